Background: an optimization exercise with open tools, aiming at small area. Do not read the settings as production practice. RTL that was checked went through simulation tests only; none was proved equivalent to the original. Runs are listed by start time; runs that overlapped did not see each other's results, and the first one shown may already differ from the original design. Some runs may be left out. An edit can pass the tests and still lose a function that they never use. Only the layout flow was run in runs 2 to 4; the RTL was not checked for function there. Power and IR drop assume default switching activity.

==> design.v <==
`timescale 1ns / 1ps
module uart_fifo #(
	parameter DATA_WIDTH = 8,
	parameter DATA_DEPTH = 8
)
(
	input wire aclk,
	input wire aresetn,
	input wire [DATA_WIDTH-1:0]s_axis_tdata,
	input wire s_axis_tvalid,
	output wire s_axis_tready,
	output wire [DATA_WIDTH-1:0]m_axis_tdata,
	output wire m_axis_tvalid,
	input wire m_axis_tready,
	output wire almost_empty,
	output wire almost_full
);
function integer clogb2;
    input [31:0]value;
    begin
        value = value - 1;
        for (clogb2 = 0; value > 0; clogb2 = clogb2 + 1) begin
            value = value >> 1;
        end
    end
endfunction
localparam RWIDTH = clogb2(DATA_DEPTH);
localparam CWIDTH = RWIDTH+1;
reg [DATA_WIDTH-1:0]data[DATA_DEPTH-1:0];
reg [RWIDTH-1:0]head;
reg [RWIDTH-1:0]tail;
reg [CWIDTH-1:0]count;
reg tready;
reg [DATA_WIDTH-1:0]tdata;
reg tvalid;
reg aempty;
reg afull;
wire wr_valid;
wire rd_valid;
integer i;
assign s_axis_tready = tready;
assign m_axis_tdata = tdata;
assign m_axis_tvalid = tvalid;
assign wr_valid = s_axis_tvalid & s_axis_tready;
assign rd_valid = m_axis_tvalid & m_axis_tready;
assign almost_empty = aempty;
assign almost_full = afull; 
always @(posedge aclk) begin
	if (aresetn == 1'b0) begin
		for (i = 0; i < DATA_DEPTH-1; i = i + 1) begin
			data[i] <= 0;
		end
		head <= 0;
		tail <= 0;
		count <= 0;
	end else begin
		case ({wr_valid,rd_valid})
		2'b00: begin
			head <= head;
			tail <= tail;
			count <= count;
		end
		2'b01: begin
			head <= head;
			tail <= tail + 1;
			count <= count - 1;
		end
		2'b10: begin
			data[head] <= s_axis_tdata;
			head <= head + 1;
			tail <= tail;
			count <= count + 1;
		end
		2'b11: begin
			data[head] <= s_axis_tdata;
			head <= head + 1;
			tail <= tail + 1;
			count <= count;
		end
		endcase
	end
end
always @(*) begin
	if (aresetn == 1'b0) begin
		tready <= 1'b0;
		tdata <= 0;
		tvalid <= 1'b0;
	end else begin
		tready <= (count < DATA_DEPTH) ? 1'b1 : 1'b0;
		tdata <= data[tail];
		tvalid <= (count > 0) ? 1'b1 : 1'b0;
	end
end
always @(*) begin
	if (aresetn == 1'b0) begin
		aempty <= 1'b0;
		afull <= 1'b0;
	end else begin
		aempty <= (count <= 1) ? 1'b1 : 1'b0;
		afull <= (count >= (DATA_DEPTH - 1)) ? 1'b1 : 1'b0;
	end
end
endmodule
`timescale 1ns / 1ps
module uart_prescaler
(
	input wire clk,
	input wire rst,
	input wire en,
	input wire [15:0]div,
	output wire stb,
	output wire half
);
reg [15:0]cnt;
reg stb_out;
reg half_out;
assign stb = stb_out;
assign half = half_out;
always @(posedge clk) begin
	if (rst == 1'b1) begin
		cnt <= 0;
	end else begin
		if (en == 1'b1) begin
			if (cnt == (div - 1)) begin
				cnt <= 0;
			end else begin
				cnt <= cnt + 1;
			end 
		end else begin
			cnt <= 0;
		end
	end
end
always @(*) begin
	if (rst == 1'b1) begin
		stb_out <= 1'b0;
	end else begin
		stb_out <= (cnt == (div - 1)) ? 1'b1 : 1'b0;
	end
end
always @(*) begin
	if (rst == 1'b1) begin
		half_out <= 1'b0;
	end else begin
		half_out <= (cnt == ({1'b0,div[15:1]} - 1)) ? 1'b1 : 1'b0;
	end
end
endmodule
`timescale 1ns / 1ps
module uart_rx #(
	parameter BAUD_PRESCALER = 12,	
	parameter PARITY = 0,
	parameter BYTE_SIZE = 8,
	parameter STOP_BITS = 0,
	parameter FIFO_DEPTH = 16
)
(
	input wire aclk,
	input wire aresetn,
	input wire [23:0]s_axis_config_tdata,
	input wire s_axis_config_tvalid,
	output wire s_axis_config_tready,
	output wire [15:0]m_axis_tdata,
	output wire [0:0]m_axis_tuser,
	output wire m_axis_tvalid,
	input wire m_axis_tready,
	input wire rxd,
	output wire rtsn
);
localparam STATE_IDLE = 0;
localparam STATE_START = 1;
localparam STATE_BYTE = 2;
localparam STATE_PAR = 3;
localparam STATE_STOP = 4;
localparam STATE_END = 5;
localparam PARITY_NONE = 3'd0;
localparam PARITY_EVEN = 3'd1;
localparam PARITY_ODD = 3'd2;
localparam PARITY_MARK = 3'd3;
localparam PARITY_SPACE = 3'd4;
localparam STOP_BITS_ONE = 1'd0;
localparam STOP_BITS_TWO = 1'd1;
reg [3:0]state;
reg [15:0]prescaler;
reg [2:0]parity;
reg [3:0]byte_size;
reg [0:0]stop_bits;
reg pre_en;
wire pre_stb;
wire pre_half;
reg [15:0]s_data;
reg s_valid;
wire s_ready;
reg [15:0]rx_data;
reg rx_par;
reg rx_par_rcv;
reg [7:0]byte_cnt;
reg [15:0]bit_cnt;
reg bit_rec;
reg parity_error;
wire afull;
(* IOB = "TRUE" *) reg rxd_in;
(* IOB = "TRUE" *) reg rtsn_out;
wire rx_fall;
wire rx_rise;
assign s_axis_config_tready = (state == STATE_IDLE) ? 1'b1 : 1'b0;
assign rtsn = rtsn_out;
always @(posedge aclk) begin
	if (aresetn == 1'b0) begin
		prescaler <= BAUD_PRESCALER;
		parity <= PARITY;
		byte_size <= BYTE_SIZE;
		stop_bits <= STOP_BITS;
	end else begin
		if ((s_axis_config_tvalid == 1'b1) && (s_axis_config_tready == 1'b1)) begin
			prescaler <= s_axis_config_tdata[15:0];
			parity <= s_axis_config_tdata[18:16];
			byte_size <= s_axis_config_tdata[22:19];
			stop_bits <= s_axis_config_tdata[23];
		end
	end
end
always @(posedge aclk) begin
	if (aresetn == 1'b0) begin
		rxd_in <= 1'b0;
		rtsn_out <= 1'b1;
	end else begin
		rxd_in <= rxd;
		rtsn_out <= (afull) ? 1'b1 : 1'b0;
	end
end
always @(posedge aclk) begin
	if (aresetn == 1'b0) begin
		bit_cnt <= 0;
	end else begin
		if (state != STATE_IDLE) begin
			if (pre_stb == 1'b1) begin
				bit_cnt <= 0;
			end else begin
				bit_cnt <= bit_cnt + rxd_in;
			end
		end else begin
			bit_cnt <= 0;
		end
	end
end
always @(*) begin
	if (aresetn == 1'b0) begin
		bit_rec <= 1'b0;
	end else begin
		bit_rec <= (bit_cnt >= {1'b0,prescaler[15:1]}) ? 1'b1 : 1'b0;
	end
end
always @(posedge aclk) begin
	if (aresetn == 1'b0) begin
		pre_en <= 1'b0;
		s_data <= 0;
		s_valid <= 1'b0;
		rx_data <= 0;
		byte_cnt <= 0;
		rx_par_rcv <= 1'b0;
		state <= STATE_IDLE;
	end else begin
		case (state)
		STATE_IDLE: begin
			if (rx_fall == 1'b1) begin
				pre_en <= 1'b1;
				state <= STATE_START;
			end else begin
				pre_en <= 1'b0;
			end
		end
		STATE_START: begin
			if (pre_stb == 1'b1) begin
				if (bit_rec == 1'b0) begin
					byte_cnt <= 0;
					rx_data <= 0;
					state <= STATE_BYTE;
				end else begin
					state <= STATE_IDLE;
				end
			end
		end
		STATE_BYTE: begin
			if (pre_stb == 1'b1) begin
				rx_data[byte_cnt] <= bit_rec;
				if (byte_cnt == (byte_size - 1)) begin
					if (parity == PARITY_NONE) begin
						state <= STATE_STOP;
					end else begin
						state <= STATE_PAR;
					end
				end else begin
					byte_cnt <= byte_cnt + 1;
				end
			end
		end
		STATE_PAR: begin
			if (pre_stb == 1'b1) begin
				rx_par_rcv <= bit_rec;
				state <= STATE_STOP;
			end
		end
		STATE_STOP: begin
			if (pre_half == 1'b1) begin
				state <= STATE_END;
			end
		end
		STATE_END: begin
			if (s_valid == 1'b0) begin
				s_valid <= 1'b1;
				s_data <= rx_data;
				if (rx_par != rx_par_rcv) begin
					parity_error <= 1'b1;
				end else begin
					parity_error <= 1'b0;
				end
			end else begin
				s_valid <= 1'b0;
				if (s_ready == 1'b1) begin
				end else begin
				end
				state <= STATE_IDLE;
			end
			pre_en <= 1'b0;
		end
		endcase
	end
end
always @(posedge aclk) begin
	if (aresetn == 1'b0) begin
		rx_par <= 1'b0;
	end else begin
		case (state)
		STATE_BYTE: begin
			if (pre_stb == 1'b1) begin
				case (parity)
				PARITY_EVEN: rx_par <= rx_par + bit_rec;
				PARITY_ODD: rx_par <= rx_par + bit_rec;
				default: rx_par <= rx_par;
				endcase
			end
		end
		STATE_PAR: begin
			rx_par <= rx_par;
		end
		STATE_STOP: begin
			rx_par <= rx_par;
		end
		default: begin
			case (parity)
			PARITY_EVEN: rx_par <= 1'b0;
			PARITY_ODD: rx_par <= 1'b1;
			PARITY_MARK: rx_par <= 1'b1;
			PARITY_SPACE: rx_par <= 1'b0;
			endcase
		end
		endcase
	end
end
uart_fifo #(
	.DATA_WIDTH(16+1),
	.DATA_DEPTH(FIFO_DEPTH)
) fifo_sync_inst (
	.aclk(aclk),
	.aresetn(aresetn),
	.s_axis_tdata({parity_error,s_data}),
	.s_axis_tvalid(s_valid),
	.s_axis_tready(s_ready),
	.m_axis_tdata({m_axis_tuser,m_axis_tdata}),
	.m_axis_tvalid(m_axis_tvalid),
	.m_axis_tready(m_axis_tready),
	.almost_full(afull)
);
uart_prescaler prescaler_inst (
	.clk(aclk),
	.rst(~aresetn),
	.en(pre_en),
	.div(prescaler),	
	.stb(pre_stb),
	.half(pre_half)
);
edge_detect #(
	.ZERO_DELAY("TRUE")
) edge_detect_inst (
	.clk(aclk),
	.sig(rxd_in),
	.fall(rx_fall),
	.rise(rx_rise)
);
endmodule
module edge_detect #(
	parameter ZERO_DELAY = "FALSE"
)
(
	input wire clk,
	input wire sig,
	output wire fall,
	output wire rise
);
reg [1:0]sig_ff;
reg fall_out;
reg rise_out;
assign fall = fall_out;
assign rise = rise_out;
always @(posedge clk) begin
	sig_ff[0] <= sig;
	sig_ff[1] <= sig_ff[0];
end
generate if (ZERO_DELAY == "FALSE") begin
	always @(posedge clk) begin
		if (sig_ff[0] & ~sig_ff[1]) begin
			rise_out <= 1'b1;
		end else begin
			rise_out <= 1'b0;
		end
		if (~sig_ff[0] & sig_ff[1]) begin
			fall_out <= 1'b1;
		end else begin
			fall_out <= 1'b0;
		end
	end
end else begin
	always @(sig, sig_ff[0]) begin
		rise_out <= sig & ~sig_ff[0];
		fall_out <= ~sig & sig_ff[0];
	end
end endgenerate
endmodule
`timescale 1ns / 1ps
module uart_tx #(
	parameter BAUD_PRESCALER = 12,
	parameter PARITY = 0,
	parameter BYTE_SIZE = 8,
	parameter STOP_BITS = 0,
	parameter FIFO_DEPTH = 16
)
(
	input wire aclk,
	input wire aresetn,
	input wire [23:0]s_axis_config_tdata,
	input wire s_axis_config_tvalid,
	output wire s_axis_config_tready,
	input wire [15:0]s_axis_tdata,
	input wire s_axis_tvalid,
	output wire s_axis_tready,
	output wire txd,
	input wire ctsn 
);
localparam PARITY_NONE = 3'd0;
localparam PARITY_EVEN = 3'd1;
localparam PARITY_ODD = 3'd2;
localparam PARITY_MARK = 3'd3;
localparam PARITY_SPACE = 3'd4;
localparam STOP_BITS_ONE = 1'd0;
localparam STOP_BITS_TWO = 1'd1;
localparam STATE_IDLE = 0;
localparam STATE_START = 1;
localparam STATE_BYTE = 2;
localparam STATE_PAR = 3;
localparam STATE_STOP = 4;
localparam STATE_END = 5;
reg [3:0]state;
reg [15:0]prescaler;
reg [2:0]parity;
reg [3:0]byte_size;
reg [0:0]stop_bits;
wire [15:0]m_data;
wire m_valid;
reg m_ready;
reg [15:0]counter;
reg pre_en;
wire pre_stb;
reg [15:0]tx_data;
reg tx_par;
(* IOB = "TRUE" *) reg txd_out;
assign txd = txd_out;
assign s_axis_config_tready = (state == STATE_IDLE) ? 1'b1 : 1'b0;
always @(posedge aclk) begin
	if (aresetn == 1'b0) begin
		prescaler <= BAUD_PRESCALER;
		parity <= PARITY;
		byte_size <= BYTE_SIZE;
		stop_bits <= STOP_BITS;
	end else begin
		if ((s_axis_config_tvalid == 1'b1) && (s_axis_config_tready == 1'b1)) begin
			prescaler <= s_axis_config_tdata[15:0];
			parity <= s_axis_config_tdata[18:16];
			byte_size <= s_axis_config_tdata[22:19];
			stop_bits <= s_axis_config_tdata[23];
		end
	end
end
always @(posedge aclk) begin
	if (aresetn <= 1'b0) begin
		txd_out <= 1'b0;
	end else begin
		case (state)
		STATE_IDLE: begin
			txd_out <= 1'b1;
		end
		STATE_START: begin
			txd_out <= 1'b0;
		end
		STATE_BYTE: begin
			txd_out <= tx_data[0];
		end
		STATE_PAR: begin
			txd_out <= tx_par;
		end
		STATE_STOP: begin
			txd_out <= 1'b1;
		end
		STATE_END: begin
			txd_out <= 1'b1;
		end
		default: begin
			txd_out <= 1'b1;
		end
		endcase
	end
end
always @(posedge aclk) begin
	if (aresetn == 1'b0) begin
		pre_en <= 1'b0;
		m_ready <= 1'b0;
		tx_data <= 0;
		counter <= 0;
		state <= STATE_IDLE;
	end else begin
		case (state)
		STATE_IDLE: begin
			if (m_ready == 1'b0) begin
				if (ctsn == 1'b0) begin
					m_ready <= 1'b1;
				end
			end else begin
				if (m_valid == 1'b1) begin
					m_ready <= 1'b0;
					tx_data <= m_data;
					counter <= 0;
					pre_en <= 1'b1;
					state <= STATE_START;
				end
			end
		end
		STATE_START: begin
			if (pre_stb == 1'b1) begin
				state <= STATE_BYTE;
			end
		end
		STATE_BYTE: begin
			if (pre_stb == 1'b1) begin
				tx_data[14:0] <= tx_data[15:1];
				if (counter == (byte_size - 1)) begin
					counter <= 0;
					if (parity == PARITY_NONE) begin
						state <= STATE_STOP;
					end else begin
						state <= STATE_PAR;
					end
				end else begin
					counter <= counter + 1;
				end
			end
		end
		STATE_PAR: begin
			if (pre_stb == 1'b1) begin
				state <= STATE_STOP;
			end
		end
		STATE_STOP: begin
			if (pre_stb == 1'b1) begin
				case (stop_bits)
				STOP_BITS_ONE: begin
					state <= STATE_END;
				end
				STOP_BITS_TWO: begin
					if (counter == 1) begin
						counter <= 0;
						state <= STATE_END;
					end else begin
						counter <= counter + 1;
					end
				end
				endcase
			end
		end
		STATE_END: begin
			if (m_ready == 1'b0) begin
				pre_en <= 1'b0;
				m_ready <= 1'b1;
			end else begin
				m_ready <= 1'b0;
				if (m_valid == 1'b1) begin
					tx_data <= m_data;
					pre_en <= 1'b1;
					state <= STATE_START;
				end else begin
					state <= STATE_IDLE;
				end
			end
		end
		default: begin
			state <= STATE_IDLE;
		end		
		endcase
	end
end
always @(posedge aclk) begin
	if (aresetn == 1'b0) begin
		tx_par <= 1'b0;
	end else begin
		case (state)
		STATE_BYTE: begin
			if (pre_stb == 1'b1) begin
				case (parity)
				PARITY_EVEN: tx_par <= tx_par + tx_data[0];
				PARITY_ODD: tx_par <= tx_par + tx_data[0];
				default: tx_par <= tx_par;
				endcase
			end
		end
		STATE_PAR: begin
			tx_par <= tx_par;
		end
		default: begin
			case (parity)
			PARITY_EVEN: tx_par <= 1'b0;
			PARITY_ODD: tx_par <= 1'b1;
			PARITY_MARK: tx_par <= 1'b1;
			PARITY_SPACE: tx_par <= 1'b0;
			endcase
		end
		endcase
	end
end
uart_fifo #(
	.DATA_WIDTH(16),
	.DATA_DEPTH(FIFO_DEPTH)
) fifo_sync_inst (
	.aclk(aclk),
	.aresetn(aresetn),
	.s_axis_tdata(s_axis_tdata),
	.s_axis_tvalid(s_axis_tvalid),
	.s_axis_tready(s_axis_tready),
	.m_axis_tdata(m_data),
	.m_axis_tvalid(m_valid),
	.m_axis_tready(m_ready)
);
uart_prescaler prescaler_inst (
	.clk(aclk),
	.rst(~aresetn),
	.en(pre_en),
	.div(prescaler),	
	.stb(pre_stb)
);
endmodule
`timescale 1ns / 1ps
module axis_uart_v1_0 #(
	parameter integer BAUD_PRESCALER = 10,	 
	parameter integer PARITY = 0, 			 
	parameter integer BYTE_SIZE = 8, 		 
	parameter integer STOP_BITS = 0, 		 
	parameter integer FIFO_DEPTH = 16,		 
	parameter integer FLOW_CONTROL = 1,		 
	parameter integer DYNAMIC_CONFIG = 1	 
)
(
	input wire aclk,
	input wire aresetn,
	input wire [23:0]s_axis_config_tdata,	 
	input wire s_axis_config_tvalid,
	output wire s_axis_config_tready,
	input wire [15:0]s_axis_tdata,
	input wire s_axis_tvalid,
	output wire s_axis_tready,
	output wire [15:0]m_axis_tdata,
	output wire m_axis_tuser,				 
	output wire m_axis_tvalid,
	input wire m_axis_tready,
	output wire tx,
	input wire rx,
	output wire rts,						 
	input wire cts							 
);
wire s_axis_config_tx_tready;
wire s_axis_config_rx_tready;
assign s_axis_config_tready = (DYNAMIC_CONFIG) ? s_axis_config_tx_tready & s_axis_config_rx_tready : 1'b0;
uart_tx #(
	.BAUD_PRESCALER(BAUD_PRESCALER),
	.PARITY(PARITY),
	.BYTE_SIZE(BYTE_SIZE),
	.STOP_BITS(STOP_BITS),
	.FIFO_DEPTH(FIFO_DEPTH)
) uart_tx_inst (
	.aclk(aclk),
	.aresetn(aresetn),
	.s_axis_config_tdata(s_axis_config_tdata),
	.s_axis_config_tvalid((DYNAMIC_CONFIG) ? (s_axis_config_tvalid & s_axis_config_rx_tready) : 1'b0),
	.s_axis_config_tready(s_axis_config_tx_tready),
	.s_axis_tdata(s_axis_tdata),
	.s_axis_tvalid(s_axis_tvalid),
	.s_axis_tready(s_axis_tready),
	.txd(tx),
	.ctsn(FLOW_CONTROL ? cts : 1'b0)
);
uart_rx #(
	.BAUD_PRESCALER(BAUD_PRESCALER),
	.PARITY(PARITY),
	.BYTE_SIZE(BYTE_SIZE),
	.STOP_BITS(STOP_BITS),
	.FIFO_DEPTH(FIFO_DEPTH)
) uart_rx_inst (
	.aclk(aclk),
	.aresetn(aresetn),
	.s_axis_config_tdata(s_axis_config_tdata),
	.s_axis_config_tvalid((DYNAMIC_CONFIG) ? (s_axis_config_tvalid & s_axis_config_tx_tready) : 1'b0),
	.s_axis_config_tready(s_axis_config_rx_tready),
	.m_axis_tdata(m_axis_tdata),
	.m_axis_tuser(m_axis_tuser),
	.m_axis_tvalid(m_axis_tvalid),
	.m_axis_tready(m_axis_tready),
	.rxd(rx),
	.rtsn(rts)
);
endmodule
==> run.sh <==
#!/bin/bash
# synth_recipe.tcl (not shown) runs the flow's synth.tcl, then flattens the netlist and writes it again
# the make line also repeats each setting of config.mk as NAME=value (left out here)
make -C /OpenROAD-flow-scripts/flow DESIGN_CONFIG=/design/flow/config.mk WORK_HOME=/design/flow/orfs CLKGATE_MAP_FILE= SYNTH_SCRIPT=/design/flow/synth_recipe.tcl finish
==> config.mk <==
export PLATFORM = sky130hd
export DESIGN_NAME = axis_uart_v1_0
export DESIGN_NICKNAME = axis_uart_v1_0
export VERILOG_FILES = /design/flow/design.v
export SDC_FILE = /design/flow/constraint.sdc
export NUM_CORES = 4
export LEC_CHECK = 0
export CAP_MARGIN = 20
export CORE_MARGIN = 2
export CORE_UTILIZATION = 40
export SLEW_MARGIN = 20
==> constraint.sdc <==
create_clock -name core_clock -period 8.0 [get_ports {aclk}]
set_input_delay 1.6000 -clock core_clock [delete_from_list [all_inputs] [get_ports {aclk}]]
set_output_delay 1.6000 -clock core_clock [all_outputs]
set_load 0.01 [all_outputs]
==> results by group, run 1 <==
Synth
  – Synth Warn #: 16
  – Syn avg cell area: 12.26 um^2
  – Most numerous cell in the Yosys netlist: edfxtp_1
  – Seq cells post-synth: 747
  – Syn_nets: 3023
  – Commonest cells post-synth: 529 x edfxtp_1, 527 x and2_1, 218 x dfxtp_1, 205 x nand2_1, 205 x nor2_1
  – Number of distinct library cells after synthesis: 76
  – Synth Cell Area: 0.03579 mm^2
  – Area leader, netlist: edfxtp_1
  – Top-area cell type share of the netlist area: 0.4439
  – Post-synth EDFFs: 529
  – Syn Inst Count: 2920
  – Sequential fraction of the synthesis area: 0.5659
  – Synth area leaders: edfxtp_1 44%, dfxtp_1 12%, mux4_2 10%
  – Most used DFF post-synth: edfxtp_1
  – Async set or reset register ratio after synthesis: 0

Clocking
  – CTS tree: built
  – CTS Buf Count: 83
  – Clock transition at path regs: 0.06 ns
  – CTS resizes: 0
  – H-tree depth: 3
  – # Post-CTS Setup Buffers: 0
  – Root Driver: clkbuf_16
  – Hold buffer count at cts: 0
  – Clock sink count: 747
  – Clock Latency Late Sink: 0.66 ns
  – Clock Path Buffers: 3

STA
  – Setup TNS: 0 ns
  – Hold Vio Cnt, Final: 0
  – F_max: 178.1 MHz
  – # setup viols final: 0
  – Slew Limit Fails: 0
  – Unrepaired setup endpoints after global routing: no
  – Worst Skew: 0.03465 ns
  – Setup ws final: 2.384 ns
  – Final Critical Period: 5.616 ns
  – Slew HR: 0.2863
  – Worst Tran Pin Value: 1.071 ns
  – Final worst path period share: 0.7020
  – Fin Hold WS: 0.4431 ns

Placement
  – Hpwl dp: 58010 um
  – Routability congestion estimate: 0.8554
  – IO Port Bufs: 68
  – Setup slack at placement: 2.279 ns
  – Post-DP Area: 0.03763 mm^2

Floorplanning
  – Die height: 303.1 um
  – Core region area: 0.08851 mm^2
  – Initial Utilization: 0.4043
  – Die Wd: 303.1 um
  – I/O pins: 69
  – # rows: 109
  – Die Area: 0.09187 mm^2

Power
  – Share of total power in the clock network: 0.389
  – Switching part of the total: 0.2635
  – Pleak: 14.21 nW
  – Cell Pwr Density: 246.8 mW/mm^2
  – Internal: 7.357 mW
  – Flop pwr share: 0.456
  – Worst vdd ir: 0.1879 mV
  – Switch Pwr: 2.632 mW
  – Combinational share of power: 0.155

Layout
  – Final Util: 0.4573
  – Largest Register: uart_rx_inst.fifo_sync_inst.data
  – Largest registers: uart_rx_inst.fifo_sync_inst.data x272, uart_tx_inst.fifo_sync_inst.data x256
  – Layout cell share with drive strength beyond 1: 0.1347
  – Synthesis-to-layout area growth: 13.12%
  – Final-stage net count: 3039
  – Max FFs per register: 272
  – Fill cell count: 7825
  – Final Instance Area: 0.04048 mm^2

Setup path
  – Worst Setup Path Type: flop to output port
  – CP Data Required Time: 6.40 ns
  – FF-to-FF path depth: 11
  – CP Max Fanout: 43
  – Crit path DAT: 4.02 ns
  – R2R Path Start: uart_rx_inst.prescaler[0]
  – Critical path startpoint category: flop
  – CP endpoint kind: output port

Global routing
  – First-pass GRT wire length: 135100 um
  – Pin count of the biggest net entering global routing: 70
  – Grt ovf: 0
  – All-Layer GR Usage: 0.1917
  – Vias in the first global route: 22800
  – Initial antenna violation count: 7

Route
  – Vias: 22620
  – Final WL: 87710 um
  – DRT iter0 DRCs: 1826
  – Drt drc: 0
  – Antenna Violating Nets Remaining: 0
  – DR pass1 iterations: 5
  – Avg Vias per Cell: 5.420
  – Mean routed wirelength per cell: 21.02 um

Min path
  – Hold path depth: 0
  – Min-Delay Path Class: flop to flop
  – Min-Delay Startpoint: uart_rx_inst.rxd_in

Run
  – Number of max-cap violations: 0

Status
  – Status: timing/DRC/antenna clean
## worst max-delay path: stages, from the launching register on
cell and delay (ns):
dfxtp_4 1.00, buf_4 0.60, mux4_2 0.63, mux4_2 0.47, and2_1 0.17, clkdlybuf4s50_1 0.50
## final timing paths
| check | to | slack [ns] |
|---|---|---|
| hold / removal | uart_rx_inst.edge_detect_inst.sig_ff[0] | 0.44 |
| hold reg to reg | uart_rx_inst.edge_detect_inst.sig_ff[0] | 0.44 |
| setup reg to reg | uart_rx_inst.prescaler_inst.cnt[0] | 3.73 |
| setup / recovery | m_axis_tdata[13] | 2.38 |
## cells in the final DEF, fill, tap and decap left out, types with 13 or more instances in the layout
cell type / n
nor4_1: 23
nand2b_1: 28
o32ai_1: 13
mux4_2: 165
nor2_1: 200
dfxtp_1: 213
and3_1: 19
o21ai_0: 48
mux2i_1: 23
nand2_1: 205
and2_1: 527
o31ai_1: 13
clkbuf_1: 21
a211oi_1: 25
buf_4: 64
ha_1: 54
nor3_1: 35
o21ai_1: 23
xor2_1: 63
xnor2_1: 69
a21oi_1: 117
nand4_1: 16
clkdlybuf4s50_1: 67
edfxtp_1: 529
nand3_1: 52
inv_1: 60
clkbuf_16: 84
## logic make-up after synthesis
family,count (synthesis),synth area share
AO/OA/AOI/OAI,348,0.06377
XOR/XNOR,132,0.03231
adder cells (fa/ha/maj),56,0.02000
buffers and inverters,261,0.02829
flip-flops,747,0.5659
multiplexers,189,0.1106
AND/OR/NAND/NOR,1187,0.1792
## metal layers
metal / global-route usage / vias up / wire (um)
met1: 0.2558 / 11300 / 38060
met5: 0 / - / 27
met2: 0.3241 / 577 / 43080
li1: - / 10600 / -
met3: 0.03127 / 142 / 4334
met4: 0.05278 / 4 / 2206
## area by class of cell
class | count | area (um^2) | area share
clock buffer | 117 | 2346 | 0.05795
sequential | 747 | 20260 | 0.5005
tap | 1165 | 1458 | 0.03601
multi-input combinational | 1912 | 14550 | 0.3595
inverter | 61 | 231.5 | 0.005718
clock inverter | 39 | 476.7 | 0.01178
antenna | 1 | 2.502 | 0.00006182
timing repair buffer | 131 | 1151 | 0.02844
## metrics by stage
step,std cells,total power [mW]
2_1_floorplan,2920,5.689
3_5_place_dp,4015,6.193
5_1_grt,4173,10.39
3_3_place_gp,4015,6.138
4_1_cts,4171,10.09
6_report,4173,9.989
## power groups by stage
stage	sequential [mW]	clock [mW]	combinational (mW)
2_1_floorplan	4.49	0	1.20
3_3_place_gp	4.63	0	1.51
3_5_place_dp	4.64	0	1.55
4_1_cts	4.56	3.97	1.56
5_1_grt	4.59	4.12	1.68
6_report	4.55	3.89	1.55
==> run 2: changes to the inputs <==
==> design.v (replaced) <==
`timescale 1ns / 1ps
module axis_uart_v1_0 #(
	parameter integer BAUD_PRESCALER = 10,
	parameter integer PARITY = 0,
	parameter integer BYTE_SIZE = 8,
	parameter integer STOP_BITS = 0,
	parameter integer FIFO_DEPTH = 16,
	parameter integer FLOW_CONTROL = 1,
	parameter integer DYNAMIC_CONFIG = 1
)
(
	input wire aclk,
	input wire aresetn,
	input wire [23:0]s_axis_config_tdata,
	input wire s_axis_config_tvalid,
	output wire s_axis_config_tready,
	input wire [15:0]s_axis_tdata,
	input wire s_axis_tvalid,
	output wire s_axis_tready,
	output wire [15:0]m_axis_tdata,
	output wire m_axis_tuser,
	output wire m_axis_tvalid,
	input wire m_axis_tready,
	output wire tx,
	input wire rx,
	output wire rts,
	input wire cts
);
localparam S_IDLE  = 3'd0;
localparam S_START = 3'd1;
localparam S_BYTE  = 3'd2;
localparam S_PAR   = 3'd3;
localparam S_STOP  = 3'd4;
localparam S_END   = 3'd5;
localparam S_END2  = 3'd6;	 
reg [15:0]prescaler;
reg [2:0]parity;
reg [3:0]byte_size;
reg stop_bits;
reg [2:0]tx_state;
reg [2:0]rx_state;
wire tx_idle = (tx_state == S_IDLE);
wire rx_idle = (rx_state == S_IDLE);
assign s_axis_config_tready = tx_idle & rx_idle;
always @(posedge aclk) begin
	if (!aresetn) begin
		prescaler <= BAUD_PRESCALER;
		parity <= PARITY;
		byte_size <= BYTE_SIZE;
		stop_bits <= STOP_BITS;
	end else if (s_axis_config_tvalid & tx_idle & rx_idle) begin
		prescaler <= s_axis_config_tdata[15:0];
		parity <= s_axis_config_tdata[18:16];
		byte_size <= s_axis_config_tdata[22:19];
		stop_bits <= s_axis_config_tdata[23];
	end
end
wire par_none = (parity == 3'd0);
wire par_calc = (parity == 3'd1) | (parity == 3'd2);	 
wire par_init1 = (parity == 3'd2) | (parity == 3'd3);	 
wire par_init0 = (parity == 3'd1) | (parity == 3'd4);	 
reg [16*15-1:0]tf_mem;
reg [4:0]tf_cnt;
reg tx_m_ready;
wire tf_valid = |tf_cnt;
wire tf_wr = s_axis_tvalid & ~tf_cnt[4];
wire tf_rd = tf_valid & tx_m_ready;
reg [14:0]tf_dout;
integer k;
always @(*) begin
	tf_dout = 15'd0;
	for (k = 0; k < 16; k = k + 1)
		tf_dout = tf_dout | (tf_mem[k*15 +: 15] & {15{tf_cnt == k + 1}});
end
assign s_axis_tready = ~tf_cnt[4];
always @(posedge aclk) begin
	tf_mem <= (tf_mem & {240{~tf_wr}}) | ({tf_mem[15*15-1:0], s_axis_tdata[14:0]} & {240{tf_wr}});
end
always @(posedge aclk) begin
	if (!aresetn)
		tf_cnt <= 5'd0;
	else
		tf_cnt <= tf_cnt + {4'd0, tf_wr} - {4'd0, tf_rd};
end
reg [15:0]tx_pcnt;
wire [15:0]tx_pcnt_inc = tx_pcnt + 16'd1;
wire tx_stb = (tx_pcnt_inc == prescaler);
wire tx_pre_en = ~tx_idle & ~((tx_state == S_END) & tx_m_ready);
always @(posedge aclk) begin
	if (!aresetn | ~tx_pre_en | tx_stb)
		tx_pcnt <= 16'd0;
	else
		tx_pcnt <= tx_pcnt_inc;
end
reg [14:0]tx_data;
reg [3:0]tx_cnt;
reg tx_par;
reg txd_out;
wire [3:0]tx_cnt_inc = tx_cnt + 4'd1;
wire tx_bit = tx_data[tx_cnt];
assign tx = txd_out;
always @(posedge aclk) begin
	if (!aresetn) begin
		tx_m_ready <= 1'b0;
		tx_cnt <= 4'd0;
		tx_state <= S_IDLE;
	end else begin
		case (tx_state)
		S_IDLE: begin
			if (!tx_m_ready) begin
				if (!cts)
					tx_m_ready <= 1'b1;
			end else if (tf_valid) begin
				tx_m_ready <= 1'b0;
				tx_state <= S_START;
			end
		end
		S_START: begin
			if (tx_stb)
				tx_state <= S_BYTE;
		end
		S_BYTE: begin
			if (tx_stb) begin
				if (tx_cnt_inc == byte_size) begin
					tx_cnt <= 4'd0;
					tx_state <= par_none ? S_STOP : S_PAR;
				end else begin
					tx_cnt <= tx_cnt_inc;
				end
			end
		end
		S_PAR: begin
			if (tx_stb)
				tx_state <= S_STOP;
		end
		S_STOP: begin
			if (tx_stb) begin
				if (!stop_bits) begin
					tx_state <= S_END;
				end else if (tx_cnt[0]) begin
					tx_cnt <= 4'd0;
					tx_state <= S_END;
				end else begin
					tx_cnt <= 4'd1;
				end
			end
		end
		default: begin	 
			if (!tx_m_ready) begin
				tx_m_ready <= 1'b1;
			end else begin
				tx_m_ready <= 1'b0;
				tx_state <= tf_valid ? S_START : S_IDLE;
			end
		end
		endcase
	end
end
always @(posedge aclk) begin
	if (tf_rd)
		tx_data <= tf_dout;
end
always @(posedge aclk) begin
	if (!aresetn) begin
		txd_out <= 1'b0;
	end else begin
		case (tx_state)
		S_START: txd_out <= 1'b0;
		S_BYTE:  txd_out <= tx_bit;
		S_PAR:   txd_out <= tx_par;
		default: txd_out <= 1'b1;
		endcase
	end
end
always @(posedge aclk) begin
	if (tx_state == S_BYTE) begin
		if (tx_stb & par_calc)
			tx_par <= tx_par ^ tx_bit;
	end else if (tx_state != S_PAR) begin
		if (par_init1)
			tx_par <= 1'b1;
		else if (par_init0)
			tx_par <= 1'b0;
	end
end
reg rxd_in;
reg rxd_d;
reg rtsn_out;
wire rx_fall = ~rxd_in & rxd_d;
reg [16*16-1:0]rf_mem;
reg [4:0]rf_cnt;
wire rf_valid = |rf_cnt;
wire rf_wr = (rx_state == S_END2) & ~rf_cnt[4];
wire rf_rd = rf_valid & m_axis_tready;
reg [15:0]rf_dout;
always @(*) begin
	rf_dout = 16'd0;
	for (k = 0; k < 16; k = k + 1)
		rf_dout = rf_dout | (rf_mem[k*16 +: 16] & {16{rf_cnt == k + 1}});
end
assign m_axis_tvalid = rf_valid;
assign m_axis_tdata = {1'b0, rf_dout[14:0]};
assign m_axis_tuser = rf_dout[15];
assign rts = rtsn_out;
reg [14:0]rx_data;
reg rx_par;
reg rx_par_rcv;
always @(posedge aclk) begin
	rf_mem <= (rf_mem & {256{~rf_wr}}) | ({rf_mem[15*16-1:0], rx_par ^ rx_par_rcv, rx_data} & {256{rf_wr}});
end
always @(posedge aclk) begin
	if (!aresetn)
		rf_cnt <= 5'd0;
	else
		rf_cnt <= rf_cnt + {4'd0, rf_wr} - {4'd0, rf_rd};
end
always @(posedge aclk) begin
	if (!aresetn) begin
		rxd_in <= 1'b0;
		rtsn_out <= 1'b1;
	end else begin
		rxd_in <= rx;
		rtsn_out <= (rf_cnt >= 5'd15);
	end
	rxd_d <= rxd_in;
end
reg rx_pre_en;
reg [15:0]rx_pcnt;
wire [15:0]rx_pcnt_inc = rx_pcnt + 16'd1;
wire rx_stb = (rx_pcnt_inc == prescaler);
wire rx_half = (rx_pcnt_inc == {1'b0, prescaler[15:1]});
always @(posedge aclk) begin
	if (!aresetn | ~rx_pre_en | rx_stb)
		rx_pcnt <= 16'd0;
	else
		rx_pcnt <= rx_pcnt_inc;
end
reg [15:0]bit_cnt;
wire bit_rec = (bit_cnt >= {1'b0, prescaler[15:1]});
always @(posedge aclk) begin
	if (!aresetn | rx_idle | rx_stb)
		bit_cnt <= 16'd0;
	else
		bit_cnt <= bit_cnt + {15'd0, rxd_in};
end
reg [3:0]rx_cnt;
wire [3:0]rx_cnt_inc = rx_cnt + 4'd1;
always @(posedge aclk) begin
	if (!aresetn) begin
		rx_pre_en <= 1'b0;
		rx_par_rcv <= 1'b0;
		rx_state <= S_IDLE;
	end else begin
		case (rx_state)
		S_IDLE: begin
			rx_pre_en <= rx_fall;
			if (rx_fall)
				rx_state <= S_START;
		end
		S_START: begin
			if (rx_stb)
				rx_state <= bit_rec ? S_IDLE : S_BYTE;
		end
		S_BYTE: begin
			if (rx_stb & (rx_cnt_inc == byte_size))
				rx_state <= par_none ? S_STOP : S_PAR;
		end
		S_PAR: begin
			if (rx_stb) begin
				rx_par_rcv <= bit_rec;
				rx_state <= S_STOP;
			end
		end
		S_STOP: begin
			if (rx_half)
				rx_state <= S_END;
		end
		S_END: begin
			rx_pre_en <= 1'b0;
			rx_state <= S_END2;
		end
		default: begin	 
			rx_pre_en <= 1'b0;
			rx_state <= S_IDLE;
		end
		endcase
	end
end
always @(posedge aclk) begin
	if (rx_state == S_START) begin
		rx_cnt <= 4'd0;
	end else if ((rx_state == S_BYTE) & rx_stb) begin
		rx_cnt <= rx_cnt_inc;
	end
end
integer i;
always @(posedge aclk) begin
	if ((rx_state == S_START) & rx_stb) begin
		rx_data <= 15'd0;
	end else if ((rx_state == S_BYTE) & rx_stb) begin
		for (i = 0; i < 15; i = i + 1)
			if (rx_cnt == i)
				rx_data[i] <= bit_rec;
	end
end
always @(posedge aclk) begin
	if (!aresetn) begin
		rx_par <= 1'b0;
	end else begin
		case (rx_state)
		S_BYTE: begin
			if (rx_stb & par_calc)
				rx_par <= rx_par ^ bit_rec;
		end
		S_PAR, S_STOP, S_END, S_END2: ;
		default: begin
			if (par_init1)
				rx_par <= 1'b1;
			else if (par_init0)
				rx_par <= 1'b0;
		end
		endcase
	end
end
endmodule
==> results by group, run 2 <==
Status
  – Status: timing/DRC/antenna clean

Synth
  – Post-synth EDFFs: 512 (-3.2%)
  – Most numerous cell in the Yosys netlist: edfxtp_1
  – Sequential fraction of the synthesis area: 0.6978 (+0.1320)
  – Syn_nets: 1872 (-38%)
  – Top-area cell type share of the netlist area: 0.6042 (+0.1603)
  – Number of distinct library cells after synthesis: 72 (-5.3%)
  – Synth Warn #: 1 (-15)
  – Async set or reset register ratio after synthesis: 0 (unchanged)
  – Syn Inst Count: 1781 (-39%)
  – Synth Cell Area: 0.02545 mm^2 (-29%)
  – Syn avg cell area: 14.29 um^2 (+17%)
  – Commonest cells post-synth: 512 x edfxtp_1, 119 x dfxtp_1, 116 x nand2_1, 106 x nor2_1, 78 x clkbuf_1
  – Most used DFF post-synth: edfxtp_1
  – Area leader, netlist: edfxtp_1
  – Synth area leaders: edfxtp_1 60%, dfxtp_1 9.4%, a221oi_1 2.3%
  – Seq cells post-synth: 631 (-16%)

Global routing
  – Vias in the first global route: 15530 (-32%)
  – All-Layer GR Usage: 0.1807 (-0.01098)
  – Grt ovf: 0 (unchanged)
  – First-pass GRT wire length: 92660 um (-31%)
  – Initial antenna violation count: 1 (-6)
  – Pin count of the biggest net entering global routing: 161 (+130%)

Setup path
  – Critical path's slowest cell: nor2_1
  – CP Max Fanout: 9 (-79%)
  – Critical path startpoint category: flop
  – CP Data Required Time: 6.40 ns (about the same)
  – R2R Path Start: rx_pcnt[0]
  – CP endpoint kind: output port
  – Worst Setup Path Type: flop to output port
  – WP buf/inv: 2 (unchanged)
  – Crit path largest cell delay: 0.85 ns (-0.15 ns)
  – Top delay family on crit path: simple AND/OR/NAND/NOR gates
  – Crit path DAT: 3.56 ns (-0.46 ns)
  – CP cell instances: nand2_1, nor2_1, buf_4, a22o_1, a221oi_1, nand4_1, clkdlybuf4s50_1
  – Critical Path Start: rf_cnt[0]

STA
  – F_max: 193.8 MHz (+8.8%)
  – Fin Hold WS: 0.4293 ns (-0.01379 ns)
  – # setup viols final: 0 (unchanged)
  – Slew HR: 0.2413 (-0.04503)
  – Final worst path period share: 0.6450 (-0.05698)
  – Final Critical Period: 5.160 ns (-0.4559 ns)
  – Worst Tran Pin Value: 1.137 ns (+0.06633 ns)
  – Worst Skew: 0.02445 ns (-0.01020 ns)
  – Hold Vio Cnt, Final: 0 (unchanged)
  – Slew Limit Fails: 0 (unchanged)
  – Unrepaired setup endpoints after global routing: no
  – Setup TNS: 0 ns (unchanged)

Floorplanning
  – # rows: 92 (-16%)
  – Die height: 256.2 um (-15%)
  – Die Area: 0.06565 mm^2 (-29%)
  – Core region area: 0.06297 mm^2 (-29%)
  – I/O pins: 69 (unchanged)
  – Die Wd: 256.2 um (-15%)
  – Initial Utilization: 0.4041 (about the same)

Placement
  – IO Port Bufs: 66 (-2.9%)
  – Hpwl dp: 35530 um (-39%)
  – Routability congestion estimate: 0.8758 (+2.4%)
  – Cells after DPL: 2619 (-35%)

Layout
  – Most frequent cells in the layout: 512 x edfxtp_1, 119 x dfxtp_1, 116 x nand2_1
  – Synthesis-to-layout area growth: 14.99%
  – Most common cell after layout, fill and taps aside: edfxtp_1
  – Non-filler instance count after layout: 2744 (-34%)
  – ANT cells: 0 (-1)
  – Reg area: 0.01776 mm^2 (-12%)
  – Fill cell count: 5527 (-29%)
  – Area of the multi-input gates: 0.007142 mm^2 (-51%)
  – Final-stage net count: 1936 (-36%)
  – Layout cell share with drive strength beyond 1: 0.08114 (-0.05355)

Route
  – Drt drc: 0 (unchanged)
  – Mean routed wirelength per cell: 21.88 um (+4.1%)
  – Final WL: 60040 um (-32%)
  – Vias: 15770 (-30%)
  – DR pass1 iterations: 8 (+3)
  – Antenna Violating Nets Remaining: 0 (unchanged)
  – Avg Vias per Cell: 5.745 (+6.0%)
  – DRT iter0 DRCs: 1751 (-4.1%)

Clocking
  – Clock transition at path regs: 0.06 ns (about the same)
  – Clock sink count: 631 (-16%)
  – CTS Buf Count: 68 (-18%)
  – Root Driver: clkbuf_16
  – H-tree depth: 3 (unchanged)
  – CTS tree: built
  – CTS resizes: 0 (unchanged)
  – Hold buffer count at cts: 0 (unchanged)
  – Clock Latency Late Sink: 0.61 ns (-0.05 ns)
  – # Post-CTS Setup Buffers: 0 (unchanged)
  – Clock Path Buffers: 3 (unchanged)

Min path
  – Min-Delay Startpoint: rx_data[13]
  – Min-Delay Path Class: flop to flop

Run
  – Number of max-cap violations: 0 (unchanged)

Power
  – Worst vdd ir: 0.1735 mV (-7.7%)
  – Pleak: 9.516 nW (-33%)
  – Cell Pwr Density: 310.0 mW/mm^2 (+26%)
-- run 2: metal layers --
layer / share of wire / track usage
met1: 0.44 / 0.2551
met4: 0.022 / 0.06043
met3: 0.077 / 0.03677
met5: 0 / 0
met2: 0.46 / 0.2794
-- run 2: cells by family after synthesis --
family          Yosys count  synth area share
mux                       9          0.005556
fa+ha+maj                44           0.02222
flops                   631            0.6978
other cells               1         0.0001474
compound gates          392            0.1182
simple gates            443           0.08934
xor+xnor                105           0.04209
buf+inv                 156           0.02463
-- run 2: final cells by class --
cell class	count	share of cell area
Timing Repair Buffer	91	0.03019
Tap cell	846	0.03618
Sequential cell	631	0.6069
Multi-Input combinational cell	994	0.2441
Clock buffer	85	0.06286
Inverter	59	0.008082
Clock inverter	38	0.01176
-- run 2: path summary, 6_finish.rpt --
check	to	slack, ns	cells past startpoint
max	m_axis_tdata[2]	2.84	7
min	flop	0.43	0
max reg2reg	rx_data[7]	3.89	9
min reg2reg	flop	0.43	0
-- run 2: power by group --
group	internal, mW	switching (mW)	leakage, nW
combinational	0.721	0.988	2.79
clock	1.80	1.29	1.06
sequential	3.99	0.276	5.66
-- run 2: metrics by stage --
| step | util | setup slack (ns) | area (um^2) | power [mW] |
|---|---|---|---|---|
| detailed placement | 0.4292 | 3.464 | 27030 | 6.025 |
| global placement | 0.4292 | 3.433 | 27030 | 5.987 |
| finish | 0.4647 | 2.840 | 29260 | 9.071 |
| global route | 0.4647 | 2.675 | 29260 | 9.493 |
| CTS | 0.4639 | 2.806 | 29210 | 9.157 |
| floorplan | - | 1.096 | 25450 | 5.326 |
==> run 3: changes to the inputs <==
==> flow/run.sh (new file) <==
#!/bin/bash
# Standard ORFS layout with two changes: port buffers use the smallest buffer,
# and clock tree synthesis uses no dummy loads and smaller clusters.
set -euo pipefail
export BUFFER_PORTS_ARGS="-buffer_cell sky130_fd_sc_hd__buf_1"
export CTS_ARGS="-sink_clustering_enable -repair_clock_nets -dont_use_dummy_load -buf_list sky130_fd_sc_hd__clkbuf_16 -sink_clustering_size 30 -sink_clustering_max_diameter 60"
bash standard.sh > standard_flow.log 2>&1
==> standard.sh (new file) <==
#!/bin/bash
# synth_recipe.tcl (not shown) runs the flow's synth.tcl, then flattens the netlist and writes it again
# the make line also repeats each setting of config.mk as NAME=value (left out here)
make -C /OpenROAD-flow-scripts/flow DESIGN_CONFIG=/design/flow/config.mk WORK_HOME=/design/flow/orfs CLKGATE_MAP_FILE= SYNTH_SCRIPT=/design/flow/synth_recipe.tcl "${@:-finish}"
--- a/config.mk
+++ b/config.mk
@@ -7,5 +7,5 @@
 export LEC_CHECK = 0
 export CAP_MARGIN = 20
 export CORE_MARGIN = 2
-export CORE_UTILIZATION = 40
+export CORE_UTILIZATION = 60
 export SLEW_MARGIN = 20
removed: run.sh
==> results by group, run 3 <==
Status
  – Status: timing/DRC/antenna clean

Route
  – Drt drc: 0 (unchanged)
  – Avg Vias per Cell: 6.606 (+15%)
  – Vias: 15580 (-1.2%)
  – DR pass1 iterations: 5 (-3)
  – Mean routed wirelength per cell: 24.23 um (+11%)
  – Final WL: 57140 um (-4.8%)
  – DRT iter0 DRCs: 1678 (-4.2%)
  – Antenna Violating Nets Remaining: 0 (unchanged)

Synth
  – Syn Inst Count: 1781 (unchanged)
  – Synth area leaders: edfxtp_1 60%, dfxtp_1 9.4%, a221oi_1 2.3%
  – Top-area cell type share of the netlist area: 0.6042 (unchanged)
  – Syn_nets: 1872 (unchanged)
  – Area leader, netlist: edfxtp_1
  – Synth Cell Area: 0.02545 mm^2 (unchanged)
  – Most numerous cell in the Yosys netlist: edfxtp_1
  – Syn avg cell area: 14.29 um^2 (unchanged)
  – Number of distinct library cells after synthesis: 72 (unchanged)
  – Most used DFF post-synth: edfxtp_1
  – Commonest cells post-synth: 512 x edfxtp_1, 119 x dfxtp_1, 116 x nand2_1, 106 x nor2_1, 78 x clkbuf_1
  – Synth Warn #: 1 (unchanged)
  – Sequential fraction of the synthesis area: 0.6978 (unchanged)
  – Seq cells post-synth: 631 (unchanged)
  – Async set or reset register ratio after synthesis: 0 (unchanged)
  – Post-synth EDFFs: 512 (unchanged)

STA
  – F_max: 215.9 MHz (+11%)
  – Slew Limit Fails: 0 (unchanged)
  – Worst Tran Pin Value: 1.149 ns (+0.01228 ns)
  – Slew HR: 0.2331 (-0.008195)
  – Setup TNS: 0 ns (unchanged)
  – Final worst path period share: 0.5789 (-0.06609)
  – Final Critical Period: 4.631 ns (-0.5287 ns)
  – Worst Skew: 0.05383 ns (+0.02938 ns)
  – # setup viols final: 0 (unchanged)
  – Hold Vio Cnt, Final: 0 (unchanged)
  – Unrepaired setup endpoints after global routing: no

Floorplanning
  – I/O pins: 69 (unchanged)
  – Die Wd: 209.9 um (-18%)
  – Die Area: 0.04407 mm^2 (-33%)
  – Initial Utilization: 0.6067 (+0.2025)
  – Die height: 209.9 um (-18%)
  – Core region area: 0.04195 mm^2 (-33%)
  – # rows: 75 (-18%)

Placement
  – Hpwl dp: 35460 um (-0.19%)
  – Routability congestion estimate: 0.8789 (+0.35%)
  – Post-DP Area: 0.02626 mm^2 (-2.8%)
  – IO Port Bufs: 66 (unchanged)

Power
  – Switch Pwr: 2.234 mW (-13%)
  – Pleak: 8.790 nW (-7.6%)
  – Switching part of the total: 0.2898 (+0.007935)
  – Flop pwr share: 0.552 (+0.082)
  – Combinational share of power: 0.200 (+0.012)
  – Share of total power in the clock network: 0.248 (-0.093)
  – Worst vdd ir: 0.2572 mV (+48%)
  – Total power: 7.710 mW (-15%)
  – Cell Pwr Density: 282.5 mW/mm^2 (-8.9%)
  – Internal: 5.476 mW (-16%)

Setup path
  – Critical path startpoint category: flop
  – CP cell instances: inv_1, ha_1, nand2_1, nor2_1, buf_4, a22o_1, a221oi_1, nand4_1, buf_1
  – WP buf/inv: 3 (+1)
  – Top delay family on crit path: simple AND/OR/NAND/NOR gates
  – Crit path DAT: 3.03 ns (-0.53 ns)
  – Worst Setup Path Type: flop to output port
  – CP Data Required Time: 6.40 ns (about the same)
  – CP endpoint kind: output port
  – CP Max Fanout: 9 (unchanged)
  – Crit path largest cell delay: 0.74 ns (-0.11 ns)
  – Critical path's slowest cell: nor2_1

Clocking
  – Root Driver: clkbuf_16
  – Clock Path Buffers: 3 (unchanged)
  – Clock sink count: 631 (unchanged)
  – Clock Latency Late Sink: 0.59 ns (-0.02 ns)
  – CTS tree: built
  – Clock transition at path regs: 0.09 ns (+0.03 ns)
  – # Post-CTS Setup Buffers: 0 (unchanged)
  – Hold buffer count at cts: 0 (unchanged)
  – H-tree depth: 2 (-1)
  – CTS resizes: 0 (unchanged)
  – CTS Buf Count: 41 (-40%)

Layout
  – Layout cell share with drive strength beyond 1: 0.05717 (-0.02396)
  – ANT cells: 0 (unchanged)
  – Most frequent cells in the layout: 512 x edfxtp_1, 119 x dfxtp_1, 116 x nand2_1
  – Most common cell after layout, fill and taps aside: edfxtp_1
  – Synthesis-to-layout area growth: 7.257%
  – Final Instance Area: 0.02729 mm^2 (-6.7%)
  – Final-stage net count: 1912 (-1.2%)

Global routing
  – Pin count of the biggest net entering global routing: 162 (+0.62%)
  – All-Layer GR Usage: 0.2585 (+0.07782)
  – Vias in the first global route: 14920 (-3.9%)
  – Grt ovf: 0 (unchanged)
  – First-pass GRT wire length: 87010 um (-6.1%)
  – Initial antenna violation count: 0 (-1)

Min path
  – Min-Delay Path Class: flop to flop

Run
  – Number of max-cap violations: 0 (unchanged)
==> run 3: cells by family after synthesis <==
group | share of synthesized area
mux | 0.005556
compound gates | 0.1182
buf+inv | 0.02463
xor+xnor | 0.04209
simple gates | 0.08934
fa+ha+maj | 0.02222
other cells | 0.0001474
flops | 0.6978
==> run 3: worst reg2reg max path, stage by stage (launching register included) <==
cell and delay, ns:
dfxtp_1 0.49, ha_1 0.32, nand4_1 0.26, or4_1 0.60
xnor2_1 0.18, o22ai_1 0.12, a211o_1 0.38, or2_1 0.51
nor3b_2 0.89, nor3_1 0.13
==> run 3: cell type report <==
cell class | count | area (um^2)
sequential | 631 | 17760
fill | 3025 | 14650
multi-input combinational | 994 | 7138
clock buffer | 41 | 1026
tap | 539 | 674.4
timing repair buffer | 94 | 461.7
inverter | 59 | 236.5
==> run 3: worst paths after layout <==
| check | from | depth (start not counted) | end | slack, ns |
|---|---|---|---|---|
| hold / removal | rx_data[4] | 0 | flop | 0.41 |
| setup reg to reg | rx_pcnt[0] | 9 | rx_data[4] | 3.99 |
| setup / recovery | rf_cnt[2] | 9 | m_axis_tdata[12] | 3.37 |
| hold reg to reg | rx_data[4] | 0 | flop | 0.41 |
==> run 3: power groups by stage <==
stage	Clock (mW)	Combinational (mW)	Sequential, mW
floorplan	0	1.10	4.22
global placement	0	1.52	4.31
detailed placement	0	1.54	4.32
CTS	1.95	1.55	4.25
global route	2.05	1.70	4.30
finish	1.91	1.54	4.26
==> run 3: per-layer routing <==
metal / share of wire / vias up / track usage
li1: - / 7030 / -
met1: 0.44 / 7825 / 0.3786
met2: 0.47 / 636 / 0.4109
met3: 0.071 / 86 / 0.03159
met4: 0.023 / 0 / 0.08144
met5: 0 / - / 0
==> run 3: per-stage QoR <==
step,std cells,setup slack (ns),util,hold slack [ns]
after global routing,2358,3.190,0.6507,0.4248
final,2358,3.369,0.6507,0.4133
after global placement,2317,3.991,0.6261,0.4167
after CTS,2358,3.316,0.6506,0.4213
after detailed placement,2317,3.949,0.6261,0.4133
after floorplan,1781,1.096,-,0.3650
==> run 4: changes to the inputs <==
==> flow/run.sh (replaced) <==
#!/bin/bash
# Standard ORFS layout with two changes: port buffers use the smallest buffer,
# and clock tree synthesis uses no dummy loads and smaller clusters.
set -euo pipefail
export BUFFER_PORTS_ARGS="-buffer_cell sky130_fd_sc_hd__buf_1"
export CTS_ARGS="-sink_clustering_enable -repair_clock_nets -dont_use_dummy_load -buf_list sky130_fd_sc_hd__clkbuf_8 -sink_clustering_size 16 -sink_clustering_max_diameter 50"
bash standard.sh > standard_flow.log 2>&1
==> results by group, run 4 <==
Layout
  – Reg area: 0.01776 mm^2 (unchanged)
  – Non-filler instance count after layout: 2369 (+0.47%)
  – Layout cell share with drive strength beyond 1: 0.06284 (+0.005667)
  – Most common cell after layout, fill and taps aside: edfxtp_1
  – Most frequent cells in the layout: 512 x edfxtp_1, 119 x dfxtp_1, 116 x nand2_1
  – Final Instance Area: 0.02698 mm^2 (-1.1%)
  – ANT cells: 0 (unchanged)
  – Fill cell count: 3068 (+1.4%)
  – Area of the multi-input gates: 0.007138 mm^2 (unchanged)
  – Synthesis-to-layout area growth: 6.038%
  – Final-stage net count: 1923 (+0.58%)

Power
  – Total power: 7.351 mW (-4.7%)
  – Pleak: 8.659 nW (-1.5%)
  – Cell Pwr Density: 272.4 mW/mm^2 (-3.6%)
  – Worst vdd ir: 0.2588 mV (+0.62%)

Floorplanning
  – Die Area: 0.04407 mm^2 (unchanged)
  – Die Wd: 209.9 um (unchanged)
  – Die height: 209.9 um (unchanged)
  – # rows: 75 (unchanged)
  – I/O pins: 69 (unchanged)
  – Initial Utilization: 0.6067 (unchanged)
  – Core region area: 0.04195 mm^2 (unchanged)

Synth
  – Number of distinct library cells after synthesis: 72 (unchanged)
  – Area leader, netlist: edfxtp_1
  – Most used DFF post-synth: edfxtp_1
  – Post-synth EDFFs: 512 (unchanged)
  – Synth Warn #: 1 (unchanged)
  – Syn_nets: 1872 (unchanged)
  – Seq cells post-synth: 631 (unchanged)
  – Syn Inst Count: 1781 (unchanged)
  – Sequential fraction of the synthesis area: 0.6978 (unchanged)
  – Async set or reset register ratio after synthesis: 0 (unchanged)
  – Synth area leaders: edfxtp_1 60%, dfxtp_1 9.4%, a221oi_1 2.3%
  – Synth Cell Area: 0.02545 mm^2 (unchanged)
  – Top-area cell type share of the netlist area: 0.6042 (unchanged)
  – Syn avg cell area: 14.29 um^2 (unchanged)
  – Most numerous cell in the Yosys netlist: edfxtp_1
  – Commonest cells post-synth: 512 x edfxtp_1, 119 x dfxtp_1, 116 x nand2_1, 106 x nor2_1, 78 x clkbuf_1

Clocking
  – CTS Buf Count: 52 (+27%)
  – Clock Path Buffers: 3 (unchanged)
  – CTS tree: built
  – CTS resizes: 0 (unchanged)
  – Hold buffer count at cts: 0 (unchanged)
  – H-tree depth: 2 (unchanged)
  – Root Driver: clkbuf_8
  – Clock transition at path regs: 0.10 ns (about the same)
  – Clock sink count: 631 (unchanged)
  – # Post-CTS Setup Buffers: 0 (unchanged)
  – Clock Latency Late Sink: 0.66 ns (+0.07 ns)

Route
  – Final WL: 57300 um (+0.27%)
  – Drt drc: 0 (unchanged)
  – Vias: 15550 (-0.21%)
  – DRT iter0 DRCs: 1741 (+3.8%)
  – Antenna Violating Nets Remaining: 0 (unchanged)
  – Mean routed wirelength per cell: 24.19 um (-0.19%)
  – DR pass1 iterations: 6 (+1)
  – Avg Vias per Cell: 6.562 (-0.67%)

STA
  – Final worst path period share: 0.5960 (+0.01708)
  – Setup ws final: 3.232 ns (-0.1367 ns)
  – # setup viols final: 0 (unchanged)
  – F_max: 209.7 MHz (-2.9%)
  – Setup TNS: 0 ns (unchanged)
  – Worst Tran Pin Value: 1.147 ns (-0.001914 ns)
  – Unrepaired setup endpoints after global routing: no
  – Slew Limit Fails: 0 (unchanged)
  – Worst Skew: 0.07389 ns (+0.02007 ns)
  – Hold Vio Cnt, Final: 0 (unchanged)
  – Final Critical Period: 4.768 ns (+0.1367 ns)
  – Slew HR: 0.2327 (-0.0003840)

Placement
  – IO Port Bufs: 66 (unchanged)
  – Cells after DPL: 2317 (unchanged)
  – Routability congestion estimate: 0.8789 (unchanged)
  – Setup slack at placement: 3.949 ns (unchanged)
  – Hpwl dp: 35460 um (unchanged)
  – Post-DP Area: 0.02626 mm^2 (unchanged)

Run
  – Number of max-cap violations: 0 (unchanged)

Global routing
  – Vias in the first global route: 15030 (+0.69%)
  – GR Layer Usage met1: 0.3789 (about the same)
  – GR peak layer: met2
  – All-Layer GR Usage: 0.2598 (+0.001224)
  – Grt ovf: 0 (unchanged)
  – Met3 global-route usage: 0.03486 (+0.003278)
  – Initial antenna violation count: 0 (unchanged)
  – First-pass GRT wire length: 87420 um (+0.47%)
  – Pin count of the biggest net entering global routing: 162 (unchanged)
  – GR Util met2: 0.4124 (+0.001489)

Setup path
  – Crit path DAT: 3.17 ns (+0.14 ns)
  – R2R Path Start: rx_pcnt[0]
  – Critical Path Start: rf_cnt[1]
  – CP endpoint kind: output port
  – Worst Setup Path Type: flop to output port
  – CP Data Required Time: 6.40 ns (about the same)
  – CP Max Fanout: 10 (+1)
  – Critical path startpoint category: flop

Status
  – Status: timing/DRC/antenna clean

Min path
  – Min-Delay Path Class: flop to flop
[run 4: cell counts after synthesis]
No cell type changed its count.
[run 4: kinds of logic after synthesis]
kind of cell | share of synthesized area
DFF | 0.6978
and+or+nand+nor | 0.08934
AOI/OAI and AO/OA | 0.1182
buffers and inverters | 0.02463
xor gates and xnor gates | 0.04209
adders and majority gates | 0.02222
muxes | 0.005556
other | 0.0001474
[run 4: layout make-up]
type	count	share of cell area
tap	539	0.02499
clock buffer	52	0.02652
multi-input combinational	994	0.2645
inverter	59	0.008764
timing repair buffer	94	0.01711
sequential	631	0.6581
[run 4: report_power, final]
part | switching, mW | total (mW) | internal (mW)
logic | 0.962 | 1.54 | 0.580
registers | 0.271 | 4.26 | 3.98
clock network | 0.973 | 1.55 | 0.580
[run 4: path summary, 6_finish.rpt]
kind,endpoint,slack (ns),depth (start not counted)
max,m_axis_tdata[12],3.23,7
max reg2reg,rx_data[4],4.01,9
min reg2reg,flop,0.41,0
min,flop,0.41,0
[run 4: metal layers]
metal / vias to the layer above / part of all wire
met5: - / 0
met4: 0 / 0.024
met3: 102 / 0.071
met2: 631 / 0.46
met1: 7767 / 0.44
li1: 7045 / -
[run 4: metrics by stage]
stage	hold WS, ns	util
finish	0.4058	0.6433
global route	0.4079	0.6433
CTS	0.4017	0.6432
detailed placement	0.4133	0.6261
global placement	0.4167	0.6261
floorplan	0.3650	-
[run 4: critical path, stage by stage (launching register included)]
cell	delay, ns
dfxtp_1	0.61
nand2b_1	0.18
nor2_1	0.76
buf_4	0.35
a22o_1	0.19
a221oi_1	0.06
nand4_1	0.17
buf_1	0.17
==> run 5: changes to the inputs <==
--- a/design.v
+++ b/design.v
@@ -1,4 +1,17 @@
 `timescale 1ns / 1ps
+module uart_hold_mux #(
+	parameter W = 1
+)
+(
+	input wire [W-1:0]q,
+	input wire [W-1:0]d,
+	input wire s,
+	input wire sn,
+	output wire [W-1:0]y
+);
+assign y = (q & {W{sn}}) | (d & {W{s}});
+endmodule
+`timescale 1ns / 1ps
 module axis_uart_v1_0 #(
 	parameter integer BAUD_PRESCALER = 10,
 	parameter integer PARITY = 0,
@@ -26,6 +39,7 @@
 	output wire rts,
 	input wire cts
 );
+genvar gi;
 localparam S_IDLE  = 3'd0;
 localparam S_START = 3'd1;
 localparam S_BYTE  = 3'd2;
@@ -73,17 +87,36 @@
 		tf_dout = tf_dout | (tf_mem[k*15 +: 15] & {15{tf_cnt == k + 1}});
 end
 assign s_axis_tready = ~tf_cnt[4];
+wire [16*15-1:0]tf_mem_nx;
+uart_hold_mux #(.W(16*15)) tf_hold (
+	.q(tf_mem), .d({tf_mem[15*15-1:0], s_axis_tdata[14:0]}),
+	.s(tf_wr), .sn(~tf_wr), .y(tf_mem_nx)
+);
 always @(posedge aclk) begin
-	tf_mem <= (tf_mem & {240{~tf_wr}}) | ({tf_mem[15*15-1:0], s_axis_tdata[14:0]} & {240{tf_wr}});
+	tf_mem <= tf_mem_nx;
 end
+wire [5:0]tf_up, tf_dn;
+wire [4:0]tf_t;
+assign tf_up[0] = tf_wr & ~tf_rd;
+assign tf_dn[0] = tf_rd & ~tf_wr;
+generate for (gi = 0; gi < 5; gi = gi + 1) begin : g_tfcnt
+	assign tf_up[gi+1] = tf_up[gi] & tf_cnt[gi];
+	assign tf_dn[gi+1] = tf_dn[gi] & ~tf_cnt[gi];
+	assign tf_t[gi] = tf_up[gi] | tf_dn[gi];
+end endgenerate
 always @(posedge aclk) begin
 	if (!aresetn)
 		tf_cnt <= 5'd0;
 	else
-		tf_cnt <= tf_cnt + {4'd0, tf_wr} - {4'd0, tf_rd};
+		tf_cnt <= tf_cnt ^ tf_t;
 end
 reg [15:0]tx_pcnt;
-wire [15:0]tx_pcnt_inc = tx_pcnt + 16'd1;
+wire [16:0]tx_c;
+assign tx_c[0] = 1'b1;
+generate for (gi = 0; gi < 16; gi = gi + 1) begin : g_txinc
+	assign tx_c[gi+1] = tx_c[gi] & tx_pcnt[gi];
+end endgenerate
+wire [15:0]tx_pcnt_inc = tx_pcnt ^ tx_c[15:0];
 wire tx_stb = (tx_pcnt_inc == prescaler);
 wire tx_pre_en = ~tx_idle & ~((tx_state == S_END) & tx_m_ready);
 always @(posedge aclk) begin
@@ -205,14 +238,28 @@
 reg [14:0]rx_data;
 reg rx_par;
 reg rx_par_rcv;
+wire [16*16-1:0]rf_mem_nx;
+uart_hold_mux #(.W(16*16)) rf_hold (
+	.q(rf_mem), .d({rf_mem[15*16-1:0], rx_par ^ rx_par_rcv, rx_data}),
+	.s(rf_wr), .sn(~rf_wr), .y(rf_mem_nx)
+);
 always @(posedge aclk) begin
-	rf_mem <= (rf_mem & {256{~rf_wr}}) | ({rf_mem[15*16-1:0], rx_par ^ rx_par_rcv, rx_data} & {256{rf_wr}});
+	rf_mem <= rf_mem_nx;
 end
+wire [5:0]rf_up, rf_dn;
+wire [4:0]rf_t;
+assign rf_up[0] = rf_wr & ~rf_rd;
+assign rf_dn[0] = rf_rd & ~rf_wr;
+generate for (gi = 0; gi < 5; gi = gi + 1) begin : g_rfcnt
+	assign rf_up[gi+1] = rf_up[gi] & rf_cnt[gi];
+	assign rf_dn[gi+1] = rf_dn[gi] & ~rf_cnt[gi];
+	assign rf_t[gi] = rf_up[gi] | rf_dn[gi];
+end endgenerate
 always @(posedge aclk) begin
 	if (!aresetn)
 		rf_cnt <= 5'd0;
 	else
-		rf_cnt <= rf_cnt + {4'd0, rf_wr} - {4'd0, rf_rd};
+		rf_cnt <= rf_cnt ^ rf_t;
 end
 always @(posedge aclk) begin
 	if (!aresetn) begin
@@ -226,9 +273,16 @@
 end
 reg rx_pre_en;
 reg [15:0]rx_pcnt;
-wire [15:0]rx_pcnt_inc = rx_pcnt + 16'd1;
-wire rx_stb = (rx_pcnt_inc == prescaler);
-wire rx_half = (rx_pcnt_inc == {1'b0, prescaler[15:1]});
+wire rx_step2 = (rx_state == S_STOP);
+wire [16:0]rx_c;
+assign rx_c[0] = 1'b1;
+assign rx_c[1] = rx_step2 | rx_pcnt[0];
+generate for (gi = 1; gi < 16; gi = gi + 1) begin : g_rxinc
+	assign rx_c[gi+1] = rx_c[gi] & rx_pcnt[gi];
+end endgenerate
+wire [15:0]rx_pcnt_inc = {rx_pcnt[15:1] ^ rx_c[15:1], rx_pcnt[0] ^ ~rx_step2};
+wire rx_half = (rx_pcnt_inc[15:1] == prescaler[15:1]);
+wire rx_stb = rx_half & (rx_pcnt_inc[0] == prescaler[0]);
 always @(posedge aclk) begin
 	if (!aresetn | ~rx_pre_en | rx_stb)
 		rx_pcnt <= 16'd0;
@@ -236,12 +290,23 @@
 		rx_pcnt <= rx_pcnt_inc;
 end
 reg [15:0]bit_cnt;
-wire bit_rec = (bit_cnt >= {1'b0, prescaler[15:1]});
+wire [16:0]bc_c;
+assign bc_c[0] = rxd_in;
+generate for (gi = 0; gi < 16; gi = gi + 1) begin : g_bcinc
+	assign bc_c[gi+1] = bc_c[gi] & bit_cnt[gi];
+end endgenerate
+wire [16:0]bc_g;
+wire [15:0]bc_thr = {1'b0, prescaler[15:1]};
+assign bc_g[0] = 1'b1;
+generate for (gi = 0; gi < 16; gi = gi + 1) begin : g_bcge
+	assign bc_g[gi+1] = (bit_cnt[gi] & ~bc_thr[gi]) | (bit_cnt[gi] & bc_g[gi]) | (~bc_thr[gi] & bc_g[gi]);
+end endgenerate
+wire bit_rec = bc_g[16];
 always @(posedge aclk) begin
 	if (!aresetn | rx_idle | rx_stb)
 		bit_cnt <= 16'd0;
 	else
-		bit_cnt <= bit_cnt + {15'd0, rxd_in};
+		bit_cnt <= bit_cnt ^ bc_c[15:0];
 end
 reg [3:0]rx_cnt;
 wire [3:0]rx_cnt_inc = rx_cnt + 4'd1;
--- a/config.mk
+++ b/config.mk
@@ -9,3 +9,4 @@
 export CORE_MARGIN = 2
 export CORE_UTILIZATION = 60
 export SLEW_MARGIN = 20
+export SYNTH_HIERARCHICAL = 1
==> results by group, run 5 <==
Status
  – Status: timing/DRC/antenna clean

Setup path
  – Worst Setup Path Type: flop to flop
  – Top delay family on crit path: adder cells
  – CP Data Required Time: 8.50 ns (+2.10 ns)
  – End of the worst register-to-register path: rx_data[3]
  – Crit path largest cell delay: 0.67 ns (-0.09 ns)
  – CP endpoint kind: flop
  – FF-to-FF path depth: 25 (+16)
  – Stages on worst setup path: 25 (+18)
  – Crit path DAT: 6.18 ns (+3.01 ns)
  – Worst R2R Setup Slack: 2.32 ns (-1.69 ns)
  – Critical path's slowest cell: and4_1
  – CP Max Fanout: 18 (+8)
  – R2R Path Start: rx_state[0]
  – Cell repeated most along the worst path: ha_1
  – WP buf/inv: 1 (-1)
  – Critical path startpoint category: flop

Clocking
  – Hold buffer count at cts: 0 (unchanged)
  – Clock transition at path regs: 0.08 ns (-0.02 ns)
  – Root Driver: clkbuf_8
  – H-tree depth: 2 (unchanged)
  – Clock sink count: 631 (unchanged)
  – Clock Latency Late Sink: 0.68 ns (+0.02 ns)
  – CTS Buf Count: 53 (+1.9%)
  – CTS resizes: 0 (unchanged)
  – Clock Path Buffers: 3 (unchanged)
  – CTS tree: built
  – # Post-CTS Setup Buffers: 0 (unchanged)

Min path
  – Hold Path Sink: rxd_d
  – Min-Delay Path Class: flop to flop
  – Min-Delay Startpoint: rxd_in
  – Hold path depth: 0 (unchanged)

Layout
  – Final-stage net count: 2260 (+18%)
  – Non-filler instance count after layout: 2690 (+14%)
  – Largest registers: rf_mem x256, tf_mem x240
  – Most common cell after layout, fill and taps aside: dfxtp_1
  – Max FFs per register: 256
  – Synthesis-to-layout area growth: 2.738%
  – Final Instance Area: 0.02540 mm^2 (-5.9%)
  – Layout cell share with drive strength beyond 1: 0.05422 (-0.008625)
  – Largest Register: rf_mem
  – ANT cells: 0 (unchanged)
  – Most frequent cells in the layout: 615 x dfxtp_1, 610 x a22o_1, 112 x a221oi_1

STA
  – Slew HR: 0.1566 (-0.07611)
  – F_max: 176.0 MHz (-16%)
  – Setup TNS: 0 ns (unchanged)
  – Worst Tran Pin Value: 1.264 ns (+0.1165 ns)
  – Hold Vio Cnt, Final: 0 (unchanged)
  – Unrepaired setup endpoints after global routing: no
  – Fin Hold WS: 0.4141 ns (+0.008309 ns)
  – Worst Skew: 0.04770 ns (-0.02619 ns)
  – # setup viols final: 0 (unchanged)
  – Slew Limit Fails: 0 (unchanged)
  – Final worst path period share: 0.7101 (+0.1141)
  – Final Critical Period: 5.681 ns (+0.9128 ns)

Synth
  – Commonest cells post-synth: 615 x dfxtp_1, 610 x a22o_1, 112 x a221oi_1, 86 x nand2_1, 62 x buf_6
  – Number of distinct library cells after synthesis: 68 (-5.6%)
  – Seq cells post-synth: 631 (unchanged)
  – Synth Warn #: 7 (+6)
  – Syn Inst Count: 2191 (+23%)
  – Most used DFF post-synth: dfxtp_1
  – Async set or reset register ratio after synthesis: 0 (unchanged)
  – Top-area cell type share of the netlist area: 0.4980 (-0.1062)
  – Synth area leaders: dfxtp_1 50%, a22o_1 22%, a221oi_1 4.0%
  – Synth Cell Area: 0.02472 mm^2 (-2.9%)
  – Sequential fraction of the synthesis area: 0.5175 (-0.1803)
  – Post-synth EDFFs: 16 (-97%)
  – Syn_nets: 2291 (+22%)
  – Syn avg cell area: 11.28 um^2 (-21%)
  – Area leader, netlist: dfxtp_1
  – Most numerous cell in the Yosys netlist: dfxtp_1

Power
  – Internal: 5.098 mW (-0.90%)
  – Share of total power in the clock network: 0.208 (-0.003)
  – Worst vdd ir: 0.2254 mV (-13%)
  – Combinational share of power: 0.210 (about the same)
  – Cell Pwr Density: 297.4 mW/mm^2 (+9.2%)
  – Pleak: 9.858 nW (+14%)
  – Flop pwr share: 0.582 (+0.003)
  – Switch Pwr: 2.455 mW (+11%)
  – Switching part of the total: 0.3250 (+0.02485)

Global routing
  – Grt ovf: 0 (unchanged)
  – First-pass GRT wire length: 94360 um (+7.9%)
  – All-Layer GR Usage: 0.2783 (+0.01857)
  – Pin count of the biggest net entering global routing: 154 (-4.9%)
  – Initial antenna violation count: 0 (unchanged)
  – Vias in the first global route: 16710 (+11%)

Placement
  – Post-DP Area: 0.02466 mm^2 (-6.1%)
  – Hpwl dp: 36220 um (+2.2%)
  – Cells after DPL: 2637 (+14%)
  – IO Port Bufs: 66 (unchanged)
  – Routability congestion estimate: 0.8525 (-3.0%)

Route
  – Final WL: 60750 um (+6.0%)
  – Met3 routed WL: 3348 um (-17%)
  – Met2 WL: 28730 um (+8.0%)
  – DRT iter0 DRCs: 1853 (+6.4%)
  – Antenna Violating Nets Remaining: 0 (unchanged)
  – Vias: 17960 (+16%)
  – Wl on met1: 26830 um (+6.1%)
  – Drt drc: 0 (unchanged)
  – Avg Vias per Cell: 6.676 (+1.7%)
  – DR pass1 iterations: 5 (-1)
  – Mean routed wirelength per cell: 22.58 um (-6.6%)
  – Max layer used: met4

Run
  – Number of max-cap violations: 0 (unchanged)

Floorplanning
  – Die Wd: 207.0 um (-1.4%)
  – Die Area: 0.04284 mm^2 (-2.8%)
  – I/O pins: 69 (unchanged)
  – Initial Utilization: 0.6068 (about the same)
  – Core region area: 0.04074 mm^2 (-2.9%)
  – # rows: 74 (-1.3%)
  – Die height: 207.0 um (-1.4%)
run 5: cell types whose count changed after synthesis, moves of 30 or more:
cell | before | now
a22oi_1 | 73 | 14
a221oi_1 | 67 | 112
inv_1 | 58 | 21
nand2_1 | 116 | 86
dfxtp_1 | 119 | 615
nor2_1 | 106 | 56
buf_6 | 1 | 62
edfxtp_1 | 512 | 16
a22o_1 | 65 | 610
and2_1 | 9 | 50
run 5: power by group through the flow:
stage	Sequential, mW	Combinational, mW	Clock (mW)
2_1_floorplan	4.21	1.33	0
3_3_place_gp	4.43	1.54	0
3_5_place_dp	4.44	1.58	0
4_1_cts	4.38	1.58	1.61
5_1_grt	4.47	1.73	1.72
6_report	4.39	1.59	1.57
run 5: cells by family (layout without fill, tap and decap cells):
| kind of cell | count (synthesis) | after routing | share of synthesized area |
|---|---|---|---|
| compound gates | 866 | 866 | 0.2918 |
| xor+xnor | 64 | 64 | 0.02267 |
| fa+ha+maj | 54 | 54 | 0.02728 |
| buf+inv | 202 | 169 | 0.05598 |
| flops | 631 | 631 | 0.5175 |
| mux | 12 | 12 | 0.006884 |
| other cells | 1 | 1 | 0.0001517 |
| simple gates | 361 | 361 | 0.07774 |
run 5: layer usage:
metal | vias to the layer above | GRT usage
li1 | 8440 | -
met1 | 8860 | 0.3711
met2 | 527 | 0.4592
met3 | 132 | 0.04239
met4 | 0 | 0.1008
met5 | - | 0
run 5: area by class of cell:
| cell class | instances | area, um^2 |
|---|---|---|
| repair buffers | 93 | 450.4 |
| clock buffers | 53 | 729.5 |
| multi-input cells | 1358 | 10660 |
| inverters | 23 | 96.34 |
| well taps | 532 | 665.6 |
| fillers | 3484 | 15340 |
| flip-flops and latches | 631 | 12790 |
run 5: worst max path at each step:
stage / from / endpoint / slack [ns]
finish: rx_state[0] / rx_data[3] / 2.32
global route: rx_state[0] / rx_data[3] / 1.93
CTS: rx_state[0] / rx_data[3] / 2.38
detailed placement: rx_state[0] / rx_data[3] / 2.42
global placement: rx_state[0] / rx_data[3] / 2.51
floorplan: rx_state[2] / rx_data[3] / 3.26
run 5: through the flow:
step                setup WS [ns]    util  total power, mW
floorplan                   3.257       -            5.545
global placement            2.508  0.6054            5.968
detailed placement          2.415  0.6054            6.019
CTS                         2.379  0.6233            7.570
global route                1.930  0.6234            7.928
finish                      2.319  0.6234            7.553
==> run 6: changes to the inputs <==
--- a/design.v
+++ b/design.v
@@ -1,17 +1,4 @@
 `timescale 1ns / 1ps
-module uart_hold_mux #(
-	parameter W = 1
-)
-(
-	input wire [W-1:0]q,
-	input wire [W-1:0]d,
-	input wire s,
-	input wire sn,
-	output wire [W-1:0]y
-);
-assign y = (q & {W{sn}}) | (d & {W{s}});
-endmodule
-`timescale 1ns / 1ps
 module axis_uart_v1_0 #(
 	parameter integer BAUD_PRESCALER = 10,
 	parameter integer PARITY = 0,
@@ -87,13 +74,8 @@
 		tf_dout = tf_dout | (tf_mem[k*15 +: 15] & {15{tf_cnt == k + 1}});
 end
 assign s_axis_tready = ~tf_cnt[4];
-wire [16*15-1:0]tf_mem_nx;
-uart_hold_mux #(.W(16*15)) tf_hold (
-	.q(tf_mem), .d({tf_mem[15*15-1:0], s_axis_tdata[14:0]}),
-	.s(tf_wr), .sn(~tf_wr), .y(tf_mem_nx)
-);
 always @(posedge aclk) begin
-	tf_mem <= tf_mem_nx;
+	tf_mem <= (tf_mem & {240{~tf_wr}}) | ({tf_mem[15*15-1:0], s_axis_tdata[14:0]} & {240{tf_wr}});
 end
 wire [5:0]tf_up, tf_dn;
 wire [4:0]tf_t;
@@ -238,13 +220,8 @@
 reg [14:0]rx_data;
 reg rx_par;
 reg rx_par_rcv;
-wire [16*16-1:0]rf_mem_nx;
-uart_hold_mux #(.W(16*16)) rf_hold (
-	.q(rf_mem), .d({rf_mem[15*16-1:0], rx_par ^ rx_par_rcv, rx_data}),
-	.s(rf_wr), .sn(~rf_wr), .y(rf_mem_nx)
-);
 always @(posedge aclk) begin
-	rf_mem <= rf_mem_nx;
+	rf_mem <= (rf_mem & {256{~rf_wr}}) | ({rf_mem[15*16-1:0], rx_par ^ rx_par_rcv, rx_data} & {256{rf_wr}});
 end
 wire [5:0]rf_up, rf_dn;
 wire [4:0]rf_t;
--- a/config.mk
+++ b/config.mk
@@ -9,4 +9,3 @@
 export CORE_MARGIN = 2
 export CORE_UTILIZATION = 60
 export SLEW_MARGIN = 20
-export SYNTH_HIERARCHICAL = 1
==> results by group, run 6 <==
Power
  – Switch Pwr: 2.107 mW (-14%)
  – Worst vdd ir: 0.1808 mV (-20%)
  – Pleak: 8.703 nW (-12%)
  – Combinational share of power: 0.200 (-0.010)
  – Internal: 5.002 mW (-1.9%)
  – Share of total power in the clock network: 0.217 (+0.009)
  – Flop pwr share: 0.583 (about the same)
  – Switching part of the total: 0.2964 (-0.02865)
  – Cell Pwr Density: 272.2 mW/mm^2 (-8.5%)

Route
  – Mean routed wirelength per cell: 24.08 um (+6.6%)
  – DRT iter0 DRCs: 1350 (-27%)
  – Drt drc: 0 (unchanged)
  – Final WL: 53060 um (-13%)
  – DR pass1 iterations: 5 (unchanged)
  – Antenna Violating Nets Remaining: 0 (unchanged)
  – Vias: 14400 (-20%)
  – Avg Vias per Cell: 6.536 (-2.1%)

Synth
  – Synth Warn #: 1 (-6)
  – Synth Cell Area: 0.02443 mm^2 (-1.2%)
  – Most used DFF post-synth: edfxtp_1
  – Number of distinct library cells after synthesis: 61 (-10%)
  – Seq cells post-synth: 631 (unchanged)
  – Area leader, netlist: edfxtp_1
  – Async set or reset register ratio after synthesis: 0 (unchanged)
  – Post-synth EDFFs: 512 (+496)
  – Most numerous cell in the Yosys netlist: edfxtp_1
  – Syn avg cell area: 15.22 um^2 (+35%)
  – Commonest cells post-synth: 512 x edfxtp_1, 126 x a221oi_1, 124 x a22o_1, 119 x dfxtp_1, 92 x nand2_1
  – Synth area leaders: edfxtp_1 63%, dfxtp_1 9.8%, a221oi_1 4.5%
  – Syn_nets: 1705 (-26%)
  – Top-area cell type share of the netlist area: 0.6293 (+0.1313)
  – Syn Inst Count: 1605 (-27%)
  – Sequential fraction of the synthesis area: 0.7268 (+0.2094)

Floorplanning
  – # rows: 73 (-1.4%)
  – Core region area: 0.04001 mm^2 (-1.8%)
  – Die height: 205.8 um (-0.58%)
  – Initial Utilization: 0.6107 (+0.003865)
  – Die Area: 0.04235 mm^2 (-1.2%)
  – Die Wd: 205.8 um (-0.58%)
  – I/O pins: 69 (unchanged)

Clocking
  – Hold buffer count at cts: 0 (unchanged)
  – Clock Path Buffers: 3 (unchanged)
  – H-tree depth: 2 (unchanged)
  – Clock sink count: 631 (unchanged)
  – CTS resizes: 0 (unchanged)
  – CTS Buf Count: 52 (-1.9%)
  – Clock Latency Late Sink: 0.66 ns (-0.02 ns)
  – Clock transition at path regs: 0.09 ns (about the same)
  – Root Driver: clkbuf_8
  – CTS tree: built
  – # Post-CTS Setup Buffers: 0 (unchanged)

Layout
  – Reg area: 0.01776 mm^2 (+39%)
  – Synthesis-to-layout area growth: 6.888%
  – Final-stage net count: 1780 (-21%)
  – Area of the multi-input gates: 0.006425 mm^2 (-40%)
  – Most frequent cells in the layout: 512 x edfxtp_1, 126 x a221oi_1, 124 x a22o_1
  – ANT cells: 0 (unchanged)
  – Layout cell share with drive strength beyond 1: 0.07151 (+0.01730)
  – Final Util: 0.6527 (+0.02931)
  – Non-filler instance count after layout: 2203 (-18%)
  – Most common cell after layout, fill and taps aside: edfxtp_1
  – Fill cell count: 2917 (-16%)

Setup path
  – FF-to-FF path depth: 24 (-4.0%)
  – Critical path startpoint category: flop
  – CP endpoint kind: flop
  – Crit path DAT: 6.27 ns (+0.09 ns)
  – CP Max Fanout: 18 (unchanged)
  – CP Data Required Time: 8.53 ns (+0.03 ns)
  – Worst Setup Path Type: flop to flop

Min path
  – Min-Delay Path Class: flop to flop
  – Hold path depth: 0 (unchanged)

Global routing
  – Pin count of the biggest net entering global routing: 109 (-29%)
  – All-Layer GR Usage: 0.2540 (-0.02430)
  – Vias in the first global route: 13910 (-17%)
  – Initial antenna violation count: 1 (+1)
  – First-pass GRT wire length: 81260 um (-14%)
  – Grt ovf: 0 (unchanged)

STA
  – Worst Tran Pin Value: 1.159 ns (-0.1051 ns)
  – Worst Skew: 0.04491 ns (-0.002792 ns)
  – Slew HR: 0.2267 (+0.07012)
  – Unrepaired setup endpoints after global routing: no
  – Slew Limit Fails: 0 (unchanged)
  – # setup viols final: 0 (unchanged)
  – Setup TNS: 0 ns (unchanged)
  – Final worst path period share: 0.7173 (+0.007254)
  – Setup ws final: 2.261 ns (-0.05803 ns)
  – Final Critical Period: 5.739 ns (+0.05803 ns)
  – Hold Vio Cnt, Final: 0 (unchanged)
  – F_max: 174.3 MHz (-1.0%)

Placement
  – Setup slack at placement: 2.299 ns (-0.1165 ns)
  – Cells after DPL: 2151 (-18%)
  – IO Port Bufs: 66 (unchanged)
  – Routability congestion estimate: 0.8286 (-2.8%)
  – Hpwl dp: 33000 um (-8.9%)

Run
  – Number of max-cap violations: 0 (unchanged)

Status
  – Status: timing/DRC/antenna clean
==> run 6: cell types whose count changed in the layout (fill, tap and decap cells not counted), moves of 13 or more <==
cell	previous run	this run
edfxtp_1	16	512
a2111oi_0	1	16
a22o_1	610	124
and3_1	19	5
dfxtp_1	615	119
a22oi_1	14	1
nor3_1	8	27
o21ai_0	36	23
a221oi_1	112	126
a21oi_1	57	37
==> run 6: cell type report <==
cell class | count | share of cell area
inverter | 25 | 0.004168
multi-input combinational | 877 | 0.2460
clock buffer | 52 | 0.02741
tap | 525 | 0.02515
sequential | 631 | 0.6800
timing repair buffer | 93 | 0.01725
==> run 6: path summary, 6_finish.rpt <==
path | start | to | slack [ns]
setup reg to reg | rx_state[0] | rx_data[7] | 2.26
setup / recovery | rx_state[0] | rx_data[7] | 2.26
hold / removal | flop | flop | 0.44
hold reg to reg | flop | flop | 0.44
==> run 6: kinds of logic after synthesis <==
kind of cell	Yosys count	synth area share
XOR/XNOR	63	0.02258
multiplexers	10	0.006146
buffers and inverters	97	0.01572
AND/OR/NAND/NOR	378	0.07989
AO/OA/AOI/OAI	372	0.1215
flip-flops	631	0.7268
other	1	0.0001535
adder cells (fa/ha/maj)	53	0.02714
==> run 6: stage by stage <==
step / power (mW) / cell area (um^2) / hold WS, ns
2_1_floorplan: 5.106 / 24430 / 0.3679
3_3_place_gp: 5.603 / 25390 / 0.4219
3_5_place_dp: 5.633 / 25390 / 0.4179
4_1_cts: 7.158 / 26100 / 0.4262
5_1_grt: 7.446 / 26110 / 0.4256
6_report: 7.109 / 26110 / 0.4350
==> run 6: power groups by stage <==
| stage | registers (mW) | logic, mW | clock network (mW) |
|---|---|---|---|
| detailed placement | 4.22 | 1.42 | 0 |
| CTS | 4.15 | 1.42 | 1.59 |
| global placement | 4.21 | 1.40 | 0 |
| floorplan | 4.11 | 0.999 | 0 |
| finish | 4.15 | 1.42 | 1.54 |
| global route | 4.19 | 1.56 | 1.70 |
==> run 6: metal layers <==
layer | vias to the layer above | wire, um | GRT usage
met2 | 594 | 25050 | 0.4055
met3 | 90 | 3809 | 0.04308
met1 | 7220 | 22940 | 0.3650
met4 | 0 | 1262 | 0.06964
met5 | - | 0 | 0
li1 | 6494 | - | -
==> run 6: critical path: stages (launching register included) <==
cell	delay [ns]
dfxtp_1	0.55
nor2_1	0.18
nand2_1	0.14
ha_1	0.16
inv_1	0.04
ha_1	0.17
ha_1	0.18
ha_1	0.19
ha_1	0.19
ha_1	0.19
ha_1	0.18
ha_1	0.18
ha_1	0.18
ha_1	0.18
ha_1	0.18
ha_1	0.18
ha_1	0.18
ha_1	0.18
ha_1	0.29
xnor2_1	0.15
nand2_1	0.08
or3_4	0.41
or4_4	0.65
a2111oi_0	0.50
nor3_1	0.08
==> run 7: changes to the inputs <==
--- a/design.v
+++ b/design.v
@@ -1,4 +1,17 @@
 `timescale 1ns / 1ps
+module uart_hold_mux #(
+	parameter W = 1
+)
+(
+	input wire [W-1:0]q,
+	input wire [W-1:0]d,
+	input wire s,
+	input wire sn,
+	output wire [W-1:0]y
+);
+assign y = (q & {W{sn}}) | (d & {W{s}});
+endmodule
+`timescale 1ns / 1ps
 module axis_uart_v1_0 #(
 	parameter integer BAUD_PRESCALER = 10,
 	parameter integer PARITY = 0,
@@ -74,8 +87,13 @@
 		tf_dout = tf_dout | (tf_mem[k*15 +: 15] & {15{tf_cnt == k + 1}});
 end
 assign s_axis_tready = ~tf_cnt[4];
+wire [16*15-1:0]tf_mem_nx;
+uart_hold_mux #(.W(16*15)) tf_hold (
+	.q(tf_mem), .d({tf_mem[15*15-1:0], s_axis_tdata[14:0]}),
+	.s(tf_wr), .sn(~tf_wr), .y(tf_mem_nx)
+);
 always @(posedge aclk) begin
-	tf_mem <= (tf_mem & {240{~tf_wr}}) | ({tf_mem[15*15-1:0], s_axis_tdata[14:0]} & {240{tf_wr}});
+	tf_mem <= tf_mem_nx;
 end
 wire [5:0]tf_up, tf_dn;
 wire [4:0]tf_t;
@@ -220,8 +238,13 @@
 reg [14:0]rx_data;
 reg rx_par;
 reg rx_par_rcv;
+wire [16*16-1:0]rf_mem_nx;
+uart_hold_mux #(.W(16*16)) rf_hold (
+	.q(rf_mem), .d({rf_mem[15*16-1:0], rx_par ^ rx_par_rcv, rx_data}),
+	.s(rf_wr), .sn(~rf_wr), .y(rf_mem_nx)
+);
 always @(posedge aclk) begin
-	rf_mem <= (rf_mem & {256{~rf_wr}}) | ({rf_mem[15*16-1:0], rx_par ^ rx_par_rcv, rx_data} & {256{rf_wr}});
+	rf_mem <= rf_mem_nx;
 end
 wire [5:0]rf_up, rf_dn;
 wire [4:0]rf_t;
==> flow/run.sh (replaced) <==
#!/bin/bash
# Standard ORFS layout (standard.sh) with two changes: port buffers use
# the smallest buffer, and clock tree synthesis uses no dummy loads and small
# clusters of small clock buffers.
set -euo pipefail
export BUFFER_PORTS_ARGS="-buffer_cell sky130_fd_sc_hd__buf_1"
export CTS_ARGS="-sink_clustering_enable -repair_clock_nets -dont_use_dummy_load -buf_list sky130_fd_sc_hd__clkbuf_4 -sink_clustering_size 11 -sink_clustering_max_diameter 45"
bash standard.sh > standard_flow.log 2>&1
--- a/config.mk
+++ b/config.mk
@@ -7,5 +7,7 @@
 export LEC_CHECK = 0
 export CAP_MARGIN = 20
 export CORE_MARGIN = 2
-export CORE_UTILIZATION = 60
+export CORE_UTILIZATION = 70
+export PLACE_DENSITY = 0.75
 export SLEW_MARGIN = 20
+export SYNTH_HIERARCHICAL = 1
==> results by group, run 7 <==
Setup path
  – End of the worst register-to-register path: rx_data[3]
  – Worst Setup Path Type: flop to flop
  – CP Data Required Time: 8.69 ns (+0.16 ns)
  – Worst R2R Setup Slack: 2.25 ns (about the same)
  – CP Max Fanout: 18 (unchanged)
  – FF-to-FF path depth: 25 (+4.2%)
  – Crit path DAT: 6.44 ns (+0.17 ns)
  – CP endpoint kind: flop
  – Critical path startpoint category: flop
  – R2R Path Start: rx_state[0]

Synth
  – Async set or reset register ratio after synthesis: 0 (unchanged)
  – Sequential fraction of the synthesis area: 0.5175 (-0.2094)
  – Commonest cells post-synth: 615 x dfxtp_1, 610 x a22o_1, 112 x a221oi_1, 86 x nand2_1, 62 x buf_6
  – Post-synth EDFFs: 16 (-97%)
  – Syn avg cell area: 11.28 um^2 (-26%)
  – Seq cells post-synth: 631 (unchanged)
  – Syn_nets: 2291 (+34%)
  – Area leader, netlist: dfxtp_1
  – Synth Cell Area: 0.02472 mm^2 (+1.2%)
  – Syn Inst Count: 2191 (+37%)
  – Synth area leaders: dfxtp_1 50%, a22o_1 22%, a221oi_1 4.0%
  – Number of distinct library cells after synthesis: 68 (+11%)
  – Synth Warn #: 7 (+6)
  – Most numerous cell in the Yosys netlist: dfxtp_1
  – Top-area cell type share of the netlist area: 0.4980 (-0.1313)
  – Most used DFF post-synth: dfxtp_1

Clocking
  – CTS resizes: 0 (unchanged)
  – Hold buffer count at cts: 0 (unchanged)
  – # Post-CTS Setup Buffers: 0 (unchanged)
  – Clock sink count: 631 (unchanged)
  – CTS Buf Count: 68 (+31%)
  – CTS tree: built
  – H-tree depth: 3 (+1)
  – Clock Path Buffers: 3 (unchanged)
  – Clock transition at path regs: 0.12 ns (+0.03 ns)
  – Root Driver: clkbuf_4
  – Clock Latency Late Sink: 0.79 ns (+0.13 ns)

Layout
  – Final Util: 0.7249 (+0.07217)
  – Largest registers: rf_mem x256, tf_mem x240
  – Most common cell after layout, fill and taps aside: dfxtp_1
  – Most frequent cells in the layout: 615 x dfxtp_1, 610 x a22o_1, 112 x a221oi_1
  – Layout cell share with drive strength beyond 1: 0.06215 (-0.009359)
  – Largest Register: rf_mem
  – Max FFs per register: 256
  – Final-stage net count: 2274 (+28%)
  – Synthesis-to-layout area growth: 1.544%

Floorplanning
  – Die height: 191.9 um (-6.7%)
  – Die Area: 0.03684 mm^2 (-13%)
  – I/O pins: 69 (unchanged)
  – # rows: 68 (-6.8%)
  – Die Wd: 191.9 um (-6.7%)
  – Initial Utilization: 0.7139 (+0.1032)
  – Core region area: 0.03463 mm^2 (-13%)

Status
  – Status: timing/DRC/antenna clean

Placement
  – IO Port Bufs: 66 (unchanged)
  – Setup slack at placement: 2.374 ns (+0.07554 ns)
  – Hpwl dp: 35620 um (+7.9%)
  – Routability congestion estimate: 0.8593 (+3.7%)

Min path
  – Min-Delay Path Class: flop to flop
  – Hold path depth: 0 (unchanged)
  – Hold Path Sink: rxd_d
  – Min-Delay Startpoint: rxd_in

STA
  – Setup ws final: 2.253 ns (-0.007960 ns)
  – Slew Limit Fails: 0 (unchanged)
  – # setup viols final: 0 (unchanged)
  – Final worst path period share: 0.7183 (+0.0009950)
  – Slew HR: 0.1380 (-0.08872)
  – Unrepaired setup endpoints after global routing: no
  – Final Critical Period: 5.747 ns (+0.007960 ns)
  – Hold Vio Cnt, Final: 0 (unchanged)
  – Setup TNS: 0 ns (unchanged)
  – Worst Skew: 0.04928 ns (+0.004370 ns)
  – F_max: 174.0 MHz (-0.14%)
  – Worst Tran Pin Value: 1.289 ns (+0.1301 ns)

Route
  – Avg Vias per Cell: 6.939 (+6.2%)
  – Mean routed wirelength per cell: 22.54 um (-6.4%)
  – Antenna Violating Nets Remaining: 0 (unchanged)
  – Drt drc: 0 (unchanged)
  – Final WL: 59230 um (+12%)
  – DRT iter0 DRCs: 1723 (+28%)
  – Vias: 18240 (+27%)
  – DR pass1 iterations: 5 (unchanged)

Run
  – Number of max-cap violations: 0 (unchanged)

Global routing
  – Grt ovf: 0 (unchanged)
  – Initial antenna violation count: 2 (+1)
  – Pin count of the biggest net entering global routing: 147 (+35%)
  – Vias in the first global route: 17160 (+23%)
  – First-pass GRT wire length: 93440 um (+15%)
  – All-Layer GR Usage: 0.3198 (+0.06575)

Power
  – Worst vdd ir: 0.2272 mV (+26%)
  – Cell Pwr Density: 292.9 mW/mm^2 (+7.6%)
  – Total power: 7.352 mW (+3.4%)
  – Pleak: 9.778 nW (+12%)
## run 7: changes by cell type after synthesis, sizes merged, moves of 20 or more
cell    previous run  this run
nor3              36        16
a22o             124       610
edfxtp           512        16
a21oi             37        57
buf                7       123
dfxtp            119       615
## run 7: worst max-delay path, cell delays in order, from the launching register on
cell and delay (ns):
dfxtp_1 0.55, nor2_1 0.18, nand2_1 0.14, ha_1 0.16, inv_1 0.04, ha_1 0.17
ha_1 0.19, ha_1 0.19, ha_1 0.18, ha_1 0.18, ha_1 0.18, ha_1 0.19
ha_1 0.18, ha_1 0.18, ha_1 0.18, ha_1 0.18, ha_1 0.19, ha_1 0.19
ha_1 0.30, xnor2_1 0.20, nand4_1 0.18, nor4_4 0.31, and4_1 0.64, nand2_2 0.16
nand4b_1 0.23, a21oi_1 0.19
## run 7: metal layers
layer	part of all wire	vias to the layer above	GRT usage
met2	0.46	702	0.5074
li1	-	8474	-
met4	0.035	2	0.1231
met3	0.073	161	0.06158
met1	0.43	8897	0.4335
met5	0.00022	-	0
## run 7: cell type report
type	count	area [um^2]
well taps	455	569.3
fillers	2520	9525
inverters	23	96.34
clock buffers	68	510.5
diodes	1	2.502
multi-input cells	1358	10680
repair buffers	92	450.4
flip-flops and latches	631	12790
## run 7: logic make-up (layout without fill, tap and decap cells)
family	Yosys count	after routing	synth area share
multiplexers	12	12	0.006884
adder cells (fa/ha/maj)	54	54	0.02728
XOR/XNOR	64	64	0.02267
flip-flops	631	631	0.5175
other	1	2	0.0001517
AND/OR/NAND/NOR	361	361	0.07774
AO/OA/AOI/OAI	866	866	0.2918
buffers and inverters	202	183	0.05598
## run 7: stage by stage
step	instances	hold WS, ns	cell area, um^2
6_report	2628	0.4187	25100
2_1_floorplan	2191	0.3630	24720
5_1_grt	2628	0.4200	25100
3_5_place_dp	2558	0.3894	24570
4_1_cts	2626	0.4126	25090
3_3_place_gp	2558	0.3967	24570
## run 7: worst max path at each step
stage	start	end	slack, ns	cells past startpoint
after detailed placement	rx_state[0]	rx_data[3]	2.37	25
after floorplan	rx_state[2]	rx_data[3]	3.26	27
after global routing	rx_state[0]	rx_data[3]	1.83	25
final	rx_state[0]	rx_data[3]	2.25	25
after global placement	rx_state[0]	rx_data[3]	2.56	25
after CTS	rx_state[0]	rx_data[3]	2.33	25
## run 7: power by group
group / leakage (nW) / switching, mW / internal (mW) / total (mW)
Sequential: 5.16 / 0.606 / 3.79 / 4.40
Combinational: 4.30 / 0.889 / 0.712 / 1.60
Clock: 0.313 / 0.955 / 0.394 / 1.35
Total: 9.78 / 2.45 / 4.90 / 7.35
==> run 8: changes to the inputs <==
--- a/design.v
+++ b/design.v
@@ -11,6 +11,35 @@
 );
 assign y = (q & {W{sn}}) | (d & {W{s}});
 endmodule
+module uart_aoi222
+(
+	input wire a1, a2, b1, b2, c1, c2,
+	output wire y
+);
+assign y = ~((a1 & a2) | (b1 & b2) | (c1 & c2));
+endmodule
+module uart_rd_mux #(
+	parameter W = 1
+)
+(
+	input wire [16*W-1:0]mem,
+	input wire [15:0]sel,
+	output wire [W-1:0]y
+);
+genvar b, g;
+generate for (b = 0; b < W; b = b + 1) begin : g_bit
+	wire [4:0]o;
+	for (g = 0; g < 5; g = g + 1) begin : g_grp
+		uart_aoi222 u_aoi (
+			.a1(mem[(3*g)*W + b]), .a2(sel[3*g]),
+			.b1(mem[(3*g+1)*W + b]), .b2(sel[3*g+1]),
+			.c1(mem[(3*g+2)*W + b]), .c2(sel[3*g+2]),
+			.y(o[g])
+		);
+	end
+	assign y[b] = ~(&o & ~(mem[15*W + b] & sel[15]));
+end endgenerate
+endmodule
 `timescale 1ns / 1ps
 module axis_uart_v1_0 #(
 	parameter integer BAUD_PRESCALER = 10,
@@ -79,13 +108,12 @@
 wire tf_valid = |tf_cnt;
 wire tf_wr = s_axis_tvalid & ~tf_cnt[4];
 wire tf_rd = tf_valid & tx_m_ready;
-reg [14:0]tf_dout;
-integer k;
-always @(*) begin
-	tf_dout = 15'd0;
-	for (k = 0; k < 16; k = k + 1)
-		tf_dout = tf_dout | (tf_mem[k*15 +: 15] & {15{tf_cnt == k + 1}});
-end
+wire [15:0]tf_sel;
+wire [14:0]tf_dout;
+generate for (gi = 0; gi < 16; gi = gi + 1) begin : g_tfsel
+	assign tf_sel[gi] = (tf_cnt == gi + 1);
+end endgenerate
+uart_rd_mux #(.W(15)) tf_rdmux (.mem(tf_mem), .sel(tf_sel), .y(tf_dout));
 assign s_axis_tready = ~tf_cnt[4];
 wire [16*15-1:0]tf_mem_nx;
 uart_hold_mux #(.W(16*15)) tf_hold (
@@ -225,12 +253,12 @@
 wire rf_valid = |rf_cnt;
 wire rf_wr = (rx_state == S_END2) & ~rf_cnt[4];
 wire rf_rd = rf_valid & m_axis_tready;
-reg [15:0]rf_dout;
-always @(*) begin
-	rf_dout = 16'd0;
-	for (k = 0; k < 16; k = k + 1)
-		rf_dout = rf_dout | (rf_mem[k*16 +: 16] & {16{rf_cnt == k + 1}});
-end
+wire [15:0]rf_sel;
+wire [15:0]rf_dout;
+generate for (gi = 0; gi < 16; gi = gi + 1) begin : g_rfsel
+	assign rf_sel[gi] = (rf_cnt == gi + 1);
+end endgenerate
+uart_rd_mux #(.W(16)) rf_rdmux (.mem(rf_mem), .sel(rf_sel), .y(rf_dout));
 assign m_axis_tvalid = rf_valid;
 assign m_axis_tdata = {1'b0, rf_dout[14:0]};
 assign m_axis_tuser = rf_dout[15];
==> flow/run.sh (replaced) <==
#!/bin/bash
# Standard ORFS layout (standard.sh) with two changes: port buffers use
# the smallest buffer, and clock tree synthesis uses no dummy loads and small
# clusters of small clock buffers.
set -euo pipefail
export BUFFER_PORTS_ARGS="-buffer_cell sky130_fd_sc_hd__buf_1"
export CTS_ARGS="-sink_clustering_enable -repair_clock_nets -dont_use_dummy_load -buf_list sky130_fd_sc_hd__clkbuf_4 -sink_clustering_size 9 -sink_clustering_max_diameter 40"
bash standard.sh > standard_flow.log 2>&1
==> results by group, run 8 <==
Clocking
  – CTS resizes: 0 (unchanged)
  – Clock Path Buffers: 3 (unchanged)
  – Root Driver: clkbuf_4
  – Hold buffer count at cts: 0 (unchanged)
  – Clock transition at path regs: 0.11 ns (about the same)
  – Clock sink count: 631 (unchanged)
  – CTS tree: built
  – Clock Latency Late Sink: 0.78 ns (about the same)
  – CTS Buf Count: 83 (+22%)
  – # Post-CTS Setup Buffers: 0 (unchanged)
  – H-tree depth: 3 (unchanged)

Floorplanning
  – Die Wd: 190.5 um (-0.75%)
  – Initial Utilization: 0.7082 (-0.005692)
  – Die Area: 0.03628 mm^2 (-1.5%)
  – I/O pins: 69 (unchanged)
  – Die height: 190.5 um (-0.75%)
  – Core region area: 0.03437 mm^2 (-0.74%)
  – # rows: 68 (unchanged)

Synth
  – Syn avg cell area: 11.59 um^2 (+2.7%)
  – Syn_nets: 2201 (-3.9%)
  – Simple-gate share of the synthesized area: 0.09139 (+0.01365)
  – Seq cells post-synth: 631 (unchanged)
  – Top-area cell type share of the netlist area: 0.5058 (+0.007730)
  – Sequential fraction of the synthesis area: 0.5255 (+0.008032)
  – Synth area leaders: dfxtp_1 51%, a22o_1 18%, a222oi_1 6.4%
  – Syn Inst Count: 2101 (-4.1%)
  – Most used DFF post-synth: dfxtp_1
  – Largest family of logic cells by synthesized area: compound AO/OA/AOI/OAI gates
  – Area leader, netlist: dfxtp_1
  – Synth Area in Adders: 0.02724 (-0.00003914)
  – Synth Warn #: 7 (unchanged)
  – Compound-gate portion of the synthesized area: 0.2662 (-0.02564)
  – Synth Cell Area: 0.02434 mm^2 (-1.5%)
  – Number of distinct library cells after synthesis: 68 (unchanged)
  – Commonest cells post-synth: 615 x dfxtp_1, 496 x a22o_1, 155 x a222oi_1, 107 x nand2_1, 66 x buf_6
  – Async set or reset register ratio after synthesis: 0 (unchanged)
  – Post-synthesis mux area share: 0.01357 (+0.006686)
  – Post-synth EDFFs: 16 (unchanged)
  – Most numerous cell in the Yosys netlist: dfxtp_1
  – Synth Area in XOR/XNOR: 0.02231 (-0.0003676)

Route
  – Final WL: 56470 um (-4.7%)
  – Vias: 17750 (-2.6%)
  – Mean routed wirelength per cell: 21.87 um (-3.0%)
  – Drt drc: 0 (unchanged)
  – DRT iter0 DRCs: 2033 (+18%)
  – Antenna Violating Nets Remaining: 0 (unchanged)
  – DR pass1 iterations: 10 (+5)
  – Avg Vias per Cell: 6.876 (-0.91%)

Min path
  – Min-Delay Path Class: flop to flop
  – Hold path depth: 0 (unchanged)
  – Min-Delay Startpoint: rxd_in

Layout
  – Largest registers: rf_mem x256, tf_mem x240
  – Most common cell after layout, fill and taps aside: dfxtp_1
  – Fill cell count: 2582 (+2.5%)
  – Area of the multi-input gates: 0.01037 mm^2 (-2.9%)
  – Max FFs per register: 256 (unchanged)
  – Synthesis-to-layout area growth: 2.334%
  – Largest Register: rf_mem
  – Final-stage net count: 2228 (-2.0%)
  – Layout cell share with drive strength beyond 1: 0.07667 (+0.01452)
  – Reg area: 0.01279 mm^2 (unchanged)
  – Most frequent cells in the layout: 615 x dfxtp_1, 496 x a22o_1, 155 x a222oi_1
  – Non-filler instance count after layout: 2582 (-1.8%)

Placement
  – IO Port Bufs: 66 (unchanged)
  – Routability congestion estimate: 0.8141 (-5.3%)
  – Hpwl dp: 33480 um (-6.0%)
  – Cells after DPL: 2496 (-2.4%)

Global routing
  – Grt ovf: 0 (unchanged)
  – Pin count of the biggest net entering global routing: 112 (-24%)
  – Vias in the first global route: 16630 (-3.1%)
  – First-pass GRT wire length: 88690 um (-5.1%)
  – All-Layer GR Usage: 0.3066 (-0.01320)
  – Initial antenna violation count: 2 (unchanged)

Power
  – Internal: 4.872 mW (-0.60%)
  – Switching part of the total: 0.3068 (-0.02652)
  – Share of total power in the clock network: 0.206 (+0.022)
  – Cell Pwr Density: 282.1 mW/mm^2 (-3.7%)
  – Pleak: 9.736 nW (-0.42%)
  – Combinational share of power: 0.183 (-0.035)
  – Worst vdd ir: 0.2497 mV (+9.9%)
  – Switch Pwr: 2.156 mW (-12%)
  – Flop pwr share: 0.612 (+0.013)

Setup path
  – CP Data Required Time: 8.64 ns (-0.05 ns)
  – FF-to-FF path depth: 25 (unchanged)
  – Critical Path Start: rx_state[1]
  – CP endpoint kind: flop
  – Worst R2R Setup Slack: 2.25 ns (about the same)
  – Critical path startpoint category: flop
  – CP Max Fanout: 18 (unchanged)
  – Worst Setup Path Type: flop to flop
  – Crit path DAT: 6.40 ns (-0.04 ns)
  – R2R Path Start: rx_state[1]

Status
  – Status: timing/DRC/antenna clean

STA
  – Unrepaired setup endpoints after global routing: no
  – # setup viols final: 0 (unchanged)
  – Setup TNS: 0 ns (unchanged)
  – Slew HR: 0.2042 (+0.06615)
  – Worst Skew: 0.07339 ns (+0.02411 ns)
  – Final worst path period share: 0.7193 (+0.0009787)
  – Worst Tran Pin Value: 1.190 ns (-0.09890 ns)
  – Slew Limit Fails: 0 (unchanged)
  – Final Critical Period: 5.754 ns (+0.007830 ns)
  – Hold Vio Cnt, Final: 0 (unchanged)
  – F_max: 173.8 MHz (-0.14%)

Run
  – Number of max-cap violations: 0 (unchanged)
[run 8: cell types whose count changed after synthesis, sizes merged, moves of 18 or more]
cell    previous run  this run
a21boi             0        22
a21oi             57        13
a221oi           112         2
a222oi             3       155
a22o             610       496
and3              19        37
clkbuf            56        25
nand2             87       112
o21ai             38        19
[run 8: cells by family after synthesis]
family | after synthesis
other | 1
multiplexers | 28
adder cells (fa/ha/maj) | 53
AND/OR/NAND/NOR | 418
flip-flops | 631
XOR/XNOR | 62
AO/OA/AOI/OAI | 735
buffers and inverters | 173
[run 8: routing by layer]
metal	GRT usage	up-vias	part of all wire
li1	-	8319	-
met1	0.4101	8743	0.43
met2	0.4934	576	0.47
met3	0.05521	116	0.066
met4	0.1240	0	0.036
met5	0	-	0
[run 8: worst paths after layout]
check / to
worst max register to register: rx_data[7]
worst min register to register: rxd_d
worst min-delay path: rxd_d
worst max-delay path: rx_data[7]
[run 8: layout make-up]
type                            instances  area share
Antenna cell                            1   0.0001005
Clock buffer                           83     0.02501
Inverter                               24    0.004018
Multi-Input combinational cell       1297      0.4164
Sequential cell                       631      0.5135
Tap cell                              455     0.02285
Timing Repair Buffer                   91     0.01813
[run 8: per-module statistics from Yosys, one instance, submodules excluded, a selection]
| module | flip-flops and latches | cells | times used | area [um^2] |
|---|---|---|---|---|
| axis_uart_v1_0 | 631 | 1244 | 1 | 16880 |
| uart_aoi222 | 0 | 1 | 155 | 10.01 |
[run 8: stage by stage]
step	hold slack [ns]	power, mW	utilization	setup WS (ns)	cell area (um^2)
finish	0.3849	7.028	0.7247	2.246	24910
detailed placement	0.3831	5.610	0.7056	2.352	24250
global route	0.4208	7.383	0.7247	1.782	24910
global placement	0.3777	5.537	0.7050	2.468	24230
CTS	0.3916	7.036	0.7237	2.288	24880
floorplan	0.3488	5.231	-	3.224	24340
[run 8: critical path, stage by stage, from the launching register on]
cell and delay (ns):
dfxtp_1 0.53, nor2_1 0.21, nand2_1 0.12, ha_1 0.14, inv_1 0.04, ha_1 0.17, ha_1 0.18, ha_1 0.18
ha_1 0.18, ha_1 0.18, ha_1 0.18, ha_1 0.18, ha_1 0.18, ha_1 0.19, ha_1 0.18, ha_1 0.19
ha_1 0.20, ha_1 0.18, ha_1 0.29, xor2_1 0.15, nor4_1 0.18, nand3_1 0.24, nor4_4 0.87, nand3_1 0.20
mux2i_1 0.22, nor2_1 0.07
[run 8: power groups by stage]
stage	clock network, mW	logic [mW]	registers (mW)
6_report	1.45	1.28	4.30
4_1_cts	1.49	1.27	4.28
2_1_floorplan	0	1.07	4.16
3_3_place_gp	0	1.22	4.32
5_1_grt	1.62	1.39	4.37
3_5_place_dp	0	1.26	4.35
==> run 9: changes to the inputs <==
==> flow/run.sh (replaced) <==
#!/bin/bash
# Standard ORFS layout (standard.sh) with two changes: port buffers use
# the smallest buffer, and clock tree synthesis uses no dummy loads and small
# clusters of small clock buffers.
set -euo pipefail
export BUFFER_PORTS_ARGS="-buffer_cell sky130_fd_sc_hd__buf_1"
export CTS_ARGS="-sink_clustering_enable -repair_clock_nets -dont_use_dummy_load -buf_list sky130_fd_sc_hd__clkbuf_4 -sink_clustering_size 10 -sink_clustering_max_diameter 45"
bash standard.sh > standard_flow.log 2>&1
==> results by group, run 9 <==
Status
  – Status: timing/DRC/antenna clean

Global routing
  – Pin count of the biggest net entering global routing: 112 (unchanged)
  – All-Layer GR Usage: 0.3060 (-0.0005871)
  – Grt ovf: 0 (unchanged)
  – First-pass GRT wire length: 88460 um (-0.25%)
  – Initial antenna violation count: 3 (+1)
  – Vias in the first global route: 16510 (-0.72%)

Setup path
  – CP Data Required Time: 8.66 ns (+0.02 ns)
  – FF-to-FF path depth: 25 (unchanged)
  – R2R Path Start: rx_state[1]
  – Crit path largest cell delay: 0.84 ns (-0.03 ns)
  – CP endpoint kind: flop
  – Cell repeated most along the worst path: ha_1
  – Critical path's slowest cell: nor4_4
  – Critical path startpoint category: flop
  – End of the worst register-to-register path: rx_data[7]
  – Worst R2R Setup Slack: 2.31 ns (+0.07 ns)
  – Worst Setup Path Type: flop to flop
  – CP Max Fanout: 18 (unchanged)
  – Crit path DAT: 6.35 ns (-0.05 ns)

Min path
  – Min-Delay Startpoint: rxd_in
  – Hold Path Sink: rxd_d
  – Min-Delay Path Class: flop to flop
  – Hold path depth: 0 (unchanged)

STA
  – Slew Limit Fails: 0 (unchanged)
  – Hold Vio Cnt, Final: 0 (unchanged)
  – Final worst path period share: 0.7109 (-0.008387)
  – Worst Tran Pin Value: 1.144 ns (-0.04619 ns)
  – Fin Hold WS: 0.3693 ns (-0.01563 ns)
  – # setup viols final: 0 (unchanged)
  – Setup TNS: 0 ns (unchanged)
  – Slew HR: 0.2351 (+0.03090)
  – Unrepaired setup endpoints after global routing: no
  – Worst Skew: 0.05569 ns (-0.01770 ns)
  – Final Critical Period: 5.687 ns (-0.06710 ns)
  – F_max: 175.8 MHz (+1.2%)

Synth
  – Synth Cell Area: 0.02434 mm^2 (unchanged)
  – Post-synth EDFFs: 16 (unchanged)
  – Commonest cells post-synth: 615 x dfxtp_1, 496 x a22o_1, 155 x a222oi_1, 107 x nand2_1, 66 x buf_6
  – Simple-gate share of the synthesized area: 0.09139 (unchanged)
  – Synth Area in Adders: 0.02724 (unchanged)
  – Syn Inst Count: 2101 (unchanged)
  – Synth area leaders: dfxtp_1 51%, a22o_1 18%, a222oi_1 6.4%
  – Top-area cell type share of the netlist area: 0.5058 (unchanged)
  – Most used DFF post-synth: dfxtp_1
  – Syn_nets: 2201 (unchanged)
  – Synth Area in XOR/XNOR: 0.02231 (unchanged)
  – Async set or reset register ratio after synthesis: 0 (unchanged)
  – Syn avg cell area: 11.59 um^2 (unchanged)
  – Post-synthesis mux area share: 0.01357 (unchanged)
  – Synth Warn #: 7 (unchanged)
  – Compound-gate portion of the synthesized area: 0.2662 (unchanged)
  – Number of distinct library cells after synthesis: 68 (unchanged)
  – Sequential fraction of the synthesis area: 0.5255 (unchanged)
  – Largest family of logic cells by synthesized area: compound AO/OA/AOI/OAI gates
  – Most numerous cell in the Yosys netlist: dfxtp_1
  – Seq cells post-synth: 631 (unchanged)
  – Area leader, netlist: dfxtp_1

Clocking
  – Hold buffer count at cts: 0 (unchanged)
  – H-tree depth: 3 (unchanged)
  – Clock Path Buffers: 3 (unchanged)
  – Clock transition at path regs: 0.11 ns (about the same)
  – # Post-CTS Setup Buffers: 0 (unchanged)
  – CTS resizes: 0 (unchanged)
  – CTS tree: built
  – Clock Latency Late Sink: 0.78 ns (about the same)
  – Root Driver: clkbuf_4
  – Clock sink count: 631 (unchanged)
  – CTS Buf Count: 73 (-12%)

Floorplanning
  – Initial Utilization: 0.7082 (unchanged)
  – Die height: 190.5 um (unchanged)
  – Core region area: 0.03437 mm^2 (unchanged)
  – Die Wd: 190.5 um (unchanged)
  – I/O pins: 69 (unchanged)
  – Die Area: 0.03628 mm^2 (unchanged)
  – # rows: 68 (unchanged)

Placement
  – IO Port Bufs: 66 (unchanged)
  – Post-DP Area: 0.02425 mm^2 (unchanged)
  – Hpwl dp: 33480 um (unchanged)
  – Routability congestion estimate: 0.8141 (unchanged)
  – Cells after DPL: 2496 (unchanged)

Layout
  – Synthesis-to-layout area growth: 2.046%
  – Largest registers: rf_mem x256, tf_mem x240
  – Most frequent cells in the layout: 615 x dfxtp_1, 496 x a22o_1, 155 x a222oi_1
  – Non-filler instance count after layout: 2574 (-0.31%)
  – Final Instance Area: 0.02484 mm^2 (-0.28%)
  – Max FFs per register: 256 (unchanged)
  – Most common cell after layout, fill and taps aside: dfxtp_1
  – Layout cell share with drive strength beyond 1: 0.07231 (-0.004364)
  – Final-stage net count: 2218 (-0.45%)
  – Largest Register: rf_mem

Route
  – Final WL: 56420 um (about the same)
  – Avg Vias per Cell: 6.890 (+0.21%)
  – Vias: 17740 (-0.10%)
  – Drt drc: 0 (unchanged)
  – DRT iter0 DRCs: 2052 (+0.93%)
  – Antenna Violating Nets Remaining: 0 (unchanged)
  – Mean routed wirelength per cell: 21.92 um (+0.22%)
  – DR pass1 iterations: 10 (unchanged)

Run
  – Number of max-cap violations: 0 (unchanged)

Power
  – Worst vdd ir: 0.2601 mV (+4.2%)
  – Pleak: 9.690 nW (-0.47%)
  – Cell Pwr Density: 280.1 mW/mm^2 (-0.71%)
run 9: cell counts after synthesis:
Identical to the previous run, type by type.
run 9: kinds of logic (layout without fill, tap and decap cells):
logic type / after synthesis / after routing
DFF: 631 / 631
adders and majority gates: 53 / 53
other: 1 / 4
muxes: 28 / 28
xor gates and xnor gates: 62 / 62
AOI/OAI and AO/OA: 735 / 735
and+or+nand+nor: 418 / 418
buffers and inverters: 173 / 188
run 9: final cells by class:
class / instances / area [um^2]
Sequential cell: 631 / 12790
Multi-Input combinational cell: 1297 / 10370
Fill cell: 2608 / 9532
Tap cell: 455 / 569.3
Clock buffer: 73 / 548.0
Timing Repair Buffer: 91 / 451.7
Inverter: 24 / 100.1
Antenna cell: 3 / 7.507
run 9: how the worst max path moves through the flow:
stage,startpoint,end,slack [ns],cells after the start
floorplan,rx_state[0],rx_pcnt[10],3.22,26
global placement,rx_state[1],rx_data[3],2.47,25
detailed placement,rx_state[1],rx_data[7],2.35,25
CTS,rx_state[1],rx_data[7],2.32,25
global route,rx_state[1],rx_data[4],1.81,25
finish,rx_state[1],rx_data[7],2.31,25
run 9: where the power goes:
| group | switching, mW | internal, mW | total [mW] | leakage [nW] |
|---|---|---|---|---|
| Sequential | 0.529 | 3.77 | 4.30 | 5.16 |
| Combinational | 0.656 | 0.627 | 1.28 | 4.19 |
| Clock | 0.957 | 0.422 | 1.38 | 0.336 |
run 9: critical path, delay by kind of cell, from the launching register on:
| family | cells | cell delay, ns |
|---|---|---|
| fa+ha+maj | 15 | 2.80 |
| flops | 1 | 0.53 |
| mux | 1 | 0.21 |
| xor+xnor | 1 | 0.15 |
| buf+inv | 1 | 0.04 |
| simple gates | 7 | 1.86 |
run 9: per-stage QoR:
stage / power (mW) / setup WS (ns) / utilization
detailed placement: 5.610 / 2.352 / 0.7056
global route: 7.306 / 1.813 / 0.7227
CTS: 6.961 / 2.316 / 0.7215
floorplan: 5.231 / 3.224 / -
finish: 6.958 / 2.313 / 0.7227
global placement: 5.537 / 2.468 / 0.7050
run 9: per-module statistics from Yosys, one instance, submodules excluded, a selection:
module / copies in the design / flip-flops and latches / cells / cell area [um^2]
uart_aoi222: 155 / 0 / 1 / 10.01
axis_uart_v1_0: 1 / 631 / 1244 / 16880
run 9: layer usage:
| metal | vias up | part of all wire | global-route usage |
|---|---|---|---|
| li1 | 8286 | - | - |
| met2 | 582 | 0.47 | 0.4972 |
| met4 | 0 | 0.032 | 0.1184 |
| met3 | 97 | 0.067 | 0.04748 |
| met5 | - | 0 | 0 |
| met1 | 8771 | 0.43 | 0.4124 |
==> run 10: changes to the inputs <==
==> config.mk (replaced) <==
export PLATFORM = sky130hd
export DESIGN_NAME = axis_uart_v1_0
export DESIGN_NICKNAME = axis_uart_v1_0
export VERILOG_FILES = /design/flow/design.v
export SDC_FILE = /design/flow/constraint.sdc
export NUM_CORES = 4
export LEC_CHECK = 0
export CAP_MARGIN = 10
export CORE_MARGIN = 2
export CORE_UTILIZATION = 80
export PLACE_DENSITY = 0.85
export SLEW_MARGIN = 10
export SYNTH_HIERARCHICAL = 1
==> results by group, run 10 <==
Layout
  – Largest Register: rf_mem
  – Most common cell after layout, fill and taps aside: dfxtp_1
  – Largest registers: rf_mem x256, tf_mem x240
  – Synthesis-to-layout area growth: 1.434%
  – Final Util: 0.8287 (+0.1060)
  – Final-stage net count: 2214 (-0.18%)
  – Most frequent cells in the layout: 615 x dfxtp_1, 496 x a22o_1, 155 x a222oi_1
  – Max FFs per register: 256 (unchanged)
  – Layout cell share with drive strength beyond 1: 0.07102 (-0.001284)

Setup path
  – Worst R2R Setup Slack: 2.10 ns (-0.21 ns)
  – CP Data Required Time: 8.61 ns (-0.05 ns)
  – Crit path DAT: 6.51 ns (+0.16 ns)
  – Worst Setup Path Type: flop to flop
  – CP endpoint kind: flop
  – CP Max Fanout: 18 (unchanged)
  – Critical path startpoint category: flop

STA
  – Worst Skew: 0.07370 ns (+0.01800 ns)
  – Final worst path period share: 0.7375 (+0.02662)
  – Unrepaired setup endpoints after global routing: no
  – Setup TNS: 0 ns (unchanged)
  – # setup viols final: 0 (unchanged)
  – Hold Vio Cnt, Final: 0 (unchanged)
  – Worst Tran Pin Value: 1.305 ns (+0.1614 ns)
  – F_max: 169.5 MHz (-3.6%)
  – Slew Limit Fails: 0 (unchanged)
  – Final Critical Period: 5.900 ns (+0.2130 ns)
  – Slew HR: 0.1290 (-0.1061)

Clocking
  – CTS Buf Count: 73 (unchanged)
  – Clock Path Buffers: 3 (unchanged)
  – Root Driver: clkbuf_4
  – CTS tree: built
  – # Post-CTS Setup Buffers: 0 (unchanged)
  – Clock transition at path regs: 0.11 ns (about the same)
  – Clock sink count: 631 (unchanged)
  – Clock Latency Late Sink: 0.78 ns (about the same)
  – H-tree depth: 3 (unchanged)
  – CTS resizes: 0 (unchanged)
  – Hold buffer count at cts: 0 (unchanged)

Synth
  – Syn_nets: 2201 (unchanged)
  – Syn Inst Count: 2101 (unchanged)
  – Compound-gate portion of the synthesized area: 0.2662 (unchanged)
  – Synth Cell Area: 0.02434 mm^2 (unchanged)
  – Most used DFF post-synth: dfxtp_1
  – Async set or reset register ratio after synthesis: 0 (unchanged)
  – Synth Warn #: 7 (unchanged)
  – Syn avg cell area: 11.59 um^2 (unchanged)
  – Post-synth EDFFs: 16 (unchanged)
  – Synth Area in Adders: 0.02724 (unchanged)
  – Synth Area in XOR/XNOR: 0.02231 (unchanged)
  – Top-area cell type share of the netlist area: 0.5058 (unchanged)
  – Number of distinct library cells after synthesis: 68 (unchanged)
  – Sequential fraction of the synthesis area: 0.5255 (unchanged)
  – Simple-gate share of the synthesized area: 0.09139 (unchanged)
  – Most numerous cell in the Yosys netlist: dfxtp_1
  – Seq cells post-synth: 631 (unchanged)
  – Synth area leaders: dfxtp_1 51%, a22o_1 18%, a222oi_1 6.4%
  – Post-synthesis mux area share: 0.01357 (unchanged)
  – Largest family of logic cells by synthesized area: compound AO/OA/AOI/OAI gates
  – Area leader, netlist: dfxtp_1
  – Commonest cells post-synth: 615 x dfxtp_1, 496 x a22o_1, 155 x a222oi_1, 107 x nand2_1, 66 x buf_6

Route
  – Mean routed wirelength per cell: 22.29 um (+1.7%)
  – DRT iter0 DRCs: 2555 (+25%)
  – Vias: 18040 (+1.7%)
  – Antenna Violating Nets Remaining: 0 (unchanged)
  – Final WL: 55800 um (-1.1%)
  – DR pass1 iterations: 13 (+3)
  – Avg Vias per Cell: 7.205 (+4.6%)
  – Drt drc: 0 (unchanged)

Global routing
  – Initial antenna violation count: 1 (-2)
  – First-pass GRT wire length: 87230 um (-1.4%)
  – GR Util met2: 0.5576 (+0.06039)
  – Met3 global-route usage: 0.05009 (+0.002606)
  – Pin count of the biggest net entering global routing: 140 (+25%)
  – GR peak layer: met2
  – Grt ovf: 0 (unchanged)
  – GR Layer Usage met1: 0.4550 (+0.04254)
  – Vias in the first global route: 16680 (+1.0%)
  – All-Layer GR Usage: 0.3425 (+0.03653)

Floorplanning
  – I/O pins: 69 (unchanged)
  – # rows: 63 (-7.4%)
  – Core region area: 0.02980 mm^2 (-13%)
  – Initial Utilization: 0.8170 (+0.1088)
  – Die Area: 0.03184 mm^2 (-12%)
  – Die Wd: 178.4 um (-6.3%)
  – Die height: 178.4 um (-6.3%)

Status
  – Status: timing/DRC/antenna clean

Power
  – Cell Pwr Density: 282.1 mW/mm^2 (+0.74%)
  – Pleak: 9.675 nW (-0.16%)
  – Worst vdd ir: 0.2812 mV (+8.1%)

Placement
  – Routability congestion estimate: 0.8396 (+3.1%)
  – IO Port Bufs: 66 (unchanged)
  – Hpwl dp: 33680 um (+0.59%)

Min path
  – Min-Delay Path Class: flop to flop

Run
  – Number of max-cap violations: 0 (unchanged)
run 10: path summary, 6_finish.rpt:
path / to / start / depth (start not counted)
worst max-delay path: rx_data[11] / rx_state[1] / 25
worst min-delay path: rxd_d / rxd_in / 0
worst max register to register: rx_data[11] / rx_state[1] / 25
worst min register to register: rxd_d / rxd_in / 0
run 10: final cells by class:
| type | instances | area [um^2] |
|---|---|---|
| well taps | 390 | 488.0 |
| fillers | 1818 | 5104 |
| inverters | 24 | 100.1 |
| multi-input cells | 1297 | 10350 |
| flip-flops and latches | 631 | 12790 |
| repair buffers | 87 | 406.6 |
| clock buffers | 73 | 548.0 |
| diodes | 1 | 2.502 |
run 10: worst max-delay path, cell delays in order, from the launching register on:
cell     delay [ns]
dfxtp_1        0.53
nor2_1         0.21
nand2_1        0.12
ha_1           0.14
inv_1          0.04
ha_1           0.17
ha_1           0.19
ha_1           0.18
ha_1           0.18
ha_1           0.18
ha_1           0.17
ha_1           0.18
ha_1           0.19
ha_1           0.18
ha_1           0.18
ha_1           0.19
ha_1           0.21
ha_1           0.19
ha_1           0.31
xor2_1         0.16
nor4_1         0.23
nand3_1        0.24
nor4_4         0.87
nand3_1        0.24
mux2i_1        0.26
nor2_1         0.07
run 10: cells by family after synthesis:
| group | Yosys count |
|---|---|
| multiplexers | 28 |
| AO/OA/AOI/OAI | 735 |
| XOR/XNOR | 62 |
| other | 1 |
| adder cells (fa/ha/maj) | 53 |
| AND/OR/NAND/NOR | 418 |
| flip-flops | 631 |
| buffers and inverters | 173 |
run 10: power by group:
part / switching [mW] / leakage (nW) / internal [mW] / total (mW)
Clock: 0.943 / 0.336 / 0.422 / 1.37
Combinational: 0.662 / 4.18 / 0.629 / 1.29
Sequential: 0.544 / 5.16 / 3.77 / 4.31
Total: 2.15 / 9.68 / 4.82 / 6.97
run 10: stage by stage:
stage | setup WS, ns | power, mW | cell area [um^2] | hold WS, ns | instances
after floorplan | 3.224 | 5.231 | 24340 | 0.3488 | 2101
after global placement | 2.489 | 5.532 | 24140 | 0.4171 | 2429
after detailed placement | 2.231 | 5.628 | 24140 | 0.4227 | 2429
after CTS | 2.218 | 6.949 | 24690 | 0.4278 | 2502
after global routing | 1.816 | 7.264 | 24690 | 0.4377 | 2503
final | 2.100 | 6.967 | 24690 | 0.4321 | 2503
run 10: layer usage:
metal / vias to the layer above / share of wire
li1: 8297 / -
met1: 8771 / 0.41
met2: 824 / 0.47
met3: 143 / 0.078
met4: 0 / 0.037
met5: - / 0
run 10: per-module statistics from Yosys (local to each module, per instance), a selection:
| module | flip-flops and latches | area [um^2] | times used |
|---|---|---|---|
| axis_uart_v1_0 | 631 | 16880 | 1 |
| uart_aoi222 | 0 | 10.01 | 155 |
==> run 11: changes to the inputs <==
--- a/design.v
+++ b/design.v
@@ -80,23 +80,24 @@
 reg [2:0]parity;
 reg [3:0]byte_size;
 reg stop_bits;
+localparam [23:0] CFG_INV = (STOP_BITS << 23) | (BYTE_SIZE << 19) | (PARITY << 16) | BAUD_PRESCALER;
+reg [23:0]cfg_q;
+wire [23:0]cfg_nx;
 reg [2:0]tx_state;
 reg [2:0]rx_state;
 wire tx_idle = (tx_state == S_IDLE);
 wire rx_idle = (rx_state == S_IDLE);
 assign s_axis_config_tready = tx_idle & rx_idle;
+wire cfg_load = s_axis_config_tvalid & tx_idle & rx_idle;
+uart_hold_mux #(.W(24)) cfg_hold (
+	.q(cfg_q), .d(s_axis_config_tdata ^ CFG_INV),
+	.s(cfg_load & aresetn), .sn(~cfg_load & aresetn), .y(cfg_nx)
+);
 always @(posedge aclk) begin
-	if (!aresetn) begin
-		prescaler <= BAUD_PRESCALER;
-		parity <= PARITY;
-		byte_size <= BYTE_SIZE;
-		stop_bits <= STOP_BITS;
-	end else if (s_axis_config_tvalid & tx_idle & rx_idle) begin
-		prescaler <= s_axis_config_tdata[15:0];
-		parity <= s_axis_config_tdata[18:16];
-		byte_size <= s_axis_config_tdata[22:19];
-		stop_bits <= s_axis_config_tdata[23];
-	end
+	cfg_q <= cfg_nx;
+end
+always @(*) begin
+	{stop_bits, byte_size, parity, prescaler} = cfg_q ^ CFG_INV;
 end
 wire par_none = (parity == 3'd0);
 wire par_calc = (parity == 3'd1) | (parity == 3'd2);	 
@@ -217,9 +218,12 @@
 		endcase
 	end
 end
+wire [14:0]tx_data_nx;
+uart_hold_mux #(.W(15)) tx_data_hold (
+	.q(tx_data), .d(tf_dout), .s(tf_rd), .sn(~tf_rd), .y(tx_data_nx)
+);
 always @(posedge aclk) begin
-	if (tf_rd)
-		tx_data <= tf_dout;
+	tx_data <= tx_data_nx;
 end
 always @(posedge aclk) begin
 	if (!aresetn) begin
==> config.mk (replaced) <==
export PLATFORM = sky130hd
export DESIGN_NAME = axis_uart_v1_0
export DESIGN_NICKNAME = axis_uart_v1_0
export VERILOG_FILES = /design/flow/design.v
export SDC_FILE = /design/flow/constraint.sdc
export NUM_CORES = 4
export LEC_CHECK = 0
export CAP_MARGIN = 20
export CORE_MARGIN = 2
export CORE_UTILIZATION = 70
export PLACE_DENSITY = 0.75
export SLEW_MARGIN = 20
export SYNTH_HIERARCHICAL = 1
==> results by group, run 11 <==
Status
  – Status: timing/DRC/antenna clean

Setup path
  – CP Data Required Time: 8.62 ns (about the same)
  – Critical path startpoint category: flop
  – Crit path DAT: 6.55 ns (+0.04 ns)
  – Critical path's slowest cell: nor2b_1
  – Cell repeated most along the worst path: ha_1
  – WP buf/inv: 1 (unchanged)
  – Worst Setup Path Type: flop to flop
  – Top delay family on crit path: adder cells
  – Crit path largest cell delay: 0.83 ns (-0.04 ns)
  – CP endpoint kind: flop
  – CP Max Fanout: 15 (-3)
  – CP cell instances: nor2_1, nand2_1, ha_1, inv_1, ha_1, ha_1, ha_1, ha_1, ha_1, ha_1, ha_1, ha_1, ha_1, ha_1, ha_1, ha_1, ha_1, ha_1, xor2_1, nor4_1, nand3b_1, or3_1, nor2b_1, nor2_1

Floorplanning
  – I/O pins: 69 (unchanged)
  – Die Wd: 190.4 um (+6.7%)
  – Die height: 190.4 um (+6.7%)
  – Die Area: 0.03624 mm^2 (+14%)
  – Core region area: 0.03437 mm^2 (+15%)
  – # rows: 68 (+7.9%)
  – Initial Utilization: 0.7074 (-0.1096)

Synth
  – Async set or reset register ratio after synthesis: 0 (unchanged)
  – Most used DFF post-synth: dfxtp_1
  – Syn avg cell area: 11.72 um^2 (+1.1%)
  – Synth area leaders: dfxtp_1 52%, a22o_1 19%, a222oi_1 6.4%
  – Number of distinct library cells after synthesis: 66 (-2.9%)
  – Top-area cell type share of the netlist area: 0.5187 (+0.01295)
  – Seq cells post-synth: 631 (unchanged)
  – Commonest cells post-synth: 630 x dfxtp_1, 526 x a22o_1, 156 x a222oi_1, 70 x buf_6, 63 x nor2_1
  – Syn Inst Count: 2075 (-1.2%)
  – Syn_nets: 2175 (-1.2%)
  – Synth Cell Area: 0.02431 mm^2 (-0.12%)
  – Post-synth EDFFs: 1 (-15)
  – Synth Warn #: 7 (unchanged)
  – Area leader, netlist: dfxtp_1
  – Most numerous cell in the Yosys netlist: dfxtp_1
  – Sequential fraction of the synthesis area: 0.5199 (-0.005553)

STA
  – Final Critical Period: 5.928 ns (+0.02781 ns)
  – Fin Hold WS: 0.4469 ns (+0.01483 ns)
  – Hold Vio Cnt, Final: 0 (unchanged)
  – Slew Limit Fails: 0 (unchanged)
  – Worst Tran Pin Value: 1.208 ns (-0.09672 ns)
  – Setup TNS: 0 ns (unchanged)
  – # setup viols final: 0 (unchanged)
  – Slew HR: 0.1935 (+0.06455)
  – Final worst path period share: 0.7410 (+0.003476)
  – Worst Skew: 0.07596 ns (+0.002264 ns)
  – Unrepaired setup endpoints after global routing: no
  – F_max: 168.7 MHz (-0.47%)

Placement
  – Routability congestion estimate: 0.8476 (+0.95%)
  – Hpwl dp: 34030 um (+1.0%)
  – IO Port Bufs: 66 (unchanged)

Layout
  – Most frequent cells in the layout: 630 x dfxtp_1, 526 x a22o_1, 156 x a222oi_1
  – Largest Register: rf_mem
  – Most common cell after layout, fill and taps aside: dfxtp_1
  – Layout cell share with drive strength beyond 1: 0.07187 (+0.0008478)
  – Max FFs per register: 256 (unchanged)
  – Final Util: 0.7215 (-0.1073)
  – Largest registers: rf_mem x256, tf_mem x240, cfg_q x24
  – Synthesis-to-layout area growth: 1.992%
  – Final-stage net count: 2203 (-0.50%)

Clocking
  – Clock transition at path regs: 0.11 ns (about the same)
  – CTS resizes: 0 (unchanged)
  – CTS tree: built
  – Root Driver: clkbuf_4
  – CTS Buf Count: 74 (+1.4%)
  – # Post-CTS Setup Buffers: 0 (unchanged)
  – Clock Path Buffers: 3 (unchanged)
  – Hold buffer count at cts: 0 (unchanged)
  – Clock sink count: 631 (unchanged)
  – Clock Latency Late Sink: 0.80 ns (+0.02 ns)
  – H-tree depth: 3 (unchanged)

Run
  – Number of max-cap violations: 0 (unchanged)

Power
  – Pleak: 9.846 nW (+1.8%)
  – Total power: 7.086 mW (+1.7%)
  – Cell Pwr Density: 285.7 mW/mm^2 (+1.3%)
  – Worst vdd ir: 0.1966 mV (-30%)

Global routing
  – Pin count of the biggest net entering global routing: 152 (+8.6%)
  – All-Layer GR Usage: 0.3006 (-0.04189)
  – First-pass GRT wire length: 87890 um (+0.75%)
  – Vias in the first global route: 16580 (-0.60%)
  – Grt ovf: 0 (unchanged)
  – Initial antenna violation count: 2 (+1)

Route
  – Antenna Violating Nets Remaining: 0 (unchanged)
  – Avg Vias per Cell: 6.923 (-3.9%)
  – Final WL: 55250 um (-0.99%)
  – DR pass1 iterations: 10 (-3)
  – DRT iter0 DRCs: 2110 (-17%)
  – Mean routed wirelength per cell: 21.59 um (-3.2%)
  – Drt drc: 0 (unchanged)
  – Vias: 17720 (-1.8%)

Min path
  – Min-Delay Path Class: flop to flop
-- run 11: cell count changes after synthesis, moves of 7 or more --
| cell | change |
|---|---|
| a22o_1 | +30 |
| dfxtp_1 | +15 |
| a21boi_0 | -15 |
| a22o_2 | +9 |
| nand2_1 | -56 |
| edfxtp_1 | -15 |
| inv_1 | +7 |
-- run 11: routing by layer --
layer | track usage | vias to the layer above | wire [um]
li1 | - | 8306 | -
met3 | 0.04821 | 129 | 3434
met2 | 0.4966 | 610 | 26300
met1 | 0.3958 | 8670 | 23720
met5 | 0 | - | 0
met4 | 0.1193 | 0 | 1802
-- run 11: cells by family (layout without fill, tap and decap cells) --
logic type,after synthesis,in the layout,share of synthesized area
AO/OA/AOI/OAI,763,763,0.2794
flip-flops,631,631,0.5199
AND/OR/NAND/NOR,361,361,0.08084
buffers and inverters,176,202,0.05522
XOR/XNOR,60,60,0.02274
adder cells (fa/ha/maj),55,55,0.02810
multiplexers,28,28,0.01364
other,1,4,0.0001542
-- run 11: final timing paths --
check	from	end	slack (ns)	depth (start not counted)
worst max-delay path	rx_state[1]	rx_data[13]	2.07	24
worst min register to register	rxd_in	rxd_d	0.45	0
worst min-delay path	rxd_in	rxd_d	0.45	0
worst max register to register	rx_state[1]	rx_data[13]	2.07	24
-- run 11: through the flow --
stage          worst slack (ns)  instance area (um^2)  std cells
2_1_floorplan             2.863                 24310       2075
3_3_place_gp              2.276                 24220       2481
3_5_place_dp              2.062                 24220       2481
4_1_cts                   2.073                 24780       2555
5_1_grt                   1.689                 24800       2559
6_report                  2.072                 24800       2559
-- run 11: layout make-up --
| cell class | count | area (um^2) |
|---|---|---|
| sequential | 631 | 12640 |
| multi-input combinational | 1268 | 10410 |
| fill | 2575 | 9574 |
| tap | 455 | 569.3 |
| clock buffer | 74 | 555.5 |
| timing repair buffer | 97 | 484.2 |
| inverter | 31 | 126.4 |
| antenna | 3 | 7.507 |
-- run 11: per-module statistics from Yosys, one instance, submodules excluded, excerpt --
module          cell area [um^2]  times used  flops+latches
uart_aoi222                10.01         155              0
axis_uart_v1_0             16440           1            631
-- run 11: where the power goes --
group	total [mW]	switching, mW	internal (mW)	leakage (nW)
sequential	4.28	0.539	3.75	5.14
combinational	1.41	0.709	0.700	4.36
clock	1.39	0.966	0.427	0.340
==> run 12: changes to the inputs <==
--- a/config.mk
+++ b/config.mk
@@ -7,7 +7,7 @@
 export LEC_CHECK = 0
 export CAP_MARGIN = 20
 export CORE_MARGIN = 2
-export CORE_UTILIZATION = 70
-export PLACE_DENSITY = 0.75
+export CORE_UTILIZATION = 75
+export PLACE_DENSITY = 0.8
 export SLEW_MARGIN = 20
 export SYNTH_HIERARCHICAL = 1
==> results by group, run 12 <==
Synth
  – Top-area cell type share of the netlist area: 0.5187 (unchanged)
  – Async set or reset register ratio after synthesis: 0 (unchanged)
  – Commonest cells post-synth: 630 x dfxtp_1, 526 x a22o_1, 156 x a222oi_1, 70 x buf_6, 63 x nor2_1
  – Synth Warn #: 7 (unchanged)
  – Post-synth EDFFs: 1 (unchanged)
  – Post-synthesis mux area share: 0.01364 (unchanged)
  – Syn avg cell area: 11.72 um^2 (unchanged)
  – Simple-gate share of the synthesized area: 0.08084 (unchanged)
  – Synth Area in XOR/XNOR: 0.02274 (unchanged)
  – Synth area leaders: dfxtp_1 52%, a22o_1 19%, a222oi_1 6.4%
  – Most used DFF post-synth: dfxtp_1
  – Syn Inst Count: 2075 (unchanged)
  – Compound-gate portion of the synthesized area: 0.2794 (unchanged)
  – Synth Cell Area: 0.02431 mm^2 (unchanged)
  – Seq cells post-synth: 631 (unchanged)
  – Largest family of logic cells by synthesized area: compound AO/OA/AOI/OAI gates
  – Syn_nets: 2175 (unchanged)
  – Number of distinct library cells after synthesis: 66 (unchanged)
  – Most numerous cell in the Yosys netlist: dfxtp_1
  – Area leader, netlist: dfxtp_1
  – Synth Area in Adders: 0.02810 (unchanged)
  – Sequential fraction of the synthesis area: 0.5199 (unchanged)

STA
  – Hold Vio Cnt, Final: 0 (unchanged)
  – Slew Limit Fails: 0 (unchanged)
  – Worst Tran Pin Value: 1.192 ns (-0.01683 ns)
  – Setup TNS: 0 ns (unchanged)
  – Slew HR: 0.2048 (+0.01123)
  – Unrepaired setup endpoints after global routing: no
  – Fin Hold WS: 0.4090 ns (-0.03795 ns)
  – Final worst path period share: 0.7349 (-0.006131)
  – # setup viols final: 0 (unchanged)
  – Final Critical Period: 5.879 ns (-0.04905 ns)
  – F_max: 170.1 MHz (+0.83%)
  – Worst Skew: 0.04852 ns (-0.02744 ns)
  – Setup ws final: 2.121 ns (+0.04905 ns)

Setup path
  – Crit path DAT: 6.48 ns (-0.07 ns)
  – CP Max Fanout: 18 (+3)
  – Critical path startpoint category: flop
  – Critical Path Start: rx_state[1]
  – CP Data Required Time: 8.60 ns (-0.02 ns)
  – R2R Path Start: rx_state[1]
  – CP endpoint kind: flop
  – Worst Setup Path Type: flop to flop

Layout
  – Largest Register: rf_mem
  – Final Instance Area: 0.02469 mm^2 (-0.43%)
  – Max FFs per register: 256 (unchanged)
  – Final-stage net count: 2197 (-0.27%)
  – Layout cell share with drive strength beyond 1: 0.07064 (-0.001226)
  – Final Util: 0.7785 (+0.05704)
  – Non-filler instance count after layout: 2498 (-2.4%)
  – Synthesis-to-layout area growth: 1.554%
  – Largest registers: rf_mem x256, tf_mem x240, cfg_q x24
  – Fill cell count: 2127 (-17%)
  – Most common cell after layout, fill and taps aside: dfxtp_1
  – Most frequent cells in the layout: 630 x dfxtp_1, 526 x a22o_1, 156 x a222oi_1

Floorplanning
  – Die Wd: 184.1 um (-3.3%)
  – Initial Utilization: 0.7666 (+0.05921)
  – Die Area: 0.03388 mm^2 (-6.5%)
  – Core region area: 0.03172 mm^2 (-7.7%)
  – # rows: 65 (-4.4%)
  – Die height: 184.1 um (-3.3%)
  – I/O pins: 69 (unchanged)

Clocking
  – Root Driver: clkbuf_4
  – H-tree depth: 3 (unchanged)
  – # Post-CTS Setup Buffers: 0 (unchanged)
  – Hold buffer count at cts: 0 (unchanged)
  – CTS Buf Count: 73 (-1.4%)
  – CTS tree: built
  – Clock transition at path regs: 0.11 ns (about the same)
  – Clock sink count: 631 (unchanged)
  – Clock Latency Late Sink: 0.76 ns (-0.04 ns)
  – Clock Path Buffers: 3 (unchanged)
  – CTS resizes: 0 (unchanged)

Route
  – Drt drc: 0 (unchanged)
  – Antenna Violating Nets Remaining: 0 (unchanged)
  – DRT iter0 DRCs: 2456 (+16%)
  – DR pass1 iterations: 8 (-2)
  – Final WL: 56130 um (+1.6%)
  – Mean routed wirelength per cell: 22.47 um (+4.1%)
  – Avg Vias per Cell: 7.147 (+3.2%)
  – Vias: 17850 (+0.78%)

Global routing
  – Initial antenna violation count: 1 (-1)
  – Pin count of the biggest net entering global routing: 206 (+36%)
  – Vias in the first global route: 16690 (+0.66%)
  – First-pass GRT wire length: 88990 um (+1.3%)
  – Grt ovf: 0 (unchanged)
  – All-Layer GR Usage: 0.3270 (+0.02639)

Min path
  – Min-Delay Path Class: flop to flop
  – Min-Delay Startpoint: rxd_in

Status
  – Status: timing/DRC/antenna clean

Power
  – Cell Pwr Density: 287.1 mW/mm^2 (+0.47%)
  – Total power: 7.089 mW (about the same)
  – Worst vdd ir: 0.2271 mV (+16%)
  – Pleak: 9.812 nW (-0.35%)

Placement
  – Post-DP Area: 0.02413 mm^2 (-0.38%)
  – Hpwl dp: 33900 um (-0.41%)
  – Routability congestion estimate: 0.8448 (-0.33%)
  – Setup slack at placement: 2.105 ns (+0.04343 ns)
  – IO Port Bufs: 66 (unchanged)
  – Cells after DPL: 2424 (-2.3%)

Run
  – Number of max-cap violations: 0 (unchanged)
run 12: cell counts after synthesis:
No cell type changed its count.
run 12: kinds of logic (layout without fill, tap and decap cells):
family | after synthesis | in the layout
AO/OA/AOI/OAI | 763 | 763
flip-flops | 631 | 631
AND/OR/NAND/NOR | 361 | 361
buffers and inverters | 176 | 196
XOR/XNOR | 60 | 60
adder cells (fa/ha/maj) | 55 | 55
multiplexers | 28 | 28
other | 1 | 2
run 12: path summary, 6_finish.rpt:
check                           slack (ns)  cells past startpoint         end
worst max-delay path                  2.12                     25  rx_data[2]
worst min-delay path                  0.41                      0       rxd_d
worst max register to register        2.12                     25  rx_data[2]
worst min register to register        0.41                      0       rxd_d
run 12: modules after synthesis, one instance, submodules excluded, excerpt:
module / times used / cell area (um^2) / cells
uart_aoi222: 155 / 10.01 / 1
axis_uart_v1_0: 1 / 16440 / 1173
run 12: layout make-up:
class,instances,area [um^2],area share
diodes,1,2.502,0.0001013
inverters,31,126.4,0.005118
well taps,402,503.0,0.02037
repair buffers,92,462.9,0.01875
multi-input cells,1268,10410,0.4215
flip-flops and latches,631,12640,0.5120
clock buffers,73,548.0,0.02219
run 12: worst max-delay path, cell delays in order (launching register included):
cell	delay, ns
dfxtp_1	0.53
nor2_1	0.20
nand2_1	0.11
ha_1	0.14
inv_1	0.04
ha_1	0.17
ha_1	0.18
ha_1	0.18
ha_1	0.18
ha_1	0.18
ha_1	0.18
ha_1	0.18
ha_1	0.19
ha_1	0.19
ha_1	0.19
ha_1	0.19
ha_1	0.18
ha_1	0.20
ha_1	0.30
xor2_1	0.16
nor4_1	0.26
nand3b_1	0.22
nor4_4	0.88
nand3_1	0.26
mux2i_1	0.22
nor2_1	0.06
run 12: power breakdown:
part / internal [mW] / switching, mW
Combinational: 0.699 / 0.719
Clock: 0.422 / 0.953
Sequential: 3.75 / 0.550
Total: 4.87 / 2.22
run 12: metal layers:
metal / GRT usage / part of all wire / wire length [um]
met1: 0.4331 / 0.42 / 23790
met3: 0.04576 / 0.063 / 3510
met2: 0.5419 / 0.48 / 26720
met4: 0.1334 / 0.038 / 2110
met5: 0 / 0 / 0
==> run 13: changes to the inputs <==
--- a/config.mk
+++ b/config.mk
@@ -7,7 +7,7 @@
 export LEC_CHECK = 0
 export CAP_MARGIN = 20
 export CORE_MARGIN = 2
-export CORE_UTILIZATION = 75
-export PLACE_DENSITY = 0.8
+export CORE_UTILIZATION = 65
+export PLACE_DENSITY = 0.7
 export SLEW_MARGIN = 20
 export SYNTH_HIERARCHICAL = 1
==> results by group, run 13 <==
Status
  – Status: timing/DRC/antenna clean

Setup path
  – Worst Setup Path Type: flop to flop
  – CP Data Required Time: 8.60 ns (about the same)
  – Worst R2R Setup Slack: 2.18 ns (+0.06 ns)
  – Top delay family on crit path: adder cells
  – Cell repeated most along the worst path: ha_1
  – Crit path largest cell delay: 0.78 ns (-0.10 ns)
  – Stages on worst setup path: 24 (-4.0%)
  – CP Max Fanout: 15 (-3)
  – CP cell instances: nor2_1, nand2_1, ha_1, inv_1, ha_1, ha_1, ha_1, ha_1, ha_1, ha_1, ha_1, ha_1, ha_1, ha_1, ha_1, ha_1, ha_1, ha_1, xor2_1, nor4_1, nand3b_1, or3_1, nor2b_1, nor2_1
  – Crit path DAT: 6.42 ns (-0.06 ns)
  – FF-to-FF path depth: 24 (-4.0%)
  – WP buf/inv: 1 (unchanged)
  – End of the worst register-to-register path: rx_data[2]
  – CP endpoint kind: flop
  – Critical path startpoint category: flop
  – R2R Path Start: rx_state[1]
  – Critical path's slowest cell: nor2b_1

Clocking
  – Clock transition at path regs: 0.11 ns (about the same)
  – Clock Path Buffers: 3 (unchanged)
  – CTS resizes: 0 (unchanged)
  – Root Driver: clkbuf_4
  – CTS Buf Count: 74 (+1.4%)
  – Clock sink count: 631 (unchanged)
  – Clock Latency Late Sink: 0.81 ns (+0.05 ns)
  – Hold buffer count at cts: 0 (unchanged)
  – H-tree depth: 3 (unchanged)
  – CTS tree: built
  – # Post-CTS Setup Buffers: 0 (unchanged)

Layout
  – Largest Register: rf_mem
  – Fill cell count: 2938 (+38%)
  – Non-filler instance count after layout: 2565 (+2.7%)
  – Final Util: 0.6754 (-0.1031)
  – Most frequent cells in the layout: 630 x dfxtp_1, 526 x a22o_1, 156 x a222oi_1
  – Layout cell share with drive strength beyond 1: 0.07204 (+0.001398)
  – Largest registers: rf_mem x256, tf_mem x240, cfg_q x24
  – Most common cell after layout, fill and taps aside: dfxtp_1
  – Max FFs per register: 256 (unchanged)
  – Synthesis-to-layout area growth: 1.935%
  – Final Instance Area: 0.02479 mm^2 (+0.38%)
  – Area of the multi-input gates: 0.01042 mm^2 (about the same)
  – Final-stage net count: 2198 (+0.046%)
  – Reg area: 0.01264 mm^2 (unchanged)

Route
  – DR pass1 iterations: 9 (+1)
  – Drt drc: 0 (unchanged)
  – Avg Vias per Cell: 6.880 (-3.7%)
  – Vias: 17650 (-1.1%)
  – Mean routed wirelength per cell: 22.29 um (-0.79%)
  – DRT iter0 DRCs: 1998 (-19%)
  – Antenna Violating Nets Remaining: 0 (unchanged)
  – Final WL: 57180 um (+1.9%)

Floorplanning
  – Initial Utilization: 0.6626 (-0.1040)
  – Core region area: 0.03670 mm^2 (+16%)
  – I/O pins: 69 (unchanged)
  – Die height: 197.4 um (+7.3%)
  – Die Area: 0.03897 mm^2 (+15%)
  – # rows: 70 (+7.7%)
  – Die Wd: 197.4 um (+7.3%)

Synth
  – Commonest cells post-synth: 630 x dfxtp_1, 526 x a22o_1, 156 x a222oi_1, 70 x buf_6, 63 x nor2_1
  – Synth Cell Area: 0.02431 mm^2 (unchanged)
  – Seq cells post-synth: 631 (unchanged)
  – Sequential fraction of the synthesis area: 0.5199 (unchanged)
  – Syn avg cell area: 11.72 um^2 (unchanged)
  – Post-synth EDFFs: 1 (unchanged)
  – Synth Warn #: 7 (unchanged)
  – Number of distinct library cells after synthesis: 66 (unchanged)
  – Most used DFF post-synth: dfxtp_1
  – Top-area cell type share of the netlist area: 0.5187 (unchanged)
  – Most numerous cell in the Yosys netlist: dfxtp_1
  – Synth area leaders: dfxtp_1 52%, a22o_1 19%, a222oi_1 6.4%
  – Syn Inst Count: 2075 (unchanged)
  – Async set or reset register ratio after synthesis: 0 (unchanged)
  – Area leader, netlist: dfxtp_1
  – Syn_nets: 2175 (unchanged)

STA
  – Worst Tran Pin Value: 1.168 ns (-0.02342 ns)
  – Setup ws final: 2.183 ns (+0.06201 ns)
  – Setup TNS: 0 ns (unchanged)
  – Hold Vio Cnt, Final: 0 (unchanged)
  – Final worst path period share: 0.7271 (-0.007751)
  – Worst Skew: 0.08804 ns (+0.03952 ns)
  – Fin Hold WS: 0.4175 ns (+0.008546 ns)
  – Final Critical Period: 5.817 ns (-0.06201 ns)
  – F_max: 171.9 MHz (+1.1%)
  – Unrepaired setup endpoints after global routing: no
  – Slew HR: 0.2212 (+0.01646)
  – # setup viols final: 0 (unchanged)
  – Slew Limit Fails: 0 (unchanged)

Placement
  – Hpwl dp: 34110 um (+0.64%)
  – Routability congestion estimate: 0.8209 (-2.8%)
  – Post-DP Area: 0.02423 mm^2 (+0.39%)
  – Cells after DPL: 2490 (+2.7%)
  – IO Port Bufs: 66 (unchanged)
  – Setup slack at placement: 2.168 ns (+0.06306 ns)

Power
  – Share of total power in the clock network: 0.195 (about the same)
  – Pleak: 9.811 nW (about the same)
  – Cell Pwr Density: 287.4 mW/mm^2 (+0.12%)
  – Switching part of the total: 0.3164 (+0.003029)
  – Internal: 4.870 mW (about the same)
  – Switch Pwr: 2.254 mW (+1.5%)
  – Combinational share of power: 0.201 (about the same)
  – Flop pwr share: 0.604 (-0.002)
  – Total power: 7.124 mW (+0.50%)
  – Worst vdd ir: 0.2133 mV (-6.1%)

Min path
  – Hold path depth: 1 (+1)
  – Hold Path Sink: rf_mem[239]
  – Min-Delay Startpoint: rf_mem[223]
  – Min-Delay Path Class: flop to flop

Global routing
  – Vias in the first global route: 16510 (-1.1%)
  – Initial antenna violation count: 1 (unchanged)
  – All-Layer GR Usage: 0.2910 (-0.03603)
  – Pin count of the biggest net entering global routing: 259 (+26%)
  – Grt ovf: 0 (unchanged)
  – First-pass GRT wire length: 89850 um (+0.97%)

Run
  – Number of max-cap violations: 0 (unchanged)
run 13: layer usage:
layer	GRT usage	up-vias	wire length, um
met1	0.3809	8715	24380
met3	0.05037	109	3500
met2	0.4735	540	26920
met4	0.1306	0	2382
met5	0	-	0
li1	-	8284	-
run 13: cell type report:
cell class              count  share of cell area
clock buffers              74             0.02241
well taps                 468             0.02363
inverters                  31            0.005099
flip-flops and latches    631              0.5101
diodes                      1           0.0001010
repair buffers             92             0.01838
multi-input cells        1268              0.4203
run 13: power groups by stage:
stage / combinational (mW) / sequential (mW) / clock, mW
floorplan: 1.20 / 4.15 / 0
global placement: 1.38 / 4.33 / 0
detailed placement: 1.42 / 4.36 / 0
CTS: 1.43 / 4.29 / 1.43
global route: 1.56 / 4.38 / 1.55
finish: 1.43 / 4.30 / 1.39
run 13: how the worst max path moves through the flow:
| stage | startpoint | endpoint |
|---|---|---|
| finish | rx_state[1] | rx_data[2] |
| global route | rx_state[1] | rx_data[2] |
| CTS | rx_state[1] | rx_data[11] |
| detailed placement | rx_state[1] | rx_data[5] |
| global placement | rx_state[1] | rx_data[8] |
| floorplan | rx_state[1] | rx_data[3] |
run 13: kinds of logic (layout without fill, tap and decap cells):
kind of cell    count (synthesis)  after routing  synth area share
flops                         631            631            0.5199
fa+ha+maj                      55             55           0.02810
xor+xnor                       60             60           0.02274
simple gates                  361            361           0.08084
buf+inv                       176            197           0.05522
other cells                     1              2         0.0001542
mux                            28             28           0.01364
compound gates                763            763            0.2794
run 13: Yosys stat by module (local to each module, per instance), a selection:
module	times used	flops+latches	area, um^2	cells
uart_aoi222	155	0	10.01	1
axis_uart_v1_0	1	631	16440	1173
==> run 14: changes to the inputs <==
--- a/design.v
+++ b/design.v
@@ -99,6 +99,8 @@
 always @(*) begin
 	{stop_bits, byte_size, parity, prescaler} = cfg_q ^ CFG_INV;
 end
+wire [23:0]cfg_nx_val = cfg_nx ^ CFG_INV;
+wire [15:0]prescaler_nx = cfg_nx_val[15:0];
 wire par_none = (parity == 3'd0);
 wire par_calc = (parity == 3'd1) | (parity == 3'd2);	 
 wire par_init1 = (parity == 3'd2) | (parity == 3'd3);	 
@@ -140,19 +142,21 @@
 		tf_cnt <= tf_cnt ^ tf_t;
 end
 reg [15:0]tx_pcnt;
-wire [16:0]tx_c;
-assign tx_c[0] = 1'b1;
-generate for (gi = 0; gi < 16; gi = gi + 1) begin : g_txinc
-	assign tx_c[gi+1] = tx_c[gi] & tx_pcnt[gi];
+wire [16:0]tx_b;
+assign tx_b[0] = 1'b1;
+generate for (gi = 0; gi < 16; gi = gi + 1) begin : g_txdec
+	assign tx_b[gi+1] = tx_b[gi] & ~tx_pcnt[gi];
 end endgenerate
-wire [15:0]tx_pcnt_inc = tx_pcnt ^ tx_c[15:0];
-wire tx_stb = (tx_pcnt_inc == prescaler);
+wire [15:0]tx_pcnt_dec = tx_pcnt ^ tx_b[15:0];
+wire tx_stb = tx_pcnt[0] & ~|tx_pcnt[15:1];
 wire tx_pre_en = ~tx_idle & ~((tx_state == S_END) & tx_m_ready);
+wire tx_pload = ~tx_pre_en | tx_stb;
+wire [15:0]tx_pcnt_nx;
+uart_hold_mux #(.W(16)) tx_pcnt_sel (
+	.q(tx_pcnt_dec), .d(prescaler_nx), .s(tx_pload), .sn(~tx_pload), .y(tx_pcnt_nx)
+);
 always @(posedge aclk) begin
-	if (!aresetn | ~tx_pre_en | tx_stb)
-		tx_pcnt <= 16'd0;
-	else
-		tx_pcnt <= tx_pcnt_inc;
+	tx_pcnt <= tx_pcnt_nx;
 end
 reg [14:0]tx_data;
 reg [3:0]tx_cnt;
@@ -321,24 +325,21 @@
 	else
 		rx_pcnt <= rx_pcnt_inc;
 end
-reg [15:0]bit_cnt;
-wire [16:0]bc_c;
-assign bc_c[0] = rxd_in;
-generate for (gi = 0; gi < 16; gi = gi + 1) begin : g_bcinc
-	assign bc_c[gi+1] = bc_c[gi] & bit_cnt[gi];
-end endgenerate
-wire [16:0]bc_g;
-wire [15:0]bc_thr = {1'b0, prescaler[15:1]};
-assign bc_g[0] = 1'b1;
-generate for (gi = 0; gi < 16; gi = gi + 1) begin : g_bcge
-	assign bc_g[gi+1] = (bit_cnt[gi] & ~bc_thr[gi]) | (bit_cnt[gi] & bc_g[gi]) | (~bc_thr[gi] & bc_g[gi]);
-end endgenerate
-wire bit_rec = bc_g[16];
+reg [14:0]bit_rem;
+wire bit_nz = |bit_rem;
+wire bit_rec = ~bit_nz;
+wire [15:0]br_b;
+assign br_b[0] = rxd_in & bit_nz;
+generate for (gi = 0; gi < 15; gi = gi + 1) begin : g_brdec
+	assign br_b[gi+1] = br_b[gi] & ~bit_rem[gi];
+end endgenerate
+wire br_load = rx_idle | rx_stb;
+wire [14:0]bit_rem_nx;
+uart_hold_mux #(.W(15)) bit_rem_sel (
+	.q(bit_rem ^ br_b[14:0]), .d(prescaler_nx[15:1]), .s(br_load), .sn(~br_load), .y(bit_rem_nx)
+);
 always @(posedge aclk) begin
-	if (!aresetn | rx_idle | rx_stb)
-		bit_cnt <= 16'd0;
-	else
-		bit_cnt <= bit_cnt ^ bc_c[15:0];
+	bit_rem <= bit_rem_nx;
 end
 reg [3:0]rx_cnt;
 wire [3:0]rx_cnt_inc = rx_cnt + 4'd1;
--- a/config.mk
+++ b/config.mk
@@ -7,7 +7,7 @@
 export LEC_CHECK = 0
 export CAP_MARGIN = 20
 export CORE_MARGIN = 2
-export CORE_UTILIZATION = 65
-export PLACE_DENSITY = 0.7
+export CORE_UTILIZATION = 75
+export PLACE_DENSITY = 0.8
 export SLEW_MARGIN = 20
 export SYNTH_HIERARCHICAL = 1
==> results by group, run 14 <==
STA
  – Unrepaired setup endpoints after global routing: no
  – Slew Limit Fails: 0 (unchanged)
  – Final Critical Period: 6.174 ns (+0.3571 ns)
  – Final worst path period share: 0.7718 (+0.04464)
  – # setup viols final: 0 (unchanged)
  – Hold Vio Cnt, Final: 0 (unchanged)
  – F_max: 162.0 MHz (-5.8%)
  – Setup TNS: 0 ns (unchanged)
  – Fin Hold WS: 0.3711 ns (-0.04642 ns)
  – Worst Tran Pin Value: 1.253 ns (+0.08519 ns)
  – Worst Skew: 0.08029 ns (-0.007747 ns)
  – Slew HR: 0.1635 (-0.05769)

Layout
  – Final-stage net count: 2223 (+1.1%)
  – Layout cell share with drive strength beyond 1: 0.08011 (+0.008071)
  – Synthesis-to-layout area growth: 1.647%
  – Most frequent cells in the layout: 629 x dfxtp_1, 546 x a22o_1, 155 x a222oi_1
  – Most common cell after layout, fill and taps aside: dfxtp_1
  – Largest registers: rf_mem x256, tf_mem x240, cfg_q x24
  – Reg area: 0.01262 mm^2 (-0.16%)
  – Area of the multi-input gates: 0.01022 mm^2 (-1.8%)
  – Max FFs per register: 256 (unchanged)
  – Fill cell count: 2145 (-27%)
  – Largest Register: rf_mem

Synth
  – Top-area cell type share of the netlist area: 0.5180 (-0.0006634)
  – Syn avg cell area: 11.53 um^2 (-1.6%)
  – Async set or reset register ratio after synthesis: 0 (unchanged)
  – Seq cells post-synth: 630 (-0.16%)
  – Number of distinct library cells after synthesis: 67 (+1.5%)
  – Most numerous cell in the Yosys netlist: dfxtp_1
  – Most used DFF post-synth: dfxtp_1
  – Sequential fraction of the synthesis area: 0.5193 (-0.0006630)
  – Synth Warn #: 7 (unchanged)
  – Post-synth EDFFs: 1 (unchanged)
  – Synth area leaders: dfxtp_1 52%, a22o_1 20%, a222oi_1 6.4%
  – Commonest cells post-synth: 629 x dfxtp_1, 546 x a22o_1, 155 x a222oi_1, 81 x inv_1, 75 x buf_6
  – Syn Inst Count: 2109 (+1.6%)
  – Syn_nets: 2208 (+1.5%)
  – Area leader, netlist: dfxtp_1
  – Synth Cell Area: 0.02431 mm^2 (about the same)

Clocking
  – Clock sink count: 630 (-0.16%)
  – Clock transition at path regs: 0.10 ns (about the same)
  – H-tree depth: 3 (unchanged)
  – Root Driver: clkbuf_4
  – # Post-CTS Setup Buffers: 0 (unchanged)
  – CTS Buf Count: 75 (+1.4%)
  – Clock Path Buffers: 3 (unchanged)
  – Clock Latency Late Sink: 0.74 ns (-0.07 ns)
  – CTS tree: built
  – CTS resizes: 0 (unchanged)
  – Hold buffer count at cts: 0 (unchanged)

Setup path
  – CP Max Fanout: 20 (+5)
  – Cell repeated most along the worst path: ha_1
  – Top delay family on crit path: adder cells
  – Worst Setup Path Type: flop to flop
  – End of the worst register-to-register path: bit_rem[1]
  – Crit path DAT: 6.75 ns (+0.33 ns)
  – Critical Path Start: rx_state[1]
  – Critical path capture point: bit_rem[1]
  – WP buf/inv: 2 (+1)
  – CP endpoint kind: flop
  – Stages on worst setup path: 25 (+4.2%)
  – CP Data Required Time: 8.57 ns (-0.03 ns)
  – FF-to-FF path depth: 25 (+4.2%)
  – Worst R2R Setup Slack: 1.83 ns (-0.36 ns)
  – Critical path's slowest cell: dfxtp_1
  – R2R Path Start: rx_state[1]
  – Critical path startpoint category: flop
  – Crit path largest cell delay: 0.56 ns (-0.22 ns)

Route
  – DR pass1 iterations: 9 (unchanged)
  – Final WL: 56740 um (-0.77%)
  – Drt drc: 0 (unchanged)
  – Avg Vias per Cell: 7.125 (+3.6%)
  – DRT iter0 DRCs: 2328 (+17%)
  – Vias: 17990 (+1.9%)
  – Antenna Violating Nets Remaining: 0 (unchanged)
  – Mean routed wirelength per cell: 22.47 um (+0.81%)

Power
  – Pleak: 9.751 nW (-0.62%)
  – Flop pwr share: 0.594 (-0.010)
  – Switch Pwr: 2.381 mW (+5.6%)
  – Switching part of the total: 0.3227 (+0.006286)
  – Combinational share of power: 0.219 (+0.018)
  – Internal: 4.998 mW (+2.6%)
  – Cell Pwr Density: 298.7 mW/mm^2 (+3.9%)
  – Worst vdd ir: 0.2506 mV (+17%)
  – Share of total power in the clock network: 0.187 (-0.008)

Floorplanning
  – Die Wd: 184.0 um (-6.8%)
  – Die Area: 0.03387 mm^2 (-13%)
  – Die height: 184.0 um (-6.8%)
  – # rows: 65 (-7.1%)
  – Core region area: 0.03172 mm^2 (-14%)
  – I/O pins: 69 (unchanged)
  – Initial Utilization: 0.7664 (+0.1038)

Placement
  – Hpwl dp: 33920 um (-0.55%)
  – Routability congestion estimate: 0.8342 (+1.6%)
  – IO Port Bufs: 66 (unchanged)

Global routing
  – First-pass GRT wire length: 89020 um (-0.93%)
  – All-Layer GR Usage: 0.3293 (+0.03825)
  – Grt ovf: 0 (unchanged)
  – Pin count of the biggest net entering global routing: 240 (-7.3%)
  – Vias in the first global route: 16890 (+2.3%)
  – Initial antenna violation count: 1 (unchanged)

Run
  – Number of max-cap violations: 0 (unchanged)

Min path
  – Min-Delay Path Class: flop to flop

Status
  – Status: timing/DRC/antenna clean
run 14: changes by cell type in the layout (fill, tap and decap cells not counted), moves of 10 or more:
cell / change
a22o_2: +11
nor2b_1: -10
and2_1: -40
nand3_1: -14
xnor2_1: -13
nand2_1: +21
inv_1: +50
nor3_1: +18
nor2_1: +10
a22o_1: +20
run 14: layout make-up:
cell class / count / area share
multi-input combinational: 1243 / 0.4138
tap: 402 / 0.02036
timing repair buffer: 93 / 0.01934
clock buffer: 75 / 0.02279
antenna: 1 / 0.0001013
inverter: 81 / 0.01271
sequential: 630 / 0.5109
run 14: per-module statistics from Yosys (local to each module, per instance), a selection:
module / cell area [um^2] / flip-flops and latches
axis_uart_v1_0: 16070 / 630
uart_aoi222: 10.01 / 0
run 14: worst min-delay path by stage:
stage,from,to,slack [ns],cells past startpoint
after floorplan,rxd_in,rxd_d,0.34,0
after CTS,rxd_in,rxd_d,0.38,0
final,rxd_in,rxd_d,0.37,0
after global routing,rxd_in,rxd_d,0.39,0
after global placement,rxd_in,rxd_d,0.36,0
after detailed placement,rxd_in,rxd_d,0.36,0
run 14: power by group through the flow:
stage	registers (mW)	clock network (mW)	logic, mW
floorplan	4.22	0	1.39
global placement	4.40	0	1.53
detailed placement	4.43	0	1.59
CTS	4.36	1.40	1.60
global route	4.46	1.52	1.77
finish	4.38	1.38	1.62
run 14: through the flow:
stage | instance area, um^2 | cells | power [mW] | worst slack [ns] | util
after floorplan | 24310 | 2109 | 5.612 | 2.948 | -
after global placement | 24100 | 2447 | 5.923 | 2.035 | 0.7599
after detailed placement | 24140 | 2449 | 6.019 | 1.882 | 0.7609
after CTS | 24700 | 2524 | 7.364 | 1.815 | 0.7787
after global routing | 24710 | 2525 | 7.750 | 1.358 | 0.7790
final | 24710 | 2525 | 7.379 | 1.826 | 0.7790
run 14: kinds of logic after synthesis:
kind of cell               share of synthesized area
AOI/OAI and AO/OA                             0.2828
xor gates and xnor gates                     0.01657
adders and majority gates                    0.02718
buffers and inverters                        0.06671
DFF                                           0.5193
muxes                                        0.01318
other                                      0.0001543
and+or+nand+nor                              0.07412
run 14: routing by layer:
layer / track usage / part of all wire / vias up
li1: - / - / 8323
met2: 0.5532 / 0.48 / 706
met5: 0 / 0 / -
met1: 0.4248 / 0.42 / 8819
met3: 0.04418 / 0.064 / 143
met4: 0.1491 / 0.039 / 0
==> run 15: changes to the inputs <==
--- a/config.mk
+++ b/config.mk
@@ -7,7 +7,7 @@
 export LEC_CHECK = 0
 export CAP_MARGIN = 20
 export CORE_MARGIN = 2
-export CORE_UTILIZATION = 75
-export PLACE_DENSITY = 0.8
+export CORE_UTILIZATION = 70
+export PLACE_DENSITY = 0.75
 export SLEW_MARGIN = 20
 export SYNTH_HIERARCHICAL = 1
==> results by group, run 15 <==
Status
  – Status: timing/DRC/antenna clean

Clocking
  – # Post-CTS Setup Buffers: 0 (unchanged)
  – Clock transition at path regs: 0.11 ns (about the same)
  – CTS resizes: 0 (unchanged)
  – CTS Buf Count: 74 (-1.3%)
  – Clock sink count: 630 (unchanged)
  – Clock Path Buffers: 3 (unchanged)
  – Root Driver: clkbuf_4
  – Clock Latency Late Sink: 0.78 ns (+0.04 ns)
  – CTS tree: built
  – Hold buffer count at cts: 0 (unchanged)
  – H-tree depth: 3 (unchanged)

Synth
  – Syn_nets: 2208 (unchanged)
  – Largest family of logic cells by synthesized area: compound AO/OA/AOI/OAI gates
  – Synth Area in Adders: 0.02718 (unchanged)
  – Top-area cell type share of the netlist area: 0.5180 (unchanged)
  – Most used DFF post-synth: dfxtp_1
  – Seq cells post-synth: 630 (unchanged)
  – Syn Inst Count: 2109 (unchanged)
  – Sequential fraction of the synthesis area: 0.5193 (unchanged)
  – Compound-gate portion of the synthesized area: 0.2828 (unchanged)
  – Synth area leaders: dfxtp_1 52%, a22o_1 20%, a222oi_1 6.4%
  – Synth Warn #: 7 (unchanged)
  – Post-synth EDFFs: 1 (unchanged)
  – Area leader, netlist: dfxtp_1
  – Syn avg cell area: 11.53 um^2 (unchanged)
  – Synth Cell Area: 0.02431 mm^2 (unchanged)
  – Async set or reset register ratio after synthesis: 0 (unchanged)
  – Post-synthesis mux area share: 0.01318 (unchanged)
  – Simple-gate share of the synthesized area: 0.07412 (unchanged)
  – Commonest cells post-synth: 629 x dfxtp_1, 546 x a22o_1, 155 x a222oi_1, 81 x inv_1, 75 x buf_6
  – Synth Area in XOR/XNOR: 0.01657 (unchanged)
  – Number of distinct library cells after synthesis: 67 (unchanged)
  – Most numerous cell in the Yosys netlist: dfxtp_1

Floorplanning
  – Core region area: 0.03437 mm^2 (+8.4%)
  – Initial Utilization: 0.7072 (-0.05919)
  – # rows: 68 (+4.6%)
  – Die Area: 0.03623 mm^2 (+7.0%)
  – Die Wd: 190.3 um (+3.4%)
  – Die height: 190.3 um (+3.4%)
  – I/O pins: 69 (unchanged)

Placement
  – Routability congestion estimate: 0.7882 (-5.5%)
  – Hpwl dp: 33870 um (-0.17%)
  – IO Port Bufs: 66 (unchanged)

STA
  – Final worst path period share: 0.7621 (-0.009618)
  – # setup viols final: 0 (unchanged)
  – Worst Skew: 0.06013 ns (-0.02016 ns)
  – Slew Limit Fails: 0 (unchanged)
  – Slew HR: 0.1752 (+0.01169)
  – F_max: 164.0 MHz (+1.3%)
  – Unrepaired setup endpoints after global routing: no
  – Final Critical Period: 6.097 ns (-0.07694 ns)
  – Worst Tran Pin Value: 1.236 ns (-0.01751 ns)
  – Hold Vio Cnt, Final: 0 (unchanged)
  – Setup TNS: 0 ns (unchanged)

Route
  – Drt drc: 0 (unchanged)
  – Avg Vias per Cell: 6.965 (-2.3%)
  – Antenna Violating Nets Remaining: 0 (unchanged)
  – DRT iter0 DRCs: 2133 (-8.4%)
  – Vias: 17900 (-0.51%)
  – Mean routed wirelength per cell: 22.39 um (-0.36%)
  – DR pass1 iterations: 7 (-2)
  – Final WL: 57540 um (+1.4%)

Global routing
  – Pin count of the biggest net entering global routing: 139 (-42%)
  – Grt ovf: 0 (unchanged)
  – Vias in the first global route: 16920 (+0.21%)
  – First-pass GRT wire length: 90490 um (+1.7%)
  – All-Layer GR Usage: 0.3125 (-0.01680)
  – Initial antenna violation count: 2 (+1)

Layout
  – Largest Register: rf_mem
  – Final-stage net count: 2214 (-0.40%)
  – Max FFs per register: 256 (unchanged)
  – Largest registers: rf_mem x256, tf_mem x240, cfg_q x24
  – Fill cell count: 2636 (+23%)
  – Most frequent cells in the layout: 629 x dfxtp_1, 546 x a22o_1, 155 x a222oi_1
  – Synthesis-to-layout area growth: 1.621% (about the same)
  – Most common cell after layout, fill and taps aside: dfxtp_1
  – Layout cell share with drive strength beyond 1: 0.07809 (-0.002025)

Setup path
  – Critical path startpoint category: flop
  – CP Data Required Time: 8.64 ns (+0.07 ns)
  – Crit path DAT: 6.73 ns (-0.02 ns)
  – CP Max Fanout: 20 (unchanged)
  – Worst Setup Path Type: flop to flop
  – FF-to-FF path depth: 25 (unchanged)
  – CP endpoint kind: flop

Min path
  – Min-Delay Path Class: flop to flop
  – Hold path depth: 0 (unchanged)

Power
  – Cell Pwr Density: 298.7 mW/mm^2 (about the same)
  – Total power: 7.378 mW (about the same)
  – Worst vdd ir: 0.2633 mV (+5.1%)
  – Pleak: 9.694 nW (-0.58%)

Run
  – Number of max-cap violations: 0 (unchanged)
[run 15: modules after synthesis, one instance, submodules excluded, excerpt]
module	cell area [um^2]	flip-flops and latches	cells inside
axis_uart_v1_0	16070	630	1170
uart_aoi222	10.01	0	1
[run 15: through the flow]
stage / area [um^2] / setup slack, ns / hold WS (ns) / cells / utilization
2_1_floorplan: 24310 / 2.948 / 0.3444 / 2109 / -
3_3_place_gp: 24130 / 2.012 / 0.3680 / 2494 / 0.7021
3_5_place_dp: 24130 / 1.949 / 0.3661 / 2494 / 0.7021
4_1_cts: 24690 / 1.903 / 0.3425 / 2568 / 0.7183
5_1_grt: 24700 / 1.475 / 0.3440 / 2570 / 0.7186
6_report: 24700 / 1.903 / 0.3349 / 2570 / 0.7186
[run 15: logic make-up after synthesis]
family	after synthesis
compound gates	775
flops	630
simple gates	341
buf+inv	236
fa+ha+maj	53
xor+xnor	46
mux	27
other cells	1
[run 15: power breakdown]
part | switching [mW] | total [mW] | leakage (nW) | internal [mW]
combinational | 0.856 | 1.62 | 4.21 | 0.760
clock | 0.960 | 1.39 | 0.340 | 0.428
sequential | 0.575 | 4.37 | 5.14 | 3.80
[run 15: final timing paths]
path	from	slack, ns	endpoint
setup / recovery	rx_state[0]	1.90	bit_rem[0]
hold / removal	rxd_in	0.33	rxd_d
setup reg to reg	rx_state[0]	1.90	bit_rem[0]
hold reg to reg	rxd_in	0.33	rxd_d
[run 15: per-layer routing]
metal / track usage / vias up / wire length (um)
li1: - / 8326 / -
met3: 0.04969 / 141 / 3767
met5: 0 / - / 0
met4: 0.1407 / 0 / 2241
met2: 0.5007 / 616 / 27210
met1: 0.4182 / 8816 / 24320
[run 15: cell type report]
class / instances / area, um^2 / share of cell area
clock buffer: 74 / 555.5 / 0.02249
antenna: 2 / 5.005 / 0.0002026
timing repair buffer: 85 / 390.4 / 0.01580
inverter: 81 / 314.1 / 0.01271
sequential: 630 / 12620 / 0.5110
multi-input combinational: 1243 / 10240 / 0.4147
tap: 455 / 569.3 / 0.02305
[run 15: critical path, cell delays in order (launching register included)]
cell	delay [ns]
dfxtp_1	0.55
nor2_1	0.14
nand2_1	0.11
ha_1	0.15
inv_1	0.04
ha_1	0.17
ha_1	0.18
ha_1	0.18
ha_1	0.18
ha_1	0.19
ha_1	0.18
ha_1	0.18
ha_1	0.18
ha_1	0.18
ha_1	0.19
ha_1	0.18
ha_1	0.18
ha_1	0.22
ha_1	0.30
xor2_1	0.17
nor4_2	0.26
nand3_2	0.40
nor3_4	0.50
or2_2	0.37
inv_1	0.29
a22o_2	0.30
==> run 16: changes to the inputs <==
--- a/design.v
+++ b/design.v
@@ -69,13 +69,22 @@
 	input wire cts
 );
 genvar gi;
-localparam S_IDLE  = 3'd0;
-localparam S_START = 3'd1;
-localparam S_BYTE  = 3'd2;
-localparam S_PAR   = 3'd3;
-localparam S_STOP  = 3'd4;
-localparam S_END   = 3'd5;
-localparam S_END2  = 3'd6;	 
+localparam T_IDLE0 = 3'd0;
+localparam T_IDLE1 = 3'd4;
+localparam T_START = 3'd2;
+localparam T_BYTE  = 3'd3;
+localparam T_PAR   = 3'd6;
+localparam T_STOP  = 3'd7;
+localparam T_END0  = 3'd1;
+localparam T_END1  = 3'd5;
+localparam R_IDLE0 = 3'd0;
+localparam R_IDLE1 = 3'd1;
+localparam R_START = 3'd2;
+localparam R_BYTE  = 3'd3;
+localparam R_PAR   = 3'd4;
+localparam R_STOP  = 3'd5;
+localparam R_END   = 3'd6;
+localparam R_END2  = 3'd7;
 reg [15:0]prescaler;
 reg [2:0]parity;
 reg [3:0]byte_size;
@@ -85,8 +94,8 @@
 wire [23:0]cfg_nx;
 reg [2:0]tx_state;
 reg [2:0]rx_state;
-wire tx_idle = (tx_state == S_IDLE);
-wire rx_idle = (rx_state == S_IDLE);
+wire tx_idle = (tx_state == T_IDLE0) | (tx_state == T_IDLE1);
+wire rx_idle = (rx_state == R_IDLE0) | (rx_state == R_IDLE1);
 assign s_axis_config_tready = tx_idle & rx_idle;
 wire cfg_load = s_axis_config_tvalid & tx_idle & rx_idle;
 uart_hold_mux #(.W(24)) cfg_hold (
@@ -107,7 +116,7 @@
 wire par_init0 = (parity == 3'd1) | (parity == 3'd4);	 
 reg [16*15-1:0]tf_mem;
 reg [4:0]tf_cnt;
-reg tx_m_ready;
+wire tx_m_ready = (tx_state == T_IDLE1) | (tx_state == T_END1);
 wire tf_valid = |tf_cnt;
 wire tf_wr = s_axis_tvalid & ~tf_cnt[4];
 wire tf_rd = tf_valid & tx_m_ready;
@@ -149,7 +158,7 @@
 end endgenerate
 wire [15:0]tx_pcnt_dec = tx_pcnt ^ tx_b[15:0];
 wire tx_stb = tx_pcnt[0] & ~|tx_pcnt[15:1];
-wire tx_pre_en = ~tx_idle & ~((tx_state == S_END) & tx_m_ready);
+wire tx_pre_en = ~tx_idle & (tx_state != T_END1);
 wire tx_pload = ~tx_pre_en | tx_stb;
 wire [15:0]tx_pcnt_nx;
 uart_hold_mux #(.W(16)) tx_pcnt_sel (
@@ -167,57 +176,53 @@
 assign tx = txd_out;
 always @(posedge aclk) begin
 	if (!aresetn) begin
-		tx_m_ready <= 1'b0;
 		tx_cnt <= 4'd0;
-		tx_state <= S_IDLE;
+		tx_state <= T_IDLE0;
 	end else begin
 		case (tx_state)
-		S_IDLE: begin
-			if (!tx_m_ready) begin
-				if (!cts)
-					tx_m_ready <= 1'b1;
-			end else if (tf_valid) begin
-				tx_m_ready <= 1'b0;
-				tx_state <= S_START;
-			end
+		T_IDLE0: begin
+			if (!cts)
+				tx_state <= T_IDLE1;
+		end
+		T_IDLE1: begin
+			if (tf_valid)
+				tx_state <= T_START;
 		end
-		S_START: begin
+		T_START: begin
 			if (tx_stb)
-				tx_state <= S_BYTE;
+				tx_state <= T_BYTE;
 		end
-		S_BYTE: begin
+		T_BYTE: begin
 			if (tx_stb) begin
 				if (tx_cnt_inc == byte_size) begin
 					tx_cnt <= 4'd0;
-					tx_state <= par_none ? S_STOP : S_PAR;
+					tx_state <= par_none ? T_STOP : T_PAR;
 				end else begin
 					tx_cnt <= tx_cnt_inc;
 				end
 			end
 		end
-		S_PAR: begin
+		T_PAR: begin
 			if (tx_stb)
-				tx_state <= S_STOP;
+				tx_state <= T_STOP;
 		end
-		S_STOP: begin
+		T_STOP: begin
 			if (tx_stb) begin
 				if (!stop_bits) begin
-					tx_state <= S_END;
+					tx_state <= T_END0;
 				end else if (tx_cnt[0]) begin
 					tx_cnt <= 4'd0;
-					tx_state <= S_END;
+					tx_state <= T_END0;
 				end else begin
 					tx_cnt <= 4'd1;
 				end
 			end
 		end
+		T_END0: begin
+			tx_state <= T_END1;
+		end
 		default: begin	 
-			if (!tx_m_ready) begin
-				tx_m_ready <= 1'b1;
-			end else begin
-				tx_m_ready <= 1'b0;
-				tx_state <= tf_valid ? S_START : S_IDLE;
-			end
+			tx_state <= tf_valid ? T_START : T_IDLE0;
 		end
 		endcase
 	end
@@ -234,18 +239,18 @@
 		txd_out <= 1'b0;
 	end else begin
 		case (tx_state)
-		S_START: txd_out <= 1'b0;
-		S_BYTE:  txd_out <= tx_bit;
-		S_PAR:   txd_out <= tx_par;
+		T_START: txd_out <= 1'b0;
+		T_BYTE:  txd_out <= tx_bit;
+		T_PAR:   txd_out <= tx_par;
 		default: txd_out <= 1'b1;
 		endcase
 	end
 end
 always @(posedge aclk) begin
-	if (tx_state == S_BYTE) begin
+	if (tx_state == T_BYTE) begin
 		if (tx_stb & par_calc)
 			tx_par <= tx_par ^ tx_bit;
-	end else if (tx_state != S_PAR) begin
+	end else if (tx_state != T_PAR) begin
 		if (par_init1)
 			tx_par <= 1'b1;
 		else if (par_init0)
@@ -259,7 +264,7 @@
 reg [16*16-1:0]rf_mem;
 reg [4:0]rf_cnt;
 wire rf_valid = |rf_cnt;
-wire rf_wr = (rx_state == S_END2) & ~rf_cnt[4];
+wire rf_wr = (rx_state == R_END2) & ~rf_cnt[4];
 wire rf_rd = rf_valid & m_axis_tready;
 wire [15:0]rf_sel;
 wire [15:0]rf_dout;
@@ -307,9 +312,9 @@
 	end
 	rxd_d <= rxd_in;
 end
-reg rx_pre_en;
+wire rx_pre_en = (rx_state != R_IDLE0) & (rx_state != R_END2);
 reg [15:0]rx_pcnt;
-wire rx_step2 = (rx_state == S_STOP);
+wire rx_step2 = (rx_state == R_STOP);
 wire [16:0]rx_c;
 assign rx_c[0] = 1'b1;
 assign rx_c[1] = rx_step2 | rx_pcnt[0];
@@ -345,57 +350,52 @@
 wire [3:0]rx_cnt_inc = rx_cnt + 4'd1;
 always @(posedge aclk) begin
 	if (!aresetn) begin
-		rx_pre_en <= 1'b0;
 		rx_par_rcv <= 1'b0;
-		rx_state <= S_IDLE;
+		rx_state <= R_IDLE0;
 	end else begin
 		case (rx_state)
-		S_IDLE: begin
-			rx_pre_en <= rx_fall;
-			if (rx_fall)
-				rx_state <= S_START;
+		R_IDLE0, R_IDLE1: begin
+			rx_state <= rx_fall ? R_START : R_IDLE0;
 		end
-		S_START: begin
+		R_START: begin
 			if (rx_stb)
-				rx_state <= bit_rec ? S_IDLE : S_BYTE;
+				rx_state <= bit_rec ? R_IDLE1 : R_BYTE;
 		end
-		S_BYTE: begin
+		R_BYTE: begin
 			if (rx_stb & (rx_cnt_inc == byte_size))
-				rx_state <= par_none ? S_STOP : S_PAR;
+				rx_state <= par_none ? R_STOP : R_PAR;
 		end
-		S_PAR: begin
+		R_PAR: begin
 			if (rx_stb) begin
 				rx_par_rcv <= bit_rec;
-				rx_state <= S_STOP;
+				rx_state <= R_STOP;
 			end
 		end
-		S_STOP: begin
+		R_STOP: begin
 			if (rx_half)
-				rx_state <= S_END;
+				rx_state <= R_END;
 		end
-		S_END: begin
-			rx_pre_en <= 1'b0;
-			rx_state <= S_END2;
+		R_END: begin
+			rx_state <= R_END2;
 		end
 		default: begin	 
-			rx_pre_en <= 1'b0;
-			rx_state <= S_IDLE;
+			rx_state <= R_IDLE0;
 		end
 		endcase
 	end
 end
 always @(posedge aclk) begin
-	if (rx_state == S_START) begin
+	if (rx_state == R_START) begin
 		rx_cnt <= 4'd0;
-	end else if ((rx_state == S_BYTE) & rx_stb) begin
+	end else if ((rx_state == R_BYTE) & rx_stb) begin
 		rx_cnt <= rx_cnt_inc;
 	end
 end
 integer i;
 always @(posedge aclk) begin
-	if ((rx_state == S_START) & rx_stb) begin
+	if ((rx_state == R_START) & rx_stb) begin
 		rx_data <= 15'd0;
-	end else if ((rx_state == S_BYTE) & rx_stb) begin
+	end else if ((rx_state == R_BYTE) & rx_stb) begin
 		for (i = 0; i < 15; i = i + 1)
 			if (rx_cnt == i)
 				rx_data[i] <= bit_rec;
@@ -406,11 +406,11 @@
 		rx_par <= 1'b0;
 	end else begin
 		case (rx_state)
-		S_BYTE: begin
+		R_BYTE: begin
 			if (rx_stb & par_calc)
 				rx_par <= rx_par ^ bit_rec;
 		end
-		S_PAR, S_STOP, S_END, S_END2: ;
+		R_PAR, R_STOP, R_END, R_END2: ;
 		default: begin
 			if (par_init1)
 				rx_par <= 1'b1;
==> results by group, run 16 <==
STA
  – Final worst path period share: 0.7444 (-0.01770)
  – Worst Skew: 0.05436 ns (-0.005766 ns)
  – F_max: 167.9 MHz (+2.4%)
  – Final Critical Period: 5.956 ns (-0.1416 ns)
  – Setup TNS: 0 ns (unchanged)
  – Worst Tran Pin Value: 1.208 ns (-0.02745 ns)
  – # setup viols final: 0 (unchanged)
  – Slew HR: 0.1944 (+0.01919)
  – Unrepaired setup endpoints after global routing: no
  – Hold Vio Cnt, Final: 0 (unchanged)
  – Slew Limit Fails: 0 (unchanged)
  – Setup ws final: 2.044 ns (+0.1416 ns)

Min path
  – Min-Delay Path Class: flop to flop

Route
  – Mean routed wirelength per cell: 22.45 um (+0.25%)
  – Avg Vias per Cell: 6.973 (+0.12%)
  – Final WL: 57420 um (-0.22%)
  – Antenna Violating Nets Remaining: 0 (unchanged)
  – Drt drc: 0 (unchanged)
  – DRT iter0 DRCs: 2227 (+4.4%)
  – DR pass1 iterations: 8 (+1)
  – Vias: 17840 (-0.35%)

Run
  – Number of max-cap violations: 0 (unchanged)

Status
  – Status: timing/DRC/antenna clean

Setup path
  – CP Data Required Time: 8.65 ns (about the same)
  – CP cell instances: inv_1, nand3_1, ha_1, inv_1, ha_1, ha_1, ha_1, ha_1, ha_1, ha_1, ha_1, ha_1, ha_1, ha_1, ha_1, ha_1, ha_1, ha_1, xor2_1, nor4_2, nand3b_1, nor2_1, nor2_1, and2_1
  – Top delay family on crit path: adder cells
  – Critical path's slowest cell: nor2_1
  – Crit path largest cell delay: 0.72 ns (+0.17 ns)
  – Worst R2R Setup Slack: 2.04 ns (+0.14 ns)
  – Cell repeated most along the worst path: ha_1
  – WP buf/inv: 2 (unchanged)
  – Worst Setup Path Type: flop to flop
  – Crit path DAT: 6.61 ns (-0.12 ns)
  – CP endpoint kind: flop
  – CP Max Fanout: 16 (-20%)
  – Critical path startpoint category: flop

Clocking
  – Clock transition at path regs: 0.10 ns (about the same)
  – CTS tree: built
  – # Post-CTS Setup Buffers: 0 (unchanged)
  – Clock Path Buffers: 3 (unchanged)
  – Clock sink count: 628 (-0.32%)
  – Root Driver: clkbuf_4
  – H-tree depth: 3 (unchanged)
  – Clock Latency Late Sink: 0.79 ns (about the same)
  – CTS Buf Count: 74 (unchanged)
  – CTS resizes: 0 (unchanged)
  – Hold buffer count at cts: 0 (unchanged)

Global routing
  – First-pass GRT wire length: 90150 um (-0.38%)
  – Grt ovf: 0 (unchanged)
  – Pin count of the biggest net entering global routing: 241 (+73%)
  – All-Layer GR Usage: 0.3130 (+0.0005525)
  – Vias in the first global route: 16810 (-0.70%)
  – Initial antenna violation count: 1 (-1)

Synth
  – Synth Cell Area: 0.02423 mm^2 (-0.30%)
  – Commonest cells post-synth: 627 x dfxtp_1, 546 x a22o_1, 155 x a222oi_1, 89 x inv_1, 75 x buf_6
  – Post-synth EDFFs: 1 (unchanged)
  – Most used DFF post-synth: dfxtp_1
  – Seq cells post-synth: 628 (-0.32%)
  – Top-area cell type share of the netlist area: 0.5179 (about the same)
  – Number of distinct library cells after synthesis: 67 (unchanged)
  – Syn_nets: 2194 (-0.63%)
  – Syn Inst Count: 2095 (-0.66%)
  – Async set or reset register ratio after synthesis: 0 (unchanged)
  – Syn avg cell area: 11.57 um^2 (+0.37%)
  – Most numerous cell in the Yosys netlist: dfxtp_1
  – Area leader, netlist: dfxtp_1
  – Synth area leaders: dfxtp_1 52%, a22o_1 20%, a222oi_1 6.4%
  – Sequential fraction of the synthesis area: 0.5192 (about the same)
  – Synth Warn #: 7 (unchanged)

Layout
  – Synthesis-to-layout area growth: 1.559% (about the same)
  – Layout cell share with drive strength beyond 1: 0.07802 (about the same)
  – Max FFs per register: 256 (unchanged)
  – Most frequent cells in the layout: 627 x dfxtp_1, 546 x a22o_1, 155 x a222oi_1
  – Largest registers: rf_mem x256, tf_mem x240, cfg_q x24
  – Largest Register: rf_mem
  – Final-stage net count: 2203 (-0.50%)
  – Most common cell after layout, fill and taps aside: dfxtp_1

Power
  – Pleak: 9.716 nW (+0.23%)
  – Worst vdd ir: 0.3096 mV (+18%)
  – Cell Pwr Density: 301.2 mW/mm^2 (+0.83%)

Placement
  – Hpwl dp: 34590 um (+2.1%)
  – IO Port Bufs: 66 (unchanged)
  – Setup slack at placement: 2.149 ns (+0.2004 ns)
  – Routability congestion estimate: 0.8437 (+7.0%)

Floorplanning
  – Die height: 190.1 um (-0.15%)
  – Core region area: 0.03429 mm^2 (-0.25%)
  – I/O pins: 69 (unchanged)
  – # rows: 68 (unchanged)
  – Die Wd: 190.1 um (-0.15%)
  – Die Area: 0.03612 mm^2 (-0.29%)
  – Initial Utilization: 0.7068 (about the same)
## run 16: per-layer routing
metal | vias up | track usage | part of all wire | routed length, um
li1 | 8319 | - | - | -
met1 | 8752 | 0.4012 | 0.42 | 23940
met2 | 638 | 0.5211 | 0.48 | 27690
met3 | 128 | 0.05184 | 0.068 | 3896
met4 | 0 | 0.1410 | 0.033 | 1893
met5 | - | 0 | 0 | 0
## run 16: final cells by class
class	count	area, um^2
antenna	1	2.502
inverter	89	344.1
timing repair buffer	89	449.2
fill	2550	9676
tap	455	569.3
clock buffer	74	555.5
multi-input combinational	1222	10110
sequential	628	12580
## run 16: cell families after synthesis
kind of cell	Yosys count	synth area share
compound gates	800	0.2908
xor+xnor	47	0.01755
fa+ha+maj	52	0.02685
buf+inv	245	0.06846
flops	628	0.5192
mux	13	0.007486
other cells	1	0.0001547
simple gates	309	0.06949
## run 16: worst paths after layout
kind / from / end / depth (start not counted)
setup / recovery: rx_state[1] / rx_pcnt[13] / 24
hold / removal: rxd_in / rxd_d / 0
setup reg to reg: rx_state[1] / rx_pcnt[13] / 24
hold reg to reg: rxd_in / rxd_d / 0
## run 16: through the flow
stage / utilization / area (um^2) / cells / total power, mW / hold slack [ns]
finish: 0.7178 / 24610 / 2558 / 7.412 / 0.4493
global route: 0.7178 / 24610 / 2558 / 7.813 / 0.4825
CTS: 0.7177 / 24610 / 2557 / 7.411 / 0.4456
detailed placement: 0.7015 / 24050 / 2483 / 6.054 / 0.4053
global placement: 0.7008 / 24030 / 2482 / 5.955 / 0.4022
floorplan: - / 24230 / 2095 / 5.601 / 0.3443
## run 16: where the power goes
group          internal (mW)  switching [mW]  leakage, nW
logic                  0.795           0.908         4.25
registers               3.77           0.551         5.12
clock network          0.428           0.963        0.340
## run 16: per-module statistics from Yosys, one instance, submodules excluded, excerpt
module          cells  copies in the design  cell area [um^2]
uart_aoi222         1                   155             10.01
axis_uart_v1_0   1156                     1             16000

what the ideal ports hide:
In the flow no input, the clock included, has a driving cell. The finished layouts below were timed again as built, in two steps.
Step 1, drivers: a clkbuf_16 drives aclk and a buf_2 each remaining input, both assumed.
Step 2, shift: input delay + t, output delay - t, t = (earliest + latest rising clock arrival at the registers) / 2. This alone moves slack from input paths to output paths.
a / b / c = ideal / step 1 / step 2; a / b = the first two.
run	shift t [ns]	setup slack, ns	hold slack, ns	clock arrival spread, ns	worst register clock-pin slew, ns
run 1	0.703	2.384 / 2.318 / 2.684	0.443 / 0.443 / 0.443	0.037 / 0.038	0.06 / 0.06
run 2	0.659	2.840 / 2.778 / 3.437	0.429 / 0.429 / 0.429	0.029 / 0.030	0.06 / 0.06
run 3	0.627	3.369 / 3.311 / 3.938	0.413 / 0.413 / 0.413	0.064 / 0.064	0.11 / 0.11
run 4	0.680	3.232 / 3.178 / 3.859	0.406 / 0.406 / 0.406	0.077 / 0.077	0.10 / 0.10
run 5	0.701	2.319 / 2.319 / 2.319	0.414 / 0.414 / 0.414	0.059 / 0.059	0.10 / 0.10
run 6	0.689	2.261 / 2.261 / 2.261	0.435 / 0.435 / 0.435	0.045 / 0.046	0.10 / 0.10
run 7	0.822	2.253 / 2.253 / 2.253	0.419 / 0.419 / 0.419	0.062 / 0.063	0.12 / 0.12
run 8	0.786	2.246 / 2.246 / 2.246	0.385 / 0.385 / 0.385	0.079 / 0.079	0.11 / 0.11
run 9	0.804	2.313 / 2.313 / 2.313	0.369 / 0.369 / 0.369	0.062 / 0.062	0.11 / 0.11
run 10	0.788	2.100 / 2.100 / 2.100	0.432 / 0.432 / 0.432	0.077 / 0.077	0.12 / 0.12
run 11	0.810	2.072 / 2.072 / 2.072	0.447 / 0.447 / 0.447	0.076 / 0.077	0.11 / 0.11
run 12	0.776	2.121 / 2.121 / 2.121	0.409 / 0.409 / 0.409	0.072 / 0.072	0.11 / 0.11
run 13	0.812	2.183 / 2.183 / 2.183	0.418 / 0.418 / 0.418	0.100 / 0.100	0.11 / 0.11
run 14	0.754	1.826 / 1.826 / 1.826	0.371 / 0.371 / 0.371	0.094 / 0.093	0.11 / 0.11
run 15	0.807	1.903 / 1.903 / 1.903	0.335 / 0.335 / 0.335	0.061 / 0.061	0.11 / 0.11
run 16	0.809	2.044 / 2.044 / 2.044	0.449 / 0.449 / 0.449	0.067 / 0.067	0.11 / 0.11
After both steps setup and hold are still met in every run listed.
